This is an optimization exercise on Yosys and OpenROAD, whose aim is small area, a short achievable clock period and few clock cycles, not a production implementation. Where RTL was checked, it was by simulation tests only, not by an equivalence proof against the original. The runs stand in the order in which they began. Some may have run side by side, so a run need not build on the results above it, and the first need not be the original design. Some runs may be left out. An edit can pass the tests and still lose a function that they never use. For runs 7, 9 and 10, only the layout was checked, not whether the RTL still works. No activity file was given, so power comes from the tool's default toggle rates.

$ cat flow/config.mk
export PLATFORM = sky130hd
export DESIGN_NAME = muldiv
export DESIGN_NICKNAME = muldiv
export VERILOG_FILES = /design/flow/design.v
export SDC_FILE = /design/flow/constraint.sdc
export NUM_CORES = 4
export LEC_CHECK = 0
export CAP_MARGIN = 20
export CORE_MARGIN = 2
export CORE_UTILIZATION = 40
export PLACE_DENSITY = 0.6
export SLEW_MARGIN = 20
$ cat flow/constraint.sdc
create_clock -name core_clock -period 5.0 [get_ports {clk}]
set_input_delay 1.0000 -clock core_clock [delete_from_list [all_inputs] [get_ports {clk}]]
set_output_delay 1.0000 -clock core_clock [all_outputs]
set_load 0.01 [all_outputs]
$ cat flow/design.v
module multiplicador (
    input  wire        clk,
    input  wire        load,
    input  wire        step,
    input  wire [31:0] multiplicand,
    input  wire [31:0] multiplier,
    output wire [31:0] mult_hi,
    output wire [31:0] mult_lo
);
reg [32:0] A;
reg [31:0] Q;
reg        Q_1;
reg [32:0] M;
wire [32:0] A_add = A + M;
wire [32:0] A_sub = A - M;
reg  [32:0] A_nxt;
always @(*) begin
    case ({Q[0], Q_1})
        2'b01:   A_nxt = A_add;
        2'b10:   A_nxt = A_sub;
        default: A_nxt = A;
    endcase
end
always @(posedge clk) begin
    if (load) begin
        A   <= 33'd0;
        Q   <= multiplier;
        Q_1 <= 1'b0;
        M   <= {multiplicand[31], multiplicand};
    end else if (step) begin
        {A, Q, Q_1} <= {A_nxt[32], A_nxt, Q};
    end
end
assign mult_hi = A[31:0];
assign mult_lo = Q;
endmodule
module divisor (
    input  wire        clk,
    input  wire        load,
    input  wire        step,
    input  wire [31:0] dividend,
    input  wire [31:0] divisor,
    output wire [31:0] div_hi,
    output wire [31:0] div_lo,
    output wire        divby0flag
);
reg [32:0] cima;    
reg [31:0] baixo;   
reg [31:0] quoc;    
reg        neg_q;
reg        neg_r;
wire [31:0] abs_dividend = dividend[31] ? -dividend : dividend;
wire [31:0] abs_divisor  = divisor[31]  ? -divisor  : divisor;
wire [32:0] shifted = {cima[31:0], quoc[31]};
wire [32:0] diff    = shifted - {1'b0, baixo};
assign divby0flag = (divisor == 32'd0);
always @(posedge clk) begin
    if (load) begin
        cima  <= 33'd0;
        baixo <= abs_divisor;
        quoc  <= abs_dividend;
        neg_q <= dividend[31] ^ divisor[31];
        neg_r <= dividend[31];
    end else if (step) begin
        if (!diff[32]) begin
            cima <= diff;
            quoc <= {quoc[30:0], 1'b1};
        end else begin
            cima <= shifted;
            quoc <= {quoc[30:0], 1'b0};
        end
    end
end
assign div_lo = neg_q ? -quoc : quoc;
assign div_hi = neg_r ? -cima[31:0] : cima[31:0];
endmodule
module muldiv (
    input  wire        clk,
    input  wire        rst,
    input  wire        start,
    input  wire        op,
    input  wire [31:0] a,
    input  wire [31:0] b,
    output reg         done,
    output reg         divby0,
    output wire [31:0] hi,
    output wire [31:0] lo
);
localparam IDLE = 2'd0, RUN = 2'd1, FIN = 2'd2;
reg  [1:0] state;
reg  [4:0] count;
reg        divOp;
reg        multOp;
wire accept = (state == IDLE) && start;
wire step   = (state == RUN);
wire [31:0] HiMul, LoMul, HiDiv, LoDiv;
wire        divby0flag;
multiplicador Multip (
    .clk(clk), .load(accept), .step(step),
    .multiplicand(a), .multiplier(b),
    .mult_hi(HiMul), .mult_lo(LoMul)
);
divisor Divisor (
    .clk(clk), .load(accept), .step(step),
    .dividend(a), .divisor(b),
    .div_hi(HiDiv), .div_lo(LoDiv), .divby0flag(divby0flag)
);
reg [31:0] HiOut, LoOut;
wire [31:0] Hi2Reg = divOp ? HiDiv : HiMul;
wire [31:0] Lo2Reg = divOp ? LoDiv : LoMul;
wire HiLoLoad = (state == FIN) && (multOp || divOp);
always @(posedge clk) begin
    if (rst) begin
        HiOut <= 32'd0;
        LoOut <= 32'd0;
    end else if (HiLoLoad) begin
        HiOut <= Hi2Reg;
        LoOut <= Lo2Reg;
    end
end
assign hi = HiOut;
assign lo = LoOut;
always @(posedge clk) begin
    if (rst) begin
        state  <= IDLE;
        count  <= 5'd0;
        divOp  <= 1'b0;
        multOp <= 1'b0;
        done   <= 1'b0;
        divby0 <= 1'b0;
    end else begin
        done <= 1'b0;
        case (state)
            IDLE: if (start) begin
                count  <= 5'd0;
                divby0 <= 1'b0;
                if (op && divby0flag) begin
                    divOp  <= 1'b0;
                    multOp <= 1'b0;
                    divby0 <= 1'b1;
                    state  <= FIN;
                end else begin
                    divOp  <= op;
                    multOp <= ~op;
                    state  <= RUN;
                end
            end
            RUN: begin
                count <= count + 5'd1;
                if (count == 5'd31) state <= FIN;
            end
            FIN: begin
                done  <= 1'b1;
                state <= IDLE;
            end
            default: state <= IDLE;
        endcase
    end
end
endmodule
$ cat flow/run.sh
#!/bin/bash
# synth_recipe.tcl (not shown) runs the flow's synth.tcl, then flattens the netlist and writes it again
# the make line also repeats each setting of config.mk as NAME=value (left out here)
make -C /OpenROAD-flow-scripts/flow DESIGN_CONFIG=/design/flow/config.mk WORK_HOME=/design/flow/orfs CLKGATE_MAP_FILE= SYNTH_SCRIPT=/design/flow/synth_recipe.tcl finish
==> results of run 1 <==
[power by group]
| group | total (mW) | switching [mW] | internal (mW) |
|---|---|---|---|
| combinational | 4.40 | 2.65 | 1.75 |
| clock | 2.51 | 1.03 | 1.49 |
| sequential | 3.20 | 0.509 | 2.69 |
[cell usage after synthesis, types with 18 or more instances]
cell / n / area share
dfxtp_1: 140 / 0.16
nor2_1: 196 / 0.043
clkbuf_1: 97 / 0.021
a211oi_1: 76 / 0.033
xor2_1: 105 / 0.054
edfxtp_1: 129 / 0.23
a21oi_1: 155 / 0.045
o31ai_1: 40 / 0.018
nand2_1: 256 / 0.056
inv_1: 67 / 0.015
o21ai_0: 134 / 0.039
a32oi_1: 18 / 0.0092
a21o_1: 31 / 0.014
nor3_1: 33 / 0.0097
ha_1: 72 / 0.053
nand3_1: 86 / 0.025
xnor2_1: 95 / 0.049
[cells by family (layout without fill, tap and decap cells)]
logic type | Yosys count | in the layout | synth area share
adder cells (fa/ha/maj) | 74 | 74 | 0.0550
flip-flops | 269 | 269 | 0.391
buffers and inverters | 178 | 281 | 0.0394
multiplexers | 16 | 16 | 0.00944
XOR/XNOR | 201 | 201 | 0.103
AND/OR/NAND/NOR | 701 | 701 | 0.189
AO/OA/AOI/OAI | 563 | 563 | 0.213
[worst min-delay path: stages (launching register included)]
cell	delay (ps)
dfxtp_1	310
nand2_1	50
a21oi_1	50
[per-layer routing]
metal,share of wire,vias to the layer above
li1,-,7406
met1,0.47,7081
met2,0.45,403
met3,0.050,94
met4,0.030,0
met5,0,-
[worst max path at each step]
stage                            from           end  slack (ps)  cells after the start
after floorplan           Multip.M[3]  Multip.A[28]         770                     16
after global placement    Multip.M[5]  Multip.A[28]         440                     15
after detailed placement  Multip.M[5]  Multip.A[28]         360                     15
after CTS                 Multip.M[5]  Multip.A[28]         360                     15
after global routing      Multip.M[5]  Multip.A[31]          90                     19
final                     Multip.M[5]  Multip.A[28]         390                     16
[state kept, by name (all words and copies together) (netlist names)]
signal	count
Divisor.baixo	32
Multip.Q	32
Multip.A	32
divby0	1
multOp	1
done	1
LoOut	32
Multip.M	32
divOp	1
Divisor.quoc	32
HiOut	32
Divisor.cima	32
Multip.Q_1	1
Divisor.neg_q	1
count	5
state	2
[per-stage QoR]
stage | power [mW] | cell area (um^2) | hold slack (ps) | instances | setup slack (ps)
floorplan | 6.32 | 17100 | 451 | 2002 | 775
global placement | 7.58 | 18900 | 450 | 2582 | 436
detailed placement | 7.61 | 18900 | 455 | 2582 | 357
CTS | 10.2 | 20000 | 461 | 2643 | 356
global route | 10.8 | 20100 | 487 | 2644 | 94.9
finish | 10.1 | 20100 | 457 | 2644 | 395
[final cells by class]
class | count | area (um^2)
Inverter | 68 | 256
Tap cell | 539 | 674
Clock inverter | 18 | 226
Multi-Input combinational cell | 1555 | 9780
Timing Repair Buffer | 152 | 1510
Sequential cell | 269 | 6680
Fill cell | 4036 | 22000
Clock buffer | 43 | 925
==> impl_results.md, run 1 <==
* Worst Path Max Fanout at 8
* Worst hold path type: flop to flop
* Total grt overflow at 0
* Commonest non-fill, non-tap cell in the layout: nand2_1
* Most frequent cells in the layout: nand2_1, nor2_1, a21oi_1
* GR Layer Usage met1 at 0.323
* Leak Pwr at 7.74 nW
* Synth-to-layout area growth at 17.3%
* Routed wire length at 52300 um
* FF-to-FF setup slack at 390 ps
* Core Util, Final at 0.477
* Initial core utilization at 0.407
* First-pass GRT wire length at 80500 um
* Synthesized area at 0.0171 mm^2
* EDFF count, synth at 129
* Largest net degree at the start of global routing at 105
* Yosys warns at 3
* Clock Tree Root: clkbuf_16
* Total negative slack at 0 ps
* Reg2reg path depth at 16
* Worst relative slew slack at 0.364
* Vias in the first global route at 14.0k
* Chip width at 211 um
* Final ANT Viol Nets at 0
* Synth async-reset ratio at 0
* Worst R2R End: Multip.A[28]
* Synth Register Bits at 269
* TritonCTS buffer count at 34
* M3 GR Usage at 0.0321
* H-tree level count at 2
* Worst VDD drop at 0.000255 V
* N_diodes at 0
* Outcome: finished clean
* Crit. End Element: flop
* Final setup fails at 0
* WP data required at 5460 ps
* CTS sink count at 269
* Hold_buf cts at 0
* Slew @ Worst Pin at 955 ps
* Critical path arrival at 5060 ps
* Final Hold Viols at 0
* Final nets at 2222
* Core area at 0.0420 mm^2
* Worst Hold Launch: divby0
* PwrDens at 504 mW/mm^2
* Most used routing layer: met2
* GR Util met2 at 0.370
* Synth cell types at 78
* Max clock buf depth at 3
* CP Cell Sequence: or4_1 > nor4_1 > buf_4 > and2_1 > a21oi_1 > xnor2_1 > ha_1 > and4_1 > and4_1 > nand4_1 > a211oi_1 > nor3_1 > or4b_1 > a21oi_1 > mux2i_1 > a221o_1
* Achievable clock frequency at 0.217 GHz
* Fin crit period at 4610 ps
* Num ports at 134
* Reg clk slew, reported paths at 60 ps
* CP max-delay cell: or4_1
* Syn nets at 2144
* Final Max Tran Viols at 0
* Syn Area/Cell at 8.54 um^2
* DR vias at 15.0k
* Hold depth at 2
* Hpwl dp at 39200 um
* Clock latency on the worst-skew pair at 570 ps
* DR pass1 iterations at 5
* RSZ-0062 raised after global routing: no
* Startpoint types: flop
* Initial DRC count at 1013
* Synth Instances at 2002
* Clock Skew at 19.7 ps
* Top FF cell, synth: dfxtp_1
* Max-cap viol count at 0
* Per-cell routed wire length at 19.8 um
* # rows at 75
* CP bufs+invs at 1
* Antenna violations before repair at 0
* CP top delay family: simple AND/OR/NAND/NOR gates
* Placer Congestion at 0.905
* Full die area at 0.0444 mm^2
* CTS tree: yes
* CTS resizes at 0
* DR DRC count at 0
* Die height at 211 um
* Via density at 5.67
* Tot GR Track Use at 0.233
* Share of cells above drive strength 1 at 0.0523
* Reg-to-Reg Start: Multip.M[5]
* PortBufs at 133
* Postcts setup bufs at 0
* Max incr delay on CP at 580 ps
* Hold Path Sink: divby0
* Critical path class: flop to flop
* Period utilization at 0.921
* Sequential fraction of the synthesis area at 0.391
Testbench counts, summed over its fixed seeds: cycles 43,528.
==> run 2: changes to the inputs <==
==> flow/design.v (replaced) <==
module muldiv (
    input  wire        clk,
    input  wire        rst,
    input  wire        start,
    input  wire        op,
    input  wire [31:0] a,
    input  wire [31:0] b,
    output reg         done,
    output reg         divby0,
    output wire [31:0] hi,
    output wire [31:0] lo
);
localparam IDLE = 3'd0, PREP = 3'd1, MSTEP = 3'd2, DSTEP = 3'd3, FIX1 = 3'd4, FIX2 = 3'd5;
reg  [2:0]  state;
reg  [31:0] H, L;
reg         Lx;           
reg  [32:0] Y;            
reg  [4:0]  cnt;          
reg         opr, an, bn, zq, swp;
reg         bs1, bs2, bs4, bsc, binv, bcin;
assign hi = H;
assign lo = L;
function [4:0] blen;
    input [31:0] v;
    integer i;
    begin
        blen = 5'd0;
        for (i = 0; i < 31; i = i + 1)
            if (v[i] ^ v[31]) blen = i + 1;
    end
endfunction
wire [4:0] lza = blen(a);
wire [4:0] lzb = blen(b);
wire       pa  = a[31] & ~|(~a[31:1] & a[30:0]);
wire [5:0] La  = {1'b0, lza} + {5'd0, pa};
wire [5:0] Lb  = {1'b0, lzb} | {5'd0, (lzb == 5'd0)};
wire [6:0] kd  = {1'b0, La} - {1'b0, Lb};
wire       zq_in  = kd[6];
wire       swp_in = (lza < lzb);
wire [4:0] lm     = swp_in ? lza : lzb;
wire       by0    = (b == 32'd0);
wire [35:0] Yx = {{3{Y[32]}}, Y};
wire [35:0] X  = ({36{bs1}} & Yx)
               | ({36{bs2}} & {Yx[34:0], 1'b0})
               | ({36{bs4}} & {Yx[33:0], 2'b00})
               | {34'd0, bsc, bsc};
wire [35:0] Bop = X ^ {36{binv}};
wire [35:0] Aop = {Lx, Lx, Lx, L, 2'b00};
wire [35:0] S   = Aop + Bop + {35'd0, bcin};
wire [4:0]  shamt = opr ? cnt : {~cnt[3:0], 1'b0};
wire [32:0] shin  = (opr | ~swp) ? Y : {L[31], L};
wire [32:0] shout = shin << shamt;
wire [29:0] Hsh = H[29:0];
wire [29:0] Hp1 = Hsh + 30'd1;
wire [29:0] Hm1 = Hsh - 30'd1;
wire [29:0] Hc  = (S[35:34] == 2'b01) ? Hp1 : (S[35:34] == 2'b11) ? Hm1 : Hsh;
reg  [29:0] mask;
integer mi;
always @(*) begin
    for (mi = 0; mi < 30; mi = mi + 1)
        mask[mi] = ({cnt, 1'b0} <= (6'd29 - mi));
end
wire [31:0] Hmul = {(mask & Hc) | (~mask & Hsh), S[33:32]};
function [2:0] booth;    
    input [2:0] x;
    begin
        booth[2] = x[1] ^ x[0];
        booth[1] = (x[2] & ~x[1] & ~x[0]) | (~x[2] & x[1] & x[0]);
        booth[0] = x[2] & ~(x[1] & x[0]);
    end
endfunction
wire [2:0] bprep = booth({shout[31:30], shout[29] & (cnt != 5'd0)});
wire [2:0] bstep = booth({H[29:28], H[27] & (cnt != 5'd1)});
wire nq  = an ^ bn;
wire sub = ~nq;
wire acc = ~(S[35] ^ an);
always @(posedge clk) begin
    if (rst) begin
        state  <= IDLE;
        done   <= 1'b0;
        divby0 <= 1'b0;
    end else begin
        done <= 1'b0;
        case (state)
            IDLE: if (start) begin
                divby0 <= op & by0;
                if (op & by0) begin
                    done <= 1'b1;
                end else begin
                    state <= PREP;
                end
            end
            PREP: begin
                if (!opr)      state <= MSTEP;
                else if (zq) begin
                    state <= IDLE;
                    done  <= 1'b1;
                end else       state <= DSTEP;
            end
            MSTEP: if (cnt == 5'd0) begin
                state <= IDLE;
                done  <= 1'b1;
            end
            DSTEP: if (cnt == 5'd0) state <= FIX1;
            FIX1: if (nq) state <= FIX2;
                  else begin
                      state <= IDLE;
                      done  <= 1'b1;
                  end
            FIX2: begin
                state <= IDLE;
                done  <= 1'b1;
            end
            default: state <= IDLE;
        endcase
    end
end
always @(posedge clk) begin
    {bs1, bs2, bs4, bsc, binv, bcin} <= 6'd0;
    case (state)
        IDLE: begin
            L   <= a;
            Lx  <= a[31];
            Y   <= {b[31], b};
            opr <= op;
            an  <= a[31];
            bn  <= b[31];
            zq  <= zq_in;
            swp <= swp_in;
            cnt <= op ? kd[4:0] : {1'b0, lm[4:1]};
            bsc  <= op & a[31] & ~zq_in;
            binv <= op & a[31] & ~zq_in;
        end
        PREP: begin
            if (!opr) begin
                H  <= shout[31:0];
                if (!swp) Y <= {L[31], L};
                L  <= 32'd0;
                Lx <= 1'b0;
                {bs1, bs2, binv} <= bprep;
                bcin <= bprep[0];
            end else if (zq) begin
                H  <= S[33:2];
                L  <= 32'd0;
            end else begin
                Y  <= shout;
                {Lx, L} <= S[34:2];
                H  <= {32{nq}};
                bs4  <= 1'b1;
                binv <= sub;
                bcin <= sub;
            end
        end
        MSTEP: begin
            H <= Hmul;
            L <= S[31:0];
            cnt <= cnt - 5'd1;
            {bs1, bs2, binv} <= bstep;
            bcin <= bstep[0];
        end
        DSTEP: begin
            if (acc) {Lx, L} <= S[34:2];
            H <= {H[30:0], acc ^ nq};
            Y <= {Y[32], Y[32:1]};
            cnt <= cnt - 5'd1;
            if (cnt == 5'd0) begin
                bsc  <= an;
                bcin <= an;
            end else begin
                bs4  <= 1'b1;
                binv <= sub;
                bcin <= sub;
            end
        end
        FIX1: begin
            H <= S[33:2];
            L <= H;
            bsc  <= 1'b1;
            bcin <= 1'b1;
        end
        FIX2: begin
            L <= S[33:2];
        end
        default: ;
    endcase
end
endmodule
==> impl_results.md, run 2 <==
* Outcome: finished clean
* Final Hold Viols at 0
* Synth Instances at 2023
* Critical path arrival at 4890 ps
* PortBufs at 133
* Per-cell routed wire length at 26.2 um
* Initial core utilization at 0.404
* # rows at 71
* Startpoint types: flop
* Setup ws final at 267 ps
* Clock Tree Root: clkbuf_16
* Top reg by flops: Y
* Yosys warns at 1
* Final Max Tran Viols at 0
* Clock Skew at 16.3 ps
* DR pass1 iterations at 10
* Chip width at 199 um
* Total grt overflow at 0
* Achievable clock frequency at 0.211 GHz
* Syn Area/Cell at 7.49 um^2
* Synthesized area at 0.0152 mm^2
* Full die area at 0.0395 mm^2
* Worst hold path type: flop to flop
* Placer Congestion at 1.00
* Most frequent cells in the layout: nand2_1, a21oi_1, buf_4
* Worst Path Max Fanout at 10
* Most used routing layer: met2
* Worst relative slew slack at 0.261
* Syn nets at 2148
* Fillers at 3805
* Share of cells above drive strength 1 at 0.131
* Top FF cell, synth: edfxtp_1
* H-tree level count at 4
* Initial DRC count at 2340
* Final ANT Viol Nets at 0
* Crit. End Element: flop
* Largest net degree at the start of global routing at 59
* Commonest cells in the netlist: nand2_1, a21oi_1, nor2_1
* Hold_buf cts at 0
* Synth Register Bits at 119
* Sequential fraction of the synthesis area at 0.228
* WP data required at 5160 ps
* Synth-to-layout area growth at 23.4%
* Via density at 6.48
* DR DRC count at 0
* Routed wire length at 71400 um
* Clock latency on the worst-skew pair at 450 ps
* Synth top area cells: edfxtp_1, a21oi_1, mux2i_1, nand2_1, o21ai_0
* Critical path class: flop to flop
* CP Cell Sequence: buf_4 > a222oi_1 > xnor2_1 > ha_1 > a21o_1 > a21oi_1 > o21bai_1 > a221o_1 > a21o_1 > a22oi_1 > o21a_1 > a31oi_1 > buf_4 > mux2i_1 > a211oi_1 > a31oi_1 > a22oi_1
* Max clock buf depth at 2
* Core area at 0.0375 mm^2
* Synth cell types at 76
* Post-synth top area cell: edfxtp_1
* DR vias at 17.7k
* CP max-delay cell: o21a_1
* Hpwl dp at 56100 um
* Num ports at 134
* CP top delay family: compound AO/OA/AOI/OAI gates
* Final nets at 2331
* CTS sink count at 119
* Reg clk slew, reported paths at 60 ps
* First-pass GRT wire length at 104000 um
* CP bufs+invs at 2
* Die height at 199 um
* Fin crit period at 4730 ps
* Share of the synthesized area in the top cell type at 0.214
* GR Util met2 at 0.549
* Placed cells at 2695
* Pre-CTS setup slack at -811 ps
* Most common cell in the netlist: nand2_1
* Slew @ Worst Pin at 1110 ps
* Max incr delay on CP at 620 ps
* Antenna violations before repair at 1
* Max-cap viol count at 0
* Biggest regs: Y: 33 flops, H: 32 flops, L: 32 flops
* Fin cells at 2730
* Placed cell area at 0.0180 mm^2
* Period utilization at 0.947
* Final setup fails at 0
* Synth async-reset ratio at 0
* EDFF count, synth at 108
* Final Instance Area at 0.0187 mm^2
* N_diodes at 0
* Vias in the first global route at 16.1k
* CTS tree: yes
* M3 GR Usage at 0.0565
* TritonCTS buffer count at 17
* Max reg flops at 33
* Tot GR Track Use at 0.357
* Commonest non-fill, non-tap cell in the layout: nand2_1
* GR Layer Usage met1 at 0.489
==> run 2: changes by cell type after synthesis, moves of 41 or more <==
cell      previous run  this run
a21oi_1            155       198
a222oi_1             0        50
dfxtp_1            140        11
mux2i_1             15        99
nand3_1             86        45
xor2_1             105        26
==> run 2: final cells by class <==
| class | instances | area, um^2 | share of cell area |
|---|---|---|---|
| Tap cell | 511 | 639 | 0.0342 |
| Multi-Input combinational cell | 1679 | 11000 | 0.586 |
| Timing Repair Buffer | 322 | 2790 | 0.149 |
| Sequential cell | 119 | 3470 | 0.185 |
| Inverter | 67 | 251 | 0.0134 |
| Clock inverter | 12 | 116 | 0.00622 |
| Clock buffer | 20 | 489 | 0.0261 |
==> run 2: final timing paths <==
check | start | end | slack, ps | cells after the start
hold reg to reg | divby0 | divby0 | 500 | 2
hold / removal | divby0 | divby0 | 500 | 2
setup reg to reg | Y[14] | H[25] | 270 | 17
setup / recovery | Y[14] | H[25] | 270 | 17
==> run 2: repair_timing <==
action / in CTS / in global routing
buffers inserted: 0 / 3
endpoints found under the setup margin: 7 / 8
hold endpoints to repair: 0 / 0
resized for setup: 8 / 29
pin swaps: 3 / 13
==> run 2: layer usage <==
metal	share of wire	vias to the layer above
met5	0	-
met4	0.053	0
met3	0.088	175
met2	0.44	979
met1	0.42	8475
li1	-	8058
==> run 2: worst min-delay path: stages (launching register included) <==
cell     delay (ps)
dfxtp_1         340
nand2_1          70
a21oi_1          50
==> run 2: stage by stage <==
step | setup TNS [ps] | utilization | hold WS (ps)
global placement | -4960 | 0.481 | 469
floorplan | 0 | - | 470
global route | -15.4 | 0.499 | 522
CTS | 0 | 0.497 | 496
finish | 0 | 0.499 | 503
detailed placement | -5110 | 0.481 | 482
==> run 2: cell families (layout without fill, tap and decap cells) <==
| group | after synthesis | count (layout) | share of synthesized area |
|---|---|---|---|
| mux | 118 | 118 | 0.0795 |
| buf+inv | 225 | 421 | 0.0562 |
| simple gates | 674 | 674 | 0.209 |
| xor+xnor | 102 | 102 | 0.0589 |
| fa+ha+maj | 57 | 57 | 0.0485 |
| compound gates | 728 | 728 | 0.320 |
| flops | 119 | 119 | 0.228 |
Testbench counts for the RTL of run 2, summed over its fixed seeds: cycles 11,934.
Power of run 2 is not shown: the default activity estimate is doubtful for this run.
==> run 3: changes to the inputs <==
==> flow/design.v (replaced) <==
module muldiv (
    input  wire        clk,
    input  wire        rst,
    input  wire        start,
    input  wire        op,
    input  wire [31:0] a,
    input  wire [31:0] b,
    output reg         done,
    output reg         divby0,
    output wire [31:0] hi,
    output wire [31:0] lo
);
localparam IDLE = 3'd0, PREP = 3'd1, MSTEP = 3'd2, DSTEP = 3'd3, FIX = 3'd4;
reg  [2:0]  state;
reg  [31:0] H, L;
reg         Lx;           
reg  [32:0] Y;            
reg         bs1, bs2, bs4, bsc, binv, bcin;
reg  [4:0]  cnt;          
reg  [4:0]  sh;           
reg         opr, an, bn, zq, swp;
assign hi = H;
assign lo = L;
function [4:0] blen;
    input [31:0] v;
    integer i;
    begin
        blen = 5'd0;
        for (i = 0; i < 31; i = i + 1)
            if (v[i] ^ v[31]) blen = i + 1;
    end
endfunction
function [2:0] booth;
    input [2:0] x;
    begin
        booth[2] = x[1] ^ x[0];
        booth[1] = (x[2] & ~x[1] & ~x[0]) | (~x[2] & x[1] & x[0]);
        booth[0] = x[2] & ~(x[1] & x[0]);
    end
endfunction
wire [4:0] lza = blen(a);
wire [4:0] lzb = blen(b);
wire       pa  = a[31] & ~|(~a[31:1] & a[30:0]);
wire [5:0] La  = {1'b0, lza} + {5'd0, pa};
wire [5:0] Lb  = {1'b0, lzb} | {5'd0, (lzb == 5'd0)};
wire [6:0] kd  = {1'b0, La} - {1'b0, Lb};
wire       zq0 = kd[6];             
wire       swp0 = (lza < lzb);      
wire [4:0] lm  = swp0 ? lza : lzb;
wire       by0 = (b == 32'd0);
wire [32:0] shin  = (opr ? ~zq : ~swp) ? Y : {L[31], L};
wire [32:0] shout = shin << sh;
wire [2:0]  bfirst = booth({shout[31:30], shout[29] & (cnt != 5'd0)});
wire [35:0] Yx = {{3{Y[32]}}, Y};
wire [35:0] X  = ({36{bs1}} & Yx)
               | ({36{bs2}} & {Yx[34:0], 1'b0})
               | ({36{bs4}} & {Yx[33:0], 2'b00})
               | {34'd0, bsc, bsc};
wire [35:0] Bop = X ^ {36{binv}};
wire [35:0] Aop = {Lx, Lx, Lx, L, 2'b00};
wire [35:0] S   = Aop + Bop + {35'd0, bcin};
wire        cpos = (S[35:34] == 2'b01);
wire        cneg = (S[35:34] == 2'b11);
reg  [29:0] mask;
integer mi;
always @(*) begin
    for (mi = 0; mi < 30; mi = mi + 1)
        mask[mi] = ({cnt, 1'b0} <= (6'd29 - mi));
end
wire [30:0] Hinc = H[30:0] + 31'd1;
wire [29:0] Hdec = H[29:0] - 30'd1;
wire [29:0] Hc   = cpos ? Hinc[29:0] : cneg ? Hdec : H[29:0];
wire [31:0] Hmul = {(mask & Hc) | (~mask & H[29:0]), S[33:32]};
wire [2:0]  bstep = booth({H[29:28], H[27] & (cnt != 5'd1)});
wire nq  = an ^ bn;
wire sub = ~nq;
wire acc = ~(S[35] ^ an);
always @(posedge clk) begin
    if (rst) begin
        state  <= IDLE;
        done   <= 1'b0;
        divby0 <= 1'b0;
    end else begin
        done <= 1'b0;
        case (state)
            IDLE: if (start) begin
                divby0 <= op & by0;
                if (op & by0) done  <= 1'b1;
                else          state <= PREP;
            end
            PREP: begin
                if (!opr)      state <= MSTEP;
                else if (zq) begin
                    state <= IDLE;
                    done  <= 1'b1;
                end else       state <= DSTEP;
            end
            MSTEP: if (cnt == 5'd0) begin
                state <= IDLE;
                done  <= 1'b1;
            end
            DSTEP: if (cnt == 5'd0) state <= FIX;
            FIX: begin
                state <= IDLE;
                done  <= 1'b1;
            end
            default: state <= IDLE;
        endcase
    end
end
always @(posedge clk) begin
    {bs1, bs2, bs4, bsc, binv, bcin} <= 6'd0;
    case (state)
        IDLE: begin
            L    <= a;
            Lx   <= a[31];
            Y    <= {b[31], b};
            swp  <= swp0;
            opr  <= op;
            an   <= a[31];
            bn   <= b[31];
            zq   <= zq0;
            cnt  <= op ? kd[4:0] : {1'b0, lm[4:1]};
            sh   <= op ? (kd[4:0] & {5{~zq0}}) : {~lm[4:1], 1'b0};
            bsc  <= op & a[31] & ~zq0;
            binv <= op & a[31] & ~zq0;
        end
        PREP: begin
            if (!opr) begin
                H  <= shout[31:0];
                if (!swp) Y <= {L[31], L};
                L  <= 32'd0;
                Lx <= 1'b0;
                {bs1, bs2, binv} <= bfirst;
                bcin <= bfirst[0];
            end else if (zq) begin
                H  <= shout[31:0];
                L  <= 32'd0;
            end else begin
                {Lx, L} <= S[34:2];
                H  <= {32{nq}};
                Y  <= shout;
                bs4  <= 1'b1;
                binv <= sub;
                bcin <= sub;
            end
        end
        MSTEP: begin
            H <= Hmul;
            L <= S[31:0];
            cnt <= cnt - 5'd1;
            {bs1, bs2, binv} <= bstep;
            bcin <= bstep[0];
        end
        DSTEP: begin
            if (acc) {Lx, L} <= S[34:2];
            if (cnt == 5'd0 && nq)
                H <= acc ? {H[30:0], 1'b1} : {Hinc, 1'b0};
            else
                H <= {H[30:0], acc ^ nq};
            cnt <= cnt - 5'd1;
            Y <= {Y[32], Y[32:1]};
            if (cnt == 5'd0) begin
                bsc  <= an;
                bcin <= an;
            end else begin
                bs4  <= 1'b1;
                binv <= sub;
                bcin <= sub;
            end
        end
        FIX: begin
            H <= S[33:2];
            L <= H;
        end
        default: ;
    endcase
end
endmodule
==> impl_results.md, run 3 <==
* Leak Pwr at 7.40 nW
* Yosys warns at 1
* H-tree level count at 4
* Total grt overflow at 0
* Top reg by flops: Y
* Max reg flops at 33
* Initial DRC count at 4037
* Share of the synthesized area in the top cell type at 0.205
* Xor and xnor area share after synthesis at 0.0570
* Total negative slack at 0 ps
* Critical path class: flop to flop
* Period utilization at 0.973
* Synth Area in Compound Gates at 0.286
* Achievable clock frequency at 0.206 GHz
* Largest net degree at the start of global routing at 74
* Final setup fails at 0
* Biggest regs: Y: 33 flops, H: 32 flops, L: 32 flops
* Commonest cells in the netlist: nand2_1, nor2_1, a21oi_1
* CP bufs+invs at 1
* CTS tree: yes
* Synthesized area at 0.0166 mm^2
* Worst hold path type: flop to flop
* Seq. cell area at 0.00362 mm^2
* Clock Skew at 16.4 ps
* Mux share of post-synthesis cell area at 0.124
* Per-cell routed wire length at 30.0 um
* Full die area at 0.0431 mm^2
* Chip width at 208 um
* EDFF count, synth at 113
* Crit. End Element: flop
* Slew @ Worst Pin at 1090 ps
* PortBufs at 133
* Num ports at 134
* CP max-delay cell: o21ai_2
* Synth Area in Simple Gates at 0.211
* Die height at 208 um
* Fillers at 4003
* Most frequent cells in the layout: nand2_1, nor2_1, buf_4
* Final ANT Viol Nets at 0
* Critical path arrival at 5040 ps
* Max incr delay on CP at 650 ps
* Most common cell in the netlist: nand2_1
* Synth cell types at 92
* Pre-CTS setup slack at -335 ps
* Worst Path Max Fanout at 12
* PwrDens at 680 mW/mm^2
* Placed cells at 2800
* Commonest non-fill, non-tap cell in the layout: nand2_1
* DR DRC count at 0
* Most used cell, CP: a21oi_1
* Fin cells at 2837
* Syn nets at 2256
* Via density at 7.02
* Syn Area/Cell at 7.78 um^2
* Clock Tree Root: clkbuf_16
* CTS sink count at 124
* Startpoint types: flop
* Reg clk slew, reported paths at 60 ps
* Worst relative slew slack at 0.267
* Setup ws final at 136 ps
* Synth Register Bits at 124
* Routed wire length at 85000 um
* Top FF cell, synth: edfxtp_1
* Post-synth top area cell: edfxtp_1
* DR vias at 19.9k
* Largest family of logic cells by synthesized area: compound AO/OA/AOI/OAI gates
* Max-cap viol count at 0
* # rows at 74
* DR pass1 iterations at 12
* Outcome: finished clean
* Core area at 0.0408 mm^2
* Synth Area in Adders at 0.0444
* Max clock buf depth at 2
* Synth async-reset ratio at 0
* Tot GR Track Use at 0.380
* Final nets at 2413
* CP top delay family: compound AO/OA/AOI/OAI gates
* Antenna violations before repair at 2
* CP Cell Sequence: a222oi_1 > xnor2_1 > ha_1 > a21oi_1 > o21ai_0 > a221oi_1 > o32ai_1 > buf_4 > a32o_1 > o21ai_2 > or3_1 > a21oi_1 > or4_1
* Hold_buf cts at 0
* WP data required at 5180 ps
* Vias in the first global route at 18.1k
* Fin crit period at 4860 ps
* Clock latency on the worst-skew pair at 450 ps
* Final Max Tran Viols at 0
* Share of cells above drive strength 1 at 0.139
* Hpwl dp at 66100 um
* TritonCTS buffer count at 17
* First-pass GRT wire length at 122000 um
* Placer Congestion at 1.08
* Synth top area cells: edfxtp_1, mux4_2, mux2i_1, nand2_1, a21oi_1
* Synth-to-layout area growth at 20.7%
* Sequential fraction of the synthesis area at 0.218
* Worst VDD drop at 0.000352 V
* Synth Instances at 2131
* Multi-input logic area at 0.0120 mm^2
* Final Hold Viols at 0
* Initial core utilization at 0.406
[run 3: cell types whose count changed after synthesis, sizes merged, moves of 15 or more]
cell | previous run | this run
nor2 | 168 | 212
mux4 | 0 | 43
a21oi | 198 | 173
o22ai | 28 | 50
nor3 | 51 | 71
nand3 | 45 | 64
a21o | 41 | 23
buf | 31 | 47
nor2b | 31 | 16
[run 3: kinds of logic after synthesis]
group / after synthesis
compound gates: 701
xor+xnor: 107
fa+ha+maj: 57
buf+inv: 244
flops: 124
mux: 147
simple gates: 751
[run 3: final cells by class]
| type | instances | area share |
|---|---|---|
| Sequential cell | 124 | 0.181 |
| Clock buffer | 26 | 0.0245 |
| Inverter | 65 | 0.0122 |
| Multi-Input combinational cell | 1763 | 0.601 |
| Clock inverter | 6 | 0.00682 |
| Timing Repair Buffer | 317 | 0.141 |
| Tap cell | 532 | 0.0333 |
| Antenna cell | 4 | 0.000501 |
[run 3: metrics by stage]
stage	instance area, um^2	util	power [mW]	hold WS, ps
2_1_floorplan	16600	-	7.46	470
3_3_place_gp	19300	0.473	11.6	448
3_5_place_dp	19300	0.473	11.6	453
4_1_cts	19900	0.488	13.0	460
5_1_grt	20000	0.489	13.9	477
6_report	20000	0.490	13.6	456
[run 3: tightest hold or removal path: stages, from the launching register on]
cell,delay [ps]
dfxtp_1,310
nand2_1,50
a21oi_1,50
[run 3: repair_timing]
action | 4_1_cts | 5_1_grt
buffers inserted | 0 | 0
gates resized for setup | 0 | 7
setup endpoints to repair | 0 | 19
[run 3: layer usage]
layer,wire (um),vias to the layer above,track usage
met3,12200,223,0.109
met2,34600,1645,0.537
met4,3770,0,0.150
met5,0,-,0
met1,34400,9562,0.541
li1,-,8485,-
[run 3: worst paths after layout]
check,cells after the start,slack [ps],start,to
setup / recovery,13,140,Y[12],H[15]
setup reg to reg,13,140,Y[12],H[15]
hold / removal,2,460,divby0,divby0
hold reg to reg,2,460,divby0,divby0
[run 3: power by group]
group / internal (mW) / switching [mW] / total [mW]
logic: 3.53 / 6.24 / 9.77
registers: 1.59 / 0.857 / 2.44
clock network: 0.876 / 0.508 / 1.38
Testbench counts for the RTL of run 3, summed over its fixed seeds: cycles 11,765.
==> run 4: changes to the inputs <==
==> flow/design.v (replaced) <==
module muldiv (
    input  wire        clk,
    input  wire        rst,
    input  wire        start,
    input  wire        op,
    input  wire [31:0] a,
    input  wire [31:0] b,
    output reg         done,
    output reg         divby0,
    output wire [31:0] hi,
    output wire [31:0] lo
);
localparam IDLE = 3'd0, PREP = 3'd1, MSTEP = 3'd2, DSTEP = 3'd3, FIX = 3'd4;
reg  [2:0]  state;
reg  [31:0] H, L;
reg         Lx;           
reg  [32:0] Y;            
reg         bs1, bs2, bs4, bsc, binv, bcin;
reg  [4:0]  cnt;          
reg         opr, an, bn, swp;
reg         nqr;          
reg         rs;           
reg         first;        
assign hi = H;
assign lo = L;
function [4:0] blen;
    input [31:0] v;
    integer i;
    begin
        blen = 5'd0;
        for (i = 0; i < 31; i = i + 1)
            if (v[i] ^ v[i+1]) blen = i + 1;
    end
endfunction
function [2:0] booth;
    input [2:0] x;
    begin
        booth[2] = x[1] ^ x[0];
        booth[1] = (x[2] & ~x[1] & ~x[0]) | (~x[2] & x[1] & x[0]);
        booth[0] = x[2] & ~(x[1] & x[0]);
    end
endfunction
wire [4:0] lza0 = blen(a);
wire [4:0] lzb0 = blen(b);
wire       pa0  = a[31] & ~|(~a[31:1] & a[30:0]);
wire       by0  = (b == 32'd0);
wire       swp0 = (lza0 < lzb0);    
wire       zq0  = swp0 & ~pa0;
reg  [4:0] lza, lzb;
reg        pa;
wire [5:0] La  = {1'b0, lza} + {5'd0, pa};
wire [5:0] Lb  = {1'b0, lzb} | {5'd0, (lzb == 5'd0)};
wire [6:0] kd  = {1'b0, La} - {1'b0, Lb};
wire       zq  = kd[6];             
wire [4:0] lm  = swp ? lza : lzb;
wire [4:0]  sh    = opr ? kd[4:0] : {~lm[4:1], 1'b0};
wire [32:0] shin  = (opr | ~swp) ? Y : {L[31], L};
wire [32:0] shout = shin << sh;
wire [2:0]  bfirst = booth({shout[31:30], shout[29] & (lm[4:1] != 4'd0)});
wire [35:0] Yx = {{3{Y[32]}}, Y};
wire [35:0] X  = ({36{bs1}} & Yx)
               | ({36{bs2}} & {Yx[34:0], 1'b0})
               | ({36{bs4}} & {Yx[33:0], 2'b00})
               | {34'd0, bsc, bsc};
wire [35:0] Bop = X ^ {36{binv}};
wire [35:0] Aop = {Lx, Lx, Lx, L, 2'b00};
wire [35:0] S   = Aop + Bop + {35'd0, bcin};
wire        cpos = (S[35:34] == 2'b01);
wire        cneg = (S[35:34] == 2'b11);
reg  [29:0] mask;
integer mi;
always @(*) begin
    for (mi = 0; mi < 30; mi = mi + 1)
        mask[mi] = ({cnt, 1'b0} <= (6'd29 - mi));
end
wire [30:0] Hinc = H[30:0] + 31'd1;
wire [29:0] Hdec = H[29:0] - 30'd1;
wire [29:0] Hc   = cpos ? Hinc[29:0] : cneg ? Hdec : H[29:0];
wire [31:0] Hmul = {(mask & Hc) | (~mask & H[29:0]), S[33:32]};
wire [2:0]  bstep = booth({H[29:28], H[27] & (cnt != 5'd1)});
wire nq  = an ^ bn;
wire rsn = an ? (S[35] | (S[35:2] == 34'd0)) : ~S[35];
wire [31:0] quo = ~nqr ? {H[30:0], rs} : rs ? {H[30:0], 1'b1} : {Hinc, 1'b0};
always @(posedge clk) begin
    if (rst) begin
        state  <= IDLE;
        done   <= 1'b0;
        divby0 <= 1'b0;
    end else begin
        done <= 1'b0;
        case (state)
            IDLE: if (start) begin
                divby0 <= op & by0;
                if (op & (by0 | zq0)) done  <= 1'b1;
                else                  state <= PREP;
            end
            PREP: state <= !opr ? MSTEP : zq ? FIX : DSTEP;
            MSTEP: if (cnt == 5'd0) begin
                state <= IDLE;
                done  <= 1'b1;
            end
            DSTEP: if (cnt == 5'd0) state <= FIX;
            FIX: begin
                state <= IDLE;
                done  <= 1'b1;
            end
            default: state <= IDLE;
        endcase
    end
end
always @(posedge clk) begin
    {bs1, bs2, bs4, bsc, binv, bcin} <= 6'd0;
    case (state)
        IDLE: begin
            H    <= a;
            L    <= a & {32{~(op & zq0)}};
            Lx   <= a[31];
            Y    <= {b[31], b};
            swp  <= swp0;
            opr  <= op;
            an   <= a[31];
            bn   <= b[31];
            lza  <= lza0;
            lzb  <= lzb0;
            pa   <= pa0;
        end
        PREP: begin
            cnt <= opr ? kd[4:0] : {1'b0, lm[4:1]};
            if (!opr) begin
                H  <= shout[31:0];
                if (!swp) Y <= {L[31], L};
                L  <= 32'd0;
                Lx <= 1'b0;
                {bs1, bs2, binv} <= bfirst;
                bcin <= bfirst[0];
            end else begin
                {Lx, L} <= S[34:2];
                H     <= {32{nq & ~zq}};
                nqr   <= nq & ~zq;
                rs    <= 1'b0;
                first <= 1'b1;
                Y     <= shout;
                bs4  <= ~zq;
                binv <= ~zq & ~nq;
                bcin <= ~zq & ~nq;
            end
        end
        MSTEP: begin
            H <= Hmul;
            L <= S[31:0];
            cnt <= cnt - 5'd1;
            {bs1, bs2, binv} <= bstep;
            bcin <= bstep[0];
        end
        DSTEP: begin
            {Lx, L} <= S[34:2];
            H     <= {H[30:0], (rs & ~first) ^ nqr};
            rs    <= rsn;
            first <= 1'b0;
            cnt   <= cnt - 5'd1;
            if (cnt != 5'd0) Y <= {Y[32], Y[32:1]};
            bs4  <= (cnt != 5'd0) | ~rsn;
            binv <= rsn ^ bn ^ an;
            bcin <= rsn ^ bn ^ an;
        end
        FIX: begin
            H <= S[33:2];
            L <= quo;
        end
        default: ;
    endcase
end
endmodule
==> impl_results.md, run 4 <==
* Synth-to-layout area growth at 19.4%
* Synth Instances at 2167
* Outcome: finished clean
* Per-cell routed wire length at 29.1 um
* First-pass GRT wire length at 120000 um
* Sequential fraction of the synthesis area at 0.225
* Syn nets at 2310
* Synthesized area at 0.0170 mm^2
* Share of the synthesized area in the top cell type at 0.214
* Top FF cell, synth: edfxtp_1
* Top reg by flops: Y
* Final Max Tran Viols at 0
* Fin crit period at 4790 ps
* Pre-CTS setup slack at -226 ps
* Commonest cells in the netlist: nand2_1, o21ai_0, nor2_1
* DR vias at 19.2k
* Largest net degree at the start of global routing at 65
* Hold depth at 2
* Yosys warns at 1
* Worst relative slew slack at 0.214
* Full die area at 0.0441 mm^2
* PortBufs at 133
* Synth async-reset ratio at 0
* Via density at 6.74
* Setup ws final at 205 ps
* Worst hold path type: flop to flop
* Hold_buf cts at 0
* Syn Area/Cell at 7.83 um^2
* Hold Path Sink: divby0
* Final ANT Viol Nets at 0
* Final Hold Viols at 0
* Synth cell types at 98
* Critical path class: flop to flop
* Initial DRC count at 2907
* Synth Register Bits at 130
* Crit. End Element: flop
* Final Instance Area at 0.0203 mm^2
* TritonCTS buffer count at 17
* DR DRC count at 0
* # rows at 75
* Slew @ Worst Pin at 1180 ps
* Vias in the first global route at 17.9k
* Reg-to-Reg Start: lzb[4]
* Placed cell area at 0.0195 mm^2
* Most common cell in the netlist: nand2_1
* Placer Congestion at 1.03
* CTS tree: yes
* CTS sink count at 130
* Startpoint types: flop
* WP data required at 5330 ps
* Most frequent cells in the layout: nand2_1, buf_4, o21ai_0
* Antenna violations before repair at 1
* Achievable clock frequency at 0.209 GHz
* Initial core utilization at 0.405
* Commonest non-fill, non-tap cell in the layout: nand2_1
* Period utilization at 0.959
* Die height at 210 um
* Core area at 0.0419 mm^2
* H-tree level count at 4
* Synth top area cells: edfxtp_1, mux2i_1, ha_1, o21ai_0, nand2_1
* Worst hold slack at 505 ps
* Final setup fails at 0
* Clock latency on the worst-skew pair at 480 ps
* Share of cells above drive strength 1 at 0.127
* EDFF count, synth at 121
* Final nets at 2444
* Core Util, Final at 0.483
* Max-cap viol count at 0
* Max clock buf depth at 2
* Max reg flops at 33
* Hpwl dp at 66000 um
* Reg clk slew, reported paths at 60 ps
* Chip width at 210 um
* DR pass1 iterations at 9
* Tot GR Track Use at 0.372
* Num ports at 134
* Worst Path Max Fanout at 11
* Worst R2R End: H[26]
* Post-synth top area cell: edfxtp_1
* Worst Hold Launch: divby0
* RSZ-0062 raised after global routing: no
* FF-to-FF setup slack at 210 ps
* Clock Tree Root: clkbuf_16
* Total grt overflow at 0
* Postcts setup bufs at 0
* Clock Skew at 14.0 ps
* Reg2reg path depth at 18
* Critical path arrival at 5120 ps
* Routed wire length at 83100 um
* Biggest regs: Y: 33 flops, H: 32 flops, L: 32 flops
==> run 4: changes by cell type in the layout (fill, tap and decap cells not counted), sizes merged, moves of 24 or more <==
cell and change:
a21oi -61, inv +33, and3 +30, o21ai +24, nand3b +25, nand2 -31, nor2 -58, mux4 -42
==> run 4: how the worst max path moves through the flow <==
stage                 from  endpoint  slack (ps)
floorplan             b[4]     L[16]         640
global placement      b[4]      L[8]        -140
detailed placement    b[4]     L[16]        -230
CTS                    bs2     H[19]         180
global route        lzb[4]      binv           4
finish              lzb[4]     H[26]         210
==> run 4: critical path, stage by stage, from the launching register on <==
cell and delay, ps:
edfxtp_1 410, inv_1 150, nand3_1 110, o21bai_1 150, ha_1 250, inv_1 60, ha_1 170, fa_1 480
mux2i_4 370, buf_4 270, buf_4 230, nor2_1 70, a211oi_1 540, mux2i_1 310, buf_4 220, mux2i_1 350
o21ai_0 200, buf_4 200, nand4_1 110
==> run 4: final cells by class <==
class / count / area, um^2
antenna: 2 / 5.00
clock buffer: 17 / 425
clock inverter: 15 / 278
fill: 4127 / 21700
inverter: 96 / 360
multi-input combinational: 1750 / 12000
sequential: 130 / 3820
tap: 539 / 674
timing repair buffer: 306 / 2660
==> run 4: through the flow <==
stage | setup TNS, ps | std cells
after floorplan | 0 | 2167
after global placement | -3330 | 2821
after detailed placement | -5280 | 2821
after CTS | 0 | 2853
after global routing | 0 | 2853
final | 0 | 2855
==> run 4: kinds of logic after synthesis <==
group / count (synthesis) / synth area share
AOI/OAI and AO/OA: 695 / 0.291
and+or+nand+nor: 721 / 0.213
DFF: 130 / 0.225
buffers and inverters: 287 / 0.0680
xor gates and xnor gates: 123 / 0.0635
adders and majority gates: 75 / 0.0562
muxes: 136 / 0.0845
==> run 4: routing by layer <==
layer / GRT usage / wire length (um)
met1: 0.482 / 33300
met4: 0.217 / 5220
met3: 0.0656 / 7670
met2: 0.582 / 36900
met5: 0 / 0
==> run 4: repair_timing <==
action                     CTS  global route
gates resized for setup      0             5
hold endpoints to repair     0             0
setup endpoints to repair    0            34
Testbench counts for the RTL of run 4, summed over its fixed seeds: cycles 11,512.
Power of run 4 is not shown: the default activity estimate is doubtful for this run.
==> run 5: changes to the inputs <==
--- a/flow/config.mk
+++ b/flow/config.mk
@@ -7,6 +7,7 @@
 export LEC_CHECK = 0
 export CAP_MARGIN = 20
 export CORE_MARGIN = 2
-export CORE_UTILIZATION = 40
-export PLACE_DENSITY = 0.6
+export CORE_UTILIZATION = 50
+export PLACE_DENSITY = 0.65
+export SETUP_SLACK_MARGIN = 0.6
 export SLEW_MARGIN = 20
==> impl_results.md, run 5 <==
* Tot GR Track Use at 0.440
* Initial core utilization at 0.507
* EDFF count, synth at 121
* Final Max Tran Viols at 0
* CTS sink count at 130
* Reg2reg path depth at 14
* Fillers at 2930
* Hold depth at 2
* FF-to-FF setup slack at 580 ps
* Clock Tree Root: clkbuf_16
* Fin crit period at 4420 ps
* Startpoint types: flop
* Top FF cell, synth: edfxtp_1
* Critical path arrival at 4720 ps
* Max reg flops at 33
* Worst relative slew slack at 0.145
* Share of the synthesized area in the top cell type at 0.214
* Max-cap viol count at 0
* Synth-to-layout area growth at 24.3%
* PortBufs at 133
* Critical path class: flop to flop
* Final ANT Viol Nets at 0
* Synth top area cells: edfxtp_1, mux2i_1, ha_1, o21ai_0, nand2_1
* Antenna violations before repair at 3
* Commonest cells in the netlist: nand2_1, o21ai_0, nor2_1
* Most frequent cells in the layout: nand2_1, buf_4, nor2_1
* Synth Area in Adders at 0.0562
* Achievable clock frequency at 0.226 GHz
* Final Hold Viols at 0
* Synth Register Bits at 130
* Worst Hold Launch: divby0
* Crit. End Element: flop
* Worst Path Max Fanout at 9
* Placer Congestion at 1.05
* RSZ-0062 raised after global routing: yes
* Full die area at 0.0354 mm^2
* Total grt overflow at 0
* Most common cell in the netlist: nand2_1
* Via density at 7.18
* Clock latency on the worst-skew pair at 460 ps
* Num ports at 134
* Max clock buf depth at 2
* Per-cell routed wire length at 29.2 um
* Syn Area/Cell at 7.83 um^2
* GR Util met2 at 0.676
* Synth Instances at 2167
* H-tree level count at 4
* DR DRC count at 0
* Largest family of logic cells by synthesized area: compound AO/OA/AOI/OAI gates
* Synth Area in Compound Gates at 0.291
* Core area at 0.0334 mm^2
* Reg-to-Reg Start: bs1
* Final setup fails at 0
* Routed wire length at 81300 um
* Chip width at 188 um
* GR Layer Usage met1 at 0.568
* Initial DRC count at 3137
* First-pass GRT wire length at 117000 um
* Share of cells above drive strength 1 at 0.180
* Synth cell types at 98
* DR vias at 20.0k
* Top reg by flops: Y
* Most used routing layer: met2
* Final nets at 2463
* Hold Path Sink: divby0
* Vias in the first global route at 18.2k
* Worst hold path type: flop to flop
* DR pass1 iterations at 8
* Synth Area in Simple Gates at 0.213
* WP data required at 5300 ps
* Largest net degree at the start of global routing at 65
* Clock Skew at 15.4 ps
* M3 GR Usage at 0.0816
* Multi-input logic area at 0.0127 mm^2
* Slew @ Worst Pin at 1280 ps
* Syn nets at 2310
* TritonCTS buffer count at 17
* Sequential fraction of the synthesis area at 0.225
* Period utilization at 0.883
* Synthesized area at 0.0170 mm^2
* Die height at 188 um
* Worst R2R End: rs
* Biggest regs: Y: 33 flops, H: 32 flops, L: 32 flops
* Hpwl dp at 60500 um
* # rows at 67
* Worst hold slack at 498 ps
* Reg clk slew, reported paths at 70 ps
* Mux share of post-synthesis cell area at 0.0845
* Post-synth top area cell: edfxtp_1
* Seq. cell area at 0.00382 mm^2
* Xor and xnor area share after synthesis at 0.0635
* CTS tree: yes
* Yosys warns at 1
* Commonest non-fill, non-tap cell in the layout: nand2_1
* Outcome: finished clean
* Synth async-reset ratio at 0
==> run 5: cell counts after synthesis <==
No cell type changed its count.
==> run 5: layout make-up <==
cell class / instances / share of cell area
antenna: 1 / 0.000119
inverter: 96 / 0.0171
clock inverter: 13 / 0.00991
multi-input combinational: 1751 / 0.604
sequential: 130 / 0.181
timing repair buffer: 324 / 0.141
tap: 448 / 0.0266
clock buffer: 19 / 0.0205
==> run 5: cell families (layout without fill, tap and decap cells) <==
| kind of cell | after synthesis | count (layout) |
|---|---|---|
| AO/OA/AOI/OAI | 695 | 695 |
| AND/OR/NAND/NOR | 721 | 721 |
| buffers and inverters | 287 | 452 |
| other | 0 | 1 |
| multiplexers | 136 | 137 |
| XOR/XNOR | 123 | 123 |
| adder cells (fa/ha/maj) | 75 | 75 |
| flip-flops | 130 | 130 |
==> run 5: worst max path at each step <==
stage,to,from,cells past startpoint
floorplan,L[16],b[4],21
global placement,L[11],b[4],21
detailed placement,L[12],b[4],21
CTS,binv,lzb[4],20
global route,H[11],Y[12],14
finish,rs,bs1,14
==> run 5: timing repair <==
item | 4_1_cts | 5_1_grt
cloned | 3 | 2
resized for setup | 50 | 144
setup buffers | 12 | 36
hold buffers | 0 | 0
pin swaps | 14 | 65
endpoints found under the setup margin | 66 | 71
==> run 5: worst max-delay path: stages, from the launching register on <==
cell and delay (ps):
dfxtp_4 390, buf_12 150, a222oi_1 470, xnor2_1 190
ha_2 340, a21o_1 240, a2111oi_0 400, nor2_1 90
and4_2 330, a221o_1 300, nor4b_2 320, nand4_1 250
nor4b_4 390, a31o_1 220, nor3b_2 160
==> run 5: stage by stage <==
| step | area [um^2] | utilization | worst slack (ps) | std cells | setup TNS, ps |
|---|---|---|---|---|---|
| after floorplan | 17000 | - | 641 | 2167 | 0 |
| after global placement | 19200 | 0.574 | -94.8 | 2696 | -1950 |
| after detailed placement | 19200 | 0.574 | -105 | 2696 | -1870 |
| after CTS | 20200 | 0.604 | 558 | 2743 | 0 |
| after global routing | 21100 | 0.630 | 461 | 2781 | 0 |
| final | 21100 | 0.630 | 584 | 2782 | 0 |
==> run 5: per-layer routing <==
metal,part of all wire,vias up
met5,0.0013,-
met2,0.43,1592
met4,0.082,6
met3,0.11,354
li1,-,8610
met1,0.37,9400
Power of run 5 is not shown: the default activity estimate is doubtful for this run.
==> run 6: changes to the inputs <==
--- a/flow/design.v
+++ b/flow/design.v
@@ -29,7 +29,7 @@
     begin
         blen = 5'd0;
         for (i = 0; i < 31; i = i + 1)
-            if (v[i] ^ v[i+1]) blen = i + 1;
+            if (v[i] ^ v[31]) blen = i + 1;
     end
 endfunction
 function [2:0] booth;
@@ -46,17 +46,16 @@
 wire       by0  = (b == 32'd0);
 wire       swp0 = (lza0 < lzb0);    
 wire       zq0  = swp0 & ~pa0;
-reg  [4:0] lza, lzb;
-reg        pa;
-wire [5:0] La  = {1'b0, lza} + {5'd0, pa};
-wire [5:0] Lb  = {1'b0, lzb} | {5'd0, (lzb == 5'd0)};
-wire [6:0] kd  = {1'b0, La} - {1'b0, Lb};
-wire       zq  = kd[6];             
-wire [4:0] lm  = swp ? lza : lzb;
-wire [4:0]  sh    = opr ? kd[4:0] : {~lm[4:1], 1'b0};
+wire [5:0] La0 = {1'b0, lza0} + {5'd0, pa0};
+wire [5:0] Lb0 = {1'b0, lzb0} | {5'd0, (lzb0 == 5'd0)};
+wire [6:0] kd0 = {1'b0, La0} - {1'b0, Lb0};
+wire [4:0] lm0 = swp0 ? lza0 : lzb0;
+reg  [4:0] sh;                      
+reg        zq;                      
+reg  [3:0] st;                      
 wire [32:0] shin  = (opr | ~swp) ? Y : {L[31], L};
 wire [32:0] shout = shin << sh;
-wire [2:0]  bfirst = booth({shout[31:30], shout[29] & (lm[4:1] != 4'd0)});
+wire [2:0]  bfirst = booth({shout[31:30], shout[29] & (st != 4'd0)});
 wire [35:0] Yx = {{3{Y[32]}}, Y};
 wire [35:0] X  = ({36{bs1}} & Yx)
                | ({36{bs2}} & {Yx[34:0], 1'b0})
@@ -120,12 +119,13 @@
             opr  <= op;
             an   <= a[31];
             bn   <= b[31];
-            lza  <= lza0;
-            lzb  <= lzb0;
-            pa   <= pa0;
+            sh   <= op ? kd0[4:0] : {~lm0[4:1], 1'b0};
+            zq   <= kd0[6];
+            st   <= lm0[4:1];
+            cnt  <= kd0[4:0];
         end
         PREP: begin
-            cnt <= opr ? kd[4:0] : {1'b0, lm[4:1]};
+            if (!opr) cnt <= {1'b0, st};
             if (!opr) begin
                 H  <= shout[31:0];
                 if (!swp) Y <= {L[31], L};
--- a/flow/config.mk
+++ b/flow/config.mk
@@ -7,7 +7,8 @@
 export LEC_CHECK = 0
 export CAP_MARGIN = 20
 export CORE_MARGIN = 2
-export CORE_UTILIZATION = 50
-export PLACE_DENSITY = 0.65
+export CORE_UTILIZATION = 45
+export GPL_TIMING_DRIVEN = 0
+export PLACE_DENSITY = 0.62
 export SETUP_SLACK_MARGIN = 0.6
 export SLEW_MARGIN = 20
==> impl_results.md, run 6 <==
* Setup crit end: H[10]
* RSZ-0062 raised after global routing: yes
* Synth async-reset ratio at 0
* CTS sink count at 129
* DR DRC count at 0
* Worst hold path type: flop to flop
* Clock latency on the worst-skew pair at 450 ps
* Critical path arrival at 4880 ps
* Critical path class: flop to flop
* Placed cell area at 0.0179 mm^2
* Biggest regs: Y: 33 flops, H: 32 flops, L: 32 flops
* Final Max Tran Viols at 0
* First-pass GRT wire length at 126000 um
* EDFF count, synth at 120
* Hpwl dp at 68300 um
* Period utilization at 0.944
* CP Cell Sequence: buf_6 > buf_8 > a222oi_1 > xnor2_1 > ha_1 > buf_6 > o211ai_1 > o211ai_2 > nand3_2 > a2111o_1 > a21o_1 > o211a_4 > buf_4 > a211o_4 > buf_12 > a211oi_4 > nand2_2 > xor2_2 > o2111ai_1
* Tot GR Track Use at 0.459
* Achievable clock frequency at 0.212 GHz
* Final nets at 2417
* Max incr delay on CP at 460 ps
* Synth cell types at 95
* Via density at 7.23
* WP data required at 5160 ps
* Largest net degree at the start of global routing at 52
* Full die area at 0.0375 mm^2
* Synthesized area at 0.0162 mm^2
* Core area at 0.0355 mm^2
* CP top delay family: compound AO/OA/AOI/OAI gates
* Core Util, Final at 0.578
* Max clock buf depth at 2
* Final ANT Viol Nets at 0
* Top FF cell, synth: edfxtp_1
* Synth Instances at 2072
* Max reg flops at 33
* Synth-to-layout area growth at 26.8%
* Clock Tree Root: clkbuf_16
* Syn nets at 2198
* Die height at 194 um
* Commonest non-fill, non-tap cell in the layout: nand2_1
* Reg clk slew, reported paths at 70 ps
* Yosys warns at 1
* FF-to-FF setup slack at 280 ps
* Commonest cells in the netlist: nand2_1, nor2_1, mux2i_1
* Top reg by flops: Y
* Crit path from: bs1
* Final Instance Area at 0.0205 mm^2
* Vias in the first global route at 18.7k
* Most frequent cells in the layout: nand2_1, nor2_1, mux2i_1
* PortBufs at 107
* Crit. End Element: flop
* Worst R2R End: H[10]
* Clock Skew at 16.8 ps
* CP max-delay cell: a222oi_1
* Initial core utilization at 0.456
* Most used cell, CP: buf_6
* Most common cell in the netlist: nand2_1
* Total grt overflow at 0
* Share of cells above drive strength 1 at 0.167
* Worst relative slew slack at 0.234
* CTS tree: yes
* Outcome: finished clean
* Synth Register Bits at 129
* Slew @ Worst Pin at 1140 ps
* Startpoint types: flop
* Crit path depth at 19
* Placer Congestion at 1.07
* # rows at 69
* Hold_buf cts at 0
* Initial DRC count at 3191
* Final Hold Viols at 0
* Antenna violations before repair at 2
* H-tree level count at 4
* Reg-to-Reg Start: bs1
* Fin crit period at 4720 ps
* CP bufs+invs at 5
* Num ports at 134
* Worst Path Max Fanout at 6
* DR pass1 iterations at 12
* Final setup fails at 0
* DR vias at 20.0k
* Hold depth at 2
* Max-cap viol count at 0
* Per-cell routed wire length at 32.8 um
* Routed wire length at 90900 um
* Synth top area cells: edfxtp_1, mux2i_1, nand2_1, o21ai_0, nor2_1
* Chip width at 194 um
* Post-synth top area cell: edfxtp_1
* Reg2reg path depth at 19
* Share of the synthesized area in the top cell type at 0.223
* Sequential fraction of the synthesis area at 0.234
* TritonCTS buffer count at 17
* Syn Area/Cell at 7.81 um^2
-- run 6: tightest hold or removal path, delay by kind of cell (launching register included) --
family | cells | cell delay (ps)
compound gates | 1 | 50
flops | 1 | 310
simple gates | 1 | 50
-- run 6: worst min-delay path by stage --
stage / endpoint / start
after floorplan: divby0 / divby0
after global placement: divby0 / divby0
after detailed placement: divby0 / divby0
after CTS: divby0 / divby0
after global routing: divby0 / divby0
final: divby0 / divby0
-- run 6: metrics by stage --
stage | setup TNS [ps] | std cells | worst slack, ps | hold slack, ps
after floorplan | 0 | 2072 | 611 | 470
final | 0 | 2768 | 279 | 457
after global placement | -55820 | 2640 | -1510 | 442
after global routing | 0 | 2765 | 111 | 477
after detailed placement | -58430 | 2642 | -1580 | 452
after CTS | 0 | 2733 | 386 | 462
-- run 6: layout make-up --
| type | instances | area [um^2] |
|---|---|---|
| Sequential cell | 129 | 3790 |
| Buffer | 185 | 973 |
| Clock inverter | 14 | 145 |
| Timing Repair Buffer | 199 | 1870 |
| Inverter | 60 | 225 |
| Clock buffer | 18 | 429 |
| Antenna cell | 3 | 7.51 |
| Tap cell | 461 | 577 |
| Multi-Input combinational cell | 1699 | 12500 |
| Fill cell | 3252 | 15000 |
-- run 6: repair_timing --
item / 4_1_cts / 5_1_grt
pin swaps: 86 / 81
endpoints found under the setup margin: 85 / 74
resized for setup: 218 / 172
buffers inserted: 57 / 32
cloned: 2 / 0
-- run 6: per-layer routing --
layer,wire length [um],GRT usage,vias up
met5,0,0,-
met4,7150,0.284,0
met3,13100,0.134,421
met2,37300,0.669,1772
met1,33400,0.598,9501
li1,-,-,8317
-- run 6: cell families (layout without fill, tap and decap cells) --
group	after synthesis	count (layout)	synth area share
mux	178	178	0.114
buf+inv	245	476	0.0597
simple gates	708	709	0.207
compound gates	638	638	0.276
xor+xnor	116	116	0.0628
fa+ha+maj	58	58	0.0462
other cells	0	3	0
flops	129	129	0.234
Testbench counts for the RTL of run 6, summed over its fixed seeds: cycles 11,512.
Power of run 6 is not shown: the default activity estimate is doubtful for this run.
==> run 7: changes to the inputs <==
==> flow/design.v (replaced) <==
module muldiv (
    input  wire        clk,
    input  wire        rst,
    input  wire        start,
    input  wire        op,
    input  wire [31:0] a,
    input  wire [31:0] b,
    output reg         done,
    output reg         divby0,
    output wire [31:0] hi,
    output wire [31:0] lo
);
localparam IDLE = 3'd0, PREP = 3'd1, MSTEP = 3'd2, DSTEP = 3'd3, FIX1 = 3'd4, FIX2 = 3'd5;
reg  [2:0]  state;
reg  [31:0] H, L;
reg         Lx;           
reg  [32:0] Y;            
reg  [4:0]  cnt;          
reg         opr, an, bn, zq, swp;
reg         bs1, bs2, bs4, bsc, binv, bcin;
assign hi = H;
assign lo = L;
function [4:0] blen;
    input [31:0] v;
    integer i;
    begin
        blen = 5'd0;
        for (i = 0; i < 31; i = i + 1)
            if (v[i] ^ v[31]) blen = i + 1;
    end
endfunction
wire [4:0] lza = blen(a);
wire [4:0] lzb = blen(b);
wire       pa  = a[31] & ~|(~a[31:1] & a[30:0]);
wire [5:0] La  = {1'b0, lza} + {5'd0, pa};
wire [5:0] Lb  = {1'b0, lzb} | {5'd0, (lzb == 5'd0)};
wire [6:0] kd  = {1'b0, La} - {1'b0, Lb};
wire       zq_in  = kd[6];
wire       swp_in = (lza < lzb);
wire [4:0] lm     = swp_in ? lza : lzb;
wire       by0    = (b == 32'd0);
wire [35:0] Yx = {{3{Y[32]}}, Y};
wire [35:0] X  = ({36{bs1}} & Yx)
               | ({36{bs2}} & {Yx[34:0], 1'b0})
               | ({36{bs4}} & {Yx[33:0], 2'b00})
               | {34'd0, bsc, bsc};
wire [35:0] Bop = X ^ {36{binv}};
wire [35:0] Aop = {Lx, Lx, Lx, L, 2'b00};
wire [35:0] S   = Aop + Bop + {35'd0, bcin};
wire [4:0]  shamt = opr ? cnt : {~cnt[3:0], 1'b0};
wire [32:0] shin  = (opr | ~swp) ? Y : {L[31], L};
wire [32:0] shout = shin << shamt;
wire [29:0] Hsh = H[29:0];
wire [29:0] Hp1 = Hsh + 30'd1;
wire [29:0] Hm1 = Hsh - 30'd1;
reg  [29:0] mask;
integer mi;
always @(*) begin
    for (mi = 0; mi < 30; mi = mi + 1)
        mask[mi] = ({cnt, 1'b0} <= (6'd29 - mi));
end
wire [29:0] Hpm  = (mask & Hp1) | (~mask & Hsh);
wire [29:0] Hmm  = (mask & Hm1) | (~mask & Hsh);
wire        cpos = (state == MSTEP) & (S[35:34] == 2'b01);
wire        cneg = (state == MSTEP) & (S[35:34] == 2'b11);
reg  [31:0] Hb;                  
function [2:0] booth;    
    input [2:0] x;
    begin
        booth[2] = x[1] ^ x[0];
        booth[1] = (x[2] & ~x[1] & ~x[0]) | (~x[2] & x[1] & x[0]);
        booth[0] = x[2] & ~(x[1] & x[0]);
    end
endfunction
wire [2:0] bprep = booth({shout[31:30], shout[29] & (cnt != 5'd0)});
wire [2:0] bstep = booth({H[29:28], H[27] & (cnt != 5'd1)});
wire nq  = an ^ bn;
wire sub = ~nq;
wire acc = ~(S[35] ^ an);
always @(*) begin
    case (state)
        PREP:    Hb = !opr ? shout[31:0] : zq ? S[33:2] : {32{nq}};
        MSTEP:   Hb = {Hsh, S[33:32]};
        DSTEP:   Hb = {H[30:0], acc ^ nq};
        FIX1:    Hb = S[33:2];
        default: Hb = H;
    endcase
end
always @(posedge clk) begin
    if (rst) begin
        state  <= IDLE;
        done   <= 1'b0;
        divby0 <= 1'b0;
    end else begin
        done <= 1'b0;
        case (state)
            IDLE: if (start) begin
                divby0 <= op & by0;
                if (op & by0) begin
                    done <= 1'b1;
                end else begin
                    state <= PREP;
                end
            end
            PREP: begin
                if (!opr)      state <= MSTEP;
                else if (zq) begin
                    state <= IDLE;
                    done  <= 1'b1;
                end else       state <= DSTEP;
            end
            MSTEP: if (cnt == 5'd0) begin
                state <= IDLE;
                done  <= 1'b1;
            end
            DSTEP: if (cnt == 5'd0) state <= FIX1;
            FIX1: if (nq) state <= FIX2;
                  else begin
                      state <= IDLE;
                      done  <= 1'b1;
                  end
            FIX2: begin
                state <= IDLE;
                done  <= 1'b1;
            end
            default: state <= IDLE;
        endcase
    end
end
always @(posedge clk) begin
    H <= {cpos ? Hpm : cneg ? Hmm : Hb[31:2], Hb[1:0]};
    {bs1, bs2, bs4, bsc, binv, bcin} <= 6'd0;
    case (state)
        IDLE: begin
            L   <= a;
            Lx  <= a[31];
            Y   <= {b[31], b};
            opr <= op;
            an  <= a[31];
            bn  <= b[31];
            zq  <= zq_in;
            swp <= swp_in;
            cnt <= op ? kd[4:0] : {1'b0, lm[4:1]};
            bsc  <= op & a[31] & ~zq_in;
            binv <= op & a[31] & ~zq_in;
        end
        PREP: begin
            if (!opr) begin
                if (!swp) Y <= {L[31], L};
                L  <= 32'd0;
                Lx <= 1'b0;
                {bs1, bs2, binv} <= bprep;
                bcin <= bprep[0];
            end else if (zq) begin
                L  <= 32'd0;
            end else begin
                Y  <= shout;
                {Lx, L} <= S[34:2];
                bs4  <= 1'b1;
                binv <= sub;
                bcin <= sub;
            end
        end
        MSTEP: begin
            L <= S[31:0];
            cnt <= cnt - 5'd1;
            {bs1, bs2, binv} <= bstep;
            bcin <= bstep[0];
        end
        DSTEP: begin
            if (acc) {Lx, L} <= S[34:2];
            Y <= {Y[32], Y[32:1]};
            cnt <= cnt - 5'd1;
            if (cnt == 5'd0) begin
                bsc  <= an;
                bcin <= an;
            end else begin
                bs4  <= 1'b1;
                binv <= sub;
                bcin <= sub;
            end
        end
        FIX1: begin
            L <= H;
            bsc  <= 1'b1;
            bcin <= 1'b1;
        end
        FIX2: begin
            L <= S[33:2];
        end
        default: ;
    endcase
end
endmodule
==> flow/flow/run.sh (new file) <==
#!/bin/bash
# The standard layout, with the smallest buffer on each port (the standard
# flow picks a delay cell). Each tool's own log stays under orfs/logs/.
set -euo pipefail
export BUFFER_PORTS_ARGS="-buffer_cell sky130_fd_sc_hd__buf_1"
bash standard.sh > flow.log 2>&1
==> flow/standard.sh (new file) <==
#!/bin/bash
# synth_recipe.tcl (not shown) runs the flow's synth.tcl, then flattens the netlist and writes it again
# the make line also repeats each setting of config.mk as NAME=value (left out here)
make -C /OpenROAD-flow-scripts/flow DESIGN_CONFIG=/design/flow/config.mk WORK_HOME=/design/flow/orfs CLKGATE_MAP_FILE= SYNTH_SCRIPT=/design/flow/synth_recipe.tcl "${@:-finish}"
--- a/flow/config.mk
+++ b/flow/config.mk
@@ -7,8 +7,6 @@
 export LEC_CHECK = 0
 export CAP_MARGIN = 20
 export CORE_MARGIN = 2
-export CORE_UTILIZATION = 45
-export GPL_TIMING_DRIVEN = 0
-export PLACE_DENSITY = 0.62
-export SETUP_SLACK_MARGIN = 0.6
+export CORE_UTILIZATION = 40
+export PLACE_DENSITY = 0.6
 export SLEW_MARGIN = 20
removed: flow/run.sh
==> impl_results.md, run 7 <==
* Outcome: finished clean
* Biggest regs: Y: 33 flops, H: 32 flops, L: 32 flops
* Chip width at 202 um
* Most common cell in the netlist: a21oi_1
* Clock Tree Root: clkbuf_16
* Syn Area/Cell at 7.73 um^2
* Routed wire length at 72600 um
* Initial DRC count at 3307
* Share of cells above drive strength 1 at 0.0958
* Worst Hold Launch: divby0
* DR DRC count at 0
* Fillers at 3989
* Per-cell routed wire length at 27.8 um
* Placer Congestion at 1.03
* CP top delay family: compound AO/OA/AOI/OAI gates
* Clock Skew at 15.3 ps
* EDFF count, synth at 108
* Full die area at 0.0406 mm^2
* Top FF cell, synth: edfxtp_1
* Reg-to-Reg Start: Y[6]
* Total negative slack at 0 ps
* Synth Register Bits at 119
* Startpoint types: flop
* Yosys warns at 1
* Max reg flops at 33
* Synthesized area at 0.0156 mm^2
* Metal3 WL at 8830 um
* Hpwl dp at 55800 um
* First-pass GRT wire length at 107000 um
* DR pass1 iterations at 9
* Fin cells at 2616
* Initial core utilization at 0.405
* Worst Path Max Fanout at 6
* Final ANT Viol Nets at 0
* Sequential fraction of the synthesis area at 0.222
* Largest net degree at the start of global routing at 65
* Final Max Tran Viols at 0
* WP data required at 5190 ps
* N_diodes at 0
* Setup ws final at 278 ps
* Crit path from: Y[6]
* Final nets at 2210
* Final Hold Viols at 0
* Post-synth top area cell: edfxtp_1
* Worst relative slew slack at 0.375
* Critical path class: flop to flop
* Synth-to-layout area growth at 11.4%
* CTS sink count at 119
* Synth Instances at 2018
* CTS tree: yes
* FF-to-FF setup slack at 280 ps
* Reg clk slew, reported paths at 70 ps
* Most frequent cells in the layout: a21oi_1, nand2_1, nor2_1
* Max-cap viol count at 0
* Die height at 202 um
* Synth top area cells: edfxtp_1, mux2i_1, a21oi_1, xnor2_1, a222oi_1
* RSZ-0062 raised after global routing: no
* TritonCTS buffer count at 17
* Period utilization at 0.944
* Slew @ Worst Pin at 936 ps
* CP max-delay cell: xor2_1
* Most used cell, CP: buf_4
* Worst R2R End: H[24]
* Crit path depth at 15
* Hold depth at 2
* CP Cell Sequence: a222oi_1 > xnor2_1 > ha_1 > nand4_1 > or3_1 > o211ai_1 > o21ai_1 > o31ai_1 > a311oi_1 > xor2_1 > nor2_1 > buf_4 > nor4_1 > buf_4 > a21oi_1
* Core area at 0.0386 mm^2
* Pre-CTS setup slack at 46.1 ps
* Share of the synthesized area in the top cell type at 0.208
* Synth async-reset ratio at 0
* Reg2reg path depth at 15
* Achievable clock frequency at 0.212 GHz
* Syn nets at 2143
* Vias in the first global route at 16.4k
* Antenna violations before repair at 0
* Commonest non-fill, non-tap cell in the layout: a21oi_1
* Worst hold path type: flop to flop
* Via density at 6.91
* DR vias at 18.1k
* # rows at 72
* Fin crit period at 4720 ps
* CP bufs+invs at 2
* Critical path arrival at 4910 ps
* Crit. End Element: flop
* Num ports at 134
* Placed cells at 2584
* Commonest cells in the netlist: a21oi_1, nand2_1, nor2_1
* Final setup fails at 0
* Metal2 WL at 31000 um
* Max incr delay on CP at 530 ps
* Tot GR Track Use at 0.344
* Top reg by flops: Y
* Max clock buf depth at 2
* Clock latency on the worst-skew pair at 450 ps
* H-tree level count at 4
* Met1 Routed Length at 28800 um
* PortBufs at 133
* Total grt overflow at 0
* Highest Signal Layer: met4
* Hold Path Sink: divby0
* Synth cell types at 87
* Postcts setup bufs at 0
-- run 7: changes by cell type after synthesis, moves of 12 or more --
cell      before  now
edfxtp_1     120  108
a21oi_1      125  184
nand2_1      231  181
o31ai_1        3   16
a222oi_1      50   68
xor2_1        37   23
o211ai_1      21   39
mux2i_1      161  102
nor2_1       186  169
o21a_1         6   24
-- run 7: worst max path at each step --
stage | endpoint | slack, ps
after floorplan | Y[0] | 120
after global routing | H[24] | 70
after CTS | H[24] | 160
after detailed placement | cnt[3] | 50
final | H[24] | 280
after global placement | cnt[1] | 110
-- run 7: worst reg2reg max path, delay by kind of cell (launching register included) --
kind | cells | cell delay, ps
AOI/OAI and AO/OA | 6 | 1480
xor gates and xnor gates | 2 | 650
adders and majority gates | 1 | 360
buffers and inverters | 2 | 360
DFF | 1 | 510
and+or+nand+nor | 4 | 1100
-- run 7: area by class of cell --
type	count	area (um^2)	area share
Sequential cell	119	3470	0.199
Timing Repair Buffer	225	1250	0.0720
Multi-Input combinational cell	1656	11200	0.646
Clock buffer	17	425	0.0245
Tap cell	518	648	0.0373
Clock inverter	15	123	0.00705
Inverter	66	248	0.0142
-- run 7: timing repair --
action	in CTS	in global routing
gates resized for setup	0	1
endpoints found under the setup margin	0	56
endpoints found under the hold margin	0	0
hold buffers	0	0
-- run 7: cells by family after synthesis --
group,share of synthesized area
multiplexers,0.0892
AO/OA/AOI/OAI,0.322
buffers and inverters,0.0614
flip-flops,0.222
adder cells (fa/ha/maj),0.0471
XOR/XNOR,0.0578
AND/OR/NAND/NOR,0.201
-- run 7: metal layers --
layer	vias to the layer above	track usage
li1	7932	-
met5	-	0
met3	237	0.0813
met2	1309	0.520
met1	8599	0.465
met4	0	0.159
-- run 7: stage by stage --
step | hold slack, ps | area [um^2] | util
2_1_floorplan | 524 | 15600 | -
3_3_place_gp | 500 | 16800 | 0.437
3_5_place_dp | 493 | 16800 | 0.437
4_1_cts | 510 | 17400 | 0.451
5_1_grt | 535 | 17400 | 0.451
6_report | 504 | 17400 | 0.451
Power of run 7 is not shown: the default activity estimate is doubtful for this run.
==> run 8: changes to the inputs <==
==> flow/design.v: back to that of run 2 <==
==> impl_results.md, run 8 <==
* Outcome: finished clean
* Clock Skew at 17.7 ps
* Syn nets at 2148
* Initial core utilization at 0.404
* Routed wire length at 69400 um
* Total grt overflow at 0
* # rows at 71
* Chip width at 199 um
* FF-to-FF setup slack at 320 ps
* Synth-to-layout area growth at 14.1%
* TritonCTS buffer count at 17
* Num ports at 134
* Metal2 WL at 30300 um
* Hold_buf cts at 0
* Setup ws final at 297 ps
* Antenna violations before repair at 2
* Worst Path Max Fanout at 3
* Crit. End Element: flop
* Reg2reg path depth at 16
* EDFF count, synth at 108
* Hpwl dp at 53700 um
* Critical path arrival at 5090 ps
* Core area at 0.0375 mm^2
* Commonest non-fill, non-tap cell in the layout: nand2_1
* Clock latency on the worst-skew pair at 450 ps
* Syn Area/Cell at 7.49 um^2
* Vias in the first global route at 16.1k
* Post-synth top area cell: edfxtp_1
* Fillers at 3919
* Fin cells at 2657
* Final nets at 2257
* Max reg flops at 33
* Final setup fails at 0
* DR vias at 17.5k
* CTS sink count at 119
* DR pass1 iterations at 10
* Most frequent cells in the layout: nand2_1, a21oi_1, nor2_1
* Per-cell routed wire length at 26.1 um
* Commonest cells in the netlist: nand2_1, a21oi_1, nor2_1
* Top FF cell, synth: edfxtp_1
* Die height at 199 um
* Via density at 6.57
* H-tree level count at 4
* Hold depth at 2
* Final Hold Viols at 0
* Biggest regs: Y: 33 flops, H: 32 flops, L: 32 flops
* Placed cell area at 0.0167 mm^2
* Synth Register Bits at 119
* Fin crit period at 4700 ps
* Critical path class: primary input to flop
* Highest Signal Layer: met4
* Reg clk slew, reported paths at 70 ps
* CTS tree: yes
* Met1 Routed Length at 28100 um
* Max-cap viol count at 0
* Synth top area cells: edfxtp_1, a21oi_1, mux2i_1, nand2_1, o21ai_0
* Most common cell in the netlist: nand2_1
* DR DRC count at 0
* Clock Tree Root: clkbuf_16
* Full die area at 0.0395 mm^2
* Worst relative slew slack at 0.329
* Synth async-reset ratio at 0
* Final ANT Viol Nets at 0
* Synthesized area at 0.0152 mm^2
* RSZ-0062 raised after global routing: no
* Top reg by flops: Y
* Slew @ Worst Pin at 1000 ps
* Yosys warns at 1
* Largest net degree at the start of global routing at 58
* Placer Congestion at 0.989
* Metal3 WL at 7060 um
* Startpoint types: primary input
* Final Instance Area at 0.0173 mm^2
* Tot GR Track Use at 0.347
* Initial DRC count at 2384
* WP data required at 5390 ps
* First-pass GRT wire length at 102000 um
* Pre-CTS setup slack at -286 ps
* Placed cells at 2624
* Final Max Tran Viols at 0
* Sequential fraction of the synthesis area at 0.228
* Period utilization at 0.941
* Synth Instances at 2023
* Synth cell types at 76
* Share of cells above drive strength 1 at 0.100
* Postcts setup bufs at 0
* Max clock buf depth at 2
* Achievable clock frequency at 0.213 GHz
* Worst hold path type: flop to flop
* Share of the synthesized area in the top cell type at 0.214
* PortBufs at 133
## run 8: cell count changes in the layout (fill, tap and decap cells not counted), sizes merged, moves of 10 or more
cell    previous run  this run
nor3              37        51
a222oi            68        50
a31oi             22        32
nand2            181       221
nand3             56        45
a211oi            21        36
o211ai            39        22
a21o              18        41
a21oi            185       198
buf              225       246
nand2b            20        32
## run 8: final cells by class
type,count,area (um^2),area share
antenna,1,2.50,0.000145
clock buffer,17,425,0.0246
clock inverter,15,159,0.00918
inverter,67,251,0.0145
multi-input combinational,1679,11000,0.634
sequential,119,3470,0.201
tap,511,639,0.0370
timing repair buffer,248,1390,0.0805
## run 8: kinds of logic after synthesis
family | after synthesis | synth area share
AO/OA/AOI/OAI | 728 | 0.320
AND/OR/NAND/NOR | 674 | 0.209
buffers and inverters | 225 | 0.0562
flip-flops | 119 | 0.228
multiplexers | 118 | 0.0795
XOR/XNOR | 102 | 0.0589
adder cells (fa/ha/maj) | 57 | 0.0485
## run 8: routing by layer
layer	vias up	global-route usage
li1	7909	-
met1	8298	0.454
met2	1043	0.531
met3	205	0.0756
met4	0	0.189
met5	-	0
## run 8: per-stage QoR
stage / setup TNS [ps] / util / hold WS, ps
after floorplan: 0 / - / 470
after global placement: -1160 / 0.444 / 470
after detailed placement: -971 / 0.444 / 464
after CTS: 0 / 0.460 / 479
after global routing: 0 / 0.461 / 533
final: 0 / 0.462 / 480
## run 8: final timing paths
kind / to / from
hold reg to reg: divby0 / divby0
hold / removal: divby0 / divby0
setup / recovery: binv / b[31]
setup reg to reg: H[19] / Y[14]
## run 8: worst max-delay path, stage by stage
cell and delay, ps:
clkbuf_4 150, and3_4 170, nor2_4 80, o21ai_1 80
a2111oi_2 400, a31oi_1 90, o21ai_1 180, a22oi_1 100
o22ai_1 150, o21ai_1 100, a311o_1 370, or4_4 420
nand3_2 90, ha_1 220, inv_1 60, ha_2 170
inv_1 50, fa_2 330, inv_2 70, a21o_1 120
a21oi_2 70, o31a_1 310, nand4b_1 210, nand2_1 100
## run 8: repair_timing
| item | 4_1_cts | 5_1_grt |
|---|---|---|
| hold endpoints to repair | 0 | 0 |
| gates resized for setup | 0 | 19 |
| setup endpoints to repair | 0 | 12 |
Testbench counts for the RTL of run 8, summed over its fixed seeds: cycles 11,934.
Power of run 8 is not shown: the default activity estimate is doubtful for this run.
==> run 9: changes to the inputs <==
--- a/flow/design.v
+++ b/flow/design.v
@@ -16,7 +16,9 @@
 reg         Lx;           
 reg  [32:0] Y;            
 reg  [4:0]  cnt;          
-reg         opr, an, bn, zq, swp;
+reg         opr, an, bn;
+reg         rs;           
+reg         first;        
 reg         bs1, bs2, bs4, bsc, binv, bcin;
 assign hi = H;
 assign lo = L;
@@ -32,13 +34,17 @@
 wire [4:0] lza = blen(a);
 wire [4:0] lzb = blen(b);
 wire       pa  = a[31] & ~|(~a[31:1] & a[30:0]);
-wire [5:0] La  = {1'b0, lza} + {5'd0, pa};
-wire [5:0] Lb  = {1'b0, lzb} | {5'd0, (lzb == 5'd0)};
+wire [5:0] La0 = {1'b0, lza} + {5'd0, op & pa};
+wire [5:0] Lb0 = {1'b0, lzb} | {5'd0, op & (lzb == 5'd0)};
+wire       zq0 = (lza < lzb) & ~pa;
+wire       by0 = (b == 32'd0);
+reg  [5:0] La, Lb;
+reg        zqf;                  
 wire [6:0] kd  = {1'b0, La} - {1'b0, Lb};
-wire       zq_in  = kd[6];
-wire       swp_in = (lza < lzb);
-wire [4:0] lm     = swp_in ? lza : lzb;
-wire       by0    = (b == 32'd0);
+wire       zq  = kd[6];          
+wire       swp = kd[6];          
+wire [4:0] lm  = swp ? La[4:0] : Lb[4:0];
+wire [4:0] cnt0 = opr ? kd[4:0] : {1'b0, lm[4:1]};
 wire [35:0] Yx = {{3{Y[32]}}, Y};
 wire [35:0] X  = ({36{bs1}} & Yx)
                | ({36{bs2}} & {Yx[34:0], 1'b0})
@@ -47,7 +53,7 @@
 wire [35:0] Bop = X ^ {36{binv}};
 wire [35:0] Aop = {Lx, Lx, Lx, L, 2'b00};
 wire [35:0] S   = Aop + Bop + {35'd0, bcin};
-wire [4:0]  shamt = opr ? cnt : {~cnt[3:0], 1'b0};
+wire [4:0]  shamt = opr ? kd[4:0] : {~lm[4:1], 1'b0};
 wire [32:0] shin  = (opr | ~swp) ? Y : {L[31], L};
 wire [32:0] shout = shin << shamt;
 wire [29:0] Hsh = H[29:0];
@@ -69,11 +75,11 @@
         booth[0] = x[2] & ~(x[1] & x[0]);
     end
 endfunction
-wire [2:0] bprep = booth({shout[31:30], shout[29] & (cnt != 5'd0)});
+wire [2:0] bprep = booth({shout[31:30], shout[29] & (lm[4:1] != 4'd0)});
 wire [2:0] bstep = booth({H[29:28], H[27] & (cnt != 5'd1)});
 wire nq  = an ^ bn;
 wire sub = ~nq;
-wire acc = ~(S[35] ^ an);
+wire rsn = an ? (S[35] | (S[35:2] == 34'd0)) : ~S[35];
 always @(posedge clk) begin
     if (rst) begin
         state  <= IDLE;
@@ -91,11 +97,12 @@
                 end
             end
             PREP: begin
-                if (!opr)      state <= MSTEP;
-                else if (zq) begin
+                if (!opr)           state <= MSTEP;
+                else if (zq & zqf) begin
                     state <= IDLE;
                     done  <= 1'b1;
-                end else       state <= DSTEP;
+                end else if (zq)    state <= FIX1;
+                else                state <= DSTEP;
             end
             MSTEP: if (cnt == 5'd0) begin
                 state <= IDLE;
@@ -125,13 +132,12 @@
             opr <= op;
             an  <= a[31];
             bn  <= b[31];
-            zq  <= zq_in;
-            swp <= swp_in;
-            cnt <= op ? kd[4:0] : {1'b0, lm[4:1]};
-            bsc  <= op & a[31] & ~zq_in;
-            binv <= op & a[31] & ~zq_in;
+            La  <= La0;
+            Lb  <= Lb0;
+            zqf <= zq0;
         end
         PREP: begin
+            cnt <= cnt0;
             if (!opr) begin
                 H  <= shout[31:0];
                 if (!swp) Y <= {L[31], L};
@@ -139,16 +145,18 @@
                 Lx <= 1'b0;
                 {bs1, bs2, binv} <= bprep;
                 bcin <= bprep[0];
-            end else if (zq) begin
+            end else if (zq & zqf) begin
                 H  <= S[33:2];
                 L  <= 32'd0;
             end else begin
                 Y  <= shout;
                 {Lx, L} <= S[34:2];
                 H  <= {32{nq}};
-                bs4  <= 1'b1;
-                binv <= sub;
-                bcin <= sub;
+                rs    <= 1'b0;
+                first <= 1'b1;
+                bs4  <= ~zq;
+                binv <= ~zq & sub;
+                bcin <= ~zq & sub;
             end
         end
         MSTEP: begin
@@ -159,22 +167,19 @@
             bcin <= bstep[0];
         end
         DSTEP: begin
-            if (acc) {Lx, L} <= S[34:2];
-            H <= {H[30:0], acc ^ nq};
-            Y <= {Y[32], Y[32:1]};
-            cnt <= cnt - 5'd1;
-            if (cnt == 5'd0) begin
-                bsc  <= an;
-                bcin <= an;
-            end else begin
-                bs4  <= 1'b1;
-                binv <= sub;
-                bcin <= sub;
-            end
+            {Lx, L} <= S[34:2];
+            H     <= {H[30:0], (rs & ~first) ^ nq};
+            rs    <= rsn;
+            first <= 1'b0;
+            cnt   <= cnt - 5'd1;
+            if (cnt != 5'd0) Y <= {Y[32], Y[32:1]};
+            bs4  <= (cnt != 5'd0) | ~rsn;
+            binv <= rsn ^ bn ^ an;
+            bcin <= rsn ^ bn ^ an;
         end
         FIX1: begin
             H <= S[33:2];
-            L <= H;
+            L <= {H[30:0], rs ^ nq};
             bsc  <= 1'b1;
             bcin <= 1'b1;
         end
==> impl_results.md, run 9 <==
* Clock Tree Root: clkbuf_16
* Critical path class: flop to flop
* Top FF cell, synth: edfxtp_1
* Die height at 206 um
* Per-cell routed wire length at 27.1 um
* Initial core utilization at 0.407
* Worst hold path type: flop to flop
* TritonCTS buffer count at 17
* Max incr delay on CP at 550 ps
* Most frequent cells in the layout: nand2_1, a21oi_1, nor2_1
* Final Max Tran Viols at 0
* CP bufs+invs at 2
* DR pass1 iterations at 10
* EDFF count, synth at 120
* N_diodes at 0
* Antenna violations before repair at 0
* Seq. cell area at 0.00383 mm^2
* Worst Path Max Fanout at 35
* Sequential fraction of the synthesis area at 0.235
* Hold depth at 2
* Clock Skew at 15.8 ps
* Chip width at 206 um
* FF-to-FF setup slack at 190 ps
* Commonest cells in the netlist: nand2_1, a21oi_1, nor2_1
* Share of cells above drive strength 1 at 0.0912
* Yosys warns at 1
* DR vias at 18.7k
* Reg-to-Reg Start: bs1
* Synth top area cells: edfxtp_1, a21oi_1, nand2_1, o21ai_0, ha_1
* Period utilization at 0.962
* Core Util, Final at 0.459
* Fillers at 4071
* Pre-CTS setup slack at -176 ps
* Synthesized area at 0.0163 mm^2
* Final Hold Viols at 0
* Total negative slack at 0 ps
* Initial DRC count at 3029
* Setup ws final at 189 ps
* WP data required at 5210 ps
* Placer Congestion at 1.02
* Most common cell in the netlist: nand2_1
* Synth Instances at 2178
* First-pass GRT wire length at 110000 um
* Core area at 0.0399 mm^2
* Synth-to-layout area growth at 12.7%
* Syn Area/Cell at 7.46 um^2
* Fin crit period at 4810 ps
* Reg clk slew, reported paths at 70 ps
* Max-cap viol count at 0
* Synth cell types at 104
* Total grt overflow at 0
* Post-synth top area cell: edfxtp_1
* Startpoint types: flop
* Final nets at 2392
* Synth Register Bits at 131
* Via density at 6.66
* RSZ-0062 raised after global routing: yes
* Final setup fails at 0
* Critical path arrival at 5020 ps
* Vias in the first global route at 16.8k
* Clock latency on the worst-skew pair at 460 ps
* Crit. End Element: flop
* Max reg flops at 33
* Share of the synthesized area in the top cell type at 0.222
* Synth async-reset ratio at 0
* Worst relative slew slack at 0.381
* Hpwl dp at 59000 um
* Final Instance Area at 0.0183 mm^2
* PortBufs at 133
* CP Cell Sequence: buf_12 > a222oi_1 > xnor2_1 > ha_1 > inv_1 > o21bai_1 > a21oi_2 > o21a_1 > o211ai_4 > a21oi_4 > a211oi_2 > nand2_1 > or4_1 > a2111oi_2 > mux2_1 > and3_1
* Achievable clock frequency at 0.208 GHz
* Biggest regs: Y: 33 flops, H: 32 flops, L: 32 flops
* CTS sink count at 131
* H-tree level count at 4
* CP top delay family: compound AO/OA/AOI/OAI gates
* Top reg by flops: Y
* DR DRC count at 0
* Worst R2R End: H[28]
* # rows at 73
* Slew @ Worst Pin at 922 ps
* Worst Hold Launch: divby0
* Routed wire length at 76000 um
* CP max-delay cell: or4_1
* Placed cell area at 0.0177 mm^2
* Multi-input logic area at 0.0116 mm^2
* Full die area at 0.0423 mm^2
* Hold_buf cts at 0
* Syn nets at 2303
* Tot GR Track Use at 0.354
* Num ports at 134
* CTS tree: yes
* Outcome: finished clean
* Reg2reg path depth at 16
* Hold Path Sink: divby0
* Final ANT Viol Nets at 0
* Commonest non-fill, non-tap cell in the layout: nand2_1
* Max clock buf depth at 2
* Largest net degree at the start of global routing at 58
run 9: cell count changes in the layout (fill, tap and decap cells not counted), moves of 15 or more:
| cell | change |
|---|---|
| mux2i_1 | -38 |
| buf_4 | -15 |
| nor2b_1 | -18 |
| a21oi_1 | +32 |
| o21ai_0 | +28 |
| nand2_1 | +56 |
| nand3_1 | +27 |
| nor2_1 | +18 |
| o21ai_1 | +20 |
run 9: cell families after synthesis:
| group | after synthesis | synth area share |
|---|---|---|
| muxes | 84 | 0.0557 |
| xor gates and xnor gates | 103 | 0.0560 |
| and+or+nand+nor | 772 | 0.224 |
| adders and majority gates | 57 | 0.0443 |
| AOI/OAI and AO/OA | 801 | 0.328 |
| buffers and inverters | 230 | 0.0567 |
| DFF | 131 | 0.235 |
run 9: cell type report:
| type | instances | area share |
|---|---|---|
| inverters | 59 | 0.0121 |
| multi-input cells | 1817 | 0.631 |
| clock buffers | 18 | 0.0240 |
| clock inverters | 14 | 0.0101 |
| repair buffers | 241 | 0.0780 |
| flip-flops and latches | 131 | 0.209 |
| well taps | 525 | 0.0359 |
run 9: timing repair:
action	CTS	global route
endpoints found under the setup margin	0	9
resized for setup	0	6
setup buffers	0	0
run 9: per-stage QoR:
step | hold slack (ps) | cells
floorplan | 470 | 2178
finish | 455 | 2805
global placement | 446 | 2773
global route | 477 | 2805
detailed placement | 451 | 2773
CTS | 461 | 2805
run 9: tightest hold or removal path, delay by kind of cell, from the launching register on:
family | cells | cell delay (ps)
DFF | 1 | 300
AOI/OAI and AO/OA | 1 | 50
and+or+nand+nor | 1 | 50
run 9: metal layers:
metal	share of wire	routed length (um)	global-route usage
met1	0.42	31900	0.493
met3	0.10	7760	0.0591
met4	0.044	3380	0.152
met2	0.43	33000	0.538
met5	0	0	0
run 9: how the worst max path moves through the flow:
stage,from,endpoint,depth (start not counted)
finish,bs1,H[28],16
global route,bs1,H[28],16
floorplan,Lb[0],Y[0],11
CTS,bs1,H[28],17
detailed placement,b[5],zqf,21
global placement,b[31],zqf,21
Power of run 9 is not shown: the default activity estimate is doubtful for this run.
==> run 10: changes to the inputs <==
--- a/flow/config.mk
+++ b/flow/config.mk
@@ -9,4 +9,5 @@
 export CORE_MARGIN = 2
 export CORE_UTILIZATION = 40
 export PLACE_DENSITY = 0.6
+export SETUP_SLACK_MARGIN = 0.5
 export SLEW_MARGIN = 20
==> impl_results.md, run 10 <==
* Synth Instances at 2178
* Via density at 6.76
* Hold Path Sink: divby0
* PortBufs at 133
* Hpwl dp at 61300 um
* Max reg flops at 33
* Tot GR Track Use at 0.369
* Total grt overflow at 0
* CP top delay family: compound AO/OA/AOI/OAI gates
* Share of cells above drive strength 1 at 0.161
* Largest net degree at the start of global routing at 58
* Startpoint types: flop
* Most common cell in the netlist: nand2_1
* Final Hold Viols at 0
* Commonest cells in the netlist: nand2_1, a21oi_1, nor2_1
* Core Util, Final at 0.489
* Synth-to-layout area growth at 20.1%
* Initial core utilization at 0.407
* Vias in the first global route at 17.3k
* Crit path depth at 17
* Crit. End Element: flop
* Top reg by flops: Y
* Synth Register Bits at 131
* Syn Area/Cell at 7.46 um^2
* Critical path arrival at 4700 ps
* Initial DRC count at 3171
* Full die area at 0.0423 mm^2
* Post-synth top area cell: edfxtp_1
* Top FF cell, synth: edfxtp_1
* Die height at 206 um
* Worst relative slew slack at 0.269
* Total negative slack at 0 ps
* Reg-to-Reg Start: bs1
* Max-cap viol count at 0
* Placer Congestion at 1.04
* Final ANT Viol Nets at 0
* Chip width at 206 um
* CTS tree: yes
* Hold_buf cts at 0
* Fillers at 3999
* EDFF count, synth at 120
* CP max-delay cell: or4_4
* Most frequent cells in the layout: nand2_1, a21oi_1, nor2_1
* CTS sink count at 131
* Sequential fraction of the synthesis area at 0.235
* DR vias at 19.5k
* Syn nets at 2303
* WP data required at 5210 ps
* Synthesized area at 0.0163 mm^2
* Yosys warns at 1
* Fin cells at 2880
* Hold depth at 2
* Synth top area cells: edfxtp_1, a21oi_1, nand2_1, o21ai_0, ha_1
* N_diodes at 0
* Max clock buf depth at 2
* H-tree level count at 4
* # rows at 73
* Reg2reg path depth at 17
* Routed wire length at 81100 um
* DR DRC count at 0
* Max incr delay on CP at 440 ps
* TritonCTS buffer count at 17
* Period utilization at 0.899
* Slew @ Worst Pin at 1090 ps
* RSZ-0062 raised after global routing: yes
* Reg clk slew, reported paths at 60 ps
* First-pass GRT wire length at 114000 um
* Worst R2R End: H[28]
* DR pass1 iterations at 9
* Final nets at 2467
* Final setup fails at 0
* Core area at 0.0399 mm^2
* Critical path class: flop to flop
* Achievable clock frequency at 0.223 GHz
* Worst Hold Launch: divby0
* Share of the synthesized area in the top cell type at 0.222
* Fin crit period at 4490 ps
* Clock Tree Root: clkbuf_16
* Worst hold path type: flop to flop
* CP Cell Sequence: clkbuf_16 > a222oi_1 > xnor2_1 > ha_1 > a21o_1 > a21oi_2 > o21bai_1 > a21oi_2 > o21a_2 > o211ai_4 > a21oi_4 > a211oi_4 > nand2_4 > or4_4 > a2111oi_4 > mux2_4 > and3_1
* Worst hold slack at 485 ps
* Worst Path Max Fanout at 7
* Outcome: finished clean
* CP bufs+invs at 1
* Per-cell routed wire length at 28.2 um
* Antenna violations before repair at 2
* FF-to-FF setup slack at 510 ps
* Num ports at 134
* Clock Skew at 10.7 ps
* Commonest non-fill, non-tap cell in the layout: nand2_1
* Synth async-reset ratio at 0
* Most used cell, CP: a21oi_2
* Synth cell types at 104
* Final Max Tran Viols at 0
* Placed cells at 2790
* Biggest regs: Y: 33 flops, H: 32 flops, L: 32 flops
* Clock latency on the worst-skew pair at 460 ps
run 10: changes by cell type in the layout (fill, tap and decap cells not counted), sizes merged:
cell,previous run,this run
buf,239,309
bufinv,4,3
clkbuf,20,26
run 10: worst max-delay path by stage:
stage | endpoint | slack, ps | start
2_1_floorplan | H[28] | 530 | bs1
4_1_cts | H[5] | 490 | bs1
3_3_place_gp | zqf | 120 | b[5]
6_report | H[28] | 510 | bs1
5_1_grt | H[28] | 360 | bs1
3_5_place_dp | zqf | 110 | b[5]
run 10: per-layer routing:
layer,part of all wire,GRT usage,vias up
met2,0.42,0.542,1268
met4,0.052,0.184,2
met3,0.11,0.0646,210
li1,-,-,8566
met5,0.00015,0,-
met1,0.41,0.519,9421
run 10: cell families after synthesis:
logic type / Yosys count / share of synthesized area
xor gates and xnor gates: 103 / 0.0560
AOI/OAI and AO/OA: 801 / 0.328
adders and majority gates: 57 / 0.0443
and+or+nand+nor: 772 / 0.224
buffers and inverters: 230 / 0.0567
muxes: 84 / 0.0557
DFF: 131 / 0.235
run 10: repair_timing:
| action | in CTS | in global routing |
|---|---|---|
| gates cloned | 1 | 4 |
| buffers inserted | 6 | 46 |
| endpoints found under the setup margin | 15 | 44 |
| resized for setup | 15 | 125 |
| pin swaps | 6 | 60 |
run 10: final cells by class:
type	count	area (um^2)	area share
repair buffers	316	2100	0.108
clock buffers	19	453	0.0232
multi-input cells	1817	12100	0.620
clock inverters	13	158	0.00808
flip-flops and latches	131	3830	0.196
well taps	525	657	0.0337
inverters	59	221	0.0113
run 10: worst min-delay path, cell delays in order (launching register included):
cell and delay, ps:
dfxtp_1 320, nand2_1 60, a21oi_1 50
run 10: through the flow:
| stage | instance area, um^2 | setup slack [ps] |
|---|---|---|
| 6_report | 19500 | 507 |
| 5_1_grt | 19500 | 364 |
| 4_1_cts | 18500 | 490 |
| 3_5_place_dp | 17800 | 109 |
| 3_3_place_gp | 17800 | 122 |
| 2_1_floorplan | 16300 | 534 |
Power of run 10 is not shown: the default activity estimate is doubtful for this run.
==> run 11: changes to the inputs <==
--- a/flow/design.v
+++ b/flow/design.v
@@ -16,9 +16,7 @@
 reg         Lx;           
 reg  [32:0] Y;            
 reg  [4:0]  cnt;          
-reg         opr, an, bn;
-reg         rs;           
-reg         first;        
+reg         opr, an, bn, zq, swp;
 reg         bs1, bs2, bs4, bsc, binv, bcin;
 assign hi = H;
 assign lo = L;
@@ -34,17 +32,14 @@
 wire [4:0] lza = blen(a);
 wire [4:0] lzb = blen(b);
 wire       pa  = a[31] & ~|(~a[31:1] & a[30:0]);
-wire [5:0] La0 = {1'b0, lza} + {5'd0, op & pa};
-wire [5:0] Lb0 = {1'b0, lzb} | {5'd0, op & (lzb == 5'd0)};
-wire       zq0 = (lza < lzb) & ~pa;
-wire       by0 = (b == 32'd0);
-reg  [5:0] La, Lb;
-reg        zqf;                  
+wire [5:0] La  = {1'b0, lza} + {5'd0, pa};
+wire [5:0] Lb  = {1'b0, lzb} | {5'd0, (lzb == 5'd0)};
 wire [6:0] kd  = {1'b0, La} - {1'b0, Lb};
-wire       zq  = kd[6];          
-wire       swp = kd[6];          
-wire [4:0] lm  = swp ? La[4:0] : Lb[4:0];
-wire [4:0] cnt0 = opr ? kd[4:0] : {1'b0, lm[4:1]};
+wire       zq_in  = kd[6];
+wire       swp_in = (lza < lzb);
+wire [4:0] lm     = swp_in ? lza : lzb;
+wire       by0    = (b == 32'd0);
+wire       zq0    = swp_in & ~pa;
 wire [35:0] Yx = {{3{Y[32]}}, Y};
 wire [35:0] X  = ({36{bs1}} & Yx)
                | ({36{bs2}} & {Yx[34:0], 1'b0})
@@ -53,7 +48,7 @@
 wire [35:0] Bop = X ^ {36{binv}};
 wire [35:0] Aop = {Lx, Lx, Lx, L, 2'b00};
 wire [35:0] S   = Aop + Bop + {35'd0, bcin};
-wire [4:0]  shamt = opr ? kd[4:0] : {~lm[4:1], 1'b0};
+wire [4:0]  shamt = opr ? cnt : {~cnt[3:0], 1'b0};
 wire [32:0] shin  = (opr | ~swp) ? Y : {L[31], L};
 wire [32:0] shout = shin << shamt;
 wire [29:0] Hsh = H[29:0];
@@ -75,11 +70,11 @@
         booth[0] = x[2] & ~(x[1] & x[0]);
     end
 endfunction
-wire [2:0] bprep = booth({shout[31:30], shout[29] & (lm[4:1] != 4'd0)});
+wire [2:0] bprep = booth({shout[31:30], shout[29] & (cnt != 5'd0)});
 wire [2:0] bstep = booth({H[29:28], H[27] & (cnt != 5'd1)});
 wire nq  = an ^ bn;
 wire sub = ~nq;
-wire rsn = an ? (S[35] | (S[35:2] == 34'd0)) : ~S[35];
+wire acc = ~(S[35] ^ an);
 always @(posedge clk) begin
     if (rst) begin
         state  <= IDLE;
@@ -90,19 +85,18 @@
         case (state)
             IDLE: if (start) begin
                 divby0 <= op & by0;
-                if (op & by0) begin
+                if (op & (by0 | zq0)) begin
                     done <= 1'b1;
                 end else begin
                     state <= PREP;
                 end
             end
             PREP: begin
-                if (!opr)           state <= MSTEP;
-                else if (zq & zqf) begin
+                if (!opr)      state <= MSTEP;
+                else if (zq) begin
                     state <= IDLE;
                     done  <= 1'b1;
-                end else if (zq)    state <= FIX1;
-                else                state <= DSTEP;
+                end else       state <= DSTEP;
             end
             MSTEP: if (cnt == 5'd0) begin
                 state <= IDLE;
@@ -126,18 +120,20 @@
     {bs1, bs2, bs4, bsc, binv, bcin} <= 6'd0;
     case (state)
         IDLE: begin
-            L   <= a;
+            H   <= a;
+            L   <= a & {32{~(op & zq0)}};
             Lx  <= a[31];
             Y   <= {b[31], b};
             opr <= op;
             an  <= a[31];
             bn  <= b[31];
-            La  <= La0;
-            Lb  <= Lb0;
-            zqf <= zq0;
+            zq  <= zq_in;
+            swp <= swp_in;
+            cnt <= op ? kd[4:0] : {1'b0, lm[4:1]};
+            bsc  <= op & a[31] & ~zq_in;
+            binv <= op & a[31] & ~zq_in;
         end
         PREP: begin
-            cnt <= cnt0;
             if (!opr) begin
                 H  <= shout[31:0];
                 if (!swp) Y <= {L[31], L};
@@ -145,18 +141,16 @@
                 Lx <= 1'b0;
                 {bs1, bs2, binv} <= bprep;
                 bcin <= bprep[0];
-            end else if (zq & zqf) begin
+            end else if (zq) begin
                 H  <= S[33:2];
                 L  <= 32'd0;
             end else begin
                 Y  <= shout;
                 {Lx, L} <= S[34:2];
                 H  <= {32{nq}};
-                rs    <= 1'b0;
-                first <= 1'b1;
-                bs4  <= ~zq;
-                binv <= ~zq & sub;
-                bcin <= ~zq & sub;
+                bs4  <= 1'b1;
+                binv <= sub;
+                bcin <= sub;
             end
         end
         MSTEP: begin
@@ -167,19 +161,22 @@
             bcin <= bstep[0];
         end
         DSTEP: begin
-            {Lx, L} <= S[34:2];
-            H     <= {H[30:0], (rs & ~first) ^ nq};
-            rs    <= rsn;
-            first <= 1'b0;
-            cnt   <= cnt - 5'd1;
-            if (cnt != 5'd0) Y <= {Y[32], Y[32:1]};
-            bs4  <= (cnt != 5'd0) | ~rsn;
-            binv <= rsn ^ bn ^ an;
-            bcin <= rsn ^ bn ^ an;
+            if (acc) {Lx, L} <= S[34:2];
+            H <= {H[30:0], acc ^ nq};
+            Y <= {Y[32], Y[32:1]};
+            cnt <= cnt - 5'd1;
+            if (cnt == 5'd0) begin
+                bsc  <= an;
+                bcin <= an;
+            end else begin
+                bs4  <= 1'b1;
+                binv <= sub;
+                bcin <= sub;
+            end
         end
         FIX1: begin
             H <= S[33:2];
-            L <= {H[30:0], rs ^ nq};
+            L <= H;
             bsc  <= 1'b1;
             bcin <= 1'b1;
         end
--- a/flow/config.mk
+++ b/flow/config.mk
@@ -9,5 +9,4 @@
 export CORE_MARGIN = 2
 export CORE_UTILIZATION = 40
 export PLACE_DENSITY = 0.6
-export SETUP_SLACK_MARGIN = 0.5
 export SLEW_MARGIN = 20
==> impl_results.md, run 11 <==
* Total negative slack at 0 ps
* Crit. End Element: flop
* CTS tree: yes
* Pre-CTS setup slack at -221 ps
* Vias in the first global route at 15.5k
* Yosys warns at 1
* Core area at 0.0367 mm^2
* GR Layer Usage met1 at 0.466
* Worst Path Max Fanout at 36
* CP Cell Sequence: buf_4 > a222oi_1 > xnor2_1 > ha_1 > o21ai_0 > o21ba_2 > a211oi_1 > o2111a_1 > o41a_1 > buf_12 > nand2_1 > mux2_2 > or4_1 > nand3_1
* Placed cell area at 0.0163 mm^2
* Initial core utilization at 0.406
* CP bufs+invs at 2
* Outcome: finished clean
* Final Max Tran Viols at 0
* Post-synth top area cell: edfxtp_1
* CP max-delay cell: a211oi_1
* Max reg flops at 33
* Max-cap viol count at 0
* Via density at 6.90
* Most frequent cells in the layout: nand2_1, o21ai_0, nor2_1
* Startpoint types: flop
* Commonest non-fill, non-tap cell in the layout: nand2_1
* # rows at 70
* EDFF count, synth at 108
* DR pass1 iterations at 11
* Syn nets at 2050
* Share of cells above drive strength 1 at 0.101
* Fin crit period at 4780 ps
* Synth async-reset ratio at 0
* Worst relative slew slack at 0.247
* Synth top area cells: edfxtp_1, o21ai_0, mux2i_1, nand2_1, ha_1
* Most common cell in the netlist: nand2_1
* H-tree level count at 4
* Achievable clock frequency at 0.209 GHz
* Synth cell types at 88
* Critical path arrival at 5100 ps
* Syn Area/Cell at 7.75 um^2
* Period utilization at 0.955
* Clock Skew at 15.6 ps
* Max clock buf depth at 2
* Top reg by flops: Y
* Routed wire length at 68300 um
* Die height at 197 um
* Tot GR Track Use at 0.342
* Synth Instances at 1925
* Final Hold Viols at 0
* DR vias at 17.2k
* CP top delay family: compound AO/OA/AOI/OAI gates
* Synth Register Bits at 119
* Placer Congestion at 0.974
* Postcts setup bufs at 0
* M3 GR Usage at 0.0599
* Worst hold path type: flop to flop
* First-pass GRT wire length at 99800 um
* Critical path class: flop to flop
* CTS resizes at 0
* GR Util met2 at 0.523
* Synth-to-layout area growth at 13.4%
* Final Instance Area at 0.0169 mm^2
* Initial DRC count at 2397
* TritonCTS buffer count at 17
* Setup ws final at 223 ps
* Reg clk slew, reported paths at 70 ps
* CTS sink count at 119
* DR DRC count at 0
* Share of the synthesized area in the top cell type at 0.217
* Per-cell routed wire length at 27.3 um
* N_diodes at 0
* Hpwl dp at 52600 um
* Hold_buf cts at 0
* Slew @ Worst Pin at 1120 ps
* Sequential fraction of the synthesis area at 0.232
* Core Util, Final at 0.461
* Clock Tree Root: clkbuf_16
* Synthesized area at 0.0149 mm^2
* Clock latency on the worst-skew pair at 460 ps
* Final ANT Viol Nets at 0
* Antenna violations before repair at 0
* Chip width at 197 um
* Largest net degree at the start of global routing at 56
* WP data required at 5320 ps
* Commonest cells in the netlist: nand2_1, o21ai_0, nor2_1
* Num ports at 134
* RSZ-0062 raised after global routing: no
* Final setup fails at 0
* Total grt overflow at 0
* Max incr delay on CP at 650 ps
* PortBufs at 133
* Most used routing layer: met2
* Top FF cell, synth: edfxtp_1
* Full die area at 0.0389 mm^2
* Final nets at 2140
* Biggest regs: Y: 33 flops, H: 32 flops, L: 32 flops
[run 11: final cells by class]
cell class | instances | area [um^2]
Inverter | 50 | 188
Fill cell | 3769 | 19800
Clock inverter | 14 | 175
Timing Repair Buffer | 236 | 1340
Clock buffer | 18 | 429
Tap cell | 468 | 586
Multi-Input combinational cell | 1591 | 10700
Sequential cell | 119 | 3470
[run 11: worst paths after layout]
path / startpoint / to / slack, ps / cells after the start
hold reg to reg: divby0 / divby0 / 470 / 2
setup reg to reg: bs1 / H[30] / 220 / 14
setup / recovery: bs1 / H[30] / 220 / 14
hold / removal: divby0 / divby0 / 470 / 2
[run 11: worst register-to-register path: stages (launching register included)]
cell and delay, ps:
dfxtp_1 300, buf_4 250, a222oi_1 430, xnor2_1 110
ha_1 370, o21ai_0 120, o21ba_2 240, a211oi_1 650
o2111a_1 360, o41a_1 390, buf_12 230, nand2_1 290
mux2_2 380, or4_1 460, nand3_1 90
[run 11: routing by layer]
metal	vias to the layer above	share of wire
met5	-	0
met4	0	0.055
met3	209	0.10
met2	1111	0.43
met1	8260	0.41
li1	7650	-
[run 11: cell families (layout without fill, tap and decap cells)]
kind of cell | Yosys count | after routing | synth area share
mux | 92 | 92 | 0.0653
fa+ha+maj | 57 | 57 | 0.0493
buf+inv | 215 | 318 | 0.0562
compound gates | 664 | 664 | 0.312
xor+xnor | 99 | 99 | 0.0581
flops | 119 | 119 | 0.232
simple gates | 679 | 679 | 0.227
[run 11: per-stage QoR]
step                      instances  hold slack (ps)
after floorplan                1925              470
after global placement         2464              445
after detailed placement       2464              466
after CTS                      2496              475
after global routing           2496              525
final                          2496              469
Testbench counts for the RTL of run 11, summed over its fixed seeds: cycles 11,676.
Power of run 11 is not shown: the default activity estimate is doubtful for this run.
==> run 12: changes to the inputs <==
--- a/flow/config.mk
+++ b/flow/config.mk
@@ -9,4 +9,5 @@
 export CORE_MARGIN = 2
 export CORE_UTILIZATION = 40
 export PLACE_DENSITY = 0.6
+export SETUP_SLACK_MARGIN = 0.5
 export SLEW_MARGIN = 20
==> impl_results.md, run 12 <==
* Outcome: finished clean
* Metal2 WL at 31200 um
* Via density at 6.90
* Final setup fails at 0
* TritonCTS buffer count at 17
* Reg2reg path depth at 9
* Placed cell area at 0.0164 mm^2
* Most used cell, CP: mux2i_1
* Share of cells above drive strength 1 at 0.126
* Synth Register Bits at 119
* Multi-input logic area at 0.0109 mm^2
* FF-to-FF setup slack at 410 ps
* Full die area at 0.0389 mm^2
* Slew @ Worst Pin at 1240 ps
* Crit. End Element: flop
* Metal3 WL at 7390 um
* Highest Signal Layer: met5
* Clock Tree Root: clkbuf_16
* Most frequent cells in the layout: nand2_1, o21ai_0, nor2_1
* Synth-to-layout area growth at 15.9%
* Worst Hold Launch: divby0
* Clock latency on the worst-skew pair at 450 ps
* Num ports at 134
* Syn nets at 2050
* EDFF count, synth at 108
* Per-cell routed wire length at 28.0 um
* Startpoint types: flop
* Antenna violations before repair at 1
* Top reg by flops: Y
* Total grt overflow at 0
* Fin crit period at 4590 ps
* Final nets at 2169
* DR pass1 iterations at 12
* Synth Instances at 1925
* Syn Area/Cell at 7.75 um^2
* CP max-delay cell: o21ai_0
* Met1 Routed Length at 28600 um
* Biggest regs: Y: 33 flops, H: 32 flops, L: 32 flops
* CP Cell Sequence: mux2_2 > o221ai_1 > mux2i_1 > o21ai_0 > mux2i_1 > mux2i_1 > o21ai_0 > a21oi_1 > nand3_1
* Reg clk slew, reported paths at 60 ps
* Seq. cell area at 0.00347 mm^2
* Hold depth at 2
* Most common cell in the netlist: nand2_1
* Fillers at 3696
* Commonest cells in the netlist: nand2_1, o21ai_0, nor2_1
* Yosys warns at 1
* DR vias at 17.4k
* RSZ-0062 raised after global routing: yes
* Top FF cell, synth: edfxtp_1
* Placer Congestion at 0.987
* Worst R2R End: H[28]
* Hold Path Sink: divby0
* Hpwl dp at 54500 um
* Final ANT Viol Nets at 0
* Critical path arrival at 4770 ps
* Worst Path Max Fanout at 30
* WP data required at 5180 ps
* N_diodes at 0
* Commonest non-fill, non-tap cell in the layout: nand2_1
* DR DRC count at 0
* Final Max Tran Viols at 0
* CP top delay family: multiplexers
* H-tree level count at 4
* CP bufs+invs at 0
* Share of the synthesized area in the top cell type at 0.217
* Reg-to-Reg Start: opr
* Synth top area cells: edfxtp_1, o21ai_0, mux2i_1, nand2_1, ha_1
* Worst hold path type: flop to flop
* Max reg flops at 33
* # rows at 70
* CTS tree: yes
* Period utilization at 0.919
* Worst relative slew slack at 0.167
* Max clock buf depth at 2
* Initial core utilization at 0.406
* Vias in the first global route at 15.8k
* Critical path class: flop to flop
* Synth async-reset ratio at 0
* Clock Skew at 12.1 ps
* Synthesized area at 0.0149 mm^2
* Max incr delay on CP at 970 ps
* Sequential fraction of the synthesis area at 0.232
* Routed wire length at 70600 um
* Max-cap viol count at 0
* PortBufs at 133
* Core area at 0.0367 mm^2
* Chip width at 197 um
* Initial DRC count at 2713
* Tot GR Track Use at 0.356
* CTS sink count at 119
* First-pass GRT wire length at 104000 um
* Largest net degree at the start of global routing at 56
* Die height at 197 um
* Final Hold Viols at 0
* Synth cell types at 88
* Post-synth top area cell: edfxtp_1
* Achievable clock frequency at 0.218 GHz
* Final Instance Area at 0.0173 mm^2
run 12: cell counts after synthesis:
Identical to the previous run, type by type.
run 12: how the worst max path moves through the flow:
stage / start / slack, ps / endpoint / cells after the start
floorplan: b[31] / 460 / binv / 21
global placement: b[31] / -20 / binv / 22
detailed placement: b[31] / -70 / bsc / 22
CTS: b[24] / 500 / bsc / 22
global route: bs1 / 430 / H[19] / 16
finish: opr / 410 / H[28] / 9
run 12: area by class of cell:
type,count,area share
multi-input cells,1591,0.631
flip-flops and latches,119,0.200
repair buffers,265,0.0917
well taps,468,0.0339
clock buffers,18,0.0248
inverters,50,0.0109
clock inverters,14,0.00782
run 12: repair_timing:
| action | 4_1_cts | 5_1_grt |
|---|---|---|
| endpoints found under the setup margin | 14 | 53 |
| pin swaps | 2 | 16 |
| gates resized for setup | 6 | 38 |
| buffers inserted | 2 | 11 |
| gates cloned | 0 | 0 |
| endpoints found under the hold margin | 0 | 0 |
| hold buffers | 0 | 0 |
run 12: worst register-to-register path, stage by stage (launching register included):
cell,delay [ps]
edfxtp_1,660
mux2_2,660
o221ai_1,420
mux2i_1,110
o21ai_0,970
mux2i_1,590
mux2i_1,470
o21ai_0,130
a21oi_1,200
nand3_1,110
run 12: per-stage QoR:
step | utilization | hold WS, ps | setup WS, ps | cells | setup TNS, ps
after global routing | 0.471 | 513 | 430 | 2525 | 0
final | 0.471 | 470 | 407 | 2525 | 0
after detailed placement | 0.448 | 461 | -70.3 | 2480 | -138
after global placement | 0.448 | 446 | -17.1 | 2480 | -23.7
after CTS | 0.464 | 470 | 504 | 2514 | 0
after floorplan | - | 470 | 462 | 1925 | 0
run 12: cells by family after synthesis:
kind of cell | Yosys count | share of synthesized area
AO/OA/AOI/OAI | 664 | 0.312
XOR/XNOR | 99 | 0.0581
AND/OR/NAND/NOR | 679 | 0.227
multiplexers | 92 | 0.0653
buffers and inverters | 215 | 0.0562
adder cells (fa/ha/maj) | 57 | 0.0493
flip-flops | 119 | 0.232
run 12: metal layers:
metal | global-route usage | vias up
met5 | 0 | -
met4 | 0.158 | 2
met2 | 0.551 | 1170
met3 | 0.0683 | 206
li1 | - | 7700
met1 | 0.481 | 8349
Power of run 12 is not shown: the default activity estimate is doubtful for this run.
==> run 13: changes to the inputs <==
--- a/flow/config.mk
+++ b/flow/config.mk
@@ -9,5 +9,5 @@
 export CORE_MARGIN = 2
 export CORE_UTILIZATION = 40
 export PLACE_DENSITY = 0.6
-export SETUP_SLACK_MARGIN = 0.5
+export SETUP_SLACK_MARGIN = 0.3
 export SLEW_MARGIN = 20
==> impl_results.md, run 13 <==
* Outcome: finished clean
* Max-cap viol count at 0
* Final ANT Viol Nets at 0
* Share of cells above drive strength 1 at 0.109
* Slew @ Worst Pin at 1080 ps
* Clock Skew at 13.8 ps
* Die height at 197 um
* Placed cell area at 0.0164 mm^2
* Via density at 6.86
* Share of the synthesized area in the top cell type at 0.217
* Worst Path Max Fanout at 19
* Commonest cells in the netlist: nand2_1, o21ai_0, nor2_1
* Per-cell routed wire length at 28.3 um
* Reg clk slew, reported paths at 70 ps
* Worst R2R End: H[31]
* Worst hold path type: flop to flop
* Placer Congestion at 0.999
* Num ports at 134
* Period utilization at 0.908
* Max incr delay on CP at 550 ps
* Hold Path Sink: divby0
* Fillers at 3716
* Biggest regs: Y: 33 flops, H: 32 flops, L: 32 flops
* H-tree level count at 4
* DR vias at 17.3k
* WP data required at 5180 ps
* CTS tree: yes
* Most used cell, CP: a21o_1
* DR DRC count at 0
* FF-to-FF setup slack at 460 ps
* Synth top area cells: edfxtp_1, o21ai_0, mux2i_1, nand2_1, ha_1
* Full die area at 0.0389 mm^2
* Tot GR Track Use at 0.358
* Worst relative slew slack at 0.272
* Most frequent cells in the layout: nand2_1, o21ai_0, nor2_1
* Total negative slack at 0 ps
* Fin crit period at 4540 ps
* Synth Register Bits at 119
* Reg2reg path depth at 15
* CP Cell Sequence: a222oi_1 > xnor2_1 > ha_1 > a21o_1 > a21o_1 > a221o_1 > a21o_1 > o41a_4 > buf_4 > buf_4 > nor4_1 > a21oi_1 > nor2_1 > mux2i_1 > a32oi_1
* Crit. End Element: flop
* Commonest non-fill, non-tap cell in the layout: nand2_1
* Syn nets at 2050
* Syn Area/Cell at 7.75 um^2
* Chip width at 197 um
* Synth async-reset ratio at 0
* Final Max Tran Viols at 0
* PortBufs at 133
* Yosys warns at 1
* Initial DRC count at 2566
* Hold depth at 2
* Vias in the first global route at 15.8k
* Critical path arrival at 4720 ps
* Top reg by flops: Y
* Final Hold Viols at 0
* # rows at 70
* Synth-to-layout area growth at 14.5%
* DR pass1 iterations at 10
* Reg-to-Reg Start: Y[11]
* Max clock buf depth at 2
* TritonCTS buffer count at 17
* Post-synth top area cell: edfxtp_1
* First-pass GRT wire length at 104000 um
* Routed wire length at 71100 um
* Initial core utilization at 0.406
* Final nets at 2159
* CTS sink count at 119
* RSZ-0062 raised after global routing: yes
* Hold_buf cts at 0
* Achievable clock frequency at 0.220 GHz
* Top FF cell, synth: edfxtp_1
* Sequential fraction of the synthesis area at 0.232
* CP top delay family: compound AO/OA/AOI/OAI gates
* Clock latency on the worst-skew pair at 450 ps
* Final Instance Area at 0.0171 mm^2
* Worst Hold Launch: divby0
* Critical path class: flop to flop
* Hpwl dp at 55500 um
* EDFF count, synth at 108
* Most common cell in the netlist: nand2_1
* CP bufs+invs at 2
* CP max-delay cell: o41a_4
* Antenna violations before repair at 3
* Total grt overflow at 0
* Synth cell types at 88
* Core area at 0.0367 mm^2
* Final setup fails at 0
* Startpoint types: flop
* Largest net degree at the start of global routing at 56
* Synth Instances at 1925
* Clock Tree Root: clkbuf_16
* Max reg flops at 33
* Synthesized area at 0.0149 mm^2
==> run 13: worst max-delay path by stage <==
stage	from	endpoint	cells past startpoint
2_1_floorplan	b[31]	binv	21
3_5_place_dp	b[31]	binv	22
3_3_place_gp	b[31]	binv	22
6_report	Y[11]	H[31]	15
5_1_grt	Y[20]	H[31]	15
4_1_cts	Y[20]	H[17]	14
==> run 13: per-layer routing <==
metal  part of all wire  vias to the layer above  track usage  wire, um
met1               0.41                     8298        0.491     29100
met2               0.45                     1087        0.559     31600
met3               0.10                      177       0.0632      7220
met4              0.043                        4        0.143      3080
met5            0.00034                        -            0        24
li1                   -                     7687            -         -
==> run 13: repair_timing <==
item	CTS	global route
pin swaps	0	6
resized for setup	1	18
buffers inserted	0	1
endpoints found under the setup margin	1	26
==> run 13: per-stage QoR <==
step	hold slack, ps	util	setup WS, ps	cells
6_report	458	0.465	459	2516
5_1_grt	493	0.465	224	2515
4_1_cts	458	0.463	339	2513
3_5_place_dp	449	0.447	-60.8	2481
3_3_place_gp	442	0.447	-64.3	2481
2_1_floorplan	470	-	321	1925
==> run 13: logic make-up (layout without fill, tap and decap cells) <==
group / Yosys count / after routing / share of synthesized area
buffers and inverters: 215 / 337 / 0.0562
XOR/XNOR: 99 / 99 / 0.0581
AND/OR/NAND/NOR: 679 / 679 / 0.227
flip-flops: 119 / 119 / 0.232
multiplexers: 92 / 92 / 0.0653
AO/OA/AOI/OAI: 664 / 664 / 0.312
other: 0 / 1 / 0
adder cells (fa/ha/maj): 57 / 57 / 0.0493
==> run 13: final cells by class <==
cell class	instances	area, um^2	share of cell area
Sequential cell	119	3470	0.203
Clock buffer	26	522	0.0305
Tap cell	468	586	0.0343
Antenna cell	1	2.50	0.000147
Timing Repair Buffer	255	1520	0.0890
Multi-Input combinational cell	1591	10800	0.630
Inverter	50	188	0.0110
Clock inverter	6	36.3	0.00212
==> run 13: tightest hold or removal path, stage by stage, from the launching register on <==
cell,delay (ps)
dfxtp_1,310
nand2_1,50
a21oi_1,50
Power of run 13 is not shown: the default activity estimate is doubtful for this run.
==> run 14: changes to the inputs <==
--- a/flow/config.mk
+++ b/flow/config.mk
@@ -8,6 +8,7 @@
 export CAP_MARGIN = 20
 export CORE_MARGIN = 2
 export CORE_UTILIZATION = 40
+export GPL_TIMING_DRIVEN = 0
 export PLACE_DENSITY = 0.6
-export SETUP_SLACK_MARGIN = 0.3
+export SETUP_SLACK_MARGIN = 0.5
 export SLEW_MARGIN = 20
==> impl_results.md, run 14 <==
* Synth-to-layout area growth at 18.3%
* Final setup fails at 0
* GR Util met2 at 0.606
* M3 GR Usage at 0.123
* Critical path arrival at 4950 ps
* WP data required at 5310 ps
* Total grt overflow at 0
* Top FF cell, synth: edfxtp_1
* CTS sink count at 119
* Crit. End Element: flop
* Initial DRC count at 2743
* Total negative slack at 0 ps
* Most common cell in the netlist: nand2_1
* Final ANT Viol Nets at 0
* Most used cell, CP: o21ai_0
* DR pass1 iterations at 13
* Outcome: finished clean
* CP max-delay cell: edfxtp_1
* Worst relative slew slack at 0.197
* Tot GR Track Use at 0.426
* Syn nets at 2050
* Hold_buf cts at 0
* Synth top area cells: edfxtp_1, o21ai_0, mux2i_1, nand2_1, ha_1
* CP bufs+invs at 2
* Largest net degree at the start of global routing at 21
* Commonest cells in the netlist: nand2_1, o21ai_0, nor2_1
* Share of cells above drive strength 1 at 0.132
* Reg clk slew, reported paths at 60 ps
* DR DRC count at 0
* Core area at 0.0367 mm^2
* CP top delay family: compound AO/OA/AOI/OAI gates
* Per-cell routed wire length at 32.9 um
* Antenna violations before repair at 2
* Core Util, Final at 0.481
* Placer Congestion at 1.05
* Syn Area/Cell at 7.75 um^2
* Synth Register Bits at 119
* Full die area at 0.0389 mm^2
* Chip width at 197 um
* TritonCTS buffer count at 17
* # rows at 70
* Share of the synthesized area in the top cell type at 0.217
* N_diodes at 0
* CTS tree: yes
* Clock Tree Root: clkbuf_16
* Num ports at 134
* Final nets at 2226
* Max-cap viol count at 0
* Clock Skew at 15.7 ps
* Top reg by flops: Y
* CP Cell Sequence: inv_1 > mux2i_2 > clkbuf_1 > nand3_1 > o21ai_1 > mux2i_1 > o211ai_1 > o21ai_0 > o21ai_0
* EDFF count, synth at 108
* Synthesized area at 0.0149 mm^2
* Critical path class: flop to flop
* Worst Path Max Fanout at 10
* Clock latency on the worst-skew pair at 470 ps
* PortBufs at 117
* Die height at 197 um
* Most frequent cells in the layout: nand2_1, nor2_1, o21ai_0
* Startpoint types: flop
* Placed cell area at 0.0161 mm^2
* Post-synth top area cell: edfxtp_1
* Synth cell types at 88
* Vias in the first global route at 16.7k
* Worst hold path type: flop to flop
* Final Max Tran Viols at 0
* DR vias at 18.5k
* Fin cells at 2582
* Final Hold Viols at 0
* Via density at 7.15
* Slew @ Worst Pin at 1190 ps
* Commonest non-fill, non-tap cell in the layout: nand2_1
* Yosys warns at 1
* Achievable clock frequency at 0.215 GHz
* Fin crit period at 4650 ps
* Fillers at 3758
* Sequential fraction of the synthesis area at 0.232
* Max clock buf depth at 2
* Period utilization at 0.929
* Max reg flops at 33
* Biggest regs: Y: 33 flops, H: 32 flops, L: 32 flops
* Placed cells at 2514
* GR Layer Usage met1 at 0.580
* First-pass GRT wire length at 119000 um
* H-tree level count at 4
* Max incr delay on CP at 790 ps
* Final Instance Area at 0.0176 mm^2
* Synth Instances at 1925
* Synth async-reset ratio at 0
* Hpwl dp at 66800 um
* Routed wire length at 84900 um
* Initial core utilization at 0.406
* Most used routing layer: met2
* RSZ-0062 raised after global routing: yes
run 14: path summary, 6_finish.rpt:
path | from | to | slack, ps | cells after the start
max | cnt[3] | Y[25] | 350 | 9
min | divby0 | divby0 | 480 | 2
max reg2reg | cnt[3] | Y[25] | 350 | 9
min reg2reg | divby0 | divby0 | 480 | 2
run 14: worst min-delay path, cell delays in order, from the launching register on:
cell	delay (ps)
dfxtp_1	320
nand2_1	50
a21oi_1	60
run 14: final cells by class:
type	instances	area, um^2	share of cell area
Multi-Input combinational cell	1593	11200	0.634
Buffer	165	875	0.0496
Tap cell	468	586	0.0332
Clock buffer	26	542	0.0307
Inverter	50	193	0.0109
Timing Repair Buffer	155	769	0.0436
Sequential cell	119	3460	0.196
Clock inverter	6	36.3	0.00206
run 14: metrics by stage:
step	setup WS, ps	hold WS, ps
6_report	353	483
5_1_grt	465	510
4_1_cts	462	488
3_5_place_dp	-1330	473
3_3_place_gp	-2750	444
2_1_floorplan	462	470
run 14: repair_timing:
action / in CTS / in global routing
setup endpoints to repair: 120 / 106
pin swaps: 22 / 47
buffers inserted: 12 / 21
resized for setup: 122 / 126
cloned: 2 / 1
run 14: logic make-up (layout without fill, tap and decap cells):
family | after synthesis | after routing | share of synthesized area
AND/OR/NAND/NOR | 679 | 681 | 0.227
AO/OA/AOI/OAI | 664 | 664 | 0.312
buffers and inverters | 215 | 402 | 0.0562
flip-flops | 119 | 119 | 0.232
XOR/XNOR | 99 | 99 | 0.0581
multiplexers | 92 | 92 | 0.0653
adder cells (fa/ha/maj) | 57 | 57 | 0.0493
run 14: routing by layer:
| layer | up-vias | wire, um |
|---|---|---|
| met1 | 8915 | 33900 |
| met2 | 1415 | 34000 |
| met4 | 4 | 5470 |
| li1 | 7835 | - |
| met3 | 294 | 11500 |
| met5 | - | 69 |
Power of run 14 is not shown: the default activity estimate is doubtful for this run.
==> run 15: changes to the inputs <==
--- a/flow/config.mk
+++ b/flow/config.mk
@@ -8,7 +8,7 @@
 export CAP_MARGIN = 20
 export CORE_MARGIN = 2
 export CORE_UTILIZATION = 40
-export GPL_TIMING_DRIVEN = 0
 export PLACE_DENSITY = 0.6
-export SETUP_SLACK_MARGIN = 0.5
+export SETUP_SLACK_MARGIN = 0.3
 export SLEW_MARGIN = 20
+export TNS_END_PERCENT = 10
==> impl_results.md, run 15 <==
* Outcome: finished clean
* # rows at 70
* CP bufs+invs at 5
* Worst hold path type: flop to flop
* Num ports at 134
* Most common cell in the netlist: nand2_1
* Period utilization at 0.905
* Final setup fails at 0
* Chip width at 197 um
* Synth top area cells: edfxtp_1, o21ai_0, mux2i_1, nand2_1, ha_1
* Synth cell types at 88
* Worst relative slew slack at 0.263
* Synth Register Bits at 119
* Clock Tree Root: clkbuf_16
* Final Hold Viols at 0
* Startpoint types: primary input
* Routed wire length at 71000 um
* Setup ws final at 476 ps
* Biggest regs: Y: 33 flops, H: 32 flops, L: 32 flops
* Final Instance Area at 0.0171 mm^2
* Largest net degree at the start of global routing at 56
* Die height at 197 um
* Critical path class: primary input to flop
* H-tree level count at 4
* Synth-to-layout area growth at 14.4%
* Hold depth at 2
* Hold Path Sink: divby0
* First-pass GRT wire length at 104000 um
* TritonCTS buffer count at 17
* Share of cells above drive strength 1 at 0.107
* CP top delay family: simple AND/OR/NAND/NOR gates
* Initial DRC count at 2594
* Max-cap viol count at 0
* Crit. End Element: flop
* Vias in the first global route at 15.8k
* Commonest cells in the netlist: nand2_1, o21ai_0, nor2_1
* Synthesized area at 0.0149 mm^2
* DR pass1 iterations at 9
* Synth async-reset ratio at 0
* Per-cell routed wire length at 28.2 um
* CP Cell Sequence: buf_1 > nor2_1 > a21oi_1 > nor3_1 > nand4_1 > a2111oi_0 > buf_4 > nand3_1 > ha_1 > inv_1 > ha_1 > inv_1 > fa_2 > inv_1 > a21o_1 > a21oi_1 > nor3_1 > nor2_1 > or4_4 > nand2_1
* Final nets at 2159
* Max incr delay on CP at 620 ps
* Post-synth top area cell: edfxtp_1
* Sequential fraction of the synthesis area at 0.232
* CTS sink count at 119
* Worst Hold Launch: divby0
* Top reg by flops: Y
* Critical path arrival at 4900 ps
* Fin crit period at 4520 ps
* Share of the synthesized area in the top cell type at 0.217
* Antenna violations before repair at 3
* Reg2reg path depth at 15
* Full die area at 0.0389 mm^2
* Achievable clock frequency at 0.221 GHz
* Via density at 6.89
* Placed cell area at 0.0164 mm^2
* Core area at 0.0367 mm^2
* Top FF cell, synth: edfxtp_1
* Clock latency on the worst-skew pair at 450 ps
* Final Max Tran Viols at 0
* Synth Instances at 1925
* Max clock buf depth at 2
* Final ANT Viol Nets at 0
* RSZ-0062 raised after global routing: yes
* Worst R2R End: H[31]
* Placer Congestion at 0.999
* Initial core utilization at 0.406
* Max reg flops at 33
* EDFF count, synth at 108
* CTS tree: yes
* Reg-to-Reg Start: Y[11]
* Pre-CTS setup slack at -60.8 ps
* Commonest non-fill, non-tap cell in the layout: nand2_1
* PortBufs at 133
* FF-to-FF setup slack at 500 ps
* Syn Area/Cell at 7.75 um^2
* Tot GR Track Use at 0.358
* DR DRC count at 0
* WP data required at 5380 ps
* DR vias at 17.3k
* Worst Path Max Fanout at 9
* Most used cell, CP: inv_1
* Syn nets at 2050
* CP max-delay cell: a2111oi_0
* Slew @ Worst Pin at 1090 ps
* Hpwl dp at 55500 um
* Hold_buf cts at 0
* Reg clk slew, reported paths at 60 ps
* Total grt overflow at 0
* Clock Skew at 14.0 ps
* Most frequent cells in the layout: nand2_1, o21ai_0, nor2_1
* Yosys warns at 1
run 15: tightest hold or removal path: cells and delay by family, from the launching register on:
kind            cells  cell delay, ps
simple gates        1              50
flops               1             310
compound gates      1              50
run 15: cells by family (layout without fill, tap and decap cells):
family          after synthesis  in the layout  synth area share
buf+inv                     215            337            0.0562
flops                       119            119             0.232
other cells                   0              2                 0
simple gates                679            679             0.227
mux                          92             92            0.0653
compound gates              664            664             0.312
fa+ha+maj                    57             57            0.0493
xor+xnor                     99             99            0.0581
run 15: worst max-delay path by stage:
stage,from,to,slack (ps),cells past startpoint
2_1_floorplan,b[31],binv,320,21
3_3_place_gp,b[31],binv,-60,22
3_5_place_dp,b[31],binv,-60,22
4_1_cts,Y[20],H[17],340,14
5_1_grt,b[31],binv,210,22
6_report,a[16],binv,480,20
run 15: through the flow:
stage          hold slack, ps  TNS [ps]  instances   util
3_5_place_dp              449     -98.7       2481  0.447
4_1_cts                   458         0       2513  0.463
3_3_place_gp              442      -113       2481  0.447
6_report                  458         0       2517  0.465
2_1_floorplan             470         0       1925      -
5_1_grt                   493         0       2515  0.465
run 15: layer usage:
layer  GRT usage  share of wire
met1       0.491           0.41
met2       0.559           0.44
met3      0.0632           0.10
met4       0.143          0.044
met5           0        0.00034
run 15: timing repair:
item                                    CTS  global route
endpoints found under the setup margin    1            26
buffers inserted                          0             1
pin swaps                                 0             5
resized for setup                         1            11
run 15: final cells by class:
type                    count  area [um^2]
well taps                 468          586
flip-flops and latches    119         3470
fillers                  3715        19600
diodes                      2         5.00
repair buffers            255         1520
clock inverters             6         36.3
multi-input cells        1591        10700
clock buffers              26          522
inverters                  50          188
Power of run 15 is not shown: the default activity estimate is doubtful for this run.
==> run 16: changes to the inputs <==
--- a/flow/config.mk
+++ b/flow/config.mk
@@ -5,10 +5,10 @@
 export SDC_FILE = /design/flow/constraint.sdc
 export NUM_CORES = 4
 export LEC_CHECK = 0
+export ABC_AREA = 1
 export CAP_MARGIN = 20
 export CORE_MARGIN = 2
 export CORE_UTILIZATION = 40
 export PLACE_DENSITY = 0.6
 export SETUP_SLACK_MARGIN = 0.3
 export SLEW_MARGIN = 20
-export TNS_END_PERCENT = 10
==> impl_results.md, run 16 <==
* H-tree level count at 4
* Yosys warns at 1
* CP top delay family: compound AO/OA/AOI/OAI gates
* Initial DRC count at 2326
* Final Hold Viols at 0
* Core area at 0.0365 mm^2
* Reg-to-Reg Start: bs4
* Most used cell, CP: nand3_1
* Biggest regs: Y: 33 flops, H: 32 flops, L: 32 flops
* Final ANT Viol Nets at 0
* Chip width at 196 um
* Startpoint types: flop
* Vias in the first global route at 15.9k
* Antenna violations before repair at 0
* Die height at 196 um
* Hold depth at 2
* Placed cells at 2838
* Total grt overflow at 0
* Clock Tree Root: clkbuf_16
* Synth async-reset ratio at 0
* Core Util, Final at 0.460
* Worst R2R End: H[19]
* RSZ-0062 raised after global routing: yes
* Hold Path Sink: divby0
* Placer Congestion at 1.01
* Commonest non-fill, non-tap cell in the layout: nand2_1
* Slew @ Worst Pin at 844 ps
* Hold_buf cts at 0
* Reg2reg path depth at 22
* Pre-CTS setup slack at -141 ps
* Syn Area/Cell at 6.51 um^2
* Max reg flops at 33
* Post-synth top area cell: edfxtp_1
* Reg clk slew, reported paths at 70 ps
* Synth Register Bits at 119
* CTS tree: yes
* CTS sink count at 119
* Clock Skew at 16.6 ps
* N_diodes at 0
* Most frequent cells in the layout: nand2_1, inv_1, o21ai_0
* Via density at 6.07
* Critical path arrival at 4760 ps
* Setup ws final at 515 ps
* CP max-delay cell: dfxtp_2
* Final setup fails at 0
* Achievable clock frequency at 0.223 GHz
* PortBufs at 133
* Fin crit period at 4490 ps
* Fin cells at 2873
* DR pass1 iterations at 6
* Routed wire length at 69000 um
* Worst hold path type: flop to flop
* Final Instance Area at 0.0168 mm^2
* Synth cell types at 74
* DR DRC count at 0
* Commonest cells in the netlist: nand2_1, inv_1, o21ai_0
* Synthesized area at 0.0148 mm^2
* WP data required at 5280 ps
* Outcome: finished clean
* Per-cell routed wire length at 24.0 um
* Final nets at 2517
* Placed cell area at 0.0160 mm^2
* Syn nets at 2398
* Share of cells above drive strength 1 at 0.0886
* CP Cell Sequence: clkinvlp_4 > o221ai_1 > xor2_1 > ha_1 > nand2_1 > nor2_1 > inv_1 > nor2_1 > inv_1 > nor4b_2 > nand3_1 > nand3_1 > or2_2 > nand2_1 > inv_2 > o21ai_1 > a21oi_1 > a21boi_2 > o211a_1 > or2_2 > nand3_1 > a32oi_1
* TritonCTS buffer count at 17
* EDFF count, synth at 108
* Max-cap viol count at 0
* Period utilization at 0.897
* Crit. End Element: flop
* Hpwl dp at 54700 um
* CP bufs+invs at 4
* Top FF cell, synth: edfxtp_1
* First-pass GRT wire length at 101000 um
* Initial core utilization at 0.405
* Most common cell in the netlist: nand2_1
* Share of the synthesized area in the top cell type at 0.219
* Synth-to-layout area growth at 13.5%
* Max clock buf depth at 2
* Sequential fraction of the synthesis area at 0.234
* Largest net degree at the start of global routing at 56
* Worst relative slew slack at 0.432
* Synth top area cells: edfxtp_1, nand2_1, o21ai_0, inv_1, nor2_1
* DR vias at 17.4k
* Critical path class: flop to flop
* Full die area at 0.0386 mm^2
* Top reg by flops: Y
* FF-to-FF setup slack at 510 ps
* Worst Path Max Fanout at 10
* Max incr delay on CP at 410 ps
* Clock latency on the worst-skew pair at 450 ps
* Tot GR Track Use at 0.351
* Synth Instances at 2273
* Worst Hold Launch: divby0
* Num ports at 134
* Final Max Tran Viols at 0
* # rows at 70
run 16: kinds of logic (layout without fill, tap and decap cells):
group | Yosys count | in the layout | share of synthesized area
buffers and inverters | 368 | 500 | 0.0979
DFF | 119 | 119 | 0.234
AOI/OAI and AO/OA | 606 | 606 | 0.262
adders and majority gates | 57 | 57 | 0.0497
muxes | 13 | 13 | 0.00879
and+or+nand+nor | 987 | 987 | 0.274
xor gates and xnor gates | 123 | 123 | 0.0733
run 16: through the flow:
stage               hold slack [ps]  setup TNS (ps)
global route                    589               0
detailed placement              538            -406
finish                          559               0
CTS                             551               0
global placement                532            -284
floorplan                       536               0
run 16: how the worst max path moves through the flow:
stage,startpoint,to,cells past startpoint
after detailed placement,b[31],binv,43
after global placement,b[31],zq,43
after global routing,b[0],bsc,45
final,bs4,H[19],22
after floorplan,b[31],zq,32
after CTS,b[31],binv,43
run 16: area by class of cell:
| type | instances | area, um^2 |
|---|---|---|
| timing repair buffer | 209 | 1150 |
| timing repair inverter | 1 | 7.51 |
| clock buffer | 17 | 425 |
| sequential | 119 | 3470 |
| clock inverter | 15 | 166 |
| multi-input combinational | 1786 | 10000 |
| fill | 3860 | 19700 |
| inverter | 258 | 975 |
| tap | 468 | 586 |
run 16: worst register-to-register path: stages (launching register included):
cell,delay (ps)
dfxtp_2,410
clkinvlp_4,220
o221ai_1,260
xor2_1,120
ha_1,390
nand2_1,100
nor2_1,110
inv_1,60
nor2_1,90
inv_1,70
nor4b_2,350
nand3_1,120
nand3_1,130
or2_2,110
nand2_1,120
inv_2,230
o21ai_1,220
a21oi_1,270
a21boi_2,320
o211a_1,210
or2_2,100
nand3_1,90
a32oi_1,230
run 16: layer usage:
| metal | GRT usage | up-vias | part of all wire |
|---|---|---|---|
| li1 | - | 8083 | - |
| met1 | 0.492 | 8210 | 0.42 |
| met2 | 0.520 | 1000 | 0.42 |
| met3 | 0.0447 | 150 | 0.099 |
| met4 | 0.196 | 0 | 0.061 |
| met5 | 0 | - | 0 |
run 16: what timing repair did:
item,4_1_cts,5_1_grt
endpoints found under the setup margin,0,26
setup buffers,0,2
resized for setup,0,48
Power of run 16 is not shown: the default activity estimate is doubtful for this run.
==> run 17: changes to the inputs <==
--- a/flow/config.mk
+++ b/flow/config.mk
@@ -10,5 +10,5 @@
 export CORE_MARGIN = 2
 export CORE_UTILIZATION = 40
 export PLACE_DENSITY = 0.6
-export SETUP_SLACK_MARGIN = 0.3
+export SETUP_SLACK_MARGIN = 0.45
 export SLEW_MARGIN = 20
==> impl_results.md, run 17 <==
* DR vias at 17.6k
* Crit path from: b[31]
* Largest net degree at the start of global routing at 56
* Fin crit period at 4550 ps
* Routed wire length at 70600 um
* H-tree level count at 4
* Syn nets at 2398
* Worst Hold Launch: divby0
* Chip width at 196 um
* Num ports at 134
* Reg-to-Reg Start: Y[15]
* Via density at 6.12
* Seq. cell area at 0.00346 mm^2
* Multi-input logic area at 0.0100 mm^2
* PortBufs at 133
* Core Util, Final at 0.460
* Share of the synthesized area in the top cell type at 0.219
* Synthesized area at 0.0148 mm^2
* Worst hold path type: flop to flop
* Initial core utilization at 0.405
* Commonest non-fill, non-tap cell in the layout: nand2_1
* Total negative slack at 0 ps
* CTS sink count at 119
* Placer Congestion at 0.986
* EDFF count, synth at 108
* Synth cell types at 74
* Tot GR Track Use at 0.358
* Synth top area cells: edfxtp_1, nand2_1, o21ai_0, inv_1, nor2_1
* Max reg flops at 33
* Period utilization at 0.910
* Clock latency on the worst-skew pair at 440 ps
* DR DRC count at 0
* # rows at 70
* Hpwl dp at 55600 um
* Per-cell routed wire length at 24.6 um
* Antenna violations before repair at 3
* DR pass1 iterations at 6
* Slew @ Worst Pin at 929 ps
* Synth Register Bits at 119
* Achievable clock frequency at 0.220 GHz
* Final Hold Viols at 0
* Sequential fraction of the synthesis area at 0.234
* Biggest regs: Y: 33 flops, H: 32 flops, L: 32 flops
* Final setup fails at 0
* Top FF cell, synth: edfxtp_1
* Max clock buf depth at 2
* Commonest cells in the netlist: nand2_1, inv_1, o21ai_0
* WP data required at 5190 ps
* RSZ-0062 raised after global routing: yes
* Clock Skew at 15.0 ps
* Full die area at 0.0386 mm^2
* Placed cells at 2823
* Most frequent cells in the layout: nand2_1, inv_1, o21ai_0
* Vias in the first global route at 16.0k
* Hold_buf cts at 0
* Fin cells at 2872
* Max-cap viol count at 0
* Total grt overflow at 0
* First-pass GRT wire length at 103000 um
* Crit. End Element: flop
* Max incr delay on CP at 410 ps
* Final Max Tran Viols at 0
* Worst relative slew slack at 0.378
* Final ANT Viol Nets at 0
* Post-synth top area cell: edfxtp_1
* CTS tree: yes
* Worst Path Max Fanout at 6
* Reg clk slew, reported paths at 60 ps
* CP max-delay cell: fa_2
* Synth Instances at 2273
* Top reg by flops: Y
* Yosys warns at 1
* Final nets at 2516
* Clock Tree Root: clkbuf_16
* Critical path class: primary input to flop
* Share of cells above drive strength 1 at 0.0907
* Synth-to-layout area growth at 13.6%
* Initial DRC count at 2493
* Syn Area/Cell at 6.51 um^2
* TritonCTS buffer count at 17
* Critical path arrival at 4740 ps
* Fillers at 3899
* N_diodes at 0
* Most common cell in the netlist: nand2_1
* Outcome: finished clean
* Most used cell, CP: nand2_1
* Core area at 0.0365 mm^2
* Startpoint types: primary input
* Synth async-reset ratio at 0
* Die height at 196 um
-- run 17: cell counts after synthesis --
Identical to the previous run, type by type.
-- run 17: worst paths after layout --
| kind | cells past startpoint | end | slack (ps) |
|---|---|---|---|
| min reg2reg | 2 | divby0 | 540 |
| max reg2reg | 19 | H[19] | 660 |
| max | 43 | zq | 450 |
| min | 2 | divby0 | 540 |
-- run 17: layer usage --
| layer | part of all wire | track usage | wire length, um | up-vias |
|---|---|---|---|---|
| li1 | - | - | - | 8054 |
| met1 | 0.41 | 0.499 | 29000 | 8257 |
| met4 | 0.059 | 0.188 | 4150 | 0 |
| met5 | 0 | 0 | 0 | - |
| met2 | 0.42 | 0.532 | 30000 | 1089 |
| met3 | 0.11 | 0.0556 | 7420 | 165 |
-- run 17: stage by stage --
step | area (um^2) | hold slack [ps] | worst slack [ps]
after floorplan | 14800 | 536 | 498
after global placement | 15900 | 528 | 47.8
after detailed placement | 15900 | 533 | 17.8
after CTS | 16500 | 540 | 477
after global routing | 16800 | 581 | 65.8
final | 16800 | 536 | 449
-- run 17: area by class of cell --
class,instances,share of cell area
multi-input cells,1786,0.598
flip-flops and latches,119,0.206
repair buffers,209,0.0688
inverters,258,0.0582
well taps,468,0.0348
clock buffers,18,0.0255
clock inverters,14,0.00908
-- run 17: worst max-delay path, delay by kind of cell --
family | cells | cell delay (ps)
and+or+nand+nor | 29 | 1590
buffers and inverters | 7 | 570
adders and majority gates | 3 | 860
xor gates and xnor gates | 1 | 130
AOI/OAI and AO/OA | 3 | 580
-- run 17: timing repair --
item,CTS,global route
setup endpoints to repair,0,51
resized for setup,0,55
buffers inserted,0,17
-- run 17: kinds of logic (layout without fill, tap and decap cells) --
kind of cell / Yosys count / count (layout) / share of synthesized area
AO/OA/AOI/OAI: 606 / 606 / 0.262
XOR/XNOR: 123 / 123 / 0.0733
adder cells (fa/ha/maj): 57 / 57 / 0.0497
buffers and inverters: 368 / 499 / 0.0979
flip-flops: 119 / 119 / 0.234
multiplexers: 13 / 13 / 0.00879
AND/OR/NAND/NOR: 987 / 987 / 0.274
Power of run 17 is not shown: the default activity estimate is doubtful for this run.
==> run 18: changes to the inputs <==
--- a/flow/config.mk
+++ b/flow/config.mk
@@ -8,7 +8,7 @@
 export ABC_AREA = 1
 export CAP_MARGIN = 20
 export CORE_MARGIN = 2
-export CORE_UTILIZATION = 40
-export PLACE_DENSITY = 0.6
-export SETUP_SLACK_MARGIN = 0.45
+export CORE_UTILIZATION = 50
+export PLACE_DENSITY = 0.7
+export SETUP_SLACK_MARGIN = 0.3
 export SLEW_MARGIN = 20
==> impl_results.md, run 18 <==
* Routed wire length at 68600 um
* Syn nets at 2398
* Seq. cell area at 0.00347 mm^2
* Tot GR Track Use at 0.430
* WP data required at 5180 ps
* Achievable clock frequency at 0.221 GHz
* Fillers at 2970
* RSZ-0062 raised after global routing: yes
* Final Hold Viols at 0
* Die height at 176 um
* DR pass1 iterations at 7
* Top FF cell, synth: edfxtp_1
* First-pass GRT wire length at 99600 um
* Max reg flops at 33
* Worst Hold Launch: divby0
* Placer Congestion at 1.03
* # rows at 63
* Final ANT Viol Nets at 0
* Period utilization at 0.906
* H-tree level count at 4
* Clock Skew at 15.2 ps
* Num ports at 134
* Hold Path Sink: divby0
* Reg-to-Reg Start: bs4
* Core area at 0.0294 mm^2
* Final nets at 2521
* Reg2reg path depth at 24
* CTS tree: yes
* Critical path class: flop to flop
* Chip width at 176 um
* Most frequent cells in the layout: nand2_1, inv_1, o21ai_0
* Commonest cells in the netlist: nand2_1, inv_1, o21ai_0
* Syn Area/Cell at 6.51 um^2
* Synthesized area at 0.0148 mm^2
* Synth Instances at 2273
* Synth top area cells: edfxtp_1, nand2_1, o21ai_0, inv_1, nor2_1
* Share of cells above drive strength 1 at 0.0913
* Synth-to-layout area growth at 13.4%
* DR DRC count at 0
* Share of the synthesized area in the top cell type at 0.219
* Slew @ Worst Pin at 1300 ps
* Fin crit period at 4530 ps
* Top reg by flops: Y
* Via density at 6.32
* EDFF count, synth at 108
* Hpwl dp at 53200 um
* Outcome: finished clean
* Yosys warns at 1
* Worst hold path type: flop to flop
* Worst relative slew slack at 0.129
* Pre-CTS setup slack at -168 ps
* Multi-input logic area at 0.0100 mm^2
* Synth Register Bits at 119
* Synth cell types at 74
* Final setup fails at 0
* Crit. End Element: flop
* Post-synth top area cell: edfxtp_1
* Reg clk slew, reported paths at 70 ps
* Initial core utilization at 0.504
* Worst R2R End: H[27]
* Worst Path Max Fanout at 6
* Final Max Tran Viols at 0
* Sequential fraction of the synthesis area at 0.234
* Vias in the first global route at 16.1k
* Synth async-reset ratio at 0
* Antenna violations before repair at 1
* Clock latency on the worst-skew pair at 440 ps
* Max clock buf depth at 2
* Max-cap viol count at 0
* DR vias at 17.7k
* Commonest non-fill, non-tap cell in the layout: nand2_1
* Hold depth at 2
* PortBufs at 133
* Most common cell in the netlist: nand2_1
* TritonCTS buffer count at 17
* Full die area at 0.0310 mm^2
* FF-to-FF setup slack at 470 ps
* Startpoint types: flop
* Critical path arrival at 4710 ps
* Biggest regs: Y: 33 flops, H: 32 flops, L: 32 flops
* Per-cell routed wire length at 24.5 um
* Largest net degree at the start of global routing at 56
* Total grt overflow at 0
* Clock Tree Root: clkbuf_16
* CTS sink count at 119
* Setup ws final at 472 ps
* Initial DRC count at 2861
-- run 18: cell counts after synthesis --
No cell type changed its count.
-- run 18: through the flow --
step           std cells  utilization  instance area [um^2]  hold slack [ps]  TNS, ps
2_1_floorplan       2273            -                 14800              536        0
3_5_place_dp        2756        0.541                 15900              519     -491
4_1_cts             2788        0.560                 16500              526        0
6_report            2800        0.571                 16800              525        0
5_1_grt             2799        0.571                 16800              571        0
3_3_place_gp        2756        0.541                 15900              520     -191
-- run 18: layout make-up --
cell class	instances	area share
multi-input cells	1786	0.598
repair buffers	213	0.0722
flip-flops and latches	119	0.207
diodes	1	0.000149
inverters	258	0.0593
well taps	390	0.0291
repair inverters	1	0.000447
clock buffers	18	0.0256
clock inverters	14	0.00857
-- run 18: how the worst max path moves through the flow --
stage / from / endpoint / slack, ps / cells past startpoint
2_1_floorplan: b[31] / zq / 310 / 32
3_3_place_gp: b[31] / zq / -80 / 39
3_5_place_dp: b[31] / zq / -170 / 39
4_1_cts: b[31] / zq / 340 / 39
5_1_grt: b[31] / binv / 280 / 46
6_report: bs4 / H[27] / 470 / 24
-- run 18: critical path, stage by stage, from the launching register on --
cell and delay, ps:
dfxtp_1 410, clkinvlp_4 140, clkbuf_4 210, o221ai_1 260, xor2_1 190, ha_1 300, nand2_1 130, inv_1 70
a21oi_1 140, nand2_1 120, a21oi_2 210, nor2_1 80, o22ai_2 160, o21ai_2 120, nand2_1 90, nand2_1 100
a21oi_2 240, inv_2 80, a21oi_2 210, o21ai_2 110, a21oi_1 170, xnor2_1 150, or2_0 240, a21oi_1 240
a22oi_1 110
-- run 18: cells by family after synthesis --
| family | share of synthesized area |
|---|---|
| buffers and inverters | 0.0979 |
| DFF | 0.234 |
| xor gates and xnor gates | 0.0733 |
| and+or+nand+nor | 0.274 |
| muxes | 0.00879 |
| AOI/OAI and AO/OA | 0.262 |
| adders and majority gates | 0.0497 |
-- run 18: routing by layer --
metal	GRT usage	vias up	part of all wire
li1	-	8085	-
met1	0.581	8120	0.39
met2	0.623	1257	0.41
met3	0.0900	245	0.12
met4	0.274	0	0.077
met5	0	-	0
-- run 18: what timing repair did --
action                                  CTS  global route
pin swaps                                 0            13
hold buffers                              0             0
endpoints found under the setup margin    3            28
setup buffers                             0             9
resized for setup                         1            63
cloned                                    0             2
Power of run 18 is not shown: the default activity estimate is doubtful for this run.
==> run 19: changes to the inputs <==
--- a/flow/config.mk
+++ b/flow/config.mk
@@ -8,7 +8,8 @@
 export ABC_AREA = 1
 export CAP_MARGIN = 20
 export CORE_MARGIN = 2
-export CORE_UTILIZATION = 50
-export PLACE_DENSITY = 0.7
+export CORE_UTILIZATION = 40
+export CTS_BUF_LIST = sky130_fd_sc_hd__clkbuf_4 sky130_fd_sc_hd__clkbuf_8
+export PLACE_DENSITY = 0.6
 export SETUP_SLACK_MARGIN = 0.3
 export SLEW_MARGIN = 20
==> impl_results.md, run 19 <==
* Reg clk slew, reported paths at 90 ps
* Final Max Tran Viols at 0
* Startpoint types: flop
* CP max-delay cell: or3b_1
* Final ANT Viol Nets at 0
* Commonest non-fill, non-tap cell in the layout: nand2_1
* Post-synth top area cell: edfxtp_1
* Critical path arrival at 4820 ps
* Tot GR Track Use at 0.350
* DR pass1 iterations at 6
* Critical path class: flop to flop
* Synth Instances at 2273
* Hold_buf cts at 0
* Final setup fails at 0
* Synth Register Bits at 119
* Syn Area/Cell at 6.51 um^2
* Fin cells at 2874
* CTS tree: yes
* CP Cell Sequence: buf_6 > nand2_1 > nand3_1 > xor2_1 > ha_1 > a21oi_1 > o21ai_0 > a21oi_1 > o2111ai_1 > or3b_1 > or2_1 > nand2_4 > o21ai_1 > a21oi_1 > a21boi_2 > o211a_1 > or2_2 > nand3_1 > a32oi_1
* Via density at 6.08
* CTS sink count at 119
* Most frequent cells in the layout: nand2_1, inv_1, o21ai_0
* Top FF cell, synth: edfxtp_1
* Fin crit period at 4510 ps
* Share of the synthesized area in the top cell type at 0.219
* Synth top area cells: edfxtp_1, nand2_1, o21ai_0, inv_1, nor2_1
* Top reg by flops: Y
* Chip width at 196 um
* Syn nets at 2398
* Yosys warns at 1
* TritonCTS buffer count at 17
* Largest net degree at the start of global routing at 56
* Biggest regs: Y: 33 flops, H: 32 flops, L: 32 flops
* RSZ-0062 raised after global routing: yes
* Achievable clock frequency at 0.222 GHz
* Die height at 196 um
* Total negative slack at 0 ps
* Period utilization at 0.903
* Initial core utilization at 0.405
* Worst relative slew slack at 0.424
* Vias in the first global route at 15.9k
* Max incr delay on CP at 420 ps
* Worst hold path type: flop to flop
* Clock Tree Root: clkbuf_8
* Total grt overflow at 0
* Clock latency on the worst-skew pair at 490 ps
* Max-cap viol count at 0
* # rows at 70
* Share of cells above drive strength 1 at 0.0881
* Max clock buf depth at 2
* EDFF count, synth at 108
* Fillers at 3885
* Most used cell, CP: a21oi_1
* Slew @ Worst Pin at 855 ps
* Most common cell in the netlist: nand2_1
* Outcome: finished clean
* First-pass GRT wire length at 101000 um
* Antenna violations before repair at 1
* Final Hold Viols at 0
* Num ports at 134
* Synthesized area at 0.0148 mm^2
* Worst Path Max Fanout at 21
* Full die area at 0.0386 mm^2
* Synth async-reset ratio at 0
* Max reg flops at 33
* Synth cell types at 74
* Crit. End Element: flop
* DR vias at 17.5k
* Clock Skew at 21.8 ps
* Hpwl dp at 54700 um
* Seq. cell area at 0.00347 mm^2
* Core area at 0.0365 mm^2
* PortBufs at 133
* DR DRC count at 0
* Multi-input logic area at 0.0100 mm^2
* Routed wire length at 68900 um
* Placer Congestion at 1.01
* Per-cell routed wire length at 24.0 um
* H-tree level count at 4
* Sequential fraction of the synthesis area at 0.234
* Synth-to-layout area growth at 12.2%
* Initial DRC count at 2254
* Placed cells at 2838
* WP data required at 5300 ps
* Commonest cells in the netlist: nand2_1, inv_1, o21ai_0
* Final nets at 2517
==> run 19: repair_timing <==
item                                    4_1_cts  5_1_grt
endpoints found under the setup margin        0       26
setup buffers                                 0        2
resized for setup                             0       47
==> run 19: path summary, 6_finish.rpt <==
check | from | to | slack (ps) | cells past startpoint
setup reg to reg | bs4 | H[19] | 490 | 19
hold / removal | divby0 | divby0 | 560 | 2
setup / recovery | bs4 | H[19] | 490 | 19
hold reg to reg | divby0 | divby0 | 560 | 2
==> run 19: layer usage <==
layer,vias to the layer above,part of all wire,GRT usage
li1,8069,-,-
met1,8215,0.41,0.489
met2,1052,0.42,0.515
met3,151,0.10,0.0484
met4,0,0.064,0.207
met5,-,0,0
==> run 19: layout make-up <==
cell class | instances | share of cell area
Multi-Input combinational cell | 1786 | 0.603
Sequential cell | 119 | 0.209
Timing Repair Buffer | 209 | 0.0692
Inverter | 258 | 0.0588
Tap cell | 468 | 0.0352
Clock buffer | 17 | 0.0141
Clock inverter | 15 | 0.0100
Timing Repair inverter | 1 | 0.000452
Antenna cell | 1 | 0.000151
==> run 19: kinds of logic after synthesis <==
logic type / after synthesis / synth area share
AND/OR/NAND/NOR: 987 / 0.274
AO/OA/AOI/OAI: 606 / 0.262
buffers and inverters: 368 / 0.0979
XOR/XNOR: 123 / 0.0733
flip-flops: 119 / 0.234
adder cells (fa/ha/maj): 57 / 0.0497
multiplexers: 13 / 0.00879
==> run 19: through the flow <==
step / util / worst slack, ps / instance area, um^2 / hold slack, ps
3_3_place_gp: 0.439 / -103 / 16000 / 532
2_1_floorplan: - / 312 / 14800 / 536
4_1_cts: 0.450 / 358 / 16400 / 554
6_report: 0.455 / 487 / 16600 / 557
3_5_place_dp: 0.439 / -141 / 16000 / 538
5_1_grt: 0.455 / 186 / 16600 / 593
==> run 19: critical path: cells and delay by family (launching register included) <==
kind / cells / cell delay (ps)
buffers and inverters: 1 / 210
AND/OR/NAND/NOR: 7 / 1210
adder cells (fa/ha/maj): 1 / 300
AO/OA/AOI/OAI: 9 / 2020
XOR/XNOR: 1 / 160
flip-flops: 1 / 410
Power of run 19 is not shown: the default activity estimate is doubtful for this run.
==> run 20: changes to the inputs <==
--- a/flow/config.mk
+++ b/flow/config.mk
@@ -10,6 +10,7 @@
 export CORE_MARGIN = 2
 export CORE_UTILIZATION = 40
 export CTS_BUF_LIST = sky130_fd_sc_hd__clkbuf_4 sky130_fd_sc_hd__clkbuf_8
+export CTS_CLUSTER_SIZE = 24
 export PLACE_DENSITY = 0.6
 export SETUP_SLACK_MARGIN = 0.3
 export SLEW_MARGIN = 20
==> impl_results.md, run 20 <==
* Most common cell in the netlist: nand2_1
* Clock Tree Root: clkbuf_8
* RSZ-0062 raised after global routing: yes
* PortBufs at 133
* Final Hold Viols at 0
* Commonest non-fill, non-tap cell in the layout: nand2_1
* Core area at 0.0365 mm^2
* CTS tree: yes
* Pre-CTS setup slack at -141 ps
* Worst relative slew slack at 0.424
* Startpoint types: flop
* Max clock buf depth at 2
* Mux share of post-synthesis cell area at 0.00879
* Top FF cell, synth: edfxtp_1
* Critical path class: flop to flop
* Synth Area in Compound Gates at 0.262
* Slew @ Worst Pin at 855 ps
* Total grt overflow at 0
* Period utilization at 0.903
* Setup ws final at 487 ps
* Synth-to-layout area growth at 12.2%
* Synth cell types at 74
* Synthesized area at 0.0148 mm^2
* Vias in the first global route at 15.9k
* Initial core utilization at 0.405
* Antenna violations before repair at 1
* Worst Path Max Fanout at 21
* Placer Congestion at 1.01
* DR DRC count at 0
* Synth top area cells: edfxtp_1, nand2_1, o21ai_0, inv_1, nor2_1
* TritonCTS buffer count at 17
* Critical path arrival at 4820 ps
* Share of cells above drive strength 1 at 0.0881
* Xor and xnor area share after synthesis at 0.0733
* Outcome: finished clean
* DR pass1 iterations at 6
* Top reg by flops: Y
* Synth Register Bits at 119
* Reg clk slew, reported paths at 90 ps
* Clock latency on the worst-skew pair at 490 ps
* Post-synth top area cell: edfxtp_1
* H-tree level count at 4
* Synth Instances at 2273
* Final setup fails at 0
* Hold_buf cts at 0
* Final Max Tran Viols at 0
* Chip width at 196 um
* DR vias at 17.5k
* Most frequent cells in the layout: nand2_1, inv_1, o21ai_0
* Syn nets at 2398
* Crit. End Element: flop
* Final ANT Viol Nets at 0
* First-pass GRT wire length at 101000 um
* Biggest regs: Y: 33 flops, H: 32 flops, L: 32 flops
* Num ports at 134
* # rows at 70
* Per-cell routed wire length at 24.0 um
* Max reg flops at 33
* Die height at 196 um
* WP data required at 5300 ps
* EDFF count, synth at 108
* Tot GR Track Use at 0.350
* Routed wire length at 68900 um
* Share of the synthesized area in the top cell type at 0.219
* Syn Area/Cell at 6.51 um^2
* Fin crit period at 4510 ps
* Max-cap viol count at 0
* Clock Skew at 21.8 ps
* Synth async-reset ratio at 0
* Full die area at 0.0386 mm^2
* Final nets at 2517
* Worst hold path type: flop to flop
* Yosys warns at 1
* Largest net degree at the start of global routing at 56
* Commonest cells in the netlist: nand2_1, inv_1, o21ai_0
* Hpwl dp at 54700 um
* Largest family of logic cells by synthesized area: simple AND/OR/NAND/NOR gates
* CTS sink count at 119
* Synth Area in Adders at 0.0497
* Via density at 6.08
* Achievable clock frequency at 0.222 GHz
* Sequential fraction of the synthesis area at 0.234
* Synth Area in Simple Gates at 0.274
* Initial DRC count at 2254
run 20: through the flow:
stage	TNS, ps	cells	hold WS, ps	utilization	instance area, um^2
floorplan	0	2273	536	-	14800
global placement	-284	2838	532	0.439	16000
detailed placement	-406	2838	538	0.439	16000
CTS	0	2870	554	0.450	16400
global route	0	2873	593	0.455	16600
finish	0	2874	557	0.455	16600
run 20: layout make-up:
cell class | count | area (um^2)
antenna | 1 | 2.50
clock buffer | 17 | 234
clock inverter | 15 | 166
fill | 3885 | 19900
inverter | 258 | 977
multi-input combinational | 1786 | 10000
sequential | 119 | 3470
tap | 468 | 586
timing repair buffer | 209 | 1150
timing repair inverter | 1 | 7.51
run 20: final timing paths:
check,from,to,slack (ps),cells past startpoint
setup reg to reg,bs4,H[19],490,19
hold / removal,divby0,divby0,560,2
setup / recovery,bs4,H[19],490,19
hold reg to reg,divby0,divby0,560,2
run 20: per-layer routing:
metal | share of wire | up-vias | GRT usage
li1 | - | 8069 | -
met1 | 0.41 | 8215 | 0.489
met2 | 0.42 | 1052 | 0.515
met3 | 0.10 | 151 | 0.0484
met4 | 0.064 | 0 | 0.207
met5 | 0 | - | 0
run 20: repair_timing:
action,4_1_cts,5_1_grt
buffers inserted,0,2
resized for setup,0,47
endpoints found under the setup margin,0,26
run 20: critical path, stage by stage (launching register included):
cell and delay, ps:
dfxtp_2 410, buf_6 210, nand2_1 70, nand3_1 100, xor2_1 160, ha_1 300, a21oi_1 250, o21ai_0 140
a21oi_1 210, o2111ai_1 190, or3b_1 420, or2_1 250, nand2_4 190, o21ai_1 200, a21oi_1 270, a21boi_2 320
o211a_1 200, or2_2 100, nand3_1 80, a32oi_1 240
run 20: cells by family after synthesis:
| logic type | after synthesis |
|---|---|
| simple gates | 987 |
| xor+xnor | 123 |
| compound gates | 606 |
| fa+ha+maj | 57 |
| flops | 119 |
| buf+inv | 368 |
| mux | 13 |
Power of run 20 is not shown: the default activity estimate is doubtful for this run.

## what the ideal ports hide
The flow's constraints put no driver on any port. The routed layouts listed below were extracted and timed again, unchanged, in two steps. Step 1 assumes that a clkbuf_16 drives the clock port and a buf_2 every other input. Step 2, shift: input delay + t, output delay - t, t = (earliest + latest rising clock arrival at the registers) / 2. This alone moves slack from input paths to output paths. a / b / c = ideal / step 1 / step 2; a / b = the first two.
| run | t, ns | slack for setup (ns) | hold slack, ns | clock arrival spread, ns |
|---|---|---|---|---|
| run 1 | 0.613 | 0.395 / 0.395 / 0.395 | 0.457 / 0.457 / 0.457 | 0.021 / 0.020 |
| run 2 | 0.490 | 0.267 / 0.267 / -0.108 | 0.503 / 0.503 / 0.503 | 0.016 / 0.017 |
| run 3 | 0.492 | 0.136 / 0.136 / -0.162 | 0.456 / 0.456 / 0.456 | 0.016 / 0.016 |
| run 4 | 0.532 | 0.205 / 0.205 / -0.272 | 0.505 / 0.505 / 0.505 | 0.016 / 0.016 |
| run 5 | 0.502 | 0.584 / 0.584 / 0.102 | 0.498 / 0.498 / 0.498 | 0.015 / 0.015 |
| run 6 | 0.497 | 0.279 / 0.279 / -0.192 | 0.457 / 0.457 / 0.457 | 0.017 / 0.017 |
| run 7 | 0.490 | 0.278 / 0.278 / 0.067 | 0.504 / 0.504 / 0.504 | 0.016 / 0.016 |
| run 8 | 0.499 | 0.297 / 0.322 / -0.170 | 0.480 / 0.480 / 0.480 | 0.018 / 0.018 |
| run 9 | 0.506 | 0.189 / 0.189 / -0.126 | 0.455 / 0.455 / 0.455 | 0.016 / 0.016 |
| run 10 | 0.502 | 0.507 / 0.507 / 0.235 | 0.485 / 0.485 / 0.485 | 0.010 / 0.011 |
| run 11 | 0.502 | 0.223 / 0.223 / -0.196 | 0.469 / 0.469 / 0.469 | 0.016 / 0.015 |
| run 12 | 0.496 | 0.407 / 0.407 / 0.110 | 0.470 / 0.470 / 0.470 | 0.013 / 0.012 |
| run 13 | 0.498 | 0.459 / 0.459 / 0.031 | 0.458 / 0.458 / 0.458 | 0.014 / 0.014 |
| run 14 | 0.520 | 0.353 / 0.353 / 0.077 | 0.483 / 0.483 / 0.483 | 0.016 / 0.016 |
| run 15 | 0.498 | 0.476 / 0.497 / 0.010 | 0.458 / 0.458 / 0.458 | 0.014 / 0.014 |
| run 16 | 0.504 | 0.515 / 0.515 / 0.172 | 0.559 / 0.559 / 0.559 | 0.017 / 0.017 |
| run 17 | 0.489 | 0.449 / 0.458 / -0.032 | 0.536 / 0.536 / 0.536 | 0.015 / 0.015 |
| run 18 | 0.490 | 0.472 / 0.472 / 0.100 | 0.525 / 0.525 / 0.525 | 0.015 / 0.015 |
| run 19 | 0.528 | 0.487 / 0.487 / 0.178 | 0.557 / 0.557 / 0.557 | 0.021 / 0.021 |
| run 20 | 0.528 | 0.487 / 0.487 / 0.178 | 0.557 / 0.557 / 0.557 | 0.021 / 0.021 |
Met with ideal ports but missed after step 2: setup timing in 8 of these runs. The setup slack of run 5, which loses most, moves by 0.000 ns with the drivers and by -0.482 ns with both steps.
